From an optimization exercise on the open Yosys and OpenROAD flow, aimed at a short achievable clock period and few clock cycles; shortcuts taken in it are not production practice.
In this exercise RTL edits were held to simulation tests only and were not proved equivalent to the original.
Order is by start time. A run may have started before the one above it ended, and the first run may already hold edits.
Not every run is shown, and edits may drop behaviour that the tests do not exercise.
No activity file was given, so power comes from the tool's default toggle rates.

<file path="design.v">
module alu(clk,src0,src1,shamt,func,dst,dst_EX_DM,ov,zr,neg);
localparam ADD	= 3'b000;
localparam SUB 	= 3'b001;
localparam AND	= 3'b010;
localparam NOR	= 3'b011; 
localparam SLL	= 3'b100;
localparam SRL	= 3'b101;
localparam SRA	= 3'b110;
localparam LHB  = 3'b111;
localparam ADDi 	= 4'b0000;
localparam ADDZi 	= 4'b0001;
localparam SUBi 	= 4'b0010;
localparam ANDi		= 4'b0011;
localparam NORi		= 4'b0100;
localparam SLLi		= 4'b0101;
localparam SRLi		= 4'b0110;
localparam SRAi		= 4'b0111;
localparam LWi		= 4'b1000;
localparam SWi		= 4'b1001;
localparam LHBi		= 4'b1010;
localparam LLBi		= 4'b1011;
localparam BRi		= 4'b1100;
localparam JALi		= 4'b1101;
localparam JRi		= 4'b1110;
localparam HLTi		= 4'b1111;
localparam RF2SRC0 	= 2'b00;
localparam IMM_BR2SRC0 = 2'b01;			 
localparam IMM_JMP2SRC0 = 2'b10;		 
localparam IMM2SRC0 = 2'b11;			 
localparam RF2SRC1	= 2'b00;
localparam IMM2SRC1 = 2'b01;			 
localparam NPC2SRC1 = 2'b10;			 
input clk;
input [15:0] src0,src1;
input [2:0] func;			 
input [3:0] shamt;			 
output [15:0] dst;			 
output reg [15:0] dst_EX_DM;
output ov,zr,neg;
wire [15:0] sum;		 
wire [15:0] sum_sat;	 
wire [15:0] src0_2s_cmp;
wire cin;
wire sat_neg,sat_pos;
wire shft_in;
wire [15:0] shft_l1,shft_l2,shft_l4,shft_l;		 
wire [15:0] shft_r1,shft_r2,shft_r4,shft_r;		 
assign src0_2s_cmp = (func==SUB) ? ~src0 : src0;	 
assign cin = (func==SUB) ? 1 : 0;					 
assign sum = src1 + src0_2s_cmp + cin;
assign sat_neg = (src1[15] && src0_2s_cmp[15] && ~sum[15]) ? 1 : 0;
assign sat_pos = (~src1[15] && !src0_2s_cmp[15] && sum[15]) ? 1 : 0;
assign sum_sat = (sat_pos) ? 16'h7fff :
                 (sat_neg) ? 16'h8000 :
				 sum;
assign ov = sat_pos | sat_neg;
assign shft_l1 = (shamt[0]) ? {src1[14:0],1'b0} : src1;
assign shft_l2 = (shamt[1]) ? {shft_l1[13:0],2'b00} : shft_l1;
assign shft_l4 = (shamt[2]) ? {shft_l2[11:0],4'h0} : shft_l2;
assign shft_l = (shamt[3]) ? {shft_l4[7:0],8'h00} : shft_l4;
assign shft_in = (func==SRA) ? src1[15] : 0;
assign shft_r1 = (shamt[0]) ? {shft_in,src1[15:1]} : src1;
assign shft_r2 = (shamt[1]) ? {{2{shft_in}},shft_r1[15:2]} : shft_r1;
assign shft_r4 = (shamt[2]) ? {{4{shft_in}},shft_r2[15:4]} : shft_r2;
assign shft_r = (shamt[3]) ? {{8{shft_in}},shft_r4[15:8]} : shft_r4;
assign dst = (func==AND) ? src1 & src0 :
			 (func==NOR) ? ~(src1 | src0) :
			 (func==SLL) ? shft_l :
			 ((func==SRL) || (func==SRA)) ? shft_r :
			 (func==LHB) ? {src1[7:0],src0[7:0]} : sum_sat;	 
assign zr = ~|dst;
assign neg = dst[15];
always @(posedge clk)
  dst_EX_DM <= dst;
endmodule
module br_bool(clk,rst_n,clk_z_ID_EX,clk_nv_ID_EX,br_instr_ID_EX,
               jmp_imm_ID_EX,jmp_reg_ID_EX,cc_ID_EX,zr,ov,neg,
			   zr_EX_DM,flow_change_ID_EX);
input clk,rst_n;
input clk_z_ID_EX;			 
input clk_nv_ID_EX;			 
input br_instr_ID_EX;		 
input jmp_imm_ID_EX;		 
input jmp_reg_ID_EX;		 
input [2:0] cc_ID_EX;		 
input zr,ov,neg;			 
output reg flow_change_ID_EX;		 
output reg zr_EX_DM;				 
reg neg_EX_DM,ov_EX_DM;
always @(posedge clk, negedge rst_n)
  if (!rst_n)
    zr_EX_DM  <= 0;
  else if (clk_z_ID_EX) 
    zr_EX_DM  <= zr;
always @(posedge clk, negedge rst_n)
  if (!rst_n)
    begin
      ov_EX_DM  <= 0;
	  neg_EX_DM <= 0;
	end
  else if (clk_nv_ID_EX)
    begin
      ov_EX_DM  <= ov;
	  neg_EX_DM <= neg;
	end
always @* begin
  flow_change_ID_EX = jmp_imm_ID_EX | jmp_reg_ID_EX;	 
  if (br_instr_ID_EX)
    case (cc_ID_EX)
	  3'b000 : flow_change_ID_EX = ~zr_EX_DM;
	  3'b001 : flow_change_ID_EX = zr_EX_DM;
	  3'b010 : flow_change_ID_EX = ~zr_EX_DM & ~neg_EX_DM;
	  3'b011 : flow_change_ID_EX = neg_EX_DM;
	  3'b100 : flow_change_ID_EX = zr_EX_DM | (~zr_EX_DM & ~neg_EX_DM);
	  3'b101 : flow_change_ID_EX = neg_EX_DM | zr_EX_DM;
	  3'b110 : flow_change_ID_EX = ov_EX_DM;
	  3'b111 : flow_change_ID_EX = 1;
	endcase
end
endmodule
module dst_mux(clk,dm_re_EX_DM,dm_rd_data_EX_DM,pc_EX_DM,dst_EX_DM,rf_w_data_DM_WB,jmp_imm_EX_DM);
input clk;
input dm_re_EX_DM;
input jmp_imm_EX_DM;
input [15:0] dm_rd_data_EX_DM;		 
input [15:0] pc_EX_DM;				 
input [15:0] dst_EX_DM;				 
output reg[15:0] rf_w_data_DM_WB;		 
always @(posedge clk)
  if (dm_re_EX_DM)
    rf_w_data_DM_WB <= dm_rd_data_EX_DM;
  else if (jmp_imm_EX_DM)
    rf_w_data_DM_WB <= pc_EX_DM;
  else
    rf_w_data_DM_WB <= dst_EX_DM;
endmodule
module src_mux(clk,stall_ID_EX,stall_EX_DM,src0sel_ID_EX,src1sel_ID_EX,p0,p1,
               imm_ID_EX,pc_ID_EX,p0_EX_DM,src0,src1,dst_EX_DM,dst_DM_WB,
			   byp0_EX,byp0_DM,byp1_EX,byp1_DM);
input clk;
input stall_ID_EX,stall_EX_DM;					 
input [1:0] src0sel_ID_EX,src1sel_ID_EX;		 
input [15:0] p0;					 
input [15:0] p1;					 
input [15:0] pc_ID_EX;				 
input [11:0] imm_ID_EX;				 
input [15:0] dst_EX_DM;				 
input [15:0] dst_DM_WB;				 
input byp0_EX,byp1_EX;				 
input byp0_DM,byp1_DM;				 
output reg [15:0] p0_EX_DM;			 
output [15:0] src0,src1;			 
reg [15:0] p0_ID_EX,p1_ID_EX;		 
wire[15:0] RF_p0,RF_p1;				 
localparam ADD	= 3'b000;
localparam SUB 	= 3'b001;
localparam AND	= 3'b010;
localparam NOR	= 3'b011; 
localparam SLL	= 3'b100;
localparam SRL	= 3'b101;
localparam SRA	= 3'b110;
localparam LHB  = 3'b111;
localparam ADDi 	= 4'b0000;
localparam ADDZi 	= 4'b0001;
localparam SUBi 	= 4'b0010;
localparam ANDi		= 4'b0011;
localparam NORi		= 4'b0100;
localparam SLLi		= 4'b0101;
localparam SRLi		= 4'b0110;
localparam SRAi		= 4'b0111;
localparam LWi		= 4'b1000;
localparam SWi		= 4'b1001;
localparam LHBi		= 4'b1010;
localparam LLBi		= 4'b1011;
localparam BRi		= 4'b1100;
localparam JALi		= 4'b1101;
localparam JRi		= 4'b1110;
localparam HLTi		= 4'b1111;
localparam RF2SRC0 	= 2'b00;
localparam IMM_BR2SRC0 = 2'b01;			 
localparam IMM_JMP2SRC0 = 2'b10;		 
localparam IMM2SRC0 = 2'b11;			 
localparam RF2SRC1	= 2'b00;
localparam IMM2SRC1 = 2'b01;			 
localparam NPC2SRC1 = 2'b10;			 
always @(posedge clk)
  if (!stall_ID_EX)
    begin
	  p0_ID_EX <= p0;
	  p1_ID_EX <= p1;
	end
assign RF_p0 = (byp0_EX) ? dst_EX_DM :		 
               (byp0_DM) ? dst_DM_WB :
			   p0_ID_EX;
assign RF_p1 = (byp1_EX) ? dst_EX_DM :		 
               (byp1_DM) ? dst_DM_WB :
			   p1_ID_EX;	
always @(posedge clk)
  if (!stall_EX_DM)
	p0_EX_DM <= RF_p0;
assign src0 = (src0sel_ID_EX == RF2SRC0) ? RF_p0 : 
              (src0sel_ID_EX == IMM_BR2SRC0) ? {{7{imm_ID_EX[8]}},imm_ID_EX[8:0]} :		 
			  (src0sel_ID_EX == IMM_JMP2SRC0) ? {{4{imm_ID_EX[11]}},imm_ID_EX[11:0]} :	 
              {{12{imm_ID_EX[3]}},imm_ID_EX[3:0]};		 
assign src1 = (src1sel_ID_EX == RF2SRC1) ? RF_p1 : 
              (src1sel_ID_EX == NPC2SRC1) ? pc_ID_EX :	 
			  {{8{imm_ID_EX[7]}},imm_ID_EX[7:0]};			 
endmodule
module pc(clk,rst_n,stall_IM_ID,dst_ID_EX,
          pc,pc_ID_EX,flow_change_ID_EX,pc_EX_DM);
input clk,rst_n;
input flow_change_ID_EX;			 
input stall_IM_ID;					 
input [15:0] dst_ID_EX;				 
output [15:0] pc;					 
output reg [15:0] pc_ID_EX;			 
output reg [15:0] pc_EX_DM;			 
reg [15:0] pc,pc_IM_ID;
wire [15:0] nxt_pc;
assign nxt_pc = pc + 1;
always @(posedge clk, negedge rst_n)
  if (!rst_n)
    pc <= 16'h0000;
  else if (!stall_IM_ID)	 
    if (flow_change_ID_EX)
      pc <= dst_ID_EX;
    else
	  pc <= nxt_pc;
always @(posedge clk)
  if (!stall_IM_ID)
    pc_IM_ID <= nxt_pc;		 
always @(posedge clk)
  pc_ID_EX <= pc_IM_ID;	 
always @(posedge clk)
  pc_EX_DM <= pc_ID_EX;	 
endmodule
module id(clk,rst_n,instr,zr_EX_DM,br_instr_ID_EX,jmp_imm_ID_EX,jmp_reg_ID_EX,
          jmp_imm_EX_DM,rf_re0,rf_re1,
          rf_we_DM_WB,rf_p0_addr,rf_p1_addr,rf_dst_addr_DM_WB,alu_func_ID_EX,src0sel_ID_EX,
		  src1sel_ID_EX,dm_re_EX_DM,dm_we_EX_DM,clk_z_ID_EX,clk_nv_ID_EX,instr_ID_EX,
		  cc_ID_EX, stall_IM_ID,stall_ID_EX,stall_EX_DM,hlt_DM_WB,byp0_EX,byp0_DM,
		  byp1_EX,byp1_DM,flow_change_ID_EX);
input clk,rst_n;
input [15:0] instr;					 
input zr_EX_DM;						 
input flow_change_ID_EX;
output reg jmp_imm_ID_EX;
output reg jmp_reg_ID_EX;
output reg br_instr_ID_EX;			 
output reg jmp_imm_EX_DM;			 
output reg rf_re0;					 
output reg rf_re1;					 
output reg rf_we_DM_WB;				 
output reg [3:0] rf_p0_addr;		 
output reg [3:0] rf_p1_addr;		 
output reg [3:0] rf_dst_addr_DM_WB;	 
output reg [2:0] alu_func_ID_EX;	 
output reg [1:0] src0sel_ID_EX;		 
output reg [1:0] src1sel_ID_EX;		 
output reg dm_re_EX_DM;				 
output reg dm_we_EX_DM;				 
output reg clk_z_ID_EX;				 
output reg clk_nv_ID_EX;			 
output [11:0] instr_ID_EX;			 
output [2:0] cc_ID_EX;				 
output stall_IM_ID;					 
output stall_ID_EX;					 
output stall_EX_DM;					 
output reg hlt_DM_WB;				 
output reg byp0_EX,byp0_DM;			 
output reg byp1_EX,byp1_DM;			 
reg br_instr;
reg jmp_imm;
reg jmp_reg;
reg rf_we;
reg hlt;
reg [3:0] rf_dst_addr;
reg [2:0] alu_func;
reg [1:0] src0sel,src1sel;
reg dm_re;
reg dm_we;
reg clk_z;
reg clk_nv;
reg cond_ex;
reg [15:0] instr_IM_ID;			 
reg	rf_we_ID_EX,rf_we_EX_DM;
reg [3:0] rf_dst_addr_ID_EX,rf_dst_addr_EX_DM;
reg	dm_re_ID_EX;
reg	dm_we_ID_EX;
reg hlt_ID_EX,hlt_EX_DM;
reg [11:0] instr_ID_EX;		 
reg flow_change_EX_DM;		 
reg cond_ex_ID_EX;			 
wire load_use_hazard,flush;
localparam ADD	= 3'b000;
localparam SUB 	= 3'b001;
localparam AND	= 3'b010;
localparam NOR	= 3'b011; 
localparam SLL	= 3'b100;
localparam SRL	= 3'b101;
localparam SRA	= 3'b110;
localparam LHB  = 3'b111;
localparam ADDi 	= 4'b0000;
localparam ADDZi 	= 4'b0001;
localparam SUBi 	= 4'b0010;
localparam ANDi		= 4'b0011;
localparam NORi		= 4'b0100;
localparam SLLi		= 4'b0101;
localparam SRLi		= 4'b0110;
localparam SRAi		= 4'b0111;
localparam LWi		= 4'b1000;
localparam SWi		= 4'b1001;
localparam LHBi		= 4'b1010;
localparam LLBi		= 4'b1011;
localparam BRi		= 4'b1100;
localparam JALi		= 4'b1101;
localparam JRi		= 4'b1110;
localparam HLTi		= 4'b1111;
localparam RF2SRC0 	= 2'b00;
localparam IMM_BR2SRC0 = 2'b01;			 
localparam IMM_JMP2SRC0 = 2'b10;		 
localparam IMM2SRC0 = 2'b11;			 
localparam RF2SRC1	= 2'b00;
localparam IMM2SRC1 = 2'b01;			 
localparam NPC2SRC1 = 2'b10;			 
always @(posedge clk, negedge rst_n)
  if (!rst_n)
    instr_IM_ID <= 16'hb000;			 
  else if (!stall_IM_ID)
    instr_IM_ID <= instr;				 
always @(posedge clk)
  if (!stall_ID_EX)
    begin
	  br_instr_ID_EX 	<= br_instr & !load_use_hazard & !flush;
	  jmp_imm_ID_EX   	<= jmp_imm & !load_use_hazard & !flush;
	  jmp_reg_ID_EX   	<= jmp_reg & !load_use_hazard & !flush;
	  rf_we_ID_EX     	<= rf_we & !load_use_hazard & !flush;
	  rf_dst_addr_ID_EX	<= rf_dst_addr;
	  alu_func_ID_EX    <= alu_func;
	  src0sel_ID_EX		<= src0sel;
	  src1sel_ID_EX		<= src1sel;
	  dm_re_ID_EX       <= dm_re & !load_use_hazard & !flush;
	  dm_we_ID_EX       <= dm_we & !load_use_hazard & !flush;
	  clk_z_ID_EX		<= clk_z & !load_use_hazard & !flush;
	  clk_nv_ID_EX		<= clk_nv & !load_use_hazard & !flush;
	  instr_ID_EX		<= instr_IM_ID[11:0];
	  cond_ex_ID_EX 	<= cond_ex;
	end
always @(posedge clk)
  if (!stall_EX_DM)
    begin
	  rf_we_EX_DM		<= rf_we_ID_EX & (!(cond_ex_ID_EX & !zr_EX_DM));	 
	  rf_dst_addr_EX_DM <= rf_dst_addr_ID_EX;
      dm_re_EX_DM		<= dm_re_ID_EX;
	  dm_we_EX_DM		<= dm_we_ID_EX;
	  jmp_imm_EX_DM 	<= jmp_imm_ID_EX;
	end
always @(posedge clk) begin
  rf_we_DM_WB 		<= rf_we_EX_DM;
  rf_dst_addr_DM_WB <= rf_dst_addr_EX_DM;
end
always @(posedge clk, negedge rst_n)
  if (!rst_n) 
    begin
	  byp0_EX <= 1'b0;
	  byp0_DM <= 1'b0;
	  byp1_EX <= 1'b0;
	  byp1_DM <= 1'b0;
	end
  else
    begin
	  byp0_EX <= (rf_dst_addr_ID_EX==rf_p0_addr) ? (rf_we_ID_EX & !(cond_ex_ID_EX & !zr_EX_DM) & |rf_p0_addr) : 1'b0;
	  byp0_DM <= (rf_dst_addr_EX_DM==rf_p0_addr) ? (rf_we_EX_DM & |rf_p0_addr) : 1'b0;
	  byp1_EX <= (rf_dst_addr_ID_EX==rf_p1_addr) ? (rf_we_ID_EX & !(cond_ex_ID_EX & !zr_EX_DM) & |rf_p1_addr) : 1'b0;
	  byp1_DM <= (rf_dst_addr_EX_DM==rf_p1_addr) ? (rf_we_EX_DM & |rf_p1_addr) : 1'b0;
	end
always @(posedge clk, negedge rst_n)
  if (!rst_n)
    begin
	  hlt_ID_EX <= 1'b0;
	  hlt_EX_DM <= 1'b0;
	  hlt_DM_WB <= 1'b0;
    end
  else
    begin
	  hlt_ID_EX <= hlt & !flush | hlt_ID_EX;	 
	  hlt_EX_DM <= hlt_ID_EX;
	  hlt_DM_WB <= hlt_EX_DM;
	end
always @(posedge clk, negedge rst_n)
  if (!rst_n)
    flow_change_EX_DM <= 1'b0;
  else if(!stall_EX_DM)
    flow_change_EX_DM <= flow_change_ID_EX;
assign flush = flow_change_ID_EX | flow_change_EX_DM | hlt_ID_EX | hlt_EX_DM;
assign load_use_hazard = (((rf_dst_addr_ID_EX==rf_p0_addr) && rf_re0) || 
                          ((rf_dst_addr_ID_EX==rf_p1_addr) && rf_re1)) ? dm_re_ID_EX : 1'b0;
assign stall_IM_ID = hlt_ID_EX | load_use_hazard;
assign stall_ID_EX = 1'b0;  
assign stall_EX_DM = 1'b0;  
assign cc_ID_EX = instr_ID_EX[11:9];
always @* begin
  br_instr = 0;
  jmp_imm = 0;
  jmp_reg = 0;
  rf_re0 = 0;
  rf_re1 = 0;
  rf_we = 0;
  rf_p0_addr = instr_IM_ID[3:0];
  rf_p1_addr = instr_IM_ID[7:4];
  rf_dst_addr = instr_IM_ID[11:8];
  alu_func = ADD;
  src0sel = RF2SRC0;
  src1sel = RF2SRC1;
  dm_re = 0;
  dm_we = 0;
  clk_z = 0;
  clk_nv = 0;
  hlt = 0;
  cond_ex = 0;
  case (instr_IM_ID[15:12])
    ADDi : begin
	  rf_re0 = 1;
	  rf_re1 = 1;
	  rf_we = 1;
      clk_z = 1;
      clk_nv = 1;
	end
	ADDZi : begin
	  rf_re0 = 1;
	  rf_re1 = 1;
	  rf_we = 1;	 
      clk_z = 1;
      clk_nv = 1;
	  cond_ex = 1;	 
	end
	SUBi : begin
	  rf_re0 = 1;
	  rf_re1 = 1;
	  rf_we = 1;
      alu_func = SUB;	
      clk_z = 1;
      clk_nv = 1;	  
	end
	ANDi : begin
	  rf_re0 = 1;
	  rf_re1 = 1;
	  rf_we = 1;
      alu_func = AND;
	  clk_z = 1;
	end
	NORi : begin
	  rf_re0 = 1;
	  rf_re1 = 1;
	  rf_we = 1;
      alu_func = NOR;
	  clk_z = 1;
	end	
	SLLi : begin
	  rf_re1 = 1;
	  rf_we = 1;
      alu_func = SLL;
	  clk_z = 1;
	end	
	SRLi : begin
	  rf_re1 = 1;
	  rf_we = 1;
      alu_func = SRL;
	  clk_z = 1;
	end	
	SRAi : begin
	  rf_re1 = 1;
	  rf_we = 1;
      alu_func = SRA;
	  clk_z = 1;
	end
	LWi : begin
	  src0sel = IMM2SRC0;		 
	  rf_re1 = 1;
	  rf_we = 1;
	  dm_re = 1;
	end
	SWi : begin
	  src0sel = IMM2SRC0;					 
	  rf_re1 = 1;							 
	  rf_re0 = 1;							 
	  rf_p0_addr = instr_IM_ID[11:8];		 
	  dm_we = 1;
	end
	LHBi : begin
	  rf_re0 = 1;
	  rf_p0_addr = instr_IM_ID[11:8];		 
	  src1sel = IMM2SRC1;					 
	  rf_we = 1;
	  alu_func = LHB;
	end
	LLBi : begin
	  rf_re0 = 1;					 
	  rf_p0_addr = 4'h0;			 
	  src1sel = IMM2SRC1;			 
	  rf_we = 1;
	end
    BRi : begin
	  src0sel = IMM_BR2SRC0;		 
	  src1sel = NPC2SRC1;			 
	  br_instr = 1;
	end
	JALi : begin
	  src0sel = IMM_JMP2SRC0;		 
	  src1sel = NPC2SRC1;			 
	  rf_we = 1;
	  rf_dst_addr = 4'hF;			 
	  jmp_imm = 1;
	end
	JRi : begin
	  rf_re0 = 1;					 
	  rf_p0_addr = 4'h0;
	  rf_re1 = 1;					 
	  jmp_reg = 1;
	end
	HLTi : begin
	  hlt = 1;
	end
  endcase
end
endmodule
module rf(clk,p0_addr,p1_addr,p0,p1,re0,re1,dst_addr,dst,we);
input clk;
input [3:0] p0_addr, p1_addr;			 
input re0,re1;							 
input [3:0] dst_addr;					 
input [15:0] dst;						 
input we;								 
output [15:0] p0,p1;  					 
reg [15:0] mem[0:15];					 
always @(posedge clk)
  if (we)
    mem[dst_addr] <= dst;
assign p0 = (p0_addr == 4'h0) ? 16'b0 : ((we && (p0_addr == dst_addr)) ? dst : mem[p0_addr]);
assign p1 = (p1_addr == 4'h0) ? 16'b0 : ((we && (p1_addr == dst_addr)) ? dst : mem[p1_addr]);
endmodule
module cpu(clk,rst_n, iaddr, instr, wdata, we, addr, re, rdata, hlt);
input clk,rst_n;
input [15:0] instr;				 
input [15:0] rdata; 			 
output we, re; 
output [15:0] iaddr;			 
output [15:0] addr; 
output [15:0] wdata; 
output hlt;						 
wire [11:0] instr_ID_EX;		 
wire [15:0] src0,src1;			 
wire [15:0] dst_EX_DM;			 
wire [15:0] dst_ID_EX;			 
wire [15:0] pc_ID_EX;			 
wire [15:0] pc_EX_DM;			 
wire [15:0] rf_w_data_DM_WB;	 
wire [15:0] p0,p1;				 
wire [3:0] rf_p0_addr;			 
wire [3:0] rf_p1_addr;			 
wire [3:0] rf_dst_addr_DM_WB;	 
wire [2:0] alu_func_ID_EX;		 
wire [1:0] src0sel_ID_EX;		 
wire [1:0] src1sel_ID_EX;		 
wire [2:0] cc_ID_EX;			 
wire [15:0] p0_EX_DM;			 
wire stall_IM_ID,stall_ID_EX,stall_EX_DM;
wire flow_change_ID_EX,zr_EX_DM,br_instr_ID_EX,jmp_imm_ID_EX,jmp_reg_ID_EX,jmp_imm_EX_DM;
wire rf_re0,rf_re1,rf_we_DM_WB,dm_re_EX_DM,dm_we_EX_DM,clk_z_ID_EX,clk_nv_ID_EX;
wire hlt_DM_WB,byp0_EX,byp0_DM,byp1_EX,byp1_DM;
wire ov,zr,neg;
pc iPC(.clk(clk), .rst_n(rst_n), .stall_IM_ID(stall_IM_ID), .pc(iaddr), .dst_ID_EX(dst_ID_EX),
       .pc_ID_EX(pc_ID_EX), .pc_EX_DM(pc_EX_DM), .flow_change_ID_EX(flow_change_ID_EX));
id	iID(.clk(clk), .rst_n(rst_n), .instr(instr), .zr_EX_DM(zr_EX_DM), .br_instr_ID_EX(br_instr_ID_EX),
        .jmp_imm_ID_EX(jmp_imm_ID_EX), .jmp_reg_ID_EX(jmp_reg_ID_EX), .jmp_imm_EX_DM(jmp_imm_EX_DM), .rf_re0(rf_re0),
		.rf_re1(rf_re1), .rf_we_DM_WB(rf_we_DM_WB), .rf_p0_addr(rf_p0_addr), .rf_p1_addr(rf_p1_addr),
		.rf_dst_addr_DM_WB(rf_dst_addr_DM_WB), .alu_func_ID_EX(alu_func_ID_EX),
		.src0sel_ID_EX(src0sel_ID_EX), .src1sel_ID_EX(src1sel_ID_EX), .dm_re_EX_DM(dm_re_EX_DM),
		.dm_we_EX_DM(dm_we_EX_DM), .clk_z_ID_EX(clk_z_ID_EX), .clk_nv_ID_EX(clk_nv_ID_EX),
		.instr_ID_EX(instr_ID_EX), .cc_ID_EX(cc_ID_EX), .stall_IM_ID(stall_IM_ID),
		.stall_ID_EX(stall_ID_EX), .stall_EX_DM(stall_EX_DM), .hlt_DM_WB(hlt_DM_WB),
		.byp0_EX(byp0_EX), .byp0_DM(byp0_DM), .byp1_EX(byp1_EX), .byp1_DM(byp1_DM),
		.flow_change_ID_EX(flow_change_ID_EX));
rf iRF(.clk(clk), .p0_addr(rf_p0_addr), .p1_addr(rf_p1_addr), .p0(p0), .p1(p1),
       .re0(rf_re0), .re1(rf_re1), .dst_addr(rf_dst_addr_DM_WB), .dst(rf_w_data_DM_WB),
 	   .we(rf_we_DM_WB));
src_mux ISRCMUX(.clk(clk), .stall_ID_EX(stall_ID_EX), .stall_EX_DM(stall_EX_DM),
                .src0sel_ID_EX(src0sel_ID_EX), .src1sel_ID_EX(src1sel_ID_EX), .p0(p0), .p1(p1),
                .imm_ID_EX(instr_ID_EX), .pc_ID_EX(pc_ID_EX), .p0_EX_DM(p0_EX_DM),
				.src0(src0), .src1(src1), .dst_EX_DM(dst_EX_DM), .dst_DM_WB(rf_w_data_DM_WB),
			    .byp0_EX(byp0_EX), .byp0_DM(byp0_DM), .byp1_EX(byp1_EX), .byp1_DM(byp1_DM));
alu iALU(.clk(clk), .src0(src0), .src1(src1), .shamt(instr_ID_EX[3:0]), .func(alu_func_ID_EX),
         .dst(dst_ID_EX), .dst_EX_DM(dst_EX_DM), .ov(ov), .zr(zr), .neg(neg));
dst_mux iDSTMUX(.clk(clk), .dm_re_EX_DM(dm_re_EX_DM), .dm_rd_data_EX_DM(rdata),
                .dst_EX_DM(dst_EX_DM), .pc_EX_DM(pc_EX_DM), .rf_w_data_DM_WB(rf_w_data_DM_WB),
				.jmp_imm_EX_DM(jmp_imm_EX_DM));
br_bool iBRL(.clk(clk), .rst_n(rst_n), .clk_z_ID_EX(clk_z_ID_EX), .clk_nv_ID_EX(clk_nv_ID_EX),
             .br_instr_ID_EX(br_instr_ID_EX), .jmp_imm_ID_EX(jmp_imm_ID_EX),
			 .jmp_reg_ID_EX(jmp_reg_ID_EX), .cc_ID_EX(cc_ID_EX), .zr(zr), .ov(ov),
			 .zr_EX_DM(zr_EX_DM), .neg(neg), .flow_change_ID_EX(flow_change_ID_EX));	
assign wdata = p0_EX_DM; 
assign addr = dst_EX_DM; 
assign re = dm_re_EX_DM;
assign we = dm_we_EX_DM; 
assign hlt = hlt_DM_WB;
endmodule
</file>
<file path="run.sh">
#!/bin/bash
# synth_recipe.tcl (not shown) runs the flow's synth.tcl, then flattens the netlist and writes it again
# the make line also repeats each setting of config.mk as NAME=value (left out here)
make -C /OpenROAD-flow-scripts/flow DESIGN_CONFIG=/design/flow/config.mk WORK_HOME=/design/flow/orfs CLKGATE_MAP_FILE= SYNTH_SCRIPT=/design/flow/synth_recipe.tcl finish
</file>
<file path="config.mk">
export PLATFORM = sky130hd
export DESIGN_NAME = cpu
export DESIGN_NICKNAME = cpu
export VERILOG_FILES = /design/flow/design.v
export SDC_FILE = /design/flow/constraint.sdc
export NUM_CORES = 4
export LEC_CHECK = 0
export CAP_MARGIN = 20
export CORE_MARGIN = 2
export CORE_UTILIZATION = 40
export SLEW_MARGIN = 20
</file>
<file path="constraint.sdc">
create_clock -name core_clock -period 6.2 [get_ports {clk}]
set_input_delay 1.2400 -clock core_clock [delete_from_list [all_inputs] [get_ports {clk}]]
set_output_delay 1.2400 -clock core_clock [all_outputs]
set_load 0.01 [all_outputs]
</file>
==> flow_metrics.py, run 1 <==
metrics = {
    "die": {
        "start_util_pct": 40.4,
        "die_h_um": 251,
        "coreArea_sq_um": 60400,
        "die_area_sq_um": 62900,
        "row_count": 90,
        "die_w_um": 251,
        "pin_count": 85,
    },
    "critical_path": {
        "crit_chain": "nor2_1 -> a221oi_1 -> xnor2_1 -> ha_1 -> and4_1 -> and2_1 -> a221oi_1 -> nand2b_1 -> o211ai_1 -> a31oi_1 -> a2111o_1 -> or4_4 -> nor3b_2 -> nand4b_1 -> o41ai_2",
        "max_stage_delay_ns": 0.78,
        "slowest_stage": "a221oi_1",
        "worstPathRequired_ns": 6.69,
        "setup.worst_path.class": "register to register",
        "path_max_fanout": 18,
        "start_kind": "register",
        "arrival_ns": 6.19,
        "crit_top_cell": "a221oi_1",
        "end_kind": "register",
        "ff2ff_setup_slack_ns": 0.50,
    },
    "final_layout": {
        "drive_gt1_share_pct": 14.9,
        "nets": 2322,
        "antennaDiodeCount": 0,
        "regArea_sq_um": 12400,
        "fillers": 5519,
        "area.growth.synth_to_final_pct": 14.9,
        "multi_input_area_sq_um": 11400,
    },
    "place": {
        "dp_hpwl_mm": 65.6,
        "io_buffers": 84,
        "place_congestion": 1.03,
    },
    "global_route": {
        "antenna_found_initial": 3,
        "grt_pass1_vias": 19285,
        "grt_pass1_wl_mm": 136,
        "grtUsageTotal_pct": 29.5,
        "overflow": 0,
        "grt_max_degree": 130,
    },
    "sta": {
        "relSlewSlack_pct": 26.7,
        "setup_viol": 0,
        "fmax_ghz": 0.175,
        "fin_crit_sh_pct": 92.0,
        "rsz0062_at_grt": "false",
        "final.setup.tns_ns": 0,
        "period_needed_ns": 5.70,
        "drv_slew": 0,
        "report.final.hold_viol_count": 0,
        "worstMarginPinSlew_ns": 1.10,
        "finalClockSkew_ns": 0.0432,
    },
    "detailed_routing": {
        "drt_iter0_drc": 2387,
        "drc": 0,
        "num_vias": 19692,
        "wire_per_inst_um": 30.3,
        "antenna_left": 0,
        "dr.pass1.iters": 5,
        "avgViaCountPerCell": 6.37,
        "wirelength_mm": 93.6,
    },
    "logic_synthesis": {
        "synth_ff_type": "edfxtp_1",
        "async_reset_ff_share_pct": 9.11,
        "yosysSeqAreaShare_pct": 50.8,
        "syn_avg_cell_area_sq_um": 11.1,
        "syn-cell-area_sq_um": 24400,
        "synth_seq_cells": 472,
        "syn_nets": 2259,
        "yosys.cell_types.count": 98,
        "synth_edf_count": 272,
        "ys_warn_count": 7,
        "syn-instance-count": 2205,
    },
    "clocking": {
        "cts_hold_buf": 0,
        "cts_root_buffer": "clkbuf_16",
        "clk_pin_slew_ns": 0.06,
        "clk_latency_ns": 0.63,
        "cts_buffers": 51,
        "cts_buffer_depth": 3,
        "cts.sinks": 472,
        "post-cts-setup-buffers": 0,
        "cts_tree": "yes",
        "htreeDepth": 2,
        "cts.repair.resized": 0,
    },
    "run_status": {
        "status": "complete, no violations",
    },
    "job": {
        "maxCapViolCount": 0,
    },
    "worst_hold_path": {
        "hp-class": "register to register",
    },
}
==> logic make-up (layout without fill, tap and decap cells) <==
group	count (synthesis)	in the layout	share of synthesized area, %
and+or+nand+nor	685	685	13.8
AOI/OAI and AO/OA	574	574	16.3
DFF	472	472	50.8
buffers and inverters	203	308	3.33
muxes	184	184	12.2
xor gates and xnor gates	67	67	2.41
adders and majority gates	20	20	1.06
==> critical path: cells and delay by family (launching register included) <==
family / cells / cell delay [ns]
and+or+nand+nor: 7 / 1.82
AOI/OAI and AO/OA: 6 / 2.52
xor gates and xnor gates: 1 / 0.14
DFF: 1 / 0.70
adders and majority gates: 1 / 0.38
==> worst paths after layout <==
check | depth (start not counted) | end | startpoint
min in group asynchronous | 2 | iPC.pc[9]$_DFFE_PN0N_ | rst_n
max in group asynchronous | 2 | iID.instr_IM_ID[4]$_DFFE_PN0N_ | rst_n
max | 15 | iBRL.zr_EX_DM$_DFFE_PN0P_ | iID.src0sel_ID_EX[0]$_DFF_P_
min | 0 | iID.dm_we_EX_DM$_DFF_P_ | iID.dm_we_ID_EX$_DFF_P_
max reg2reg | 15 | iBRL.zr_EX_DM$_DFFE_PN0P_ | iID.src0sel_ID_EX[0]$_DFF_P_
min reg2reg | 0 | iID.dm_we_EX_DM$_DFF_P_ | iID.dm_we_ID_EX$_DFF_P_
==> per-layer routing <==
| layer | share of wire, % | global-route usage (%) |
|---|---|---|
| met1 | 44 | 42.4 |
| met2 | 44 | 44.4 |
| met3 | 8.6 | 5.96 |
| met4 | 3.6 | 10.4 |
| met5 | 0.019 | 0 |
==> sequential cells by signal (all words and copies together) (netlist names), 12 cells and up <==
name                     flops
iALU.dst_EX_DM              16
ISRCMUX.p0_ID_EX            16
iRF.mem                    256
iPC.pc_IM_ID                16
iPC.pc_EX_DM                16
iPC.pc_ID_EX                16
iPC.pc                      16
iDSTMUX.rf_w_data_DM_WB     16
iID.instr_IM_ID             16
iID.instr_ID_EX             12
ISRCMUX.p0_EX_DM            16
ISRCMUX.p1_ID_EX            16
==> synthesized netlist by cell type (6+ instances only) <==
cell      instances  area, sq um
o31ai_1           6         45.0
ha_1             19          238
o221ai_1         11         96.3
nor4_1            9         56.3
nor2b_1          17          106
inv_1            38          143
xnor2_1          38          333
or3_1             8         50.1
a211o_1          10         87.6
o22ai_1          16          100
o211ai_1         25          188
nand3_1          33          165
a221oi_1         16          140
nand2b_1         36          225
dfrtp_1          40         1000
a21oi_1         114          571
buf_1            14         52.6
or4bb_1           6         67.6
dfxtp_1         157         3140
a22oi_1           8         60.1
mux2i_1          71          711
edfxtp_1        272         8170
nor2_1          138          518
nor3_1           38          190
a311oi_1         32          280
mux4_2           88         1980
nand4_1          12         75.1
nand3b_1         12         90.1
mux2_2           23          259
o21ai_0          95          475
and2_1           70          438
xor2_1           29          254
o311ai_0          6         52.6
a22o_1            7         61.3
buf_2            16         80.1
a31oi_1          47          294
nand2_1         252          946
a21o_1            6         45.0
clkbuf_1        124          465
o31a_1            6         52.6
a211oi_1        112          841
and3_1           14         87.6
==> area by class of cell <==
cell class	instances	area share [%]
clock inverter	21	0.567
tap	782	3.49
sequential	472	44.2
inverter	44	0.607
multi-input combinational	1530	40.6
timing repair buffer	169	5.30
clock buffer	74	5.22
==> per-stage QoR <==
| step | instances | utilization, % | instance area, sq um | setup slack (ns) | hold WS [ns] |
|---|---|---|---|---|---|
| global placement | 2997 | 43.7 | 26400 | 0.801 | 0.322 |
| CTS | 3092 | 46.4 | 28000 | 0.675 | 0.337 |
| floorplan | 2205 | - | 24400 | 1.21 | 0.310 |
| finish | 3092 | 46.4 | 28000 | 0.496 | 0.332 |
| detailed placement | 2997 | 43.7 | 26400 | 0.722 | 0.323 |
| global route | 3092 | 46.4 | 28000 | 0.275 | 0.344 |
==> placed cells by master, fill, tap and decap left out, drive strengths merged, types with 9 or more instances in the layout <==
cell type,n
a211o,10
a211oi,112
a21oi,115
a221oi,17
a311oi,32
a31oi,48
and2,74
and3,14
buf,86
clkbuf,74
clkdlybuf4s50,83
clkinv,17
dfrtp,40
dfxtp,157
edfxtp,272
ha,19
inv,47
mux2,24
mux2i,72
mux4,88
nand2,254
nand2b,36
nand3,33
nand3b,12
nand4,13
nor2,139
nor2b,17
nor3,39
nor4,9
o211ai,25
o21ai,95
o221ai,12
o22ai,16
or3,10
xnor2,38
xor2,29
Testbench counts, summed over its fixed seeds: cycles 91,947.
Power of run 1 is left out: the tool's default activity adds up to more than one toggle a clock period on the data nets, which glitch-free logic cannot reach.
==> run 2: changes to the inputs <==
==> design.v (replaced) <==
module cpu(clk,rst_n, iaddr, instr, wdata, we, addr, re, rdata, hlt);
input clk,rst_n;
input [15:0] instr;
input [15:0] rdata;
output we, re;
output [15:0] iaddr;
output [15:0] addr;
output [15:0] wdata;
output hlt;
function [15:0] satadd;
  input [15:0] a, b;
  reg [15:0] s;
  begin
    s = a + b;
    if (a[15] == b[15] && s[15] != a[15])
      satadd = a[15] ? 16'h8000 : 16'h7fff;
    else
      satadd = s;
  end
endfunction
wire        redirect;         
wire [15:0] redirect_pc;
wire        stall_id;         
wire        halt_dec;         
reg         halted;
reg  [15:0] pc;
reg  [15:0] ras;              
wire [15:0] pc1 = pc + 16'd1;
wire [3:0]  if_op    = instr[15:12];
wire        if_jal   = (if_op == 4'hD);
wire        if_br    = (if_op == 4'hC) & (|instr[8:0]);
wire        if_jr    = (if_op == 4'hE);
wire        if_br_pt = if_br & ((&instr[11:9]) | instr[8]);    
wire [15:0] if_off   = if_jal ? {{4{instr[11]}}, instr[11:0]} : {{7{instr[8]}}, instr[8:0]};
wire [15:0] if_tgt   = satadd(pc1, if_off);
always @(posedge clk, negedge rst_n)
  if (!rst_n)
    pc <= 16'h0000;
  else if (redirect)
    pc <= redirect_pc;
  else if (!stall_id)
    pc <= (if_jal | if_br_pt) ? if_tgt : if_jr ? ras : pc1;
always @(posedge clk, negedge rst_n)
  if (!rst_n)
    ras <= 16'h0000;
  else if (!redirect && !stall_id && if_jal)
    ras <= pc1;
assign iaddr = pc;
reg         v_d;
reg  [15:0] instr_d;
reg  [15:0] pc1_d;
reg         pt_d;             
reg  [15:0] alt_d;            
always @(posedge clk, negedge rst_n)
  if (!rst_n)
    v_d <= 1'b0;
  else if (redirect || halt_dec || halted)
    v_d <= 1'b0;
  else if (!stall_id)
    v_d <= 1'b1;
always @(posedge clk)
  if (!stall_id) begin
    instr_d <= instr;
    pc1_d   <= pc1;
    pt_d    <= if_br_pt;
    alt_d   <= if_jr ? ras : if_br_pt ? pc1 : if_tgt;
  end
wire [3:0] op   = instr_d[15:12];
wire [3:0] f_rd = instr_d[11:8];
wire [3:0] f_rs = instr_d[7:4];
wire [3:0] f_rt = instr_d[3:0];
wire d_add  = (op == 4'h0);
wire d_addz = (op == 4'h1);
wire d_sub  = (op == 4'h2);
wire d_and  = (op == 4'h3);
wire d_nor  = (op == 4'h4);
wire d_sll  = (op == 4'h5);
wire d_srl  = (op == 4'h6);
wire d_sra  = (op == 4'h7);
wire d_lw   = (op == 4'h8);
wire d_sw   = (op == 4'h9);
wire d_lhb  = (op == 4'hA);
wire d_llb  = (op == 4'hB);
wire d_br   = (op == 4'hC) & (|instr_d[8:0]);
wire d_jal  = (op == 4'hD);
wire d_jr   = (op == 4'hE);
wire d_hlt  = (op == 4'hF);
wire d_rr    = d_add | d_addz | d_sub | d_and | d_nor;    
wire d_shift = d_sll | d_srl | d_sra;
wire d_sum   = d_add | d_addz | d_lw | d_sw | d_llb | d_jal;
wire d_wr    = d_rr | d_shift | d_lw | d_lhb | d_llb | d_jal;
wire d_setz  = d_rr | d_shift;
wire d_setnv = d_add | d_addz | d_sub;
wire [3:0] ra    = d_lhb ? f_rd : (d_llb | d_jal) ? 4'h0 : f_rs;
wire [3:0] rb    = d_sw ? f_rd : f_rt;
wire [3:0] d_dst = d_jal ? 4'hF : f_rd;
wire use_a_ex = d_rr | d_shift | d_lw | d_sw | d_jr;
wire use_b_ex = d_rr;
reg  [15:0] rf [1:15];
wire [15:0] rf_a = (ra == 4'h0) ? 16'h0000 : rf[ra];
wire [15:0] rf_b = (rb == 4'h0) ? 16'h0000 : rf[rb];
reg         v_m_wr;           
reg  [3:0]  dst_m;
reg  [15:0] res_m;
reg         re_m, we_m;
reg  [15:0] wdata_m;
wire [15:0] dm_res = re_m ? rdata : res_m;
wire a_dm = v_m_wr & (dst_m == ra) & (|ra);
wire b_dm = v_m_wr & (dst_m == rb) & (|rb);
wire [15:0] a_val = a_dm ? dm_res : rf_a;
wire [15:0] y_val = b_dm ? dm_res : rf_b;
wire [15:0] imm_val = (d_lw | d_sw) ? {{12{instr_d[3]}}, instr_d[3:0]} :
                      d_jal          ? pc1_d :
                                       {{8{instr_d[7]}}, instr_d[7:0]};
wire [15:0] b_val = d_rr ? y_val : imm_val;
reg         v_e;
reg  [15:0] a_e, b_e, c_e;
reg         bypA_e, bypB_e, bypC_e;
reg         f_sum_e, f_sub_e, f_and_e, f_nor_e, f_sll_e, f_shr_e, f_lhb_e;
reg         sra_e;
reg  [3:0]  shamt_e;
reg  [3:0]  dst_e;
reg         wr_e, addz_e, lw_e, sw_e, setz_e, setnv_e, br_e, jr_e, pt_e;
reg  [2:0]  cc_e;
reg  [15:0] alt_e;
reg         zf, nf, vf;
wire e_writes = v_e & wr_e & ~(addz_e & ~zf);
assign stall_id = v_d & v_e & lw_e & (|dst_e) &
                  ((use_a_ex & (dst_e == ra)) | (use_b_ex & (dst_e == rb)));
assign halt_dec = v_d & d_hlt & ~redirect;
always @(posedge clk, negedge rst_n)
  if (!rst_n)
    halted <= 1'b0;
  else if (halt_dec)
    halted <= 1'b1;
wire issue = v_d & ~stall_id & ~redirect & ~halted;
always @(posedge clk, negedge rst_n)
  if (!rst_n) begin
    v_e <= 1'b0;
  end else begin
    v_e <= issue & ~d_hlt;
  end
always @(posedge clk) begin
  a_e     <= a_val;
  b_e     <= b_val;
  c_e     <= y_val;
  bypA_e  <= e_writes & (dst_e == ra) & (|ra);
  bypB_e  <= e_writes & (dst_e == rb) & (|rb) & d_rr;
  bypC_e  <= e_writes & (dst_e == rb) & (|rb);
  f_sum_e <= d_sum;
  f_sub_e <= d_sub;
  f_and_e <= d_and;
  f_nor_e <= d_nor;
  f_sll_e <= d_sll;
  f_shr_e <= d_srl | d_sra;
  f_lhb_e <= d_lhb;
  sra_e   <= d_sra;
  shamt_e <= f_rt;
  dst_e   <= d_dst;
  wr_e    <= d_wr;
  addz_e  <= d_addz;
  lw_e    <= d_lw;
  sw_e    <= d_sw;
  setz_e  <= d_setz;
  setnv_e <= d_setnv;
  br_e    <= d_br;
  jr_e    <= d_jr;
  pt_e    <= pt_d;
  cc_e    <= instr_d[11:9];
  alt_e   <= alt_d;
end
wire [15:0] A = bypA_e ? res_m : a_e;
wire [15:0] B = bypB_e ? res_m : b_e;
wire [15:0] Bx  = f_sub_e ? ~B : B;
wire [15:0] sum = A + Bx + {15'd0, f_sub_e};
wire sat_pos = ~A[15] & ~Bx[15] &  sum[15];
wire sat_neg =  A[15] &  Bx[15] & ~sum[15];
wire ovf = sat_pos | sat_neg;
wire [15:0] sum_sat = sat_pos ? 16'h7fff : sat_neg ? 16'h8000 : sum;
wire [15:0] shl = A << shamt_e;
wire        shin = sra_e & A[15];
wire [15:0] shr1 = shamt_e[0] ? {shin, A[15:1]} : A;
wire [15:0] shr2 = shamt_e[1] ? {{2{shin}}, shr1[15:2]} : shr1;
wire [15:0] shr4 = shamt_e[2] ? {{4{shin}}, shr2[15:4]} : shr2;
wire [15:0] shr  = shamt_e[3] ? {{8{shin}}, shr4[15:8]} : shr4;
wire [7:0] lhb_lo = bypA_e ? dm_res[7:0] : a_e[7:0];
wire [15:0] res_e = ({16{f_sum_e | f_sub_e}} & sum_sat) |
                    ({16{f_and_e}} & (A & B)) |
                    ({16{f_nor_e}} & ~(A | B)) |
                    ({16{f_sll_e}} & shl) |
                    ({16{f_shr_e}} & shr) |
                    ({16{f_lhb_e}} & {b_e[7:0], lhb_lo});
wire [15:0] c_fwd = bypC_e ? dm_res : c_e;
always @(posedge clk, negedge rst_n)
  if (!rst_n) begin
    zf <= 1'b0; nf <= 1'b0; vf <= 1'b0;
  end else begin
    if (v_e & setz_e)  zf <= ~|res_e;
    if (v_e & setnv_e) begin nf <= res_e[15]; vf <= ovf; end
  end
reg taken;
always @* begin
  case (cc_e)
    3'b000: taken = ~zf;
    3'b001: taken = zf;
    3'b010: taken = ~zf & ~nf;
    3'b011: taken = nf;
    3'b100: taken = zf | ~nf;
    3'b101: taken = nf | zf;
    3'b110: taken = vf;
    default: taken = 1'b1;
  endcase
end
wire br_mis = v_e & br_e & (taken ^ pt_e);
wire jr_mis = v_e & jr_e & (A != alt_e);
assign redirect    = br_mis | jr_mis;
assign redirect_pc = jr_e ? A : alt_e;
always @(posedge clk, negedge rst_n)
  if (!rst_n) begin
    v_m_wr <= 1'b0;
    re_m   <= 1'b0;
    we_m   <= 1'b0;
  end else begin
    v_m_wr <= e_writes;
    re_m   <= v_e & lw_e;
    we_m   <= v_e & sw_e;
  end
always @(posedge clk) begin
  dst_m   <= dst_e;
  res_m   <= res_e;
  wdata_m <= c_fwd;
end
always @(posedge clk)
  if (v_m_wr && (|dst_m))
    rf[dst_m] <= dm_res;
assign addr  = res_m;
assign re    = re_m;
assign we    = we_m;
assign wdata = wdata_m;
assign hlt   = halted;
endmodule
--- a/config.mk
+++ b/config.mk
@@ -5,7 +5,9 @@
 export SDC_FILE = /design/flow/constraint.sdc
 export NUM_CORES = 4
 export LEC_CHECK = 0
+export ABC_CLOCK_PERIOD_IN_PS = 3000
 export CAP_MARGIN = 20
 export CORE_MARGIN = 2
 export CORE_UTILIZATION = 40
+export SETUP_SLACK_MARGIN = 3.0
 export SLEW_MARGIN = 20
==> flow_metrics.py, run 2 <==
metrics = {
    "power_and_ir_drop": {
        "combPwrFrac_pct": 40.3,
        "p_per_area_nw_per_um2": 400,
        "p_total_mw": 12.8,
        "p_sw_share_pct": 37.2,
        "leakage_nw": 12.0,
        "p_switching_mw": 4.78,
        "intPower_mw": 8.07,
        "seq_power_share_pct": 35.3,
        "ir_worst_vdd_uv": 245,
        "clkPwrFrac_pct": 24.4,
    },
    "place": {
        "post-place-ws_ns": 1.40,
        "io_buffers": 84,
        "place_congestion": 0.969,
        "dpl-instance-area_sq_um": 26400,
        "dp_hpwl_mm": 57.5,
    },
    "sta": {
        "rsz0062_at_grt": "true",
        "worstMarginPinSlew_ns": 1.09,
        "fin_crit_sh_pct": 61.9,
        "drv_slew": 0,
        "period_needed_ns": 3.84,
        "setup_viol": 0,
        "fmax_ghz": 0.260,
        "relSlewSlack_pct": 26.8,
        "finalWorstSetupSlack_ns": 2.36,
        "report.final.hold_viol_count": 0,
        "finalClockSkew_ns": 0.0427,
        "final.setup.tns_ns": 0,
    },
    "run_status": {
        "status": "complete, no violations",
    },
    "logic_synthesis": {
        "yosys.cell_types.count": 89,
        "yosysMostFrequentCell": "nand2_1",
        "async_reset_ff_share_pct": 8.89,
        "netlist_top_cells_area": "edfxtp_1 (36%), dfxtp_1 (11%), mux4_2 (9.2%)",
        "synth_top_cell_by_area": "edfxtp_1",
        "synth_common_cells": "nand2_1 (328), edfxtp_1 (289), nor2_1 (179)",
        "syn_nets": 2317,
        "synth_edf_count": 289,
        "ys_warn_count": 1,
        "syn-cell-area_sq_um": 24400,
        "synth_seq_cells": 461,
        "synth_ff_type": "edfxtp_1",
        "syn_avg_cell_area_sq_um": 10.8,
        "syn-instance-count": 2249,
        "synth.top_cell.area_share_pct": 35.6,
        "yosysSeqAreaShare_pct": 50.6,
    },
    "clocking": {
        "clk_pin_slew_ns": 0.07,
        "cts_tree": "yes",
        "clk_latency_ns": 0.63,
        "cts.sinks": 461,
        "cts_root_buffer": "clkbuf_16",
        "htreeDepth": 2,
        "cts_buffers": 50,
        "cts_buffer_depth": 3,
    },
    "critical_path": {
        "reg2reg_depth": 14,
        "ff2ff_setup_slack_ns": 2.36,
        "path_max_fanout": 8,
        "start_kind": "register",
        "end_kind": "register",
        "setup.worst_path.class": "register to register",
        "r2r-end": "zf$_DFFE_PN0P_",
        "r2r_start": "bypB_e$_DFF_P_",
        "worstPathRequired_ns": 6.71,
        "arrival_ns": 4.35,
    },
    "detailed_routing": {
        "antenna_left": 0,
        "wl_met3_mm": 8.02,
        "drc": 0,
        "met1Wirelength_mm": 36.6,
        "num_vias": 20751,
        "wire_per_inst_um": 28.1,
        "drt_iter0_drc": 2375,
        "dr.pass1.iters": 6,
        "avgViaCountPerCell": 6.19,
        "met2_wirelength_mm": 44.3,
        "highest_layer": "met4",
        "wirelength_mm": 94.1,
    },
    "global_route": {
        "antenna_found_initial": 2,
        "grt_pass1_vias": 19914,
        "overflow": 0,
        "grtUsageTotal_pct": 28.6,
        "grt_pass1_wl_mm": 133,
        "grt_max_degree": 43,
    },
    "worst_hold_path": {
        "whs_path_depth": 0,
        "hold_path.startpoint": "alt_d[0]$_DFFE_PN_",
        "hold_end": "alt_e[0]$_DFF_P_",
        "hp-class": "register to register",
    },
    "final_layout": {
        "drive_gt1_share_pct": 31.5,
        "nets": 2593,
        "layout_commonest_cell": "nand2_1",
        "layout_common_cells": "nand2_1 (305), edfxtp_1 (289), buf_4 (185)",
        "largest_reg_flops": 240,
        "area.growth.synth_to_final_pct": 32.0,
        "fillers": 5049,
        "largest_register": "rf",
        "stdcell_area_sq_um": 32200,
        "postLayoutCoreUtil_pct": 53.4,
    },
    "die": {
        "row_count": 90,
        "start_util_pct": 40.4,
        "die_area_sq_um": 62900,
        "die_h_um": 251,
        "pin_count": 85,
        "die_w_um": 251,
        "coreArea_sq_um": 60200,
    },
    "job": {
        "maxCapViolCount": 0,
    },
}
## run 2: layer usage
metal | global-route usage (%) | vias to the layer above
li1 | - | 8981
met1 | 37.4 | 10259
met2 | 45.7 | 1242
met3 | 4.92 | 269
met4 | 15.0 | 0
met5 | 0 | -
## run 2: cells by family after synthesis
logic type | after synthesis | share of synthesized area [%]
AND/OR/NAND/NOR | 719 | 13.0
AO/OA/AOI/OAI | 538 | 14.3
flip-flops | 461 | 50.6
buffers and inverters | 203 | 3.34
multiplexers | 198 | 13.5
XOR/XNOR | 95 | 3.42
adder cells (fa/ha/maj) | 35 | 1.82
## run 2: critical path, cell delays in order, from the launching register on
cell	delay (ns)
dfxtp_4	0.37
buf_12	0.16
mux2i_4	0.34
xnor2_4	0.17
ha_4	0.24
a21o_1	0.15
a21o_1	0.18
a221o_1	0.38
and2_4	0.17
a21o_1	0.18
o2111ai_2	0.21
nand2_2	0.14
a211o_1	0.26
or4_1	0.54
o31ai_2	0.24
## run 2: what timing repair did
action | 4_1_cts | 5_1_grt
cloned | 15 | 10
hold buffers | 0 | 0
setup endpoints to repair | 170 | 150
setup buffers | 142 | 59
hold endpoints to repair | 0 | 0
pin swaps | 75 | 107
gates resized for setup | 272 | 205
## run 2: layout make-up
type	instances	area (sq um)	share of cell area, %
diodes	1	2.50	0.00778
clock buffers	66	1380	4.30
clock inverters	28	342	1.06
inverters	60	236	0.735
multi-input cells	1598	13300	41.3
flip-flops and latches	461	12400	38.4
well taps	782	978	3.04
repair buffers	354	3590	11.2
## run 2: how the worst max path moves through the flow
stage / from / to / cells past startpoint
after global placement: instr[14] / pc[3]$_DFFE_PN0P_ / 15
after floorplan: bypB_e$_DFF_P_ / zf$_DFFE_PN0P_ / 16
final: bypB_e$_DFF_P_ / zf$_DFFE_PN0P_ / 14
after detailed placement: instr_d[13]$_DFFE_PN_ / pc[0]$_DFFE_PN0P_ / 9
after CTS: bypA_e$_DFF_P_ / zf$_DFFE_PN0P_ / 14
after global routing: bypA_e$_DFF_P_ / zf$_DFFE_PN0P_ / 15
## run 2: power groups by stage
stage               clock (mW)  sequential [mW]  combinational [mW]
floorplan                    0             4.34                2.50
finish                    3.14             4.54                5.18
detailed placement           0             4.54                3.85
CTS                       3.16             4.49                4.65
global route              3.29             4.56                5.46
global placement             0             4.54                3.82
## run 2: through the flow
step	instances	hold slack [ns]
after floorplan	2249	0.323
after global placement	3028	0.337
after detailed placement	3029	0.329
after CTS	3280	0.351
after global routing	3349	0.361
final	3350	0.349
Testbench counts for the RTL of run 2, summed over its fixed seeds: cycles 71,233.
==> run 3: changes to the inputs <==
--- a/design.v
+++ b/design.v
@@ -20,7 +20,7 @@
 endfunction
 wire        redirect;         
 wire [15:0] redirect_pc;
-wire        stall_id;         
+reg         stall_id;         
 wire        halt_dec;         
 reg         halted;
 reg  [15:0] pc;
@@ -46,11 +46,34 @@
   else if (!redirect && !stall_id && if_jal)
     ras <= pc1;
 assign iaddr = pc;
+wire p_add  = (if_op == 4'h0);
+wire p_addz = (if_op == 4'h1);
+wire p_sub  = (if_op == 4'h2);
+wire p_and  = (if_op == 4'h3);
+wire p_nor  = (if_op == 4'h4);
+wire p_sll  = (if_op == 4'h5);
+wire p_srl  = (if_op == 4'h6);
+wire p_sra  = (if_op == 4'h7);
+wire p_lw   = (if_op == 4'h8);
+wire p_sw   = (if_op == 4'h9);
+wire p_lhb  = (if_op == 4'hA);
+wire p_llb  = (if_op == 4'hB);
+wire p_hlt  = (if_op == 4'hF);
+wire p_rr    = p_add | p_addz | p_sub | p_and | p_nor;    
+wire p_shift = p_sll | p_srl | p_sra;
+wire [3:0] p_ra  = p_lhb ? instr[11:8] : (p_llb | if_jal) ? 4'h0 : instr[7:4];
+wire [3:0] p_rb  = p_sw ? instr[11:8] : instr[3:0];
+wire [3:0] p_dst = if_jal ? 4'hF : instr[11:8];
+wire p_use_a = p_rr | p_shift | p_lw | p_sw | if_jr;
+wire p_use_b = p_rr;
 reg         v_d;
 reg  [15:0] instr_d;
 reg  [15:0] pc1_d;
 reg         pt_d;             
 reg  [15:0] alt_d;            
+reg  [3:0]  ra_d, rb_d, dst_d;
+reg         d_rr, d_sum, d_sub, d_and, d_nor, d_sll, d_shr, d_sra, d_lhb, d_wr,
+            d_addz, d_lw, d_sw, d_setz, d_setnv, d_br, d_jr, d_hlt, d_jal, d_immls;
 always @(posedge clk, negedge rst_n)
   if (!rst_n)
     v_d <= 1'b0;
@@ -64,59 +87,52 @@
     pc1_d   <= pc1;
     pt_d    <= if_br_pt;
     alt_d   <= if_jr ? ras : if_br_pt ? pc1 : if_tgt;
-  end
-wire [3:0] op   = instr_d[15:12];
-wire [3:0] f_rd = instr_d[11:8];
-wire [3:0] f_rs = instr_d[7:4];
-wire [3:0] f_rt = instr_d[3:0];
-wire d_add  = (op == 4'h0);
-wire d_addz = (op == 4'h1);
-wire d_sub  = (op == 4'h2);
-wire d_and  = (op == 4'h3);
-wire d_nor  = (op == 4'h4);
-wire d_sll  = (op == 4'h5);
-wire d_srl  = (op == 4'h6);
-wire d_sra  = (op == 4'h7);
-wire d_lw   = (op == 4'h8);
-wire d_sw   = (op == 4'h9);
-wire d_lhb  = (op == 4'hA);
-wire d_llb  = (op == 4'hB);
-wire d_br   = (op == 4'hC) & (|instr_d[8:0]);
-wire d_jal  = (op == 4'hD);
-wire d_jr   = (op == 4'hE);
-wire d_hlt  = (op == 4'hF);
-wire d_rr    = d_add | d_addz | d_sub | d_and | d_nor;    
-wire d_shift = d_sll | d_srl | d_sra;
-wire d_sum   = d_add | d_addz | d_lw | d_sw | d_llb | d_jal;
-wire d_wr    = d_rr | d_shift | d_lw | d_lhb | d_llb | d_jal;
-wire d_setz  = d_rr | d_shift;
-wire d_setnv = d_add | d_addz | d_sub;
-wire [3:0] ra    = d_lhb ? f_rd : (d_llb | d_jal) ? 4'h0 : f_rs;
-wire [3:0] rb    = d_sw ? f_rd : f_rt;
-wire [3:0] d_dst = d_jal ? 4'hF : f_rd;
-wire use_a_ex = d_rr | d_shift | d_lw | d_sw | d_jr;
-wire use_b_ex = d_rr;
+    ra_d    <= p_ra;
+    rb_d    <= p_rb;
+    dst_d   <= p_dst;
+    d_rr    <= p_rr;
+    d_sum   <= p_add | p_addz | p_lw | p_sw | p_llb | if_jal;
+    d_sub   <= p_sub;
+    d_and   <= p_and;
+    d_nor   <= p_nor;
+    d_sll   <= p_sll;
+    d_shr   <= p_srl | p_sra;
+    d_sra   <= p_sra;
+    d_lhb   <= p_lhb;
+    d_wr    <= p_rr | p_shift | p_lw | p_lhb | p_llb | if_jal;
+    d_addz  <= p_addz;
+    d_lw    <= p_lw;
+    d_sw    <= p_sw;
+    d_setz  <= p_rr | p_shift;
+    d_setnv <= p_add | p_addz | p_sub;
+    d_br    <= if_br;
+    d_jr    <= if_jr;
+    d_hlt   <= p_hlt;
+    d_jal   <= if_jal;
+    d_immls <= p_lw | p_sw;
+  end
 reg  [15:0] rf [1:15];
-wire [15:0] rf_a = (ra == 4'h0) ? 16'h0000 : rf[ra];
-wire [15:0] rf_b = (rb == 4'h0) ? 16'h0000 : rf[rb];
+wire [15:0] rf_a = (ra_d == 4'h0) ? 16'h0000 : rf[ra_d];
+wire [15:0] rf_b = (rb_d == 4'h0) ? 16'h0000 : rf[rb_d];
 reg         v_m_wr;           
 reg  [3:0]  dst_m;
 reg  [15:0] res_m;
 reg         re_m, we_m;
 reg  [15:0] wdata_m;
 wire [15:0] dm_res = re_m ? rdata : res_m;
-wire a_dm = v_m_wr & (dst_m == ra) & (|ra);
-wire b_dm = v_m_wr & (dst_m == rb) & (|rb);
+wire a_dm = v_m_wr & (dst_m == ra_d) & (|ra_d);
+wire b_dm = v_m_wr & (dst_m == rb_d) & (|rb_d);
 wire [15:0] a_val = a_dm ? dm_res : rf_a;
 wire [15:0] y_val = b_dm ? dm_res : rf_b;
-wire [15:0] imm_val = (d_lw | d_sw) ? {{12{instr_d[3]}}, instr_d[3:0]} :
-                      d_jal          ? pc1_d :
-                                       {{8{instr_d[7]}}, instr_d[7:0]};
+wire [15:0] imm_val = d_immls ? {{12{instr_d[3]}}, instr_d[3:0]} :
+                      d_jal   ? pc1_d :
+                                {{8{instr_d[7]}}, instr_d[7:0]};
 wire [15:0] b_val = d_rr ? y_val : imm_val;
+wire [15:0] shmask = d_sll ? (16'hffff >> instr_d[3:0]) : (16'hffff << instr_d[3:0]);
 reg         v_e;
-reg  [15:0] a_e, b_e, c_e;
+reg  [15:0] a_e, b_e, c_e, mask_e;
 reg         bypA_e, bypB_e, bypC_e;
-reg         f_sum_e, f_sub_e, f_and_e, f_nor_e, f_sll_e, f_shr_e, f_lhb_e;
+reg         f_sum_e, f_sub_e, f_and_e, f_nor_e, f_sll_e, f_shr_e, f_lhb_e, f_sh_e;
 reg         sra_e;
 reg  [3:0]  shamt_e;
 reg  [3:0]  dst_e;
@@ -125,8 +141,6 @@
 reg  [15:0] alt_e;
 reg         zf, nf, vf;
 wire e_writes = v_e & wr_e & ~(addz_e & ~zf);
-assign stall_id = v_d & v_e & lw_e & (|dst_e) &
-                  ((use_a_ex & (dst_e == ra)) | (use_b_ex & (dst_e == rb)));
 assign halt_dec = v_d & d_hlt & ~redirect;
 always @(posedge clk, negedge rst_n)
   if (!rst_n)
@@ -135,6 +149,12 @@
     halted <= 1'b1;
 wire issue = v_d & ~stall_id & ~redirect & ~halted;
 always @(posedge clk, negedge rst_n)
+  if (!rst_n)
+    stall_id <= 1'b0;
+  else
+    stall_id <= issue & d_lw & (|dst_d) & ~halt_dec &
+                ((p_use_a & (p_ra == dst_d)) | (p_use_b & (p_rb == dst_d)));
+always @(posedge clk, negedge rst_n)
   if (!rst_n) begin
     v_e <= 1'b0;
   end else begin
@@ -144,19 +164,21 @@
   a_e     <= a_val;
   b_e     <= b_val;
   c_e     <= y_val;
-  bypA_e  <= e_writes & (dst_e == ra) & (|ra);
-  bypB_e  <= e_writes & (dst_e == rb) & (|rb) & d_rr;
-  bypC_e  <= e_writes & (dst_e == rb) & (|rb);
+  mask_e  <= shmask;
+  bypA_e  <= e_writes & (dst_e == ra_d) & (|ra_d);
+  bypB_e  <= e_writes & (dst_e == rb_d) & (|rb_d) & d_rr;
+  bypC_e  <= e_writes & (dst_e == rb_d) & (|rb_d);
   f_sum_e <= d_sum;
   f_sub_e <= d_sub;
   f_and_e <= d_and;
   f_nor_e <= d_nor;
   f_sll_e <= d_sll;
-  f_shr_e <= d_srl | d_sra;
+  f_shr_e <= d_shr;
+  f_sh_e  <= d_sll | d_shr;
   f_lhb_e <= d_lhb;
   sra_e   <= d_sra;
-  shamt_e <= f_rt;
-  dst_e   <= d_dst;
+  shamt_e <= instr_d[3:0];
+  dst_e   <= dst_d;
   wr_e    <= d_wr;
   addz_e  <= d_addz;
   lw_e    <= d_lw;
@@ -172,7 +194,8 @@
 wire [15:0] A = bypA_e ? res_m : a_e;
 wire [15:0] B = bypB_e ? res_m : b_e;
 wire [15:0] Bx  = f_sub_e ? ~B : B;
-wire [15:0] sum = A + Bx + {15'd0, f_sub_e};
+wire [16:0] sum1 = {A, 1'b1} + {Bx, f_sub_e};
+wire [15:0] sum = sum1[16:1];
 wire sat_pos = ~A[15] & ~Bx[15] &  sum[15];
 wire sat_neg =  A[15] &  Bx[15] & ~sum[15];
 wire ovf = sat_pos | sat_neg;
@@ -191,12 +214,19 @@
                     ({16{f_shr_e}} & shr) |
                     ({16{f_lhb_e}} & {b_e[7:0], lhb_lo});
 wire [15:0] c_fwd = bypC_e ? dm_res : c_e;
+wire        f_ar_e = f_sum_e | f_sub_e;
+wire [15:0] kin    = {A[14:0] | Bx[14:0], f_sub_e};
+wire [15:0] zbits  = ({16{f_ar_e}}  & ~(A ^ Bx ^ kin)) |
+                     ({16{f_and_e}} & ~(A & B)) |
+                     ({16{f_nor_e}} &  (A | B)) |
+                     ({16{f_sh_e}}  & ~(A & mask_e));
+wire        z_e    = (&zbits) & ~(f_ar_e & A[15] & Bx[15]);
 always @(posedge clk, negedge rst_n)
   if (!rst_n) begin
     zf <= 1'b0; nf <= 1'b0; vf <= 1'b0;
   end else begin
-    if (v_e & setz_e)  zf <= ~|res_e;
-    if (v_e & setnv_e) begin nf <= res_e[15]; vf <= ovf; end
+    if (v_e & setz_e)  zf <= z_e;
+    if (v_e & setnv_e) begin nf <= ovf ? A[15] : sum[15]; vf <= ovf; end
   end
 reg taken;
 always @* begin
@@ -211,8 +241,9 @@
     default: taken = 1'b1;
   endcase
 end
+wire jr_neq = bypA_e ? (res_m != alt_e) : (a_e != alt_e);
 wire br_mis = v_e & br_e & (taken ^ pt_e);
-wire jr_mis = v_e & jr_e & (A != alt_e);
+wire jr_mis = v_e & jr_e & jr_neq;
 assign redirect    = br_mis | jr_mis;
 assign redirect_pc = jr_e ? A : alt_e;
 always @(posedge clk, negedge rst_n)
==> config.mk (replaced) <==
export PLATFORM = sky130hd
export DESIGN_NAME = cpu
export DESIGN_NICKNAME = cpu
export VERILOG_FILES = /design/flow/design.v
export SDC_FILE = /design/flow/constraint.sdc
export NUM_CORES = 4
export LEC_CHECK = 0
export ABC_CLOCK_PERIOD_IN_PS = 2500
export CAP_MARGIN = 20
export CORE_MARGIN = 2
export CORE_UTILIZATION = 40
export SETUP_SLACK_MARGIN = 3.6
export SLEW_MARGIN = 20
==> flow_metrics.py, run 3 <==
metrics = {
    "run_status": {
        "status": "complete, no violations",
    },
    "global_route": {
        "grt_max_degree": 66,
        "busiest_layer": "met2",
        "grt.met3_usage_pct": 5.80,
        "gr-usage-met2_pct": 39.5,
        "grt_pass1_wl_mm": 133,
        "antenna_found_initial": 2,
        "overflow": 0,
        "grt_use_met1_pct": 36.8,
        "grt_pass1_vias": 20269,
        "grtUsageTotal_pct": 26.3,
    },
    "clocking": {
        "cts_buffers": 55,
        "cts_hold_buf": 0,
        "cts_buffer_depth": 3,
        "cts.sinks": 514,
        "clk_latency_ns": 0.64,
        "cts_root_buffer": "clkbuf_16",
        "clk_pin_slew_ns": 0.07,
        "cts_tree": "yes",
        "htreeDepth": 2,
    },
    "critical_path": {
        "start_kind": "register",
        "setup.worst_path.class": "register to register",
        "worstPathRequired_ns": 6.72,
        "r2r_start": "bypA_e$_DFF_P_",
        "end_kind": "register",
        "path_max_fanout": 7,
        "critPathLaunch": "bypA_e$_DFF_P_",
        "arrival_ns": 4.58,
        "ff2ff_setup_slack_ns": 2.14,
    },
    "place": {
        "dpl-instance-area_sq_um": 28800,
        "dp_hpwl_mm": 59.7,
        "io_buffers": 84,
        "post-place-ws_ns": 0.937,
        "place_inst": 3114,
        "place_congestion": 0.968,
    },
    "detailed_routing": {
        "wirelength_mm": 92.3,
        "antenna_left": 0,
        "wire_per_inst_um": 27.0,
        "num_vias": 20881,
        "drc": 0,
        "avgViaCountPerCell": 6.11,
        "dr.pass1.iters": 5,
        "drt_iter0_drc": 2148,
    },
    "logic_synthesis": {
        "synth_common_cells": "edfxtp_1 (316), nor2_1 (183), dfxtp_1 (156)",
        "synth.top_cell.area_share_pct": 35.6,
        "syn_nets": 2334,
        "ys_warn_count": 1,
        "syn-cell-area_sq_um": 26600,
        "syn-instance-count": 2250,
        "yosysSeqAreaShare_pct": 51.3,
        "synth_seq_cells": 514,
        "synth_edf_count": 316,
        "synth_top_cell_by_area": "edfxtp_1",
        "syn_avg_cell_area_sq_um": 11.8,
        "async_reset_ff_share_pct": 8.17,
        "synth_ff_type": "edfxtp_1",
        "yosysMostFrequentCell": "edfxtp_1",
        "netlist_top_cells_area": "edfxtp_1 (36%), dfxtp_1 (12%), mux4_2 (11%)",
        "yosys.cell_types.count": 85,
    },
    "die": {
        "die_h_um": 262,
        "coreArea_sq_um": 65900,
        "die_w_um": 262,
        "row_count": 94,
        "pin_count": 85,
        "start_util_pct": 40.5,
        "die_area_sq_um": 68700,
    },
    "job": {
        "maxCapViolCount": 0,
    },
    "final_layout": {
        "area.growth.synth_to_final_pct": 28.6,
        "finalNonFillerCells": 3415,
        "nets": 2589,
        "layout_commonest_cell": "edfxtp_1",
        "drive_gt1_share_pct": 33.2,
        "largest_reg_flops": 240,
        "postLayoutCoreUtil_pct": 52.0,
        "largest_register": "rf",
        "layout_common_cells": "edfxtp_1 (316), buf_4 (184), nor2_1 (165)",
        "stdcell_area_sq_um": 34300,
        "antennaDiodeCount": 0,
    },
    "sta": {
        "setup_viol": 0,
        "fin_crit_sh_pct": 65.5,
        "fin_hold_ws_ns": 0.337,
        "rsz0062_at_grt": "true",
        "fmax_ghz": 0.246,
        "drv_slew": 0,
        "finalWorstSetupSlack_ns": 2.14,
        "relSlewSlack_pct": 32.9,
        "final.setup.tns_ns": 0,
        "period_needed_ns": 4.06,
        "worstMarginPinSlew_ns": 0.997,
        "finalClockSkew_ns": 0.0347,
        "report.final.hold_viol_count": 0,
    },
    "power_and_ir_drop": {
        "leakage_nw": 12.6,
        "p_switching_mw": 5.23,
        "p_sw_share_pct": 36.2,
        "intPower_mw": 9.23,
        "seq_power_share_pct": 33.8,
        "p_per_area_nw_per_um2": 422,
        "p_total_mw": 14.5,
        "ir_worst_vdd_uv": 231,
        "clkPwrFrac_pct": 24.2,
        "combPwrFrac_pct": 42.1,
    },
    "worst_hold_path": {
        "hp-class": "register to register",
        "hold_path.startpoint": "d_and$_DFFE_PN_",
    },
}
==> run 3: repair_timing <==
item,4_1_cts,5_1_grt
cloned,4,0
endpoints found under the setup margin,179,104
setup buffers,137,57
resized for setup,441,105
pin swaps,88,58
==> run 3: worst paths after layout <==
kind	depth (start not counted)	endpoint
hold / removal	0	f_and_e$_DFF_P_
setup / recovery	17	res_m[11]$_DFF_P_
max in group asynchronous	2	pc[13]$_DFFE_PN0P_
hold reg to reg	0	f_and_e$_DFF_P_
min in group asynchronous	2	ras[3]$_DFFE_PN0P_
setup reg to reg	17	res_m[11]$_DFF_P_
==> run 3: per-layer routing <==
| layer | wire length, um | vias to the layer above | part of all wire [%] |
|---|---|---|---|
| met3 | 8500 | 246 | 9.2 |
| met2 | 41200 | 1070 | 45 |
| met4 | 4270 | 0 | 4.6 |
| li1 | - | 9042 | - |
| met5 | 0 | - | 0 |
| met1 | 38300 | 10523 | 42 |
==> run 3: cell families after synthesis <==
family	share of synthesized area, %
compound gates	12.3
xor+xnor	3.42
fa+ha+maj	2.44
buf+inv	3.41
flops	51.3
mux	17.6
simple gates	9.49
==> run 3: critical path, stage by stage (launching register included) <==
cell	delay, ns
dfxtp_4	0.43
buf_12	0.12
buf_8	0.12
mux2i_4	0.27
inv_1	0.15
ha_1	0.49
and3_1	0.31
a21boi_4	0.09
o21ai_2	0.13
o21ai_2	0.10
fa_2	0.61
nor2b_4	0.06
buf_4	0.14
nor2b_4	0.16
buf_6	0.14
a221oi_2	0.16
nand3_1	0.16
a221o_1	0.32
==> run 3: final cells by class <==
cell class	instances	area, sq um
fillers	5565	31600
multi-input cells	1508	14000
flip-flops and latches	514	13800
repair buffers	339	3140
clock buffers	71	1460
well taps	864	1080
clock inverters	32	458
inverters	87	349
==> run 3: power groups by stage <==
| stage | registers, mW | logic [mW] | clock network [mW] |
|---|---|---|---|
| finish | 4.88 | 6.08 | 3.50 |
| floorplan | 4.74 | 2.64 | 0 |
| CTS | 4.86 | 5.34 | 3.54 |
| global placement | 4.93 | 4.03 | 0 |
| detailed placement | 4.94 | 4.06 | 0 |
| global route | 4.92 | 6.41 | 3.69 |
Testbench counts for the RTL of run 3, summed over its fixed seeds: cycles 71,233.
==> run 4: changes to the inputs <==
--- a/design.v
+++ b/design.v
@@ -18,7 +18,10 @@
       satadd = s;
   end
 endfunction
-wire        redirect;         
+wire        kill_e;           
+wire        redirect_ex;      
+wire        redirect_id;      
+wire        redirect = kill_e | redirect_ex | redirect_id;
 wire [15:0] redirect_pc;
 reg         stall_id;         
 wire        halt_dec;         
@@ -30,16 +33,30 @@
 wire        if_jal   = (if_op == 4'hD);
 wire        if_br    = (if_op == 4'hC) & (|instr[8:0]);
 wire        if_jr    = (if_op == 4'hE);
-wire        if_br_pt = if_br & ((&instr[11:9]) | instr[8]);    
-wire [15:0] if_off   = if_jal ? {{4{instr[11]}}, instr[11:0]} : {{7{instr[8]}}, instr[8:0]};
-wire [15:0] if_tgt   = satadd(pc1, if_off);
+wire [2:0]  if_cc    = instr[11:9];
+wire        if_br_pt = if_br & ((&if_cc) | (if_cc == 3'b000) | (if_cc == 3'b100) | instr[8]);
+wire        pc1_neg  = pc[15] ^ (&pc[14:0]);           
+wire [6:0]  hi9_p1   = pc[15:9] + 7'd1;
+wire [6:0]  hi9_m1   = pc[15:9] - 7'd1;
+wire [3:0]  hi12_p1  = pc[15:12] + 4'd1;
+wire [3:0]  hi12_m1  = pc[15:12] - 4'd1;
+wire [9:0]  lo9      = {1'b0, pc[8:0]} + {1'b0, instr[8:0]} + 10'd1;
+wire [6:0]  hi9      = (instr[8] == lo9[9]) ? pc[15:9] : lo9[9] ? hi9_p1 : hi9_m1;
+wire [15:0] raw9     = {hi9, lo9[8:0]};
+wire        ovf9     = (pc1_neg == instr[8]) & (raw9[15] != pc1_neg);
+wire [15:0] tgt_br   = ovf9 ? (pc1_neg ? 16'h8000 : 16'h7fff) : raw9;
+wire [12:0] lo12     = {1'b0, pc[11:0]} + {1'b0, instr[11:0]} + 13'd1;
+wire [3:0]  hi12     = (instr[11] == lo12[12]) ? pc[15:12] : lo12[12] ? hi12_p1 : hi12_m1;
+wire [15:0] raw12    = {hi12, lo12[11:0]};
+wire        ovf12    = (pc1_neg == instr[11]) & (raw12[15] != pc1_neg);
+wire [15:0] tgt_jal  = ovf12 ? (pc1_neg ? 16'h8000 : 16'h7fff) : raw12;
 always @(posedge clk, negedge rst_n)
   if (!rst_n)
     pc <= 16'h0000;
   else if (redirect)
     pc <= redirect_pc;
   else if (!stall_id)
-    pc <= (if_jal | if_br_pt) ? if_tgt : if_jr ? ras : pc1;
+    pc <= if_jal ? tgt_jal : if_br_pt ? tgt_br : if_jr ? ras : pc1;
 always @(posedge clk, negedge rst_n)
   if (!rst_n)
     ras <= 16'h0000;
@@ -64,7 +81,7 @@
 wire [3:0] p_ra  = p_lhb ? instr[11:8] : (p_llb | if_jal) ? 4'h0 : instr[7:4];
 wire [3:0] p_rb  = p_sw ? instr[11:8] : instr[3:0];
 wire [3:0] p_dst = if_jal ? 4'hF : instr[11:8];
-wire p_use_a = p_rr | p_shift | p_lw | p_sw | if_jr;
+wire p_use_a = p_rr | p_shift | p_lw | p_sw;
 wire p_use_b = p_rr;
 reg         v_d;
 reg  [15:0] instr_d;
@@ -86,7 +103,7 @@
     instr_d <= instr;
     pc1_d   <= pc1;
     pt_d    <= if_br_pt;
-    alt_d   <= if_jr ? ras : if_br_pt ? pc1 : if_tgt;
+    alt_d   <= if_jr ? ras : if_br_pt ? pc1 : tgt_br;
     ra_d    <= p_ra;
     rb_d    <= p_rb;
     dst_d   <= p_dst;
@@ -111,14 +128,19 @@
     d_jal   <= if_jal;
     d_immls <= p_lw | p_sw;
   end
-reg  [15:0] rf [1:15];
-wire [15:0] rf_a = (ra_d == 4'h0) ? 16'h0000 : rf[ra_d];
-wire [15:0] rf_b = (rb_d == 4'h0) ? 16'h0000 : rf[rb_d];
+reg  [255:16] rf;
+wire [255:0]  rf_all = {rf, 16'h0000};
+wire [15:0]   rf_a = rf_all[ra_d*16 +: 16];
+wire [15:0]   rf_b = rf_all[rb_d*16 +: 16];
 reg         v_m_wr;           
 reg  [3:0]  dst_m;
 reg  [15:0] res_m;
 reg         re_m, we_m;
 reg  [15:0] wdata_m;
+reg         jrl_m;            
+reg  [15:0] alt_m;            
+reg  [15:0] wb_res;           
+assign kill_e = jrl_m & (wb_res != alt_m);
 wire [15:0] dm_res = re_m ? rdata : res_m;
 wire a_dm = v_m_wr & (dst_m == ra_d) & (|ra_d);
 wire b_dm = v_m_wr & (dst_m == rb_d) & (|rb_d);
@@ -140,20 +162,38 @@
 reg  [2:0]  cc_e;
 reg  [15:0] alt_e;
 reg         zf, nf, vf;
-wire e_writes = v_e & wr_e & ~(addz_e & ~zf);
-assign halt_dec = v_d & d_hlt & ~redirect;
+wire e_live   = v_e & ~kill_e;
+wire e_writes = e_live & wr_e & ~(addz_e & ~zf);
+wire jr_defer = bypA_e & re_m;
+assign halt_dec = v_d & d_hlt & ~stall_id & ~redirect_ex & ~kill_e;
 always @(posedge clk, negedge rst_n)
   if (!rst_n)
     halted <= 1'b0;
   else if (halt_dec)
     halted <= 1'b1;
-wire issue = v_d & ~stall_id & ~redirect & ~halted;
+wire issue = v_d & ~stall_id & ~redirect_ex & ~kill_e & ~halted;
+wire ex_setsflags = v_e & (setz_e | setnv_e);
+reg  taken_id;
+always @* begin
+  case (instr_d[11:9])
+    3'b000: taken_id = ~zf;
+    3'b001: taken_id = zf;
+    3'b010: taken_id = ~zf & ~nf;
+    3'b011: taken_id = nf;
+    3'b100: taken_id = zf | ~nf;
+    3'b101: taken_id = nf | zf;
+    3'b110: taken_id = vf;
+    default: taken_id = 1'b1;
+  endcase
+end
+assign redirect_id = v_d & d_br & ~ex_setsflags & (taken_id ^ pt_d) & ~redirect_ex & ~kill_e;
 always @(posedge clk, negedge rst_n)
   if (!rst_n)
     stall_id <= 1'b0;
   else
-    stall_id <= issue & d_lw & (|dst_d) & ~halt_dec &
-                ((p_use_a & (p_ra == dst_d)) | (p_use_b & (p_rb == dst_d)));
+    stall_id <= (issue & d_lw & (|dst_d) &
+                 ((p_use_a & (p_ra == dst_d)) | (p_use_b & (p_rb == dst_d)))) |
+                (issue & d_jr & p_hlt & e_writes & lw_e & (dst_e == ra_d) & (|ra_d));
 always @(posedge clk, negedge rst_n)
   if (!rst_n) begin
     v_e <= 1'b0;
@@ -185,7 +225,7 @@
   sw_e    <= d_sw;
   setz_e  <= d_setz;
   setnv_e <= d_setnv;
-  br_e    <= d_br;
+  br_e    <= d_br & ex_setsflags;       
   jr_e    <= d_jr;
   pt_e    <= pt_d;
   cc_e    <= instr_d[11:9];
@@ -225,8 +265,8 @@
   if (!rst_n) begin
     zf <= 1'b0; nf <= 1'b0; vf <= 1'b0;
   end else begin
-    if (v_e & setz_e)  zf <= z_e;
-    if (v_e & setnv_e) begin nf <= ovf ? A[15] : sum[15]; vf <= ovf; end
+    if (e_live & setz_e)  zf <= z_e;
+    if (e_live & setnv_e) begin nf <= ovf ? A[15] : sum[15]; vf <= ovf; end
   end
 reg taken;
 always @* begin
@@ -242,28 +282,34 @@
   endcase
 end
 wire jr_neq = bypA_e ? (res_m != alt_e) : (a_e != alt_e);
-wire br_mis = v_e & br_e & (taken ^ pt_e);
-wire jr_mis = v_e & jr_e & jr_neq;
-assign redirect    = br_mis | jr_mis;
-assign redirect_pc = jr_e ? A : alt_e;
+wire br_mis = e_live & br_e & (taken ^ pt_e);
+wire jr_mis = e_live & jr_e & ~jr_defer & jr_neq;
+assign redirect_ex = br_mis | jr_mis;
+assign redirect_pc = kill_e ? wb_res : redirect_ex ? (jr_e ? A : alt_e) : alt_d;
 always @(posedge clk, negedge rst_n)
   if (!rst_n) begin
     v_m_wr <= 1'b0;
     re_m   <= 1'b0;
     we_m   <= 1'b0;
+    jrl_m  <= 1'b0;
   end else begin
     v_m_wr <= e_writes;
-    re_m   <= v_e & lw_e;
-    we_m   <= v_e & sw_e;
+    re_m   <= e_live & lw_e;
+    we_m   <= e_live & sw_e;
+    jrl_m  <= e_live & jr_e & jr_defer;
   end
 always @(posedge clk) begin
+  alt_m   <= alt_e;
+  wb_res  <= dm_res;
   dst_m   <= dst_e;
   res_m   <= res_e;
   wdata_m <= c_fwd;
 end
+integer k;
 always @(posedge clk)
-  if (v_m_wr && (|dst_m))
-    rf[dst_m] <= dm_res;
+  for (k = 1; k < 16; k = k + 1)
+    if (v_m_wr && (dst_m == k))
+      rf[k*16 +: 16] <= dm_res;
 assign addr  = res_m;
 assign re    = re_m;
 assign we    = we_m;
==> flow/run.sh (new file) <==
#!/bin/bash
# The standard layout (standard.sh), except that synthesis does not
# map adders onto the library's full/half-adder cells (ADDER_MAP_FILE left
# empty), so abc restructures the carry logic for speed.  Registers are
# unchanged.  make's full output goes to make.log in the work folder.
set -euo pipefail
bash standard.sh ADDER_MAP_FILE= finish > make.log 2>&1
==> standard.sh (new file) <==
#!/bin/bash
# synth_recipe.tcl (not shown) runs the flow's synth.tcl, then flattens the netlist and writes it again
# the make line also repeats each setting of config.mk as NAME=value (left out here)
make -C /OpenROAD-flow-scripts/flow DESIGN_CONFIG=/design/flow/config.mk WORK_HOME=/design/flow/orfs CLKGATE_MAP_FILE= SYNTH_SCRIPT=/design/flow/synth_recipe.tcl "${@:-finish}"
==> config.mk (replaced) <==
export PLATFORM = sky130hd
export DESIGN_NAME = cpu
export DESIGN_NICKNAME = cpu
export VERILOG_FILES = /design/flow/design.v
export SDC_FILE = /design/flow/constraint.sdc
export NUM_CORES = 4
export LEC_CHECK = 0
export ABC_CLOCK_PERIOD_IN_PS = 2200
export CAP_MARGIN = 20
export CORE_MARGIN = 2
export CORE_UTILIZATION = 40
export SETUP_SLACK_MARGIN = 3.8
export SLEW_MARGIN = 20
removed: run.sh
==> flow_metrics.py, run 4 <==
metrics = {
    "run_status": {
        "status": "complete, no violations",
    },
    "logic_synthesis": {
        "yosys.cell_types.count": 93,
        "yosysMostFrequentCell": "edfxtp_1",
        "netlist_top_cells_area": "edfxtp_1 (33%), dfxtp_1 (12%), mux4_2 (10%)",
        "syn-instance-count": 2523,
        "syn-cell-area_sq_um": 28800,
        "synth_seq_cells": 539,
        "synth_edf_count": 316,
        "async_reset_ff_share_pct": 7.98,
        "synth_top_cell_by_area": "edfxtp_1",
        "yosysSeqAreaShare_pct": 49.1,
        "synth_ff_type": "edfxtp_1",
        "synth.top_cell.area_share_pct": 32.9,
        "ys_warn_count": 1,
        "syn_avg_cell_area_sq_um": 11.4,
        "synth_common_cells": "edfxtp_1 (316), nor2_1 (190), dfxtp_1 (180)",
        "syn_nets": 2557,
    },
    "sta": {
        "period_needed_ns": 3.43,
        "finalClockSkew_ns": 0.0343,
        "final.setup.tns_ns": 0,
        "report.final.hold_viol_count": 0,
        "fmax_ghz": 0.292,
        "drv_slew": 0,
        "worstMarginPinSlew_ns": 1.19,
        "relSlewSlack_pct": 20.6,
        "rsz0062_at_grt": "true",
        "setup_viol": 0,
        "finalWorstSetupSlack_ns": 2.77,
        "fin_crit_sh_pct": 55.3,
    },
    "clocking": {
        "cts_buffers": 60,
        "cts_hold_buf": 0,
        "cts_buffer_depth": 3,
        "cts.sinks": 539,
        "clk_pin_slew_ns": 0.06,
        "cts_root_buffer": "clkbuf_16",
        "htreeDepth": 2,
        "clk_latency_ns": 0.66,
        "cts_tree": "yes",
    },
    "final_layout": {
        "postLayoutCoreUtil_pct": 53.8,
        "layout_commonest_cell": "edfxtp_1",
        "area.growth.synth_to_final_pct": 33.3,
        "largest_reg_flops": 240,
        "largest_register": "rf",
        "layout_common_cells": "edfxtp_1 (316), buf_4 (243), dfxtp_1 (158)",
        "nets": 2905,
        "stdcell_area_sq_um": 38400,
        "drive_gt1_share_pct": 40.9,
    },
    "global_route": {
        "grt_use_met1_pct": 42.2,
        "gr-usage-met2_pct": 44.6,
        "busiest_layer": "met2",
        "grt_max_degree": 61,
        "grt_pass1_wl_mm": 161,
        "grtUsageTotal_pct": 29.6,
        "overflow": 0,
        "grt_pass1_vias": 23226,
        "grt.met3_usage_pct": 5.02,
        "antenna_found_initial": 5,
    },
    "detailed_routing": {
        "num_vias": 24170,
        "drt_iter0_drc": 3200,
        "antenna_left": 0,
        "wirelength_mm": 113,
        "wire_per_inst_um": 29.2,
        "drc": 0,
        "dr.pass1.iters": 6,
        "avgViaCountPerCell": 6.24,
    },
    "power_and_ir_drop": {
        "leakage_nw": 14.2,
        "ir_worst_vdd_uv": 311,
        "p_total_mw": 14.8,
        "p_per_area_nw_per_um2": 384,
    },
    "worst_hold_path": {
        "hp-class": "register to register",
    },
    "die": {
        "die_h_um": 272,
        "die_w_um": 272,
        "die_area_sq_um": 74200,
        "row_count": 98,
        "coreArea_sq_um": 71500,
        "start_util_pct": 40.3,
        "pin_count": 85,
    },
    "place": {
        "dpl-instance-area_sq_um": 31000,
        "place_congestion": 0.953,
        "post-place-ws_ns": 1.14,
        "io_buffers": 84,
        "dp_hpwl_mm": 70.0,
    },
    "critical_path": {
        "max_stage_delay_ns": 0.39,
        "end_kind": "register",
        "path_max_fanout": 7,
        "arrival_ns": 3.96,
        "crit_chain": "buf_12 -> a211oi_4 -> a311oi_4 -> o21ai_2 -> nand3_2 -> maj3_4 -> mux2i_4 -> mux2_4 -> a21oi_4 -> nand3_1 -> a311o_1 -> mux2_2",
        "slowest_stage": "maj3_4",
        "start_kind": "primary input",
        "worstPathRequired_ns": 6.73,
        "setup.worst_path.class": "primary input to register",
    },
    "job": {
        "maxCapViolCount": 0,
    },
}
==> run 4: final cells by class <==
type	count	area, sq um
Multi-Input combinational cell	1742	15800
Tap cell	950	1190
Clock inverter	30	259
Sequential cell	539	14300
Timing Repair Buffer	476	4960
Fill cell	5841	33100
Antenna cell	2	5.00
Inverter	52	214
Clock buffer	83	1760
==> run 4: per-stage QoR <==
stage                     hold WS (ns)  std cells
final                            0.324       3874
after global routing             0.342       3873
after CTS                        0.332       3800
after detailed placement         0.327       3438
after global placement           0.328       3438
after floorplan                  0.323       2523
==> run 4: final timing paths <==
| check | cells past startpoint | startpoint | end | slack (ns) |
|---|---|---|---|---|
| max reg2reg | 14 | bypA_e$_DFF_P_ | res_m[10]$_DFF_P_ | 2.81 |
| min reg2reg | 0 | d_wr$_DFFE_PN_ | wr_e$_DFF_P_ | 0.32 |
| min in group asynchronous | 2 | rst_n | pc[14]$_DFFE_PN0P_ | 0.72 |
| max in group asynchronous | 2 | rst_n | halted$_DFFE_PN0P_ | 4.96 |
| min | 0 | d_wr$_DFFE_PN_ | wr_e$_DFF_P_ | 0.32 |
| max | 12 | instr[2] | pc[13]$_DFFE_PN0P_ | 2.77 |
==> run 4: where the power goes <==
| group | switching (mW) | internal [mW] |
|---|---|---|
| Combinational | 3.18 | 2.73 |
| Clock | 1.58 | 2.04 |
| Sequential | 0.649 | 4.59 |
| Total | 5.41 | 9.37 |
==> run 4: layer usage <==
metal	share of wire, %	vias to the layer above
met5	0	-
met3	10	319
met1	41	12080
met2	44	1519
met4	4.9	0
li1	-	10252
==> run 4: critical path, delay by kind of cell <==
kind            cells  cell delay (ns)
compound gates      5             1.04
fa+ha+maj           1             0.39
buf+inv             1             0.13
mux                 3             0.94
simple gates        2             0.22
==> run 4: timing repair <==
| action | CTS | global route |
|---|---|---|
| setup endpoints to repair | 208 | 138 |
| buffers inserted | 232 | 69 |
| gates cloned | 17 | 3 |
| pin swaps | 94 | 74 |
| gates resized for setup | 701 | 197 |
==> run 4: cell families (layout without fill, tap and decap cells) <==
group           Yosys count  after routing  share of synthesized area (%)
other cells               0              2                              0
compound gates          615            615                           13.8
mux                     339            339                           18.1
flops                   539            539                           49.1
simple gates            604            606                           9.82
buf+inv                 244            641                           3.54
fa+ha+maj                10             10                          0.360
xor+xnor                172            172                           5.22
Testbench counts for the RTL of run 4, summed over its fixed seeds: cycles 68,708.
==> run 5: changes to the inputs <==
==> config.mk (replaced) <==
export PLATFORM = sky130hd
export DESIGN_NAME = cpu
export DESIGN_NICKNAME = cpu
export VERILOG_FILES = /design/flow/design.v
export SDC_FILE = /design/flow/constraint.sdc
export NUM_CORES = 4
export LEC_CHECK = 0
export ABC_CLOCK_PERIOD_IN_PS = 2000
export CAP_MARGIN = 20
export CORE_MARGIN = 2
export CORE_UTILIZATION = 40
export SETUP_SLACK_MARGIN = 4.3
export SLEW_MARGIN = 20
==> flow_metrics.py, run 5 <==
metrics = {
    "run_status": {
        "status": "complete, no violations",
    },
    "sta": {
        "rsz0062_at_grt": "true",
        "relSlewSlack_pct": 23.5,
        "setup_viol": 0,
        "fin_hold_ws_ns": 0.341,
        "final.setup.tns_ns": 0,
        "fin_crit_sh_pct": 55.0,
        "report.final.hold_viol_count": 0,
        "fmax_ghz": 0.293,
        "finalClockSkew_ns": 0.0382,
        "worstMarginPinSlew_ns": 1.15,
        "drv_slew": 0,
        "period_needed_ns": 3.41,
    },
    "detailed_routing": {
        "wire_per_inst_um": 29.4,
        "antenna_left": 0,
        "avgViaCountPerCell": 6.27,
        "drc": 0,
        "dr.pass1.iters": 6,
        "drt_iter0_drc": 3077,
        "num_vias": 24408,
        "wirelength_mm": 114,
    },
    "critical_path": {
        "path_max_fanout": 4,
        "setup.worst_path.class": "primary input to register",
        "end_kind": "register",
        "critPathLaunch": "instr[0]",
        "start_kind": "primary input",
        "worstPathRequired_ns": 6.77,
        "arrival_ns": 3.98,
        "crit_chain": "buf_6 -> buf_8 -> nor2_4 -> a311oi_4 -> o21ai_2 -> nand3_2 -> maj3_4 -> mux2i_4 -> mux2i_4 -> buf_6 -> buf_12 -> nand3_1 -> a32o_2 -> buf_4 -> a21oi_1 -> o22a_1",
        "max_stage_delay_ns": 0.37,
        "slowest_stage": "maj3_4",
        "r2r_start": "bypA_e$_DFF_P_",
    },
    "logic_synthesis": {
        "yosysSeqAreaShare_pct": 49.1,
        "synth_common_cells": "edfxtp_1 (316), nor2_1 (190), dfxtp_1 (180)",
        "syn_nets": 2557,
        "syn_avg_cell_area_sq_um": 11.4,
        "synth_edf_count": 316,
        "synth_top_cell_by_area": "edfxtp_1",
        "synth_seq_cells": 539,
        "netlist_top_cells_area": "edfxtp_1 (33%), dfxtp_1 (12%), mux4_2 (10%)",
        "syn-instance-count": 2523,
        "async_reset_ff_share_pct": 7.98,
        "synth.top_cell.area_share_pct": 32.9,
        "syn-cell-area_sq_um": 28800,
        "ys_warn_count": 1,
        "synth_ff_type": "edfxtp_1",
        "yosys.cell_types.count": 93,
        "yosysMostFrequentCell": "edfxtp_1",
    },
    "final_layout": {
        "nets": 2925,
        "layout_commonest_cell": "edfxtp_1",
        "layout_common_cells": "edfxtp_1 (316), buf_4 (214), nor2_1 (152)",
        "largest_register": "rf",
        "multi_input_area_sq_um": 15900,
        "drive_gt1_share_pct": 41.1,
        "fillers": 5841,
        "area.growth.synth_to_final_pct": 36.1,
        "largest_reg_flops": 240,
        "regArea_sq_um": 14300,
    },
    "die": {
        "die_h_um": 272,
        "row_count": 98,
        "start_util_pct": 40.3,
        "pin_count": 85,
        "die_w_um": 272,
        "coreArea_sq_um": 71500,
        "die_area_sq_um": 74200,
    },
    "clocking": {
        "cts_tree": "yes",
        "clk_pin_slew_ns": 0.06,
        "cts_hold_buf": 0,
        "cts_buffer_depth": 3,
        "htreeDepth": 2,
        "cts.sinks": 539,
        "clk_latency_ns": 0.64,
        "cts_root_buffer": "clkbuf_16",
        "cts_buffers": 57,
    },
    "power_and_ir_drop": {
        "p_total_mw": 14.6,
        "combPwrFrac_pct": 40.8,
        "ir_worst_vdd_uv": 237,
        "leakage_nw": 14.6,
        "p_switching_mw": 5.31,
        "intPower_mw": 9.34,
        "p_sw_share_pct": 36.3,
        "seq_power_share_pct": 35.8,
        "clkPwrFrac_pct": 23.5,
        "p_per_area_nw_per_um2": 373,
    },
    "global_route": {
        "grt_max_degree": 67,
        "grt_pass1_vias": 23477,
        "antenna_found_initial": 2,
        "overflow": 0,
        "grt_pass1_wl_mm": 164,
        "grtUsageTotal_pct": 30.2,
    },
    "place": {
        "place_congestion": 0.969,
        "dp_hpwl_mm": 68.5,
        "io_buffers": 84,
    },
    "job": {
        "maxCapViolCount": 0,
    },
    "worst_hold_path": {
        "hp-class": "register to register",
        "hold_path.startpoint": "d_setz$_DFFE_PN_",
    },
}
-- run 5: changes by cell type in the layout (fill, tap and decap cells not counted), sizes merged --
cell,change
clkdlybuf4s15,-3
nor2,+1
dlygate4sd2,+1
clkinvlp,-1
buf,+26
clkbuf,-9
inv,+1
bufinv,+2
or2,+1
bufbuf,-2
clkinv,+1
-- run 5: area by class of cell --
cell class / instances / area share, %
clock buffers: 75 / 4.04
clock inverters: 33 / 0.733
multi-input cells: 1744 / 40.5
well taps: 950 / 3.03
flip-flops and latches: 539 / 36.4
repair buffers: 497 / 14.6
inverters: 52 / 0.584
diodes: 2 / 0.0128
-- run 5: kinds of logic after synthesis --
family                     Yosys count  share of synthesized area (%)
DFF                                539                           49.1
buffers and inverters              244                           3.54
and+or+nand+nor                    604                           9.82
xor gates and xnor gates           172                           5.22
AOI/OAI and AO/OA                  615                           13.8
muxes                              339                           18.1
adders and majority gates           10                          0.360
-- run 5: repair_timing --
item	4_1_cts	5_1_grt
gates resized for setup	756	190
buffers inserted	265	49
pin swaps	89	72
cloned	31	2
setup endpoints to repair	420	292
-- run 5: final timing paths --
kind                                            to  slack, ns  cells after the start
worst max-delay path            pc[10]$_DFFE_PN0P_       2.79                     16
worst min-delay path                setz_e$_DFF_P_       0.34                      0
worst max register to register  pc[13]$_DFFE_PN0P_       2.79                     16
worst min register to register      setz_e$_DFF_P_       0.34                      0
max in group asynchronous        pc[0]$_DFFE_PN0P_       4.94                      2
min in group asynchronous       pc[15]$_DFFE_PN0P_       0.73                      2
-- run 5: power groups by stage --
stage          Sequential (mW)  Combinational (mW)  Clock, mW
6_report                  5.24                5.97       3.44
5_1_grt                   5.27                6.27       3.61
4_1_cts                   5.18                5.43       3.47
3_5_place_dp              5.34                3.96          0
3_3_place_gp              5.33                3.93          0
2_1_floorplan             4.96                2.85          0
-- run 5: per-stage QoR --
stage                     utilization (%)  worst slack [ns]  cells  instance area [sq um]
final                                54.9              2.79   3892                  39200
after global routing                 54.9              2.68   3890                  39200
after CTS                            53.2              2.80   3839                  38000
after detailed placement             43.6              1.01   3435                  31200
after global placement               43.6              1.10   3435                  31200
after floorplan                         -              2.38   2523                  30000
-- run 5: per-layer routing --
metal  global-route usage [%]  vias up  wire [um]
met3                     6.30      333      11800
met1                     41.8    12200      46000
li1                         -    10288          -
met5                        0        -         11
met2                     46.3     1585      50900
met4                     12.1        2       5660
-- run 5: critical path: cells and delay by family --
kind / cells / cell delay [ns]
AOI/OAI and AO/OA: 5 / 0.86
adders and majority gates: 1 / 0.37
buffers and inverters: 5 / 0.58
muxes: 2 / 0.61
and+or+nand+nor: 3 / 0.30
==> run 6: changes to the inputs <==
--- a/design.v
+++ b/design.v
@@ -34,7 +34,8 @@
 wire        if_br    = (if_op == 4'hC) & (|instr[8:0]);
 wire        if_jr    = (if_op == 4'hE);
 wire [2:0]  if_cc    = instr[11:9];
-wire        if_br_pt = if_br & ((&if_cc) | (if_cc == 3'b000) | (if_cc == 3'b100) | instr[8]);
+wire        if_bra   = (if_op == 4'hC);
+wire        if_br_pt = if_bra & ((&if_cc) | (if_cc == 3'b000) | (if_cc == 3'b100) | instr[8]);
 wire        pc1_neg  = pc[15] ^ (&pc[14:0]);           
 wire [6:0]  hi9_p1   = pc[15:9] + 7'd1;
 wire [6:0]  hi9_m1   = pc[15:9] - 7'd1;
@@ -50,13 +51,14 @@
 wire [15:0] raw12    = {hi12, lo12[11:0]};
 wire        ovf12    = (pc1_neg == instr[11]) & (raw12[15] != pc1_neg);
 wire [15:0] tgt_jal  = ovf12 ? (pc1_neg ? 16'h8000 : 16'h7fff) : raw12;
+wire [15:0] pred_pc  = if_jal ? tgt_jal : if_br_pt ? tgt_br : if_jr ? ras : pc1;
+wire        special  = redirect | stall_id;
+wire [15:0] spec_pc  = redirect ? redirect_pc : pc;
 always @(posedge clk, negedge rst_n)
   if (!rst_n)
     pc <= 16'h0000;
-  else if (redirect)
-    pc <= redirect_pc;
-  else if (!stall_id)
-    pc <= if_jal ? tgt_jal : if_br_pt ? tgt_br : if_jr ? ras : pc1;
+  else
+    pc <= special ? spec_pc : pred_pc;
 always @(posedge clk, negedge rst_n)
   if (!rst_n)
     ras <= 16'h0000;
@@ -153,7 +155,8 @@
 wire [15:0] shmask = d_sll ? (16'hffff >> instr_d[3:0]) : (16'hffff << instr_d[3:0]);
 reg         v_e;
 reg  [15:0] a_e, b_e, c_e, mask_e;
-reg         bypA_e, bypB_e, bypC_e;
+reg         bypC_e;
+reg         aL_e;             
 reg         f_sum_e, f_sub_e, f_and_e, f_nor_e, f_sll_e, f_shr_e, f_lhb_e, f_sh_e;
 reg         sra_e;
 reg  [3:0]  shamt_e;
@@ -164,7 +167,7 @@
 reg         zf, nf, vf;
 wire e_live   = v_e & ~kill_e;
 wire e_writes = e_live & wr_e & ~(addz_e & ~zf);
-wire jr_defer = bypA_e & re_m;
+wire jr_defer = aL_e;
 assign halt_dec = v_d & d_hlt & ~stall_id & ~redirect_ex & ~kill_e;
 always @(posedge clk, negedge rst_n)
   if (!rst_n)
@@ -200,14 +203,16 @@
   end else begin
     v_e <= issue & ~d_hlt;
   end
+wire [15:0] res_e;            
+wire bypA_n = e_writes & (dst_e == ra_d) & (|ra_d);
+wire bypY_n = e_writes & (dst_e == rb_d) & (|rb_d);
 always @(posedge clk) begin
-  a_e     <= a_val;
-  b_e     <= b_val;
+  a_e     <= bypA_n ? res_e : a_val;
+  b_e     <= (bypY_n & d_rr) ? res_e : b_val;
   c_e     <= y_val;
   mask_e  <= shmask;
-  bypA_e  <= e_writes & (dst_e == ra_d) & (|ra_d);
-  bypB_e  <= e_writes & (dst_e == rb_d) & (|rb_d) & d_rr;
-  bypC_e  <= e_writes & (dst_e == rb_d) & (|rb_d);
+  bypC_e  <= bypY_n;
+  aL_e    <= bypA_n & lw_e;
   f_sum_e <= d_sum;
   f_sub_e <= d_sub;
   f_and_e <= d_and;
@@ -231,8 +236,8 @@
   cc_e    <= instr_d[11:9];
   alt_e   <= alt_d;
 end
-wire [15:0] A = bypA_e ? res_m : a_e;
-wire [15:0] B = bypB_e ? res_m : b_e;
+wire [15:0] A = a_e;
+wire [15:0] B = b_e;
 wire [15:0] Bx  = f_sub_e ? ~B : B;
 wire [16:0] sum1 = {A, 1'b1} + {Bx, f_sub_e};
 wire [15:0] sum = sum1[16:1];
@@ -246,8 +251,8 @@
 wire [15:0] shr2 = shamt_e[1] ? {{2{shin}}, shr1[15:2]} : shr1;
 wire [15:0] shr4 = shamt_e[2] ? {{4{shin}}, shr2[15:4]} : shr2;
 wire [15:0] shr  = shamt_e[3] ? {{8{shin}}, shr4[15:8]} : shr4;
-wire [7:0] lhb_lo = bypA_e ? dm_res[7:0] : a_e[7:0];
-wire [15:0] res_e = ({16{f_sum_e | f_sub_e}} & sum_sat) |
+wire [7:0] lhb_lo = aL_e ? rdata[7:0] : a_e[7:0];
+assign res_e = ({16{f_sum_e | f_sub_e}} & sum_sat) |
                     ({16{f_and_e}} & (A & B)) |
                     ({16{f_nor_e}} & ~(A | B)) |
                     ({16{f_sll_e}} & shl) |
@@ -281,11 +286,11 @@
     default: taken = 1'b1;
   endcase
 end
-wire jr_neq = bypA_e ? (res_m != alt_e) : (a_e != alt_e);
+wire jr_neq = (a_e != alt_e);
 wire br_mis = e_live & br_e & (taken ^ pt_e);
 wire jr_mis = e_live & jr_e & ~jr_defer & jr_neq;
 assign redirect_ex = br_mis | jr_mis;
-assign redirect_pc = kill_e ? wb_res : redirect_ex ? (jr_e ? A : alt_e) : alt_d;
+assign redirect_pc = kill_e ? wb_res : redirect_ex ? (jr_e ? a_e : alt_e) : alt_d;
 always @(posedge clk, negedge rst_n)
   if (!rst_n) begin
     v_m_wr <= 1'b0;
==> config.mk (replaced) <==
export PLATFORM = sky130hd
export DESIGN_NAME = cpu
export DESIGN_NICKNAME = cpu
export VERILOG_FILES = /design/flow/design.v
export SDC_FILE = /design/flow/constraint.sdc
export NUM_CORES = 4
export LEC_CHECK = 0
export ABC_CLOCK_PERIOD_IN_PS = 2200
export CAP_MARGIN = 20
export CORE_MARGIN = 2
export CORE_UTILIZATION = 40
export SETUP_SLACK_MARGIN = 3.8
export SLEW_MARGIN = 20
==> flow_metrics.py, run 6 <==
metrics = {
    "final_layout": {
        "nets": 2948,
        "antennaDiodeCount": 0,
        "drive_gt1_share_pct": 38.1,
        "layout_common_cells": "edfxtp_1 (316), buf_4 (224), nand2_1 (162)",
        "largest_register": "rf",
        "area.growth.synth_to_final_pct": 30.5,
        "stdcell_area_sq_um": 37900,
        "multi_input_area_sq_um": 15700,
        "postLayoutCoreUtil_pct": 52.9,
        "layout_commonest_cell": "edfxtp_1",
        "regArea_sq_um": 14300,
        "largest_reg_flops": 240,
        "fillers": 6014,
        "finalNonFillerCells": 3911,
    },
    "critical_path": {
        "max_stage_delay_ns": 0.41,
        "start_kind": "primary input",
        "setup.worst_path.class": "primary input to register",
        "crit_buf_inv": 5,
        "slowest_stage": "o41ai_4",
        "crit_chain": "buf_12 -> nor2_4 -> o311ai_4 -> a21oi_2 -> o41ai_4 -> buf_6 -> nor3b_4 -> nor2_4 -> buf_4 -> buf_6 -> buf_6 -> a211oi_1 -> o21ai_0 -> nor2_1 -> a21oi_1 -> a21oi_1",
        "arrival_ns": 3.89,
        "crit_family": "compound AO/OA/AOI/OAI gates",
        "worstPathRequired_ns": 6.68,
        "crit_top_cell": "buf_6",
        "end_kind": "register",
        "path_max_fanout": 4,
    },
    "place": {
        "io_buffers": 84,
        "dp_hpwl_mm": 67.9,
        "dpl-instance-area_sq_um": 31400,
        "place_inst": 3516,
        "place_congestion": 0.953,
    },
    "global_route": {
        "grtUsageTotal_pct": 28.3,
        "antenna_found_initial": 5,
        "overflow": 0,
        "grt_max_degree": 78,
        "grt_pass1_wl_mm": 157,
        "grt_pass1_vias": 23531,
    },
    "detailed_routing": {
        "wirelength_mm": 109,
        "num_vias": 24261,
        "drc": 0,
        "dr.pass1.iters": 6,
        "avgViaCountPerCell": 6.20,
        "wire_per_inst_um": 27.7,
        "drt_iter0_drc": 2968,
        "antenna_left": 0,
    },
    "logic_synthesis": {
        "async_reset_ff_share_pct": 7.99,
        "syn_nets": 2658,
        "syn-cell-area_sq_um": 29000,
        "netlist_top_cells_area": "edfxtp_1 (33%), dfxtp_1 (12%), mux4_2 (10%)",
        "syn_avg_cell_area_sq_um": 11.1,
        "syn-instance-count": 2624,
        "synth_seq_cells": 538,
        "yosys.cell_types.count": 94,
        "synth_ff_type": "edfxtp_1",
        "yosysSeqAreaShare_pct": 48.7,
        "yosysMostFrequentCell": "edfxtp_1",
        "ys_warn_count": 1,
        "synth_common_cells": "edfxtp_1 (316), o21ai_0 (193), nor2_1 (189)",
        "synth_top_cell_by_area": "edfxtp_1",
        "synth.top_cell.area_share_pct": 32.7,
        "synth_edf_count": 316,
    },
    "die": {
        "pin_count": 85,
        "row_count": 98,
        "start_util_pct": 40.5,
        "coreArea_sq_um": 71700,
        "die_h_um": 273,
        "die_area_sq_um": 74800,
        "die_w_um": 273,
    },
    "power_and_ir_drop": {
        "ir_worst_vdd_uv": 291,
        "leakage_nw": 14.1,
        "p_per_area_nw_per_um2": 391,
    },
    "clocking": {
        "cts.sinks": 538,
        "cts_buffer_depth": 3,
        "clk_pin_slew_ns": 0.06,
        "htreeDepth": 2,
        "clk_latency_ns": 0.64,
        "cts_root_buffer": "clkbuf_16",
        "cts_tree": "yes",
        "cts_buffers": 57,
    },
    "sta": {
        "relSlewSlack_pct": 27.5,
        "drv_slew": 0,
        "finalClockSkew_ns": 0.0231,
        "fin_crit_sh_pct": 55.0,
        "period_needed_ns": 3.41,
        "final.setup.tns_ns": 0,
        "rsz0062_at_grt": "true",
        "worstMarginPinSlew_ns": 1.09,
        "fin_hold_ws_ns": 0.344,
        "setup_viol": 0,
        "fmax_ghz": 0.293,
        "report.final.hold_viol_count": 0,
    },
    "worst_hold_path": {
        "hp-class": "register to register",
    },
    "run_status": {
        "status": "complete, no violations",
    },
    "job": {
        "maxCapViolCount": 0,
    },
}
[run 6: changes by cell type after synthesis, sizes merged, moves of 18 or more]
cell,change
inv,+39
xnor2,-18
nor3,+22
nor2b,-25
o21ai,+26
mux2,-26
clkbuf,+36
[run 6: where the power goes]
part           switching (mW)  internal [mW]  total [mW]
combinational            3.27           2.61        5.88
sequential              0.640           4.64        5.28
clock                    1.52           2.12        3.64
total                    5.44           9.37        14.8
[run 6: area by class of cell]
type	count	share of cell area, %
Clock buffer	74	4.21
Timing Repair inverter	1	0.0132
Timing Repair Buffer	444	11.5
Multi-Input combinational cell	1783	41.5
Sequential cell	538	37.7
Inverter	89	0.960
Clock inverter	32	1.01
Tap cell	950	3.14
[run 6: cell families after synthesis]
kind of cell | after synthesis | synth area share [%]
flops | 538 | 48.7
compound gates | 682 | 15.5
simple gates | 636 | 10.2
buf+inv | 307 | 4.10
mux | 308 | 16.8
fa+ha+maj | 6 | 0.215
xor+xnor | 147 | 4.43
[run 6: final timing paths]
check | from | endpoint | slack [ns] | cells after the start
setup / recovery | instr[1] | alt_d[9]$_DFFE_PN_ | 2.79 | 16
setup reg to reg | a_e[6]$_DFF_P_ | b_e[6]$_DFF_P_ | 2.92 | 15
max in group asynchronous | rst_n | pc[15]$_DFFE_PN0P_ | 4.90 | 2
min in group asynchronous | rst_n | ras[15]$_DFFE_PN0P_ | 0.73 | 2
hold reg to reg | d_wr$_DFFE_PN_ | wr_e$_DFF_P_ | 0.34 | 0
hold / removal | d_wr$_DFFE_PN_ | wr_e$_DFF_P_ | 0.34 | 0
[run 6: routing by layer]
layer	GRT usage, %	wire length [um]	vias up
li1	-	-	10485
met1	40.1	45300	12173
met2	43.2	48500	1335
met3	4.71	9830	266
met4	11.2	4890	2
met5	0	7	-
[run 6: repair_timing]
| action | in CTS | in global routing |
|---|---|---|
| buffers inserted | 211 | 63 |
| pin swaps | 103 | 94 |
| endpoints found under the setup margin | 186 | 134 |
| cloned | 11 | 4 |
| gates resized for setup | 667 | 197 |
| hold buffers | 0 | 0 |
[run 6: stage by stage]
step	power [mW]	setup slack [ns]
4_1_cts	14.2	2.85
2_1_floorplan	7.91	2.45
5_1_grt	15.3	2.67
3_5_place_dp	9.51	1.26
6_report	14.8	2.79
3_3_place_gp	9.44	1.34
Testbench counts for the RTL of run 6, summed over its fixed seeds: cycles 68,708.
==> run 7: changes to the inputs <==
==> flow/run.sh (replaced) <==
#!/bin/bash
# The standard layout (standard.sh) with two changes:
#  - synthesis does not map adders onto the library's full/half-adder cells
#    (ADDER_MAP_FILE left empty), so abc restructures the carry logic for
#    speed; registers are unchanged;
#  - every input and output port is still buffered, but with buf_4 instead
#    of the delay-cell buffer buffer_ports picks by itself.
# make's full output goes to make.log in the work folder.
set -euo pipefail
bash standard.sh ADDER_MAP_FILE= "BUFFER_PORTS_ARGS=-buffer_cell sky130_fd_sc_hd__buf_4" finish > make.log 2>&1
==> flow_metrics.py, run 7 <==
metrics = {
    "detailed_routing": {
        "wire_per_inst_um": 28.4,
        "drc": 0,
        "num_vias": 23719,
        "drt_iter0_drc": 2771,
        "dr.pass1.iters": 6,
        "avgViaCountPerCell": 6.21,
        "antenna_left": 0,
        "wirelength_mm": 108,
    },
    "final_layout": {
        "layout_commonest_cell": "edfxtp_1",
        "largest_reg_flops": 240,
        "layout_common_cells": "edfxtp_1 (316), buf_4 (234), nand2_1 (170)",
        "area.growth.synth_to_final_pct": 27.0,
        "stdcell_area_sq_um": 36900,
        "fillers": 6239,
        "multi_input_area_sq_um": 15500,
        "regArea_sq_um": 14300,
        "antennaDiodeCount": 0,
        "largest_register": "rf",
        "drive_gt1_share_pct": 35.4,
        "nets": 2854,
    },
    "critical_path": {
        "slowest_stage": "o41ai_4",
        "crit_buf_inv": 2,
        "end_kind": "register",
        "arrival_ns": 3.70,
        "setup.worst_path.class": "primary input to register",
        "crit_family": "compound AO/OA/AOI/OAI gates",
        "crit_top_cell": "nor2_4",
        "start_kind": "primary input",
        "crit_chain": "buf_12 -> nor2_4 -> o311ai_4 -> a21oi_2 -> o41ai_4 -> buf_6 -> nor3b_4 -> nor2_4 -> mux2_4 -> and2b_4 -> nor2_2 -> o311ai_1 -> nand2_1",
        "worstPathRequired_ns": 6.59,
        "path_max_fanout": 6,
        "ff2ff_setup_slack_ns": 2.93,
        "max_stage_delay_ns": 0.36,
    },
    "logic_synthesis": {
        "syn_avg_cell_area_sq_um": 11.1,
        "syn_nets": 2658,
        "async_reset_ff_share_pct": 7.99,
        "synth_compound_area_share_pct": 15.5,
        "synth_ff_type": "edfxtp_1",
        "syn-instance-count": 2624,
        "synth_adder_area_share_pct": 0.215,
        "synth_mux_area_share_pct": 16.8,
        "synth_edf_count": 316,
        "synth.top_cell.area_share_pct": 32.7,
        "netlist_top_cells_area": "edfxtp_1 (33%), dfxtp_1 (12%), mux4_2 (10%)",
        "synth_top_family_by_area": "multiplexers",
        "yosysMostFrequentCell": "edfxtp_1",
        "synth_seq_cells": 538,
        "ys_warn_count": 1,
        "synth_xor_area_share_pct": 4.43,
        "synth_top_cell_by_area": "edfxtp_1",
        "syn-cell-area_sq_um": 29000,
        "synth_common_cells": "edfxtp_1 (316), o21ai_0 (193), nor2_1 (189)",
        "yosys.area_share.simple_pct": 10.2,
        "yosysSeqAreaShare_pct": 48.7,
        "yosys.cell_types.count": 94,
    },
    "run_status": {
        "status": "complete, no violations",
    },
    "place": {
        "place_congestion": 0.975,
        "io_buffers": 84,
        "dpl-instance-area_sq_um": 31100,
        "dp_hpwl_mm": 70.8,
    },
    "sta": {
        "relSlewSlack_pct": 31.0,
        "setup_viol": 0,
        "fin_hold_ws_ns": 0.342,
        "fmax_ghz": 0.302,
        "fin_crit_sh_pct": 53.4,
        "period_needed_ns": 3.31,
        "finalClockSkew_ns": 0.0487,
        "worstMarginPinSlew_ns": 1.04,
        "drv_slew": 0,
        "rsz0062_at_grt": "true",
        "final.setup.tns_ns": 0,
        "report.final.hold_viol_count": 0,
    },
    "global_route": {
        "grt_pass1_vias": 22944,
        "grt_pass1_wl_mm": 157,
        "antenna_found_initial": 7,
        "overflow": 0,
        "grt_max_degree": 58,
        "grtUsageTotal_pct": 28.5,
    },
    "die": {
        "die_h_um": 273,
        "die_area_sq_um": 74800,
        "pin_count": 85,
        "coreArea_sq_um": 71700,
        "die_w_um": 273,
        "row_count": 98,
        "start_util_pct": 40.5,
    },
    "job": {
        "maxCapViolCount": 0,
    },
    "clocking": {
        "cts_buffer_depth": 3,
        "cts_tree": "yes",
        "clk_pin_slew_ns": 0.06,
        "htreeDepth": 2,
        "cts.sinks": 538,
        "clk_latency_ns": 0.66,
        "cts_root_buffer": "clkbuf_16",
        "cts_buffers": 57,
    },
    "power_and_ir_drop": {
        "p_sw_share_pct": 37.1,
        "combPwrFrac_pct": 38.3,
        "intPower_mw": 9.01,
        "clkPwrFrac_pct": 24.2,
        "p_switching_mw": 5.32,
        "leakage_nw": 13.6,
        "ir_worst_vdd_uv": 283,
        "p_per_area_nw_per_um2": 388,
        "seq_power_share_pct": 37.5,
    },
    "worst_hold_path": {
        "hp-class": "register to register",
    },
}
==> run 7: cell types whose count changed in the layout (fill, tap and decap cells not counted), sizes merged <==
cell	before	now
clkinvlp	9	10
dlygate4sd2	2	0
buf	414	344
clkbuf	79	78
clkinv	16	20
o31a	4	3
clkdlybuf4s50	16	0
nor3	58	57
inv	90	87
bufinv	7	3
and2	13	14
clkdlybuf4s15	4	0
bufbuf	3	7
==> run 7: power groups by stage <==
stage | registers [mW] | clock network (mW) | logic, mW
6_report | 5.37 | 3.47 | 5.49
5_1_grt | 5.41 | 3.64 | 5.80
4_1_cts | 5.32 | 3.49 | 4.99
3_5_place_dp | 5.41 | 0 | 4.06
3_3_place_gp | 5.40 | 0 | 4.04
2_1_floorplan | 4.96 | 0 | 2.95
==> run 7: cell families (layout without fill, tap and decap cells) <==
family | count (synthesis) | in the layout
AOI/OAI and AO/OA | 682 | 682
buffers and inverters | 307 | 549
and+or+nand+nor | 636 | 639
xor gates and xnor gates | 147 | 147
DFF | 538 | 538
muxes | 308 | 308
adders and majority gates | 6 | 6
==> run 7: metal layers <==
layer / share of wire [%] / wire length (um) / track usage (%) / vias up
met2: 45 / 48300 / 43.2 / 1298
met3: 9.4 / 10200 / 5.49 / 264
met4: 4.8 / 5230 / 12.2 / 4
met1: 41 / 44700 / 39.8 / 11871
li1: - / - / - / 10282
met5: 0.025 / 27 / 0 / -
==> run 7: timing repair <==
action / in CTS / in global routing
cloned: 13 / 2
endpoints found under the setup margin: 153 / 139
setup buffers: 135 / 53
gates resized for setup: 369 / 147
pin swaps: 90 / 88
hold buffers: 0 / 0
==> run 7: final timing paths <==
check / depth (start not counted) / startpoint / end
setup / recovery: 13 / instr[1] / alt_d[7]$_DFFE_PN_
hold / removal: 0 / d_sub$_DFFE_PN_ / f_sub_e$_DFF_P_
setup reg to reg: 13 / a_e[10]$_DFF_P_ / a_e[10]$_DFF_P_
hold reg to reg: 0 / d_sub$_DFFE_PN_ / f_sub_e$_DFF_P_
max in group asynchronous: 1 / rst_n / re_m$_DFF_PN0_
min in group asynchronous: 1 / rst_n / pc[14]$_DFFE_PN0P_
==> run 7: metrics by stage <==
step | power [mW] | worst slack, ns | std cells | util [%]
after floorplan | 7.91 | 2.45 | 2624 | -
after global placement | 9.44 | 1.88 | 3507 | 43.3
after detailed placement | 9.47 | 1.85 | 3508 | 43.4
after CTS | 13.8 | 2.92 | 3764 | 49.9
after global routing | 14.8 | 2.80 | 3819 | 51.4
final | 14.3 | 2.89 | 3819 | 51.4
==> run 7: cell type report <==
| class | instances | area share [%] |
|---|---|---|
| clock inverter | 31 | 0.905 |
| sequential | 538 | 38.8 |
| timing repair buffer | 352 | 9.80 |
| clock buffer | 77 | 4.27 |
| tap | 950 | 3.22 |
| multi-input combinational | 1782 | 42.1 |
| inverter | 89 | 0.994 |
==> run 8: changes to the inputs <==
--- a/design.v
+++ b/design.v
@@ -36,21 +36,30 @@
 wire [2:0]  if_cc    = instr[11:9];
 wire        if_bra   = (if_op == 4'hC);
 wire        if_br_pt = if_bra & ((&if_cc) | (if_cc == 3'b000) | (if_cc == 3'b100) | instr[8]);
-wire        pc1_neg  = pc[15] ^ (&pc[14:0]);           
-wire [6:0]  hi9_p1   = pc[15:9] + 7'd1;
-wire [6:0]  hi9_m1   = pc[15:9] - 7'd1;
-wire [3:0]  hi12_p1  = pc[15:12] + 4'd1;
-wire [3:0]  hi12_m1  = pc[15:12] - 4'd1;
-wire [9:0]  lo9      = {1'b0, pc[8:0]} + {1'b0, instr[8:0]} + 10'd1;
-wire [6:0]  hi9      = (instr[8] == lo9[9]) ? pc[15:9] : lo9[9] ? hi9_p1 : hi9_m1;
-wire [15:0] raw9     = {hi9, lo9[8:0]};
-wire        ovf9     = (pc1_neg == instr[8]) & (raw9[15] != pc1_neg);
-wire [15:0] tgt_br   = ovf9 ? (pc1_neg ? 16'h8000 : 16'h7fff) : raw9;
-wire [12:0] lo12     = {1'b0, pc[11:0]} + {1'b0, instr[11:0]} + 13'd1;
-wire [3:0]  hi12     = (instr[11] == lo12[12]) ? pc[15:12] : lo12[12] ? hi12_p1 : hi12_m1;
-wire [15:0] raw12    = {hi12, lo12[11:0]};
-wire        ovf12    = (pc1_neg == instr[11]) & (raw12[15] != pc1_neg);
-wire [15:0] tgt_jal  = ovf12 ? (pc1_neg ? 16'h8000 : 16'h7fff) : raw12;
+wire [6:0]  h9       = pc1[15:9];
+wire [6:0]  h9_p1    = h9 + 7'd1;
+wire [6:0]  h9_m1    = h9 - 7'd1;
+wire        ov9_p    = (h9 == 7'h3f);
+wire        ov9_m    = (h9 == 7'h40);
+wire [9:0]  lo9      = {1'b0, pc1[8:0]} + {1'b0, instr[8:0]};
+wire        s9       = instr[8];
+wire        c9       = lo9[9];
+wire [6:0]  tb_hi    = (s9 == c9) ? h9 :
+                       c9 ? (ov9_p ? 7'h3f : h9_p1) : (ov9_m ? 7'h40 : h9_m1);
+wire [8:0]  tb_lo    = (~s9 & c9 & ov9_p) ? 9'h1ff : (s9 & ~c9 & ov9_m) ? 9'h000 : lo9[8:0];
+wire [15:0] tgt_br   = {tb_hi, tb_lo};
+wire [3:0]  h12      = pc1[15:12];
+wire [3:0]  h12_p1   = h12 + 4'd1;
+wire [3:0]  h12_m1   = h12 - 4'd1;
+wire        ov12_p   = (h12 == 4'h7);
+wire        ov12_m   = (h12 == 4'h8);
+wire [12:0] lo12     = {1'b0, pc1[11:0]} + {1'b0, instr[11:0]};
+wire        s12      = instr[11];
+wire        c12      = lo12[12];
+wire [3:0]  tj_hi    = (s12 == c12) ? h12 :
+                       c12 ? (ov12_p ? 4'h7 : h12_p1) : (ov12_m ? 4'h8 : h12_m1);
+wire [11:0] tj_lo    = (~s12 & c12 & ov12_p) ? 12'hfff : (s12 & ~c12 & ov12_m) ? 12'h000 : lo12[11:0];
+wire [15:0] tgt_jal  = {tj_hi, tj_lo};
 wire [15:0] pred_pc  = if_jal ? tgt_jal : if_br_pt ? tgt_br : if_jr ? ras : pc1;
 wire        special  = redirect | stall_id;
 wire [15:0] spec_pc  = redirect ? redirect_pc : pc;
@@ -239,12 +248,18 @@
 wire [15:0] A = a_e;
 wire [15:0] B = b_e;
 wire [15:0] Bx  = f_sub_e ? ~B : B;
-wire [16:0] sum1 = {A, 1'b1} + {Bx, f_sub_e};
-wire [15:0] sum = sum1[16:1];
-wire sat_pos = ~A[15] & ~Bx[15] &  sum[15];
-wire sat_neg =  A[15] &  Bx[15] & ~sum[15];
-wire ovf = sat_pos | sat_neg;
-wire [15:0] sum_sat = sat_pos ? 16'h7fff : sat_neg ? 16'h8000 : sum;
+wire [8:0]  slo  = {1'b0, A[7:0]} + {1'b0, Bx[7:0]} + {8'd0, f_sub_e};
+wire [7:0]  shi0 = A[15:8] + Bx[15:8];
+wire [7:0]  shi1 = A[15:8] + Bx[15:8] + 8'd1;
+wire        c8   = slo[8];
+wire        same = (A[15] == Bx[15]);
+wire        ovf0 = same & (shi0[7] != A[15]);
+wire        ovf1 = same & (shi1[7] != A[15]);
+wire [7:0]  sat_hi = {A[15], {7{~A[15]}}};
+wire [7:0]  ar_hi0 = ovf0 ? sat_hi : shi0;
+wire [7:0]  ar_hi1 = ovf1 ? sat_hi : shi1;
+wire        ovf  = c8 ? ovf1 : ovf0;
+wire [15:0] sum_sat = {c8 ? ar_hi1 : ar_hi0, ovf ? {8{~A[15]}} : slo[7:0]};
 wire [15:0] shl = A << shamt_e;
 wire        shin = sra_e & A[15];
 wire [15:0] shr1 = shamt_e[0] ? {shin, A[15:1]} : A;
@@ -271,7 +286,7 @@
     zf <= 1'b0; nf <= 1'b0; vf <= 1'b0;
   end else begin
     if (e_live & setz_e)  zf <= z_e;
-    if (e_live & setnv_e) begin nf <= ovf ? A[15] : sum[15]; vf <= ovf; end
+    if (e_live & setnv_e) begin nf <= sum_sat[15]; vf <= ovf; end
   end
 reg taken;
 always @* begin
==> flow_metrics.py, run 8 <==
metrics = {
    "run_status": {
        "status": "complete, no violations",
    },
    "logic_synthesis": {
        "syn_avg_cell_area_sq_um": 11.0,
        "yosys.cell_types.count": 102,
        "synth.top_cell.area_share_pct": 32.5,
        "synth_ff_type": "edfxtp_1",
        "syn-instance-count": 2654,
        "netlist_top_cells_area": "edfxtp_1 (33%), dfxtp_1 (12%), mux4_2 (10%)",
        "synth_common_cells": "edfxtp_1 (316), nand2_1 (227), o21ai_0 (212)",
        "ys_warn_count": 1,
        "synth_edf_count": 316,
        "synth_compound_area_share_pct": 15.3,
        "synth_adder_area_share_pct": 0.352,
        "syn_nets": 2688,
        "synth_seq_cells": 538,
        "synth_xor_area_share_pct": 4.32,
        "synth_mux_area_share_pct": 16.8,
        "yosysSeqAreaShare_pct": 48.5,
        "synth_top_family_by_area": "multiplexers",
        "async_reset_ff_share_pct": 7.99,
        "yosys.area_share.simple_pct": 10.8,
        "syn-cell-area_sq_um": 29200,
        "synth_top_cell_by_area": "edfxtp_1",
        "yosysMostFrequentCell": "edfxtp_1",
    },
    "final_layout": {
        "layout_commonest_cell": "edfxtp_1",
        "largest_reg_flops": 240,
        "nets": 2906,
        "multi_input_area_sq_um": 15500,
        "regArea_sq_um": 14300,
        "fillers": 6439,
        "largest_register": "rf",
        "area.growth.synth_to_final_pct": 25.6,
        "layout_common_cells": "edfxtp_1 (316), buf_4 (266), nand2_1 (216)",
        "drive_gt1_share_pct": 36.0,
        "finalNonFillerCells": 3880,
    },
    "global_route": {
        "antenna_found_initial": 2,
        "grt_pass1_wl_mm": 155,
        "grt_max_degree": 81,
        "busiest_layer": "met2",
        "gr-usage-met2_pct": 44.2,
        "grt_pass1_vias": 23016,
        "grt_use_met1_pct": 37.4,
        "grtUsageTotal_pct": 27.9,
        "grt.met3_usage_pct": 5.43,
        "overflow": 0,
    },
    "power_and_ir_drop": {
        "p_per_area_nw_per_um2": 403,
        "intPower_mw": 9.22,
        "seq_power_share_pct": 36.2,
        "p_switching_mw": 5.52,
        "clkPwrFrac_pct": 23.2,
        "p_sw_share_pct": 37.5,
        "leakage_nw": 13.5,
        "ir_worst_vdd_uv": 351,
        "combPwrFrac_pct": 40.6,
    },
    "detailed_routing": {
        "dr.pass1.iters": 6,
        "wire_per_inst_um": 27.5,
        "drt_iter0_drc": 2775,
        "num_vias": 23837,
        "antenna_left": 0,
        "drc": 0,
        "avgViaCountPerCell": 6.14,
        "wirelength_mm": 107,
    },
    "sta": {
        "worstMarginPinSlew_ns": 1.10,
        "finalWorstSetupSlack_ns": 2.72,
        "rsz0062_at_grt": "true",
        "final.setup.tns_ns": 0,
        "report.final.hold_viol_count": 0,
        "drv_slew": 0,
        "setup_viol": 0,
        "fin_crit_sh_pct": 56.1,
        "fmax_ghz": 0.287,
        "fin_hold_ws_ns": 0.337,
        "finalClockSkew_ns": 0.0585,
        "relSlewSlack_pct": 26.9,
        "period_needed_ns": 3.48,
    },
    "clocking": {
        "cts_tree": "yes",
        "clk_latency_ns": 0.66,
        "cts.sinks": 538,
        "clk_pin_slew_ns": 0.06,
        "cts_buffer_depth": 3,
        "cts_root_buffer": "clkbuf_16",
        "cts_buffers": 58,
        "cts_hold_buf": 0,
        "htreeDepth": 2,
    },
    "worst_hold_path": {
        "hold_path.startpoint": "d_sra$_DFFE_PN_",
        "hp-class": "register to register",
    },
    "critical_path": {
        "arrival_ns": 3.86,
        "max_stage_delay_ns": 0.37,
        "setup.worst_path.class": "primary input to register",
        "worstPathRequired_ns": 6.58,
        "r2r_start": "pc[1]$_DFFE_PN0P_",
        "slowest_stage": "maj3_2",
        "path_max_fanout": 8,
        "end_kind": "register",
        "critPathLaunch": "instr[1]",
        "start_kind": "primary input",
        "crit_chain": "buf_6 -> a211oi_4 -> nor3b_2 -> o221a_4 -> maj3_2 -> o211ai_4 -> buf_4 -> buf_6 -> a31oi_4 -> o211ai_1 -> buf_4 -> a311oi_2 -> a311oi_2 -> nand2_1 -> o21ai_1 -> a21oi_1",
    },
    "place": {
        "io_buffers": 84,
        "post-place-ws_ns": 1.72,
        "dp_hpwl_mm": 69.4,
        "place_inst": 3546,
        "place_congestion": 0.964,
    },
    "die": {
        "pin_count": 85,
        "row_count": 99,
        "start_util_pct": 40.2,
        "die_w_um": 274,
        "die_h_um": 274,
        "die_area_sq_um": 75100,
        "coreArea_sq_um": 72600,
    },
    "job": {
        "maxCapViolCount": 0,
    },
}
## run 8: changes by cell type after synthesis, moves of 8 or more
cell	before	now
a211oi_1	43	25
mux2i_1	84	69
o21a_1	10	18
o211ai_1	13	23
nand3_1	44	33
o311ai_2	9	0
mux2_2	90	109
o21ai_0	193	212
nor3_1	56	38
a22oi_1	24	14
nand2_1	184	227
inv_1	86	74
## run 8: worst max-delay path, delay by kind of cell
family / cells / cell delay, ns
simple gates: 2 / 0.23
buf+inv: 4 / 0.51
fa+ha+maj: 1 / 0.37
compound gates: 9 / 1.48
## run 8: power by group through the flow
stage               clock network, mW  logic (mW)  registers, mW
floorplan                           0        3.12           4.98
global placement                    0        4.35           5.37
detailed placement                  0        4.38           5.37
CTS                              3.45        5.48           5.29
global route                     3.61        6.33           5.39
finish                           3.42        5.98           5.34
## run 8: cell families (layout without fill, tap and decap cells)
group | Yosys count | in the layout
XOR/XNOR | 141 | 141
AND/OR/NAND/NOR | 671 | 674
adder cells (fa/ha/maj) | 10 | 10
other | 0 | 1
flip-flops | 538 | 538
AO/OA/AOI/OAI | 691 | 692
buffers and inverters | 292 | 554
multiplexers | 311 | 311
## run 8: repair_timing
item,CTS,global route
resized for setup,349,136
setup endpoints to repair,157,132
pin swaps,120,86
gates cloned,10,1
buffers inserted,168,46
## run 8: stage by stage
step	instance area, sq um	utilization (%)	power [mW]
3_5_place_dp	31000	42.7	9.75
3_3_place_gp	31000	42.7	9.72
4_1_cts	35700	49.2	14.2
6_report	36600	50.4	14.7
5_1_grt	36600	50.4	15.3
2_1_floorplan	29600	-	8.10
## run 8: cell type report
type                       instances  share of cell area (%)
clock buffer                      79                    4.51
antenna                            1                 0.00683
timing repair buffer             365                    9.32
sequential                       538                    39.0
clock inverter                    29                   0.639
multi-input combinational       1828                    42.3
tap                              959                    3.28
inverter                          81                   0.909
## run 8: worst paths after layout
check | end | slack (ns) | cells past startpoint
worst max register to register | pc[14]$_DFFE_PN0P_ | 2.76 | 14
worst min register to register | sra_e$_DFF_P_ | 0.34 | 0
worst min-delay path | sra_e$_DFF_P_ | 0.34 | 0
max in group asynchronous | zf$_DFFE_PN0P_ | 5.00 | 1
worst max-delay path | alt_d[14]$_DFFE_PN_ | 2.72 | 16
min in group asynchronous | ras[13]$_DFFE_PN0P_ | 0.64 | 1
## run 8: layer usage
layer	vias to the layer above	wire length, um
met5	-	0
met4	0	4980
met3	234	8760
met2	1218	48900
met1	11959	44200
li1	10426	-
Testbench counts for the RTL of run 8, summed over its fixed seeds: cycles 68,708.
==> run 9: changes to the inputs <==
--- a/config.mk
+++ b/config.mk
@@ -8,6 +8,7 @@
 export ABC_CLOCK_PERIOD_IN_PS = 2200
 export CAP_MARGIN = 20
 export CORE_MARGIN = 2
-export CORE_UTILIZATION = 40
+export CORE_UTILIZATION = 55
+export PLACE_DENSITY = 0.7
 export SETUP_SLACK_MARGIN = 3.8
 export SLEW_MARGIN = 20
==> flow_metrics.py, run 9 <==
metrics = {
    "run_status": {
        "status": "complete, no violations",
    },
    "logic_synthesis": {
        "yosys.cell_types.count": 102,
        "synth_top_family_by_area": "multiplexers",
        "syn_nets": 2688,
        "yosysMostFrequentCell": "edfxtp_1",
        "yosysSeqAreaShare_pct": 48.5,
        "synth_mux_area_share_pct": 16.8,
        "yosys.area_share.simple_pct": 10.8,
        "synth_seq_cells": 538,
        "synth_ff_type": "edfxtp_1",
        "synth.top_cell.area_share_pct": 32.5,
        "synth_common_cells": "edfxtp_1 (316), nand2_1 (227), o21ai_0 (212)",
        "synth_adder_area_share_pct": 0.352,
        "synth_top_cell_by_area": "edfxtp_1",
        "syn_avg_cell_area_sq_um": 11.0,
        "synth_xor_area_share_pct": 4.32,
        "syn-instance-count": 2654,
        "netlist_top_cells_area": "edfxtp_1 (33%), dfxtp_1 (12%), mux4_2 (10%)",
        "synth_compound_area_share_pct": 15.3,
        "async_reset_ff_share_pct": 7.99,
        "synth_edf_count": 316,
        "syn-cell-area_sq_um": 29200,
        "ys_warn_count": 1,
    },
    "sta": {
        "finalClockSkew_ns": 0.0391,
        "relSlewSlack_pct": 35.6,
        "final.setup.tns_ns": 0,
        "worstMarginPinSlew_ns": 0.965,
        "drv_slew": 0,
        "fmax_ghz": 0.276,
        "rsz0062_at_grt": "true",
        "report.final.hold_viol_count": 0,
        "setup_viol": 0,
        "fin_crit_sh_pct": 58.4,
        "period_needed_ns": 3.62,
        "fin_hold_ws_ns": 0.329,
    },
    "critical_path": {
        "path_max_fanout": 7,
        "setup.worst_path.class": "primary input to register",
        "slowest_stage": "maj3_2",
        "arrival_ns": 4.14,
        "end_kind": "register",
        "worstPathRequired_ns": 6.72,
        "crit_chain": "buf_12 -> o21a_1 -> o22a_1 -> o221a_4 -> maj3_2 -> o211ai_4 -> a222oi_1 -> o22a_1 -> maj3_2 -> nor4_4 -> or2_4 -> o21ai_2 -> a221o_1",
        "max_stage_delay_ns": 0.38,
        "ff2ff_setup_slack_ns": 2.67,
        "start_kind": "primary input",
    },
    "power_and_ir_drop": {
        "clkPwrFrac_pct": 22.9,
        "p_switching_mw": 5.55,
        "combPwrFrac_pct": 41.5,
        "intPower_mw": 9.25,
        "p_per_area_nw_per_um2": 405,
        "leakage_nw": 13.6,
        "ir_worst_vdd_uv": 322,
        "seq_power_share_pct": 35.5,
        "p_sw_share_pct": 37.5,
    },
    "place": {
        "dpl-instance-area_sq_um": 30600,
        "dp_hpwl_mm": 66.0,
        "place_congestion": 0.975,
        "io_buffers": 84,
    },
    "job": {
        "maxCapViolCount": 0,
    },
    "die": {
        "die_h_um": 234,
        "die_area_sq_um": 54900,
        "row_count": 84,
        "die_w_um": 234,
        "start_util_pct": 55.6,
        "pin_count": 85,
        "coreArea_sq_um": 52400,
    },
    "detailed_routing": {
        "wire_per_inst_um": 29.0,
        "dr.pass1.iters": 6,
        "antenna_left": 0,
        "num_vias": 24553,
        "wirelength_mm": 105,
        "drt_iter0_drc": 3225,
        "avgViaCountPerCell": 6.79,
        "drc": 0,
    },
    "final_layout": {
        "largest_register": "rf",
        "nets": 2914,
        "area.growth.synth_to_final_pct": 25.2,
        "largest_reg_flops": 240,
        "stdcell_area_sq_um": 36500,
        "postLayoutCoreUtil_pct": 69.6,
        "layout_common_cells": "edfxtp_1 (316), buf_4 (275), nand2_1 (220)",
        "drive_gt1_share_pct": 36.5,
        "layout_commonest_cell": "edfxtp_1",
    },
    "clocking": {
        "clk_latency_ns": 0.65,
        "clk_pin_slew_ns": 0.07,
        "cts_buffer_depth": 3,
        "cts_root_buffer": "clkbuf_16",
        "cts_buffers": 54,
        "htreeDepth": 2,
        "cts_tree": "yes",
        "cts.sinks": 538,
    },
    "global_route": {
        "grt_pass1_vias": 23162,
        "grtUsageTotal_pct": 37.6,
        "antenna_found_initial": 3,
        "grt_pass1_wl_mm": 151,
        "overflow": 0,
        "grt_max_degree": 69,
    },
    "worst_hold_path": {
        "hp-class": "register to register",
    },
}
[run 9: cell counts after synthesis]
Identical to the previous run, type by type.
[run 9: kinds of logic after synthesis]
group	count (synthesis)
AOI/OAI and AO/OA	691
xor gates and xnor gates	141
adders and majority gates	10
buffers and inverters	292
DFF	538
muxes	311
and+or+nand+nor	671
[run 9: stage by stage]
stage / setup slack (ns) / power [mW] / instances
2_1_floorplan: 2.21 / 8.10 / 2654
3_3_place_gp: 1.66 / 9.54 / 3266
3_5_place_dp: 1.68 / 9.61 / 3266
4_1_cts: 2.68 / 14.1 / 3544
5_1_grt: 2.55 / 15.3 / 3614
6_report: 2.58 / 14.8 / 3616
[run 9: power groups by stage]
stage | logic (mW) | clock network (mW) | registers (mW)
floorplan | 3.12 | 0 | 4.98
detailed placement | 4.26 | 0 | 5.34
CTS | 5.44 | 3.41 | 5.21
global route | 6.47 | 3.54 | 5.30
finish | 6.15 | 3.39 | 5.26
global placement | 4.21 | 0 | 5.33
[run 9: layout make-up]
cell class | count | area (sq um)
Antenna cell | 2 | 5.00
Clock buffer | 75 | 1600
Clock inverter | 27 | 256
Fill cell | 3606 | 15900
Inverter | 81 | 335
Multi-Input combinational cell | 1826 | 15600
Sequential cell | 538 | 14300
Tap cell | 688 | 861
Timing Repair Buffer | 378 | 3530
Timing Repair inverter | 1 | 5.00
[run 9: worst paths after layout]
check,start,to,cells after the start
worst max-delay path,instr[0],pc[0]$_DFFE_PN0P_,13
worst min-delay path,d_setnv$_DFFE_PN_,setnv_e$_DFF_P_,0
worst max register to register,pc[1]$_DFFE_PN0P_,pc[0]$_DFFE_PN0P_,13
worst min register to register,d_setnv$_DFFE_PN_,setnv_e$_DFF_P_,0
max in group asynchronous,rst_n,re_m$_DFF_PN0_,1
min in group asynchronous,rst_n,pc[7]$_DFFE_PN0P_,1
[run 9: critical path, delay by kind of cell]
family	cells	cell delay (ns)
buffers and inverters	1	0.11
adder cells (fa/ha/maj)	2	0.74
AND/OR/NAND/NOR	2	0.53
AO/OA/AOI/OAI	8	1.51
[run 9: layer usage]
layer / up-vias / part of all wire, % / track usage [%]
li1: 10416 / - / -
met5: - / 0.010 / 0
met4: 2 / 7.1 / 21.1
met2: 1631 / 45 / 57.3
met1: 12087 / 38 / 50.8
met3: 417 / 9.9 / 7.00
[run 9: timing repair]
item,4_1_cts,5_1_grt
pin swaps,103,101
endpoints found under the hold margin,0,0
setup endpoints to repair,151,146
setup buffers,167,68
resized for setup,344,169
hold buffers,0,0
gates cloned,9,2
==> run 10: changes to the inputs <==
--- a/design.v
+++ b/design.v
@@ -36,30 +36,21 @@
 wire [2:0]  if_cc    = instr[11:9];
 wire        if_bra   = (if_op == 4'hC);
 wire        if_br_pt = if_bra & ((&if_cc) | (if_cc == 3'b000) | (if_cc == 3'b100) | instr[8]);
-wire [6:0]  h9       = pc1[15:9];
-wire [6:0]  h9_p1    = h9 + 7'd1;
-wire [6:0]  h9_m1    = h9 - 7'd1;
-wire        ov9_p    = (h9 == 7'h3f);
-wire        ov9_m    = (h9 == 7'h40);
-wire [9:0]  lo9      = {1'b0, pc1[8:0]} + {1'b0, instr[8:0]};
-wire        s9       = instr[8];
-wire        c9       = lo9[9];
-wire [6:0]  tb_hi    = (s9 == c9) ? h9 :
-                       c9 ? (ov9_p ? 7'h3f : h9_p1) : (ov9_m ? 7'h40 : h9_m1);
-wire [8:0]  tb_lo    = (~s9 & c9 & ov9_p) ? 9'h1ff : (s9 & ~c9 & ov9_m) ? 9'h000 : lo9[8:0];
-wire [15:0] tgt_br   = {tb_hi, tb_lo};
-wire [3:0]  h12      = pc1[15:12];
-wire [3:0]  h12_p1   = h12 + 4'd1;
-wire [3:0]  h12_m1   = h12 - 4'd1;
-wire        ov12_p   = (h12 == 4'h7);
-wire        ov12_m   = (h12 == 4'h8);
-wire [12:0] lo12     = {1'b0, pc1[11:0]} + {1'b0, instr[11:0]};
-wire        s12      = instr[11];
-wire        c12      = lo12[12];
-wire [3:0]  tj_hi    = (s12 == c12) ? h12 :
-                       c12 ? (ov12_p ? 4'h7 : h12_p1) : (ov12_m ? 4'h8 : h12_m1);
-wire [11:0] tj_lo    = (~s12 & c12 & ov12_p) ? 12'hfff : (s12 & ~c12 & ov12_m) ? 12'h000 : lo12[11:0];
-wire [15:0] tgt_jal  = {tj_hi, tj_lo};
+wire        pc1_neg  = pc[15] ^ (&pc[14:0]);           
+wire [6:0]  hi9_p1   = pc[15:9] + 7'd1;
+wire [6:0]  hi9_m1   = pc[15:9] - 7'd1;
+wire [3:0]  hi12_p1  = pc[15:12] + 4'd1;
+wire [3:0]  hi12_m1  = pc[15:12] - 4'd1;
+wire [9:0]  lo9      = {1'b0, pc[8:0]} + {1'b0, instr[8:0]} + 10'd1;
+wire [6:0]  hi9      = (instr[8] == lo9[9]) ? pc[15:9] : lo9[9] ? hi9_p1 : hi9_m1;
+wire [15:0] raw9     = {hi9, lo9[8:0]};
+wire        ovf9     = (pc1_neg == instr[8]) & (raw9[15] != pc1_neg);
+wire [15:0] tgt_br   = ovf9 ? (pc1_neg ? 16'h8000 : 16'h7fff) : raw9;
+wire [12:0] lo12     = {1'b0, pc[11:0]} + {1'b0, instr[11:0]} + 13'd1;
+wire [3:0]  hi12     = (instr[11] == lo12[12]) ? pc[15:12] : lo12[12] ? hi12_p1 : hi12_m1;
+wire [15:0] raw12    = {hi12, lo12[11:0]};
+wire        ovf12    = (pc1_neg == instr[11]) & (raw12[15] != pc1_neg);
+wire [15:0] tgt_jal  = ovf12 ? (pc1_neg ? 16'h8000 : 16'h7fff) : raw12;
 wire [15:0] pred_pc  = if_jal ? tgt_jal : if_br_pt ? tgt_br : if_jr ? ras : pc1;
 wire        special  = redirect | stall_id;
 wire [15:0] spec_pc  = redirect ? redirect_pc : pc;
@@ -184,12 +175,15 @@
   else if (halt_dec)
     halted <= 1'b1;
 wire issue = v_d & ~stall_id & ~redirect_ex & ~kill_e & ~halted;
+wire z_e;                     
 wire ex_setsflags = v_e & (setz_e | setnv_e);
+wire d_zonly      = (instr_d[11:10] == 2'b00);
+wire z_now        = (v_e & setz_e) ? z_e : zf;
 reg  taken_id;
 always @* begin
   case (instr_d[11:9])
-    3'b000: taken_id = ~zf;
-    3'b001: taken_id = zf;
+    3'b000: taken_id = ~z_now;
+    3'b001: taken_id = z_now;
     3'b010: taken_id = ~zf & ~nf;
     3'b011: taken_id = nf;
     3'b100: taken_id = zf | ~nf;
@@ -198,7 +192,7 @@
     default: taken_id = 1'b1;
   endcase
 end
-assign redirect_id = v_d & d_br & ~ex_setsflags & (taken_id ^ pt_d) & ~redirect_ex & ~kill_e;
+assign redirect_id = v_d & d_br & (~ex_setsflags | d_zonly) & (taken_id ^ pt_d) & ~redirect_ex & ~kill_e;
 always @(posedge clk, negedge rst_n)
   if (!rst_n)
     stall_id <= 1'b0;
@@ -239,7 +233,7 @@
   sw_e    <= d_sw;
   setz_e  <= d_setz;
   setnv_e <= d_setnv;
-  br_e    <= d_br & ex_setsflags;       
+  br_e    <= d_br & ex_setsflags & ~d_zonly;    
   jr_e    <= d_jr;
   pt_e    <= pt_d;
   cc_e    <= instr_d[11:9];
@@ -248,18 +242,12 @@
 wire [15:0] A = a_e;
 wire [15:0] B = b_e;
 wire [15:0] Bx  = f_sub_e ? ~B : B;
-wire [8:0]  slo  = {1'b0, A[7:0]} + {1'b0, Bx[7:0]} + {8'd0, f_sub_e};
-wire [7:0]  shi0 = A[15:8] + Bx[15:8];
-wire [7:0]  shi1 = A[15:8] + Bx[15:8] + 8'd1;
-wire        c8   = slo[8];
-wire        same = (A[15] == Bx[15]);
-wire        ovf0 = same & (shi0[7] != A[15]);
-wire        ovf1 = same & (shi1[7] != A[15]);
-wire [7:0]  sat_hi = {A[15], {7{~A[15]}}};
-wire [7:0]  ar_hi0 = ovf0 ? sat_hi : shi0;
-wire [7:0]  ar_hi1 = ovf1 ? sat_hi : shi1;
-wire        ovf  = c8 ? ovf1 : ovf0;
-wire [15:0] sum_sat = {c8 ? ar_hi1 : ar_hi0, ovf ? {8{~A[15]}} : slo[7:0]};
+wire [16:0] sum1 = {A, 1'b1} + {Bx, f_sub_e};
+wire [15:0] sum = sum1[16:1];
+wire sat_pos = ~A[15] & ~Bx[15] &  sum[15];
+wire sat_neg =  A[15] &  Bx[15] & ~sum[15];
+wire ovf = sat_pos | sat_neg;
+wire [15:0] sum_sat = sat_pos ? 16'h7fff : sat_neg ? 16'h8000 : sum;
 wire [15:0] shl = A << shamt_e;
 wire        shin = sra_e & A[15];
 wire [15:0] shr1 = shamt_e[0] ? {shin, A[15:1]} : A;
@@ -280,13 +268,13 @@
                      ({16{f_and_e}} & ~(A & B)) |
                      ({16{f_nor_e}} &  (A | B)) |
                      ({16{f_sh_e}}  & ~(A & mask_e));
-wire        z_e    = (&zbits) & ~(f_ar_e & A[15] & Bx[15]);
+assign z_e = (&zbits) & ~(f_ar_e & A[15] & Bx[15]);
 always @(posedge clk, negedge rst_n)
   if (!rst_n) begin
     zf <= 1'b0; nf <= 1'b0; vf <= 1'b0;
   end else begin
     if (e_live & setz_e)  zf <= z_e;
-    if (e_live & setnv_e) begin nf <= sum_sat[15]; vf <= ovf; end
+    if (e_live & setnv_e) begin nf <= ovf ? A[15] : sum[15]; vf <= ovf; end
   end
 reg taken;
 always @* begin
--- a/config.mk
+++ b/config.mk
@@ -8,7 +8,6 @@
 export ABC_CLOCK_PERIOD_IN_PS = 2200
 export CAP_MARGIN = 20
 export CORE_MARGIN = 2
-export CORE_UTILIZATION = 55
-export PLACE_DENSITY = 0.7
+export CORE_UTILIZATION = 40
 export SETUP_SLACK_MARGIN = 3.8
 export SLEW_MARGIN = 20
==> flow_metrics.py, run 10 <==
metrics = {
    "clocking": {
        "cts.sinks": 538,
        "cts_root_buffer": "clkbuf_16",
        "cts_buffer_depth": 3,
        "htreeDepth": 2,
        "clk_latency_ns": 0.65,
        "cts_buffers": 57,
        "cts_tree": "yes",
        "clk_pin_slew_ns": 0.06,
    },
    "detailed_routing": {
        "wirelength_mm": 110,
        "wire_per_inst_um": 28.6,
        "num_vias": 24475,
        "avgViaCountPerCell": 6.38,
        "drt_iter0_drc": 2920,
        "drc": 0,
        "dr.pass1.iters": 24,
        "antenna_left": 0,
    },
    "logic_synthesis": {
        "yosysMostFrequentCell": "edfxtp_1",
        "netlist_top_cells_area": "edfxtp_1 (32%), dfxtp_1 (12%), mux4_2 (10%)",
        "syn_nets": 2672,
        "synth_compound_area_share_pct": 15.7,
        "async_reset_ff_share_pct": 7.99,
        "ys_warn_count": 1,
        "syn-instance-count": 2638,
        "synth_xor_area_share_pct": 4.26,
        "synth_top_family_by_area": "multiplexers",
        "synth_common_cells": "edfxtp_1 (316), nor2_1 (194), dfxtp_1 (179)",
        "synth_edf_count": 316,
        "syn-cell-area_sq_um": 29600,
        "synth.top_cell.area_share_pct": 32.1,
        "synth_ff_type": "edfxtp_1",
        "synth_seq_cells": 538,
        "synth_mux_area_share_pct": 17.1,
        "synth_adder_area_share_pct": 0.237,
        "syn_avg_cell_area_sq_um": 11.2,
        "yosys.area_share.simple_pct": 10.9,
        "yosysSeqAreaShare_pct": 47.9,
        "yosys.cell_types.count": 98,
        "synth_top_cell_by_area": "edfxtp_1",
    },
    "sta": {
        "period_needed_ns": 3.28,
        "fin_crit_sh_pct": 52.9,
        "worstMarginPinSlew_ns": 1.05,
        "drv_slew": 0,
        "rsz0062_at_grt": "true",
        "finalClockSkew_ns": 0.0694,
        "final.setup.tns_ns": 0,
        "fmax_ghz": 0.305,
        "setup_viol": 0,
        "relSlewSlack_pct": 30.1,
        "report.final.hold_viol_count": 0,
        "finalWorstSetupSlack_ns": 2.92,
    },
    "worst_hold_path": {
        "hold_path.startpoint": "d_nor$_DFFE_PN_",
        "hold_end": "f_nor_e$_DFF_P_",
        "whs_path_depth": 0,
        "hp-class": "register to register",
    },
    "die": {
        "die_h_um": 276,
        "die_area_sq_um": 76100,
        "die_w_um": 276,
        "start_util_pct": 40.4,
        "pin_count": 85,
        "coreArea_sq_um": 73100,
        "row_count": 99,
    },
    "power_and_ir_drop": {
        "p_per_area_nw_per_um2": 389,
        "leakage_nw": 13.7,
        "p_total_mw": 14.6,
        "ir_worst_vdd_uv": 268,
    },
    "place": {
        "dpl-instance-area_sq_um": 31500,
        "post-place-ws_ns": 1.63,
        "dp_hpwl_mm": 70.8,
        "io_buffers": 84,
        "place_congestion": 0.986,
    },
    "critical_path": {
        "setup.worst_path.class": "register to register",
        "reg2reg_depth": 12,
        "arrival_ns": 3.80,
        "worstPathRequired_ns": 6.72,
        "path_max_fanout": 8,
        "r2r-end": "ras[0]$_DFFE_PN0P_",
        "start_kind": "register",
        "r2r_start": "f_sub_e$_DFF_P_",
        "ff2ff_setup_slack_ns": 2.92,
        "end_kind": "register",
    },
    "final_layout": {
        "nets": 2860,
        "largest_reg_flops": 240,
        "layout_common_cells": "edfxtp_1 (316), buf_4 (247), nor2_1 (171)",
        "drive_gt1_share_pct": 37.3,
        "stdcell_area_sq_um": 37400,
        "layout_commonest_cell": "edfxtp_1",
        "largest_register": "rf",
        "antennaDiodeCount": 0,
        "area.growth.synth_to_final_pct": 26.7,
        "postLayoutCoreUtil_pct": 51.2,
    },
    "global_route": {
        "grt_pass1_vias": 23002,
        "grtUsageTotal_pct": 27.9,
        "overflow": 0,
        "grt_max_degree": 52,
        "antenna_found_initial": 4,
        "grt_pass1_wl_mm": 157,
    },
    "run_status": {
        "status": "complete, no violations",
    },
    "job": {
        "maxCapViolCount": 0,
    },
}
[run 10: cells by family (layout without fill, tap and decap cells)]
logic type                 count (synthesis)  count (layout)
muxes                                    320             320
buffers and inverters                    285             522
xor gates and xnor gates                 142             142
adders and majority gates                  7               7
AOI/OAI and AO/OA                        682             682
DFF                                      538             538
and+or+nand+nor                          664             664
[run 10: layer usage]
metal	vias up	GRT usage [%]	share of wire (%)
li1	10398	-	-
met1	12314	39.2	41
met2	1511	44.2	46
met3	250	4.06	9.5
met4	2	9.88	3.9
met5	-	0	0.010
[run 10: repair_timing]
item / in CTS / in global routing
buffers inserted: 144 / 52
hold buffers: 0 / 0
cloned: 14 / 3
pin swaps: 94 / 61
resized for setup: 381 / 109
setup endpoints to repair: 194 / 131
[run 10: cell type report]
type / count / area [sq um]
Inverter: 60 / 253
Timing Repair Buffer: 354 / 3610
Tap cell: 959 / 1200
Sequential cell: 538 / 14300
Fill cell: 6212 / 35600
Multi-Input combinational cell: 1815 / 16100
Clock buffer: 76 / 1570
Clock inverter: 32 / 365
[run 10: power by group]
part | switching (mW) | internal (mW) | total, mW
registers | 0.798 | 4.65 | 5.44
clock network | 1.52 | 2.01 | 3.52
logic | 3.08 | 2.50 | 5.58
total | 5.40 | 9.15 | 14.6
[run 10: worst max-delay path by stage]
stage / to / slack [ns] / from
6_report: ras[0]$_DFFE_PN0P_ / 2.92 / f_sub_e$_DFF_P_
5_1_grt: ras[1]$_DFFE_PN0P_ / 2.88 / f_sub_e$_DFF_P_
4_1_cts: ras[0]$_DFFE_PN0P_ / 2.99 / f_sub_e$_DFF_P_
3_5_place_dp: pc[0]$_DFFE_PN0P_ / 1.63 / instr[0]
3_3_place_gp: pc[0]$_DFFE_PN0P_ / 1.59 / instr[0]
2_1_floorplan: pc[14]$_DFFE_PN0P_ / 2.64 / instr[8]
[run 10: stage by stage]
step                cells  hold slack [ns]
finish               3834            0.319
global route         3834            0.328
global placement     3513            0.325
floorplan            2638            0.323
CTS                  3779            0.295
detailed placement   3513            0.327
[run 10: worst max-delay path, stage by stage, from the launching register on]
cell	delay (ns)
dfxtp_4	0.48
clkinvlp_4	0.18
buf_12	0.17
a31o_4	0.22
o32ai_4	0.23
o21ai_1	0.11
and4b_2	0.38
a31oi_4	0.12
o311ai_4	0.34
and3b_4	0.35
buf_6	0.16
buf_16	0.13
mux2_2	0.32
Testbench counts for the RTL of run 10, summed over its fixed seeds: cycles 67,984.
==> run 11: changes to the inputs <==
--- a/design.v
+++ b/design.v
@@ -45,13 +45,11 @@
 wire [6:0]  hi9      = (instr[8] == lo9[9]) ? pc[15:9] : lo9[9] ? hi9_p1 : hi9_m1;
 wire [15:0] raw9     = {hi9, lo9[8:0]};
 wire        ovf9     = (pc1_neg == instr[8]) & (raw9[15] != pc1_neg);
-wire [15:0] tgt_br   = ovf9 ? (pc1_neg ? 16'h8000 : 16'h7fff) : raw9;
 wire [12:0] lo12     = {1'b0, pc[11:0]} + {1'b0, instr[11:0]} + 13'd1;
 wire [3:0]  hi12     = (instr[11] == lo12[12]) ? pc[15:12] : lo12[12] ? hi12_p1 : hi12_m1;
 wire [15:0] raw12    = {hi12, lo12[11:0]};
 wire        ovf12    = (pc1_neg == instr[11]) & (raw12[15] != pc1_neg);
-wire [15:0] tgt_jal  = ovf12 ? (pc1_neg ? 16'h8000 : 16'h7fff) : raw12;
-wire [15:0] pred_pc  = if_jal ? tgt_jal : if_br_pt ? tgt_br : if_jr ? ras : pc1;
+wire [15:0] pred_pc  = if_jal ? raw12 : if_br_pt ? raw9 : if_jr ? ras : pc1;
 wire        special  = redirect | stall_id;
 wire [15:0] spec_pc  = redirect ? redirect_pc : pc;
 always @(posedge clk, negedge rst_n)
@@ -90,6 +88,8 @@
 reg  [15:0] pc1_d;
 reg         pt_d;             
 reg  [15:0] alt_d;            
+reg  [15:0] rawb_d;           
+reg         satb_d, satj_d;   
 reg  [3:0]  ra_d, rb_d, dst_d;
 reg         d_rr, d_sum, d_sub, d_and, d_nor, d_sll, d_shr, d_sra, d_lhb, d_wr,
             d_addz, d_lw, d_sw, d_setz, d_setnv, d_br, d_jr, d_hlt, d_jal, d_immls;
@@ -105,7 +105,10 @@
     instr_d <= instr;
     pc1_d   <= pc1;
     pt_d    <= if_br_pt;
-    alt_d   <= if_jr ? ras : if_br_pt ? pc1 : tgt_br;
+    alt_d   <= if_jr ? ras : pc1;
+    rawb_d  <= raw9;
+    satb_d  <= ovf9;
+    satj_d  <= ovf12;
     ra_d    <= p_ra;
     rb_d    <= p_rb;
     dst_d   <= p_dst;
@@ -192,7 +195,15 @@
     default: taken_id = 1'b1;
   endcase
 end
-assign redirect_id = v_d & d_br & (~ex_setsflags | d_zonly) & (taken_id ^ pt_d) & ~redirect_ex & ~kill_e;
+wire        resolv     = ~ex_setsflags | d_zonly;
+wire [15:0] tgt_br_fix = satb_d ? (instr_d[8] ? 16'h8000 : 16'h7fff) : rawb_d;
+wire [15:0] alt_id     = (d_br & ~pt_d) ? tgt_br_fix : alt_d;
+assign redirect_id = v_d & ~redirect_ex & ~kill_e &
+                     ((d_jal & satj_d) |
+                      (d_br & resolv & ((taken_id ^ pt_d) | (taken_id & pt_d & satb_d))) |
+                      (d_br & ~resolv & pt_d & satb_d));
+wire [15:0] id_target  = d_jal ? (instr_d[11] ? 16'h8000 : 16'h7fff) :
+                         (resolv & ~taken_id) ? pc1_d : tgt_br_fix;
 always @(posedge clk, negedge rst_n)
   if (!rst_n)
     stall_id <= 1'b0;
@@ -237,7 +248,7 @@
   jr_e    <= d_jr;
   pt_e    <= pt_d;
   cc_e    <= instr_d[11:9];
-  alt_e   <= alt_d;
+  alt_e   <= alt_id;
 end
 wire [15:0] A = a_e;
 wire [15:0] B = b_e;
@@ -293,7 +304,7 @@
 wire br_mis = e_live & br_e & (taken ^ pt_e);
 wire jr_mis = e_live & jr_e & ~jr_defer & jr_neq;
 assign redirect_ex = br_mis | jr_mis;
-assign redirect_pc = kill_e ? wb_res : redirect_ex ? (jr_e ? a_e : alt_e) : alt_d;
+assign redirect_pc = kill_e ? wb_res : redirect_ex ? (jr_e ? a_e : alt_e) : id_target;
 always @(posedge clk, negedge rst_n)
   if (!rst_n) begin
     v_m_wr <= 1'b0;
==> flow_metrics.py, run 11 <==
metrics = {
    "global_route": {
        "grt_pass1_wl_mm": 154,
        "grt_max_degree": 73,
        "grt_pass1_vias": 22393,
        "grtUsageTotal_pct": 27.7,
        "overflow": 0,
        "antenna_found_initial": 2,
    },
    "sta": {
        "period_needed_ns": 3.67,
        "fin_crit_sh_pct": 59.3,
        "fmax_ghz": 0.272,
        "finalWorstSetupSlack_ns": 2.53,
        "worstMarginPinSlew_ns": 1.00,
        "final.setup.tns_ns": 0,
        "report.final.hold_viol_count": 0,
        "drv_slew": 0,
        "finalClockSkew_ns": 0.0691,
        "relSlewSlack_pct": 32.8,
        "rsz0062_at_grt": "true",
        "setup_viol": 0,
    },
    "logic_synthesis": {
        "syn_avg_cell_area_sq_um": 11.6,
        "synth_common_cells": "edfxtp_1 (335), dfxtp_1 (179), nor2_1 (171)",
        "syn-instance-count": 2541,
        "ys_warn_count": 1,
        "yosys.cell_types.count": 95,
        "synth_seq_cells": 557,
        "synth_edf_count": 335,
        "synth.top_cell.area_share_pct": 34.1,
        "async_reset_ff_share_pct": 7.72,
        "yosysSeqAreaShare_pct": 49.9,
        "netlist_top_cells_area": "edfxtp_1 (34%), dfxtp_1 (12%), mux4_2 (11%)",
        "syn_nets": 2575,
        "synth_top_cell_by_area": "edfxtp_1",
        "yosysMostFrequentCell": "edfxtp_1",
        "syn-cell-area_sq_um": 29500,
        "synth_ff_type": "edfxtp_1",
    },
    "die": {
        "die_w_um": 276,
        "row_count": 99,
        "die_h_um": 276,
        "coreArea_sq_um": 73000,
        "start_util_pct": 40.5,
        "die_area_sq_um": 76000,
        "pin_count": 85,
    },
    "final_layout": {
        "stdcell_area_sq_um": 36800,
        "postLayoutCoreUtil_pct": 50.5,
        "largest_reg_flops": 240,
        "layout_commonest_cell": "edfxtp_1",
        "nets": 2765,
        "drive_gt1_share_pct": 35.9,
        "largest_register": "rf",
        "area.growth.synth_to_final_pct": 24.8,
        "layout_common_cells": "edfxtp_1 (335), buf_4 (243), nand2_1 (154)",
    },
    "detailed_routing": {
        "antenna_left": 0,
        "avgViaCountPerCell": 6.18,
        "wirelength_mm": 107,
        "dr.pass1.iters": 7,
        "num_vias": 23115,
        "drc": 0,
        "drt_iter0_drc": 2764,
        "wire_per_inst_um": 28.5,
    },
    "clocking": {
        "cts.sinks": 557,
        "htreeDepth": 2,
        "cts_buffers": 60,
        "clk_latency_ns": 0.67,
        "cts_buffer_depth": 3,
        "cts_tree": "yes",
        "clk_pin_slew_ns": 0.07,
        "cts_root_buffer": "clkbuf_16",
        "cts_hold_buf": 0,
    },
    "place": {
        "io_buffers": 84,
        "place_congestion": 0.963,
        "dpl-instance-area_sq_um": 31400,
        "dp_hpwl_mm": 69.5,
        "post-place-ws_ns": 1.41,
    },
    "power_and_ir_drop": {
        "ir_worst_vdd_uv": 294,
        "p_per_area_nw_per_um2": 400,
        "leakage_nw": 13.8,
    },
    "run_status": {
        "status": "complete, no violations",
    },
    "worst_hold_path": {
        "hp-class": "register to register",
    },
    "critical_path": {
        "reg2reg_depth": 12,
        "r2r-end": "pc[9]$_DFFE_PN0P_",
        "start_kind": "register",
        "ff2ff_setup_slack_ns": 2.53,
        "worstPathRequired_ns": 6.74,
        "crit_end": "pc[9]$_DFFE_PN0P_",
        "r2r_start": "a_e[10]$_DFF_P_",
        "arrival_ns": 4.22,
        "setup.worst_path.class": "register to register",
        "end_kind": "register",
        "path_max_fanout": 5,
        "critPathLaunch": "a_e[10]$_DFF_P_",
    },
    "job": {
        "maxCapViolCount": 0,
    },
}
## run 11: layout make-up
cell class	count	area, sq um
fillers	6276	36100
multi-input cells	1702	15000
flip-flops and latches	557	14900
repair buffers	337	3250
clock buffers	88	1890
well taps	959	1200
inverters	73	290
clock inverters	24	278
diodes	2	5.00
## run 11: what timing repair did
| action | CTS | global route |
|---|---|---|
| cloned | 12 | 1 |
| pin swaps | 62 | 40 |
| setup buffers | 157 | 31 |
| gates resized for setup | 314 | 72 |
| endpoints found under the setup margin | 158 | 159 |
## run 11: cell families (layout without fill, tap and decap cells)
logic type               after synthesis  count (layout)  share of synthesized area [%]
flip-flops                           557             557                           49.9
buffers and inverters                286             522                           3.77
AND/OR/NAND/NOR                      592             593                           9.54
XOR/XNOR                             142             142                           4.28
AO/OA/AOI/OAI                        610             613                           14.1
adder cells (fa/ha/maj)               18              18                          0.610
multiplexers                         336             336                           17.8
other                                  0               2                              0
## run 11: per-stage QoR
stage / instances / power, mW / hold WS (ns)
after global placement: 3427 / 9.61 / 0.327
after CTS: 3708 / 14.4 / 0.318
after detailed placement: 3427 / 9.67 / 0.334
final: 3742 / 14.7 / 0.327
after global routing: 3741 / 15.3 / 0.340
after floorplan: 2541 / 8.11 / 0.323
## run 11: how the worst min path moves through the flow
stage | startpoint | end | slack, ns | cells past startpoint
after floorplan | d_addz$_DFFE_PN_ | addz_e$_DFF_P_ | 0.32 | 0
after CTS | d_lhb$_DFFE_PN_ | f_lhb_e$_DFF_P_ | 0.32 | 0
after global routing | d_lhb$_DFFE_PN_ | f_lhb_e$_DFF_P_ | 0.34 | 0
after detailed placement | d_wr$_DFFE_PN_ | wr_e$_DFF_P_ | 0.33 | 0
final | d_lhb$_DFFE_PN_ | f_lhb_e$_DFF_P_ | 0.33 | 0
after global placement | d_wr$_DFFE_PN_ | wr_e$_DFF_P_ | 0.33 | 0
## run 11: report_power, final
| group | total, mW | leakage, nW | internal (mW) | switching [mW] |
|---|---|---|---|---|
| Sequential | 5.63 | 5.27 | 4.88 | 0.744 |
| Clock | 3.85 | 1.07 | 2.27 | 1.59 |
| Combinational | 5.24 | 7.45 | 2.36 | 2.87 |
| Total | 14.7 | 13.8 | 9.51 | 5.20 |
## run 11: per-layer routing
metal,vias up,part of all wire (%),track usage [%]
li1,9999,-,-
met2,1177,45,42.5
met4,0,4.2,10.9
met5,-,0,0
met1,11727,43,39.3
met3,212,8.3,4.51
## run 11: worst max-delay path, cell delays in order, from the launching register on
cell,delay (ns)
dfxtp_4,0.38
xnor2_4,0.16
a21bo_1,0.23
a221oi_4,0.35
o21ai_1,0.12
or4_4,0.44
or4_4,0.48
mux2i_2,0.19
mux2i_2,0.20
o21a_4,0.25
buf_4,0.15
or2_4,0.30
o311ai_4,0.30
Testbench counts for the RTL of run 11, summed over its fixed seeds: cycles 67,984.
==> run 12: changes to the inputs <==
--- a/config.mk
+++ b/config.mk
@@ -5,7 +5,8 @@
 export SDC_FILE = /design/flow/constraint.sdc
 export NUM_CORES = 4
 export LEC_CHECK = 0
-export ABC_CLOCK_PERIOD_IN_PS = 2200
+export ABC_AREA = 1
+export ABC_CLOCK_PERIOD_IN_PS = 1000
 export CAP_MARGIN = 20
 export CORE_MARGIN = 2
 export CORE_UTILIZATION = 40
==> flow_metrics.py, run 12 <==
metrics = {
    "critical_path": {
        "setup.worst_path.class": "register to register",
        "arrival_ns": 3.57,
        "reg2reg_depth": 26,
        "start_kind": "register",
        "worstPathRequired_ns": 6.72,
        "end_kind": "register",
        "path_max_fanout": 7,
    },
    "place": {
        "dpl-instance-area_sq_um": 30700,
        "place_congestion": 0.994,
        "io_buffers": 84,
        "post-place-ws_ns": 1.73,
        "dp_hpwl_mm": 74.2,
        "place_inst": 4397,
    },
    "final_layout": {
        "layout_common_cells": "nand2_1 (599), o21ai_0 (352), inv_1 (337)",
        "layout_commonest_cell": "nand2_1",
        "largest_reg_flops": 240,
        "antennaDiodeCount": 0,
        "drive_gt1_share_pct": 26.4,
        "area.growth.synth_to_final_pct": 28.0,
        "stdcell_area_sq_um": 37100,
        "finalNonFillerCells": 4758,
        "multi_input_area_sq_um": 14000,
        "regArea_sq_um": 14800,
        "nets": 3794,
        "fillers": 6635,
        "largest_register": "rf",
    },
    "logic_synthesis": {
        "synth_seq_cells": 557,
        "yosysSeqAreaShare_pct": 50.8,
        "synth_ff_type": "edfxtp_1",
        "synth_edf_count": 335,
        "syn_nets": 3533,
        "syn-instance-count": 3499,
        "yosysMostFrequentCell": "nand2_1",
        "ys_warn_count": 1,
        "netlist_top_cells_area": "edfxtp_1 (35%), dfxtp_1 (12%), nand2_1 (9.5%)",
        "yosys.cell_types.count": 67,
        "syn_avg_cell_area_sq_um": 8.28,
        "syn-cell-area_sq_um": 29000,
        "synth.top_cell.area_share_pct": 34.7,
        "synth_top_cell_by_area": "edfxtp_1",
        "synth_common_cells": "nand2_1 (733), o21ai_0 (398), inv_1 (394)",
        "async_reset_ff_share_pct": 7.72,
    },
    "sta": {
        "setup_viol": 0,
        "rsz0062_at_grt": "true",
        "drv_slew": 0,
        "fin_crit_sh_pct": 49.1,
        "report.final.hold_viol_count": 0,
        "fin_hold_ws_ns": 0.361,
        "final.setup.tns_ns": 0,
        "finalWorstSetupSlack_ns": 3.16,
        "period_needed_ns": 3.04,
        "finalClockSkew_ns": 0.0243,
        "relSlewSlack_pct": 26.9,
        "worstMarginPinSlew_ns": 1.09,
        "fmax_ghz": 0.329,
    },
    "clocking": {
        "clk_pin_slew_ns": 0.07,
        "cts.sinks": 557,
        "cts_hold_buf": 0,
        "htreeDepth": 2,
        "clk_latency_ns": 0.64,
        "cts_root_buffer": "clkbuf_16",
        "cts_tree": "yes",
        "cts_buffer_depth": 3,
        "cts_buffers": 58,
    },
    "power_and_ir_drop": {
        "p_per_area_nw_per_um2": 389,
        "intPower_mw": 8.87,
        "p_sw_share_pct": 38.6,
        "p_switching_mw": 5.57,
        "leakage_nw": 15.3,
        "combPwrFrac_pct": 38.1,
        "seq_power_share_pct": 37.3,
        "ir_worst_vdd_uv": 287,
        "clkPwrFrac_pct": 24.6,
    },
    "detailed_routing": {
        "wirelength_mm": 116,
        "drt_iter0_drc": 3510,
        "drc": 0,
        "antenna_left": 0,
        "avgViaCountPerCell": 5.86,
        "wire_per_inst_um": 24.3,
        "dr.pass1.iters": 6,
        "num_vias": 27873,
    },
    "die": {
        "die_w_um": 273,
        "coreArea_sq_um": 71600,
        "die_area_sq_um": 74600,
        "row_count": 98,
        "start_util_pct": 40.5,
        "die_h_um": 273,
        "pin_count": 85,
    },
    "global_route": {
        "grtUsageTotal_pct": 29.8,
        "overflow": 0,
        "grt_pass1_vias": 25525,
        "antenna_found_initial": 5,
        "grt_max_degree": 93,
        "grt_pass1_wl_mm": 166,
    },
    "worst_hold_path": {
        "hp-class": "register to register",
        "whs_path_depth": 0,
    },
    "job": {
        "maxCapViolCount": 0,
    },
    "run_status": {
        "status": "complete, no violations",
    },
}
==> run 12: cell types whose count changed in the layout (fill, tap and decap cells not counted), moves of 58 or more <==
| cell | previous run | this run |
|---|---|---|
| xnor2_1 | 78 | 20 |
| nand3_1 | 36 | 152 |
| mux2_2 | 101 | 3 |
| o221ai_1 | 11 | 74 |
| o21ai_0 | 101 | 352 |
| nand2_1 | 154 | 599 |
| mux4_2 | 138 | 0 |
| a21oi_1 | 103 | 236 |
| inv_1 | 62 | 337 |
| nand2_2 | 4 | 106 |
==> run 12: final timing paths <==
path                                       from                  end  slack, ns
worst max register to register  f_sub_e$_DFF_P_   pc[13]$_DFFE_PN0P_       3.16
worst min-delay path             d_sw$_DFFE_PN_         sw_e$_DFF_P_       0.36
min in group asynchronous                 rst_n  ras[12]$_DFFE_PN0P_       0.62
worst min register to register   d_sw$_DFFE_PN_         sw_e$_DFF_P_       0.36
max in group asynchronous                 rst_n       re_m$_DFF_PN0_       5.03
worst max-delay path            f_sub_e$_DFF_P_   pc[13]$_DFFE_PN0P_       3.16
==> run 12: power by group through the flow <==
stage          Combinational [mW]  Sequential [mW]  Clock, mW
4_1_cts                      4.85             5.35       3.56
2_1_floorplan                2.57             5.15          0
5_1_grt                      5.91             5.43       3.70
3_5_place_dp                 3.80             5.49          0
6_report                     5.51             5.39       3.54
3_3_place_gp                 3.79             5.49          0
==> run 12: final cells by class <==
type | instances | area share, %
Timing Repair inverter | 5 | 0.128
Multi-Input combinational cell | 2350 | 37.7
Clock inverter | 29 | 0.864
Inverter | 410 | 4.56
Timing Repair Buffer | 378 | 9.25
Sequential cell | 557 | 40.0
Tap cell | 950 | 3.20
Clock buffer | 79 | 4.30
==> run 12: logic make-up (layout without fill, tap and decap cells) <==
group,count (synthesis),after routing,share of synthesized area [%]
and+or+nand+nor,1330,1336,19.8
DFF,557,557,50.8
AOI/OAI and AO/OA,949,949,19.3
buffers and inverters,598,901,8.03
xor gates and xnor gates,58,58,1.80
muxes,7,7,0.259
==> run 12: layer usage <==
metal	routed length, um	vias to the layer above	GRT usage, %
met4	5670	4	13.3
met2	49400	1734	44.3
met1	47600	13217	42.1
met3	12900	300	5.49
met5	21	-	0
li1	-	12618	-
==> run 12: repair_timing <==
item | CTS | global route
buffers inserted | 177 | 59
gates resized for setup | 433 | 242
gates cloned | 13 | 4
setup endpoints to repair | 153 | 138
pin swaps | 89 | 102
==> run 12: metrics by stage <==
stage               total power [mW]  utilization (%)
finish                          14.4             51.8
global route                    15.0             51.8
CTS                             13.8             49.8
detailed placement              9.29             42.9
global placement                9.28             42.8
floorplan                       7.72                -
==> run 12: worst max-delay path, stage by stage (launching register included) <==
cell and delay (ns):
dfxtp_4 0.37, buf_12 0.16, buf_12 0.16, nand2_4 0.08
nand2_1 0.06, nand2_2 0.09, nand2_4 0.07, a21oi_2 0.11
o21ai_1 0.08, nand2_1 0.10, nand3_2 0.10, nor2_4 0.19
nand3_4 0.12, nand3_4 0.11, nand3_4 0.08, buf_6 0.13
nor2_4 0.18, buf_12 0.17, nand2_4 0.04, nand3_2 0.05
nand2_1 0.06, nand2_1 0.07, nand2_1 0.06, nand2_1 0.06
nand2_1 0.07, nand3_1 0.08, nand2_1 0.07
==> run 13: changes to the inputs <==
--- a/design.v
+++ b/design.v
@@ -198,12 +198,12 @@
 wire        resolv     = ~ex_setsflags | d_zonly;
 wire [15:0] tgt_br_fix = satb_d ? (instr_d[8] ? 16'h8000 : 16'h7fff) : rawb_d;
 wire [15:0] alt_id     = (d_br & ~pt_d) ? tgt_br_fix : alt_d;
+wire        br_refetch = d_br & pt_d & satb_d;
 assign redirect_id = v_d & ~redirect_ex & ~kill_e &
-                     ((d_jal & satj_d) |
-                      (d_br & resolv & ((taken_id ^ pt_d) | (taken_id & pt_d & satb_d))) |
-                      (d_br & ~resolv & pt_d & satb_d));
+                     ((d_jal & satj_d) | br_refetch |
+                      (d_br & resolv & (taken_id ^ pt_d)));
 wire [15:0] id_target  = d_jal ? (instr_d[11] ? 16'h8000 : 16'h7fff) :
-                         (resolv & ~taken_id) ? pc1_d : tgt_br_fix;
+                         (pt_d & ~satb_d) ? pc1_d : tgt_br_fix;
 always @(posedge clk, negedge rst_n)
   if (!rst_n)
     stall_id <= 1'b0;
@@ -244,7 +244,7 @@
   sw_e    <= d_sw;
   setz_e  <= d_setz;
   setnv_e <= d_setnv;
-  br_e    <= d_br & ex_setsflags & ~d_zonly;    
+  br_e    <= d_br & (~resolv | (pt_d & satb_d));    
   jr_e    <= d_jr;
   pt_e    <= pt_d;
   cc_e    <= instr_d[11:9];
==> flow_metrics.py, run 13 <==
metrics = {
    "critical_path": {
        "ff2ff_setup_slack_ns": 3.15,
        "critPathLaunch": "a_e[9]$_DFF_P_",
        "worstPathRequired_ns": 6.73,
        "start_kind": "register",
        "reg2reg_depth": 22,
        "r2r_start": "a_e[9]$_DFF_P_",
        "end_kind": "register",
        "arrival_ns": 3.58,
        "setup.worst_path.class": "register to register",
        "path_max_fanout": 10,
        "crit_end": "pc[14]$_DFFE_PN0P_",
        "r2r-end": "pc[14]$_DFFE_PN0P_",
    },
    "clocking": {
        "clk_pin_slew_ns": 0.06,
        "clk_latency_ns": 0.64,
        "cts_hold_buf": 0,
        "htreeDepth": 2,
        "cts_tree": "yes",
        "cts_buffer_depth": 3,
        "cts.sinks": 557,
        "cts_root_buffer": "clkbuf_16",
        "cts_buffers": 56,
    },
    "die": {
        "die_w_um": 272,
        "coreArea_sq_um": 71400,
        "row_count": 98,
        "die_area_sq_um": 74000,
        "die_h_um": 272,
        "start_util_pct": 40.3,
        "pin_count": 85,
    },
    "logic_synthesis": {
        "synth_common_cells": "nand2_1 (685), o21ai_0 (386), inv_1 (379)",
        "synth_top_cell_by_area": "edfxtp_1",
        "syn-instance-count": 3452,
        "synth_compound_area_share_pct": 19.9,
        "syn_avg_cell_area_sq_um": 8.33,
        "syn-cell-area_sq_um": 28800,
        "synth_edf_count": 335,
        "yosysMostFrequentCell": "nand2_1",
        "ys_warn_count": 1,
        "synth_xor_area_share_pct": 2.04,
        "synth_top_family_by_area": "compound AO/OA/AOI/OAI gates",
        "synth_seq_cells": 557,
        "synth_ff_type": "edfxtp_1",
        "synth_mux_area_share_pct": 0.178,
        "synth_adder_area_share_pct": 0,
        "yosys.area_share.simple_pct": 18.8,
        "yosysSeqAreaShare_pct": 51.2,
        "netlist_top_cells_area": "edfxtp_1 (35%), dfxtp_1 (12%), nand2_1 (8.9%)",
        "syn_nets": 3486,
        "synth.top_cell.area_share_pct": 35.0,
        "yosys.cell_types.count": 70,
        "async_reset_ff_share_pct": 7.72,
    },
    "final_layout": {
        "regArea_sq_um": 14800,
        "largest_register": "rf",
        "multi_input_area_sq_um": 13700,
        "drive_gt1_share_pct": 25.8,
        "largest_reg_flops": 240,
        "fillers": 6552,
        "finalNonFillerCells": 4723,
        "antennaDiodeCount": 0,
        "layout_common_cells": "nand2_1 (567), o21ai_0 (350), edfxtp_1 (335)",
        "area.growth.synth_to_final_pct": 27.8,
        "layout_commonest_cell": "nand2_1",
        "postLayoutCoreUtil_pct": 51.5,
        "nets": 3759,
    },
    "global_route": {
        "antenna_found_initial": 0,
        "grt_pass1_wl_mm": 164,
        "overflow": 0,
        "grt_pass1_vias": 25567,
        "grt_max_degree": 76,
        "grtUsageTotal_pct": 29.3,
    },
    "job": {
        "maxCapViolCount": 0,
    },
    "sta": {
        "fmax_ghz": 0.328,
        "finalClockSkew_ns": 0.0512,
        "final.setup.tns_ns": 0,
        "drv_slew": 0,
        "period_needed_ns": 3.05,
        "fin_crit_sh_pct": 49.2,
        "relSlewSlack_pct": 31.4,
        "worstMarginPinSlew_ns": 1.02,
        "report.final.hold_viol_count": 0,
        "setup_viol": 0,
        "rsz0062_at_grt": "true",
    },
    "place": {
        "place_congestion": 1.01,
        "io_buffers": 84,
        "dp_hpwl_mm": 73.4,
        "place_inst": 4362,
    },
    "worst_hold_path": {
        "hp-class": "register to register",
    },
    "power_and_ir_drop": {
        "p_per_area_nw_per_um2": 385,
        "ir_worst_vdd_uv": 237,
        "leakage_nw": 15.1,
        "p_total_mw": 14.2,
    },
    "run_status": {
        "status": "complete, no violations",
    },
    "detailed_routing": {
        "wire_per_inst_um": 23.8,
        "num_vias": 27542,
        "drc": 0,
        "wirelength_mm": 112,
        "dr.pass1.iters": 6,
        "avgViaCountPerCell": 5.83,
        "drt_iter0_drc": 3732,
        "antenna_left": 0,
    },
}
-- run 13: cell type report --
cell class,instances,area share (%)
timing repair inverter,7,0.150
timing repair buffer,386,9.46
tap,950,3.23
sequential,557,40.3
multi-input combinational,2315,37.3
clock inverter,24,0.677
inverter,402,4.54
clock buffer,82,4.32
-- run 13: how the worst min path moves through the flow --
stage                     start         endpoint  slack, ns  depth (start not counted)
2_1_floorplan  d_addz$_DFFE_PN_   addz_e$_DFF_P_       0.32                          0
3_3_place_gp     d_wr$_DFFE_PN_     wr_e$_DFF_P_       0.32                          0
3_5_place_dp    d_lhb$_DFFE_PN_  f_lhb_e$_DFF_P_       0.33                          0
4_1_cts         d_lhb$_DFFE_PN_  f_lhb_e$_DFF_P_       0.34                          0
5_1_grt         d_lhb$_DFFE_PN_  f_lhb_e$_DFF_P_       0.34                          0
6_report        d_sum$_DFFE_PN_  f_sum_e$_DFF_P_       0.34                          0
-- run 13: cells by family after synthesis --
logic type	count (synthesis)
flip-flops	557
AND/OR/NAND/NOR	1272
buffers and inverters	585
XOR/XNOR	66
AO/OA/AOI/OAI	967
multiplexers	5
-- run 13: worst max-delay path, stage by stage, from the launching register on --
cell and delay (ns):
dfxtp_1 0.33, buf_6 0.22, clkinvlp_4 0.20, buf_4 0.21, a21oi_1 0.14, nor3_1 0.07, nand2_2 0.07, nand3_2 0.10
nor2_4 0.14, nand4_1 0.21, nand3_1 0.16, nand3_1 0.09, nand2_1 0.08, nand3_2 0.06, nand2_2 0.09, nand2_4 0.09
buf_4 0.14, buf_6 0.11, buf_4 0.13, nand4_1 0.07, nand2_1 0.12, nand3_2 0.08, nand2_1 0.06
-- run 13: repair_timing --
| action | CTS | global route |
|---|---|---|
| pin swaps | 86 | 83 |
| cloned | 15 | 1 |
| resized for setup | 417 | 201 |
| buffers inserted | 170 | 69 |
| hold endpoints to repair | 0 | 0 |
| endpoints found under the setup margin | 158 | 210 |
-- run 13: power breakdown --
part           switching, mW  internal [mW]  leakage [nW]  total (mW)
combinational           3.30           2.02          8.93        5.32
clock                   1.49           1.92         0.899        3.41
sequential             0.647           4.80          5.25        5.44
-- run 13: layer usage --
layer / vias to the layer above / part of all wire (%) / track usage (%)
met5: - / 0 / 0
met2: 1584 / 43 / 44.4
met1: 13127 / 41 / 41.5
li1: 12521 / - / -
met4: 0 / 4.8 / 11.8
met3: 310 / 10 / 5.03
-- run 13: stage by stage --
| stage | cell area [sq um] | hold WS [ns] | setup slack [ns] |
|---|---|---|---|
| finish | 36800 | 0.341 | 3.15 |
| global route | 36800 | 0.344 | 3.03 |
| CTS | 35500 | 0.341 | 3.29 |
| detailed placement | 30700 | 0.327 | 2.02 |
| global placement | 30700 | 0.325 | 2.09 |
| floorplan | 29100 | 0.323 | 3.11 |
Testbench counts for the RTL of run 13, summed over its fixed seeds: cycles 67,984.
==> run 14: changes to the inputs <==
--- a/design.v
+++ b/design.v
@@ -178,15 +178,12 @@
   else if (halt_dec)
     halted <= 1'b1;
 wire issue = v_d & ~stall_id & ~redirect_ex & ~kill_e & ~halted;
-wire z_e;                     
 wire ex_setsflags = v_e & (setz_e | setnv_e);
-wire d_zonly      = (instr_d[11:10] == 2'b00);
-wire z_now        = (v_e & setz_e) ? z_e : zf;
 reg  taken_id;
 always @* begin
   case (instr_d[11:9])
-    3'b000: taken_id = ~z_now;
-    3'b001: taken_id = z_now;
+    3'b000: taken_id = ~zf;
+    3'b001: taken_id = zf;
     3'b010: taken_id = ~zf & ~nf;
     3'b011: taken_id = nf;
     3'b100: taken_id = zf | ~nf;
@@ -195,7 +192,7 @@
     default: taken_id = 1'b1;
   endcase
 end
-wire        resolv     = ~ex_setsflags | d_zonly;
+wire        resolv     = ~ex_setsflags;
 wire [15:0] tgt_br_fix = satb_d ? (instr_d[8] ? 16'h8000 : 16'h7fff) : rawb_d;
 wire [15:0] alt_id     = (d_br & ~pt_d) ? tgt_br_fix : alt_d;
 wire        br_refetch = d_br & pt_d & satb_d;
@@ -279,7 +276,7 @@
                      ({16{f_and_e}} & ~(A & B)) |
                      ({16{f_nor_e}} &  (A | B)) |
                      ({16{f_sh_e}}  & ~(A & mask_e));
-assign z_e = (&zbits) & ~(f_ar_e & A[15] & Bx[15]);
+wire   z_e = (&zbits) & ~(f_ar_e & A[15] & Bx[15]);
 always @(posedge clk, negedge rst_n)
   if (!rst_n) begin
     zf <= 1'b0; nf <= 1'b0; vf <= 1'b0;
==> flow_metrics.py, run 14 <==
metrics = {
    "sta": {
        "final.setup.tns_ns": 0,
        "fin_hold_ws_ns": 0.340,
        "relSlewSlack_pct": 27.8,
        "worstMarginPinSlew_ns": 1.08,
        "finalClockSkew_ns": 0.0436,
        "drv_slew": 0,
        "report.final.hold_viol_count": 0,
        "rsz0062_at_grt": "true",
        "period_needed_ns": 2.69,
        "fmax_ghz": 0.371,
        "setup_viol": 0,
        "fin_crit_sh_pct": 43.4,
    },
    "critical_path": {
        "start_kind": "register",
        "end_kind": "register",
        "arrival_ns": 3.21,
        "worstPathRequired_ns": 6.72,
        "setup.worst_path.class": "register to register",
        "path_max_fanout": 8,
    },
    "final_layout": {
        "area.growth.synth_to_final_pct": 30.7,
        "largest_reg_flops": 240,
        "drive_gt1_share_pct": 29.4,
        "layout_common_cells": "nand2_1 (557), o21ai_0 (347), edfxtp_1 (335)",
        "largest_register": "rf",
        "postLayoutCoreUtil_pct": 52.6,
        "layout_commonest_cell": "nand2_1",
        "nets": 3834,
    },
    "logic_synthesis": {
        "syn_nets": 3523,
        "syn-instance-count": 3489,
        "yosysMostFrequentCell": "nand2_1",
        "synth_edf_count": 335,
        "async_reset_ff_share_pct": 7.72,
        "syn-cell-area_sq_um": 29300,
        "yosysSeqAreaShare_pct": 50.3,
        "synth_seq_cells": 557,
        "synth_ff_type": "edfxtp_1",
        "ys_warn_count": 1,
        "netlist_top_cells_area": "edfxtp_1 (34%), dfxtp_1 (12%), nand2_1 (9.0%)",
        "yosys.cell_types.count": 76,
        "syn_avg_cell_area_sq_um": 8.39,
        "synth_common_cells": "nand2_1 (700), o21ai_0 (420), inv_1 (380)",
        "synth.top_cell.area_share_pct": 34.4,
        "synth_top_cell_by_area": "edfxtp_1",
    },
    "clocking": {
        "cts_buffer_depth": 3,
        "clk_latency_ns": 0.65,
        "cts_buffers": 57,
        "cts_hold_buf": 0,
        "cts_tree": "yes",
        "htreeDepth": 2,
        "cts_root_buffer": "clkbuf_16",
        "cts.sinks": 557,
        "clk_pin_slew_ns": 0.07,
    },
    "place": {
        "io_buffers": 84,
        "place_congestion": 0.975,
        "dp_hpwl_mm": 76.0,
    },
    "detailed_routing": {
        "avgViaCountPerCell": 5.96,
        "num_vias": 28655,
        "drc": 0,
        "drt_iter0_drc": 4614,
        "antenna_left": 0,
        "dr.pass1.iters": 6,
        "wirelength_mm": 119,
        "wire_per_inst_um": 24.8,
    },
    "global_route": {
        "grt_max_degree": 62,
        "grt_pass1_wl_mm": 170,
        "antenna_found_initial": 5,
        "overflow": 0,
        "gr-usage-met2_pct": 44.8,
        "grt_pass1_vias": 25720,
        "grtUsageTotal_pct": 30.4,
        "grt_use_met1_pct": 43.4,
        "busiest_layer": "met2",
        "grt.met3_usage_pct": 6.31,
    },
    "die": {
        "coreArea_sq_um": 72700,
        "start_util_pct": 40.3,
        "die_h_um": 274,
        "row_count": 99,
        "die_w_um": 274,
        "die_area_sq_um": 75300,
        "pin_count": 85,
    },
    "worst_hold_path": {
        "hp-class": "register to register",
    },
    "power_and_ir_drop": {
        "p_per_area_nw_per_um2": 402,
        "ir_worst_vdd_uv": 450,
        "leakage_nw": 15.7,
    },
    "run_status": {
        "status": "complete, no violations",
    },
    "job": {
        "maxCapViolCount": 0,
    },
}
[run 14: changes by cell type after synthesis, sizes merged, moves of 15 or more]
| cell | delta |
|---|---|
| nand2 | +45 |
| nand3 | -37 |
| o21ai | +35 |
| a21oi | -33 |
| o221ai | +29 |
| o211ai | -28 |
| mux2 | +22 |
| nand4 | +22 |
| nor3 | -15 |
[run 14: metal layers]
| metal | vias up | part of all wire [%] |
|---|---|---|
| met5 | - | 0.0084 |
| met4 | 2 | 4.7 |
| met3 | 354 | 12 |
| met2 | 2037 | 42 |
| met1 | 13539 | 41 |
| li1 | 12723 | - |
[run 14: worst paths after layout]
path                                  startpoint  depth (start not counted)               end  slack, ns
worst min-delay path            d_setz$_DFFE_PN_                          0    setz_e$_DFF_P_       0.34
worst min register to register  d_setz$_DFFE_PN_                          0    setz_e$_DFF_P_       0.34
worst max register to register   f_sub_e$_DFF_P_                         21   a_e[14]$_DFF_P_       3.51
max in group asynchronous                  rst_n                          1    we_m$_DFF_PN0_       5.04
min in group asynchronous                  rst_n                          1  v_m_wr$_DFF_PN0_       0.65
worst max-delay path             f_sub_e$_DFF_P_                         21   a_e[14]$_DFF_P_       3.51
[run 14: cell type report]
| type | count | area, sq um |
|---|---|---|
| clock buffer | 78 | 1620 |
| tap | 959 | 1200 |
| clock inverter | 30 | 487 |
| fill | 6482 | 34500 |
| sequential | 557 | 14800 |
| timing repair inverter | 11 | 77.6 |
| antenna | 1 | 2.50 |
| timing repair buffer | 421 | 3990 |
| inverter | 404 | 1670 |
| multi-input combinational | 2348 | 14400 |
[run 14: power breakdown]
group          total, mW  switching [mW]  internal, mW
clock network       3.87            1.54          2.33
registers           5.35           0.570          4.78
logic               6.16            3.87          2.29
total               15.4            5.98          9.40
[run 14: critical path, cell delays in order (launching register included)]
cell        delay, ns
dfxtp_4          0.37
buf_12           0.12
clkinvlp_4       0.10
buf_8            0.16
nand2_4          0.08
nand2_4          0.05
nand2_4          0.08
nand2_4          0.08
inv_4            0.09
nand2_4          0.06
nor3_4           0.17
nand2_2          0.10
nand2_4          0.09
nand4_4          0.12
nand2_4          0.11
nand3_4          0.11
buf_4            0.19
o21ai_2          0.06
nand2_2          0.09
nand2_4          0.13
nand2_1          0.08
o21ai_2          0.13
[run 14: stage by stage]
step / worst slack (ns) / power [mW] / std cells / instance area, sq um
floorplan: 3.38 / 7.82 / 3489 / 29500
global placement: 2.52 / 9.50 / 4406 / 30900
detailed placement: 2.45 / 9.51 / 4406 / 30900
CTS: 3.58 / 14.3 / 4717 / 36100
global route: 3.41 / 15.9 / 4808 / 38200
finish: 3.51 / 15.4 / 4809 / 38300
[run 14: kinds of logic (layout without fill, tap and decap cells)]
family	Yosys count	in the layout	share of synthesized area (%)
multiplexers	25	25	0.953
XOR/XNOR	59	59	1.86
buffers and inverters	590	944	8.09
AND/OR/NAND/NOR	1300	1306	19.4
other	0	1	0
AO/OA/AOI/OAI	958	958	19.4
flip-flops	557	557	50.3
[run 14: repair_timing]
action                                 CTS  global route
gates cloned                            24             3
gates resized for setup                404           393
setup buffers                          179            88
pin swaps                               96           158
setup endpoints to repair              200           125
endpoints found under the hold margin    0             0
Testbench counts for the RTL of run 14, summed over its fixed seeds: cycles 68,708.
==> run 15: changes to the inputs <==
--- a/design.v
+++ b/design.v
@@ -28,7 +28,9 @@
 reg         halted;
 reg  [15:0] pc;
 reg  [15:0] ras;              
-wire [15:0] pc1 = pc + 16'd1;
+reg  [15:0] ras1;             
+reg  [15:0] pc1r;             
+wire [15:0] pc1 = pc1r;
 wire [3:0]  if_op    = instr[15:12];
 wire        if_jal   = (if_op == 4'hD);
 wire        if_br    = (if_op == 4'hC) & (|instr[8:0]);
@@ -36,32 +38,46 @@
 wire [2:0]  if_cc    = instr[11:9];
 wire        if_bra   = (if_op == 4'hC);
 wire        if_br_pt = if_bra & ((&if_cc) | (if_cc == 3'b000) | (if_cc == 3'b100) | instr[8]);
-wire        pc1_neg  = pc[15] ^ (&pc[14:0]);           
-wire [6:0]  hi9_p1   = pc[15:9] + 7'd1;
-wire [6:0]  hi9_m1   = pc[15:9] - 7'd1;
-wire [3:0]  hi12_p1  = pc[15:12] + 4'd1;
-wire [3:0]  hi12_m1  = pc[15:12] - 4'd1;
-wire [9:0]  lo9      = {1'b0, pc[8:0]} + {1'b0, instr[8:0]} + 10'd1;
-wire [6:0]  hi9      = (instr[8] == lo9[9]) ? pc[15:9] : lo9[9] ? hi9_p1 : hi9_m1;
+wire        pc1_neg  = pc1[15];                        
+wire [6:0]  hi9_p1   = pc1[15:9] + 7'd1;
+wire [6:0]  hi9_m1   = pc1[15:9] - 7'd1;
+wire [3:0]  hi12_p1  = pc1[15:12] + 4'd1;
+wire [3:0]  hi12_m1  = pc1[15:12] - 4'd1;
+wire [9:0]  lo9      = {1'b0, pc1[8:0]} + {1'b0, instr[8:0]};
+wire [6:0]  hi9      = (instr[8] == lo9[9]) ? pc1[15:9] : lo9[9] ? hi9_p1 : hi9_m1;
 wire [15:0] raw9     = {hi9, lo9[8:0]};
 wire        ovf9     = (pc1_neg == instr[8]) & (raw9[15] != pc1_neg);
-wire [12:0] lo12     = {1'b0, pc[11:0]} + {1'b0, instr[11:0]} + 13'd1;
-wire [3:0]  hi12     = (instr[11] == lo12[12]) ? pc[15:12] : lo12[12] ? hi12_p1 : hi12_m1;
+wire [9:0]  lo9p     = {1'b0, pc1[8:0]} + {1'b0, instr[8:0]} + 10'd1;
+wire [6:0]  hi9p     = (instr[8] == lo9p[9]) ? pc1[15:9] : lo9p[9] ? hi9_p1 : hi9_m1;
+wire [15:0] raw9p    = {hi9p, lo9p[8:0]};
+wire [12:0] lo12     = {1'b0, pc1[11:0]} + {1'b0, instr[11:0]};
+wire [3:0]  hi12     = (instr[11] == lo12[12]) ? pc1[15:12] : lo12[12] ? hi12_p1 : hi12_m1;
 wire [15:0] raw12    = {hi12, lo12[11:0]};
 wire        ovf12    = (pc1_neg == instr[11]) & (raw12[15] != pc1_neg);
+wire [12:0] lo12p    = {1'b0, pc1[11:0]} + {1'b0, instr[11:0]} + 13'd1;
+wire [3:0]  hi12p    = (instr[11] == lo12p[12]) ? pc1[15:12] : lo12p[12] ? hi12_p1 : hi12_m1;
+wire [15:0] raw12p   = {hi12p, lo12p[11:0]};
 wire [15:0] pred_pc  = if_jal ? raw12 : if_br_pt ? raw9 : if_jr ? ras : pc1;
+wire [15:0] pred_pc1 = if_jal ? raw12p : if_br_pt ? raw9p : if_jr ? ras1 : pc1 + 16'd1;
 wire        special  = redirect | stall_id;
 wire [15:0] spec_pc  = redirect ? redirect_pc : pc;
+wire [15:0] spec_pc1 = redirect ? redirect_pc + 16'd1 : pc1;
 always @(posedge clk, negedge rst_n)
-  if (!rst_n)
-    pc <= 16'h0000;
-  else
-    pc <= special ? spec_pc : pred_pc;
+  if (!rst_n) begin
+    pc   <= 16'h0000;
+    pc1r <= 16'h0001;
+  end else begin
+    pc   <= special ? spec_pc : pred_pc;
+    pc1r <= special ? spec_pc1 : pred_pc1;
+  end
 always @(posedge clk, negedge rst_n)
-  if (!rst_n)
-    ras <= 16'h0000;
-  else if (!redirect && !stall_id && if_jal)
-    ras <= pc1;
+  if (!rst_n) begin
+    ras  <= 16'h0000;
+    ras1 <= 16'h0001;
+  end else if (!redirect && !stall_id && if_jal) begin
+    ras  <= pc1;
+    ras1 <= pc1 + 16'd1;
+  end
 assign iaddr = pc;
 wire p_add  = (if_op == 4'h0);
 wire p_addz = (if_op == 4'h1);
==> flow_metrics.py, run 15 <==
metrics = {
    "detailed_routing": {
        "avgViaCountPerCell": 5.88,
        "drt_iter0_drc": 4258,
        "wire_per_inst_um": 24.4,
        "met2_wirelength_mm": 56.8,
        "wirelength_mm": 131,
        "drc": 0,
        "num_vias": 31604,
        "dr.pass1.iters": 14,
        "antenna_left": 0,
        "met1Wirelength_mm": 53.4,
        "wl_met3_mm": 14.0,
        "highest_layer": "met5",
    },
    "die": {
        "die_w_um": 285,
        "row_count": 103,
        "die_area_sq_um": 81300,
        "pin_count": 85,
        "die_h_um": 285,
        "coreArea_sq_um": 78600,
        "start_util_pct": 40.2,
    },
    "logic_synthesis": {
        "synth_mux_area_share_pct": 0.946,
        "yosysMostFrequentCell": "nand2_1",
        "syn-cell-area_sq_um": 31600,
        "synth_common_cells": "nand2_1 (905), inv_1 (439), o21ai_0 (431)",
        "synth_xor_area_share_pct": 1.39,
        "netlist_top_cells_area": "edfxtp_1 (32%), dfxtp_1 (11%), nand2_1 (11%)",
        "synth_edf_count": 335,
        "synth.top_cell.area_share_pct": 31.8,
        "syn_avg_cell_area_sq_um": 8.06,
        "synth_adder_area_share_pct": 0,
        "syn-instance-count": 3922,
        "synth_seq_cells": 589,
        "yosys.cell_types.count": 73,
        "yosysSeqAreaShare_pct": 49.1,
        "yosys.area_share.simple_pct": 21.1,
        "synth_top_family_by_area": "simple AND/OR/NAND/NOR gates",
        "async_reset_ff_share_pct": 12.7,
        "syn_nets": 3956,
        "synth_ff_type": "edfxtp_1",
        "ys_warn_count": 1,
        "synth_compound_area_share_pct": 19.0,
        "synth_top_cell_by_area": "edfxtp_1",
    },
    "critical_path": {
        "worstPathRequired_ns": 6.70,
        "crit_family": "buffers and inverters",
        "crit_top_cell": "nand2_4",
        "max_stage_delay_ns": 0.36,
        "arrival_ns": 3.42,
        "slowest_stage": "dfxtp_4",
        "crit_buf_inv": 10,
        "setup.worst_path.class": "register to register",
        "end_kind": "register",
        "start_kind": "register",
        "ff2ff_setup_slack_ns": 3.28,
        "crit_chain": "buf_12 -> clkinvlp_4 -> buf_12 -> nand2_4 -> nand2_4 -> nand2_4 -> buf_6 -> a21oi_4 -> inv_2 -> a21oi_4 -> nand2_4 -> a21oi_4 -> buf_12 -> nor2_4 -> clkinv_4 -> buf_12 -> nand2_4 -> nand2_2 -> nand4_1 -> buf_6 -> buf_4",
        "path_max_fanout": 7,
    },
    "final_layout": {
        "finalNonFillerCells": 5378,
        "fillers": 7130,
        "nets": 4305,
        "postLayoutCoreUtil_pct": 53.0,
        "regArea_sq_um": 15600,
        "largest_register": "rf",
        "largest_reg_flops": 240,
        "area.growth.synth_to_final_pct": 31.8,
        "multi_input_area_sq_um": 16000,
        "drive_gt1_share_pct": 28.3,
        "layout_commonest_cell": "nand2_1",
        "layout_common_cells": "nand2_1 (715), inv_1 (382), o21ai_0 (366)",
    },
    "clocking": {
        "clk_pin_slew_ns": 0.06,
        "cts_buffers": 68,
        "clk_latency_ns": 0.64,
        "cts.sinks": 589,
        "cts_buffer_depth": 3,
        "cts_hold_buf": 0,
        "htreeDepth": 3,
        "cts_root_buffer": "clkbuf_16",
        "cts_tree": "yes",
    },
    "sta": {
        "final.setup.tns_ns": 0,
        "relSlewSlack_pct": 29.6,
        "drv_slew": 0,
        "report.final.hold_viol_count": 0,
        "fmax_ghz": 0.343,
        "period_needed_ns": 2.92,
        "setup_viol": 0,
        "fin_hold_ws_ns": 0.338,
        "worstMarginPinSlew_ns": 1.05,
        "rsz0062_at_grt": "true",
        "fin_crit_sh_pct": 47.1,
        "finalClockSkew_ns": 0.0409,
    },
    "power_and_ir_drop": {
        "p_per_area_nw_per_um2": 410,
        "ir_worst_vdd_uv": 282,
        "leakage_nw": 17.4,
        "p_total_mw": 17.1,
    },
    "place": {
        "place_congestion": 0.998,
        "dp_hpwl_mm": 85.3,
        "io_buffers": 84,
        "place_inst": 4919,
    },
    "job": {
        "maxCapViolCount": 0,
    },
    "global_route": {
        "grt_max_degree": 82,
        "grt_pass1_vias": 28432,
        "grtUsageTotal_pct": 30.5,
        "antenna_found_initial": 4,
        "overflow": 0,
        "grt_pass1_wl_mm": 186,
    },
    "run_status": {
        "status": "complete, no violations",
    },
    "worst_hold_path": {
        "hp-class": "register to register",
    },
}
## run 15: cell count changes in the layout (fill, tap and decap cells not counted), sizes merged, moves of 27 or more
cell and change:
nand2 +190, inv +87, nor2 +60, nand3 +48, buf +33, dfrtp +30
a21oi +27
## run 15: timing repair
item,CTS,global route
cloned,22,6
setup buffers,166,138
hold endpoints to repair,0,0
setup endpoints to repair,167,239
gates resized for setup,423,430
pin swaps,114,156
## run 15: logic make-up (layout without fill, tap and decap cells)
| logic type | after synthesis | in the layout |
|---|---|---|
| flops | 589 | 589 |
| other cells | 0 | 3 |
| mux | 27 | 27 |
| buf+inv | 673 | 1068 |
| simple gates | 1574 | 1582 |
| xor+xnor | 45 | 45 |
| compound gates | 1014 | 1014 |
## run 15: cell type report
cell class                      instances  share of cell area [%]
Sequential cell                       589                    37.5
Inverter                              479                    4.84
Multi-Input combinational cell       2668                    38.4
Timing Repair inverter                 16                   0.402
Timing Repair Buffer                  449                    10.2
Clock buffer                           98                    4.69
Antenna cell                            3                  0.0180
Clock inverter                         26                   0.748
Tap cell                             1050                    3.15
## run 15: worst register-to-register path: stages, from the launching register on
cell and delay, ns:
dfxtp_4 0.36, buf_12 0.15, clkinvlp_4 0.19, buf_12 0.17, nand2_4 0.06, nand2_4 0.10
nand2_4 0.08, buf_6 0.12, a21oi_4 0.16, inv_2 0.06, a21oi_4 0.16, nand2_4 0.07
a21oi_4 0.14, buf_12 0.16, nor2_4 0.07, clkinv_4 0.11, buf_12 0.13, nand2_4 0.04
nand2_2 0.05, nand4_1 0.13, buf_6 0.17, buf_4 0.14
## run 15: path summary, 6_finish.rpt
| check | from | end | cells after the start |
|---|---|---|---|
| worst max register to register | f_sub_e$_DFF_P_ | res_m[2]$_DFF_P_ | 21 |
| worst max-delay path | f_sub_e$_DFF_P_ | res_m[2]$_DFF_P_ | 21 |
| min in group asynchronous | rst_n | ras[8]$_DFFE_PN0P_ | 1 |
| worst min register to register | d_sub$_DFFE_PN_ | f_sub_e$_DFF_P_ | 0 |
| max in group asynchronous | rst_n | re_m$_DFF_PN0_ | 1 |
| worst min-delay path | d_sub$_DFFE_PN_ | f_sub_e$_DFF_P_ | 0 |
## run 15: per-stage QoR
step / area [sq um] / setup slack, ns
floorplan: 31900 / 3.19
global placement: 33500 / 2.24
detailed placement: 33500 / 2.23
CTS: 39000 / 3.40
global route: 41600 / 3.24
finish: 41700 / 3.28
## run 15: power breakdown
| group | switching [mW] | internal [mW] | total [mW] |
|---|---|---|---|
| Clock | 1.70 | 2.39 | 4.09 |
| Sequential | 0.747 | 5.08 | 5.83 |
| Combinational | 4.53 | 2.61 | 7.14 |
## run 15: per-layer routing
metal / GRT usage [%] / vias to the layer above
li1: - / 14143
met1: 42.5 / 15028
met2: 46.0 / 2016
met3: 5.71 / 415
met4: 13.6 / 2
met5: 0 / -
Testbench counts for the RTL of run 15, summed over its fixed seeds: cycles 68,708.
==> run 16: changes to the inputs <==
==> design.v: back to that of run 14 <==
--- a/config.mk
+++ b/config.mk
@@ -10,5 +10,5 @@
 export CAP_MARGIN = 20
 export CORE_MARGIN = 2
 export CORE_UTILIZATION = 40
-export SETUP_SLACK_MARGIN = 3.8
+export SETUP_SLACK_MARGIN = 4.3
 export SLEW_MARGIN = 20
==> flow_metrics.py, run 16 <==
metrics = {
    "place": {
        "dpl-instance-area_sq_um": 31300,
        "dp_hpwl_mm": 76.6,
        "io_buffers": 84,
        "post-place-ws_ns": 2.38,
        "place_congestion": 1.03,
    },
    "sta": {
        "fin_crit_sh_pct": 42.8,
        "fmax_ghz": 0.377,
        "report.final.hold_viol_count": 0,
        "finalClockSkew_ns": 0.0267,
        "relSlewSlack_pct": 43.0,
        "final.setup.tns_ns": 0,
        "setup_viol": 0,
        "worstMarginPinSlew_ns": 0.854,
        "rsz0062_at_grt": "true",
        "finalWorstSetupSlack_ns": 3.55,
        "period_needed_ns": 2.65,
        "fin_hold_ws_ns": 0.340,
        "drv_slew": 0,
    },
    "power_and_ir_drop": {
        "leakage_nw": 16.5,
        "p_total_mw": 15.6,
        "ir_worst_vdd_uv": 349,
        "p_per_area_nw_per_um2": 386,
    },
    "final_layout": {
        "stdcell_area_sq_um": 40500,
        "fillers": 6205,
        "layout_common_cells": "nand2_1 (551), edfxtp_1 (335), o21ai_0 (320)",
        "nets": 3896,
        "drive_gt1_share_pct": 34.1,
        "layout_commonest_cell": "nand2_1",
        "largest_reg_flops": 240,
        "largest_register": "rf",
        "area.growth.synth_to_final_pct": 38.4,
    },
    "clocking": {
        "cts.sinks": 557,
        "htreeDepth": 2,
        "clk_pin_slew_ns": 0.06,
        "cts_root_buffer": "clkbuf_16",
        "cts_buffers": 60,
        "clk_latency_ns": 0.65,
        "cts_buffer_depth": 3,
        "cts_tree": "yes",
    },
    "critical_path": {
        "max_stage_delay_ns": 0.35,
        "crit_chain": "buf_12 -> buf_6 -> buf_16 -> nand2_4 -> nand2_2 -> nand2_2 -> nand2_4 -> inv_4 -> nand2_4 -> nor3_4 -> nand2_2 -> nand2_2 -> nand4_4 -> buf_12 -> nand3_4 -> buf_4 -> buf_6 -> buf_4 -> nand2_2 -> nand2_1 -> o21ai_0",
        "end_kind": "register",
        "arrival_ns": 3.16,
        "crit_top_cell": "nand2_2",
        "setup.worst_path.class": "register to register",
        "worstPathRequired_ns": 6.70,
        "slowest_stage": "dfxtp_4",
        "start_kind": "register",
        "path_max_fanout": 8,
    },
    "logic_synthesis": {
        "ys_warn_count": 1,
        "yosys.cell_types.count": 76,
        "syn_avg_cell_area_sq_um": 8.39,
        "syn-instance-count": 3489,
        "synth_seq_cells": 557,
        "syn-cell-area_sq_um": 29300,
        "yosysMostFrequentCell": "nand2_1",
        "synth_common_cells": "nand2_1 (700), o21ai_0 (420), inv_1 (380)",
        "netlist_top_cells_area": "edfxtp_1 (34%), dfxtp_1 (12%), nand2_1 (9.0%)",
        "synth_ff_type": "edfxtp_1",
        "syn_nets": 3523,
        "synth.top_cell.area_share_pct": 34.4,
        "synth_top_cell_by_area": "edfxtp_1",
        "synth_edf_count": 335,
        "yosysSeqAreaShare_pct": 50.3,
        "async_reset_ff_share_pct": 7.72,
    },
    "detailed_routing": {
        "avgViaCountPerCell": 5.96,
        "drc": 0,
        "antenna_left": 0,
        "drt_iter0_drc": 4232,
        "wirelength_mm": 123,
        "num_vias": 29032,
        "wire_per_inst_um": 25.2,
        "dr.pass1.iters": 6,
    },
    "global_route": {
        "grt_pass1_wl_mm": 174,
        "grt_max_degree": 96,
        "overflow": 0,
        "grtUsageTotal_pct": 31.0,
        "grt_pass1_vias": 26411,
        "antenna_found_initial": 1,
    },
    "die": {
        "coreArea_sq_um": 72700,
        "die_area_sq_um": 75300,
        "row_count": 99,
        "pin_count": 85,
        "start_util_pct": 40.3,
        "die_h_um": 274,
        "die_w_um": 274,
    },
    "run_status": {
        "status": "complete, no violations",
    },
    "worst_hold_path": {
        "hp-class": "register to register",
    },
    "job": {
        "maxCapViolCount": 0,
    },
}
==> run 16: changes by cell type in the layout (fill, tap and decap cells not counted), moves of 21 or more <==
cell	delta
nand2_1	-164
inv_1	-72
buf_6	+58
nand3_1	-55
nor2_1	-55
o21ai_0	-46
buf_4	-37
dfrtp_1	-37
a21oi_1	-36
o221ai_2	+21
==> run 16: through the flow <==
stage,cells,utilization (%)
final,4875,55.7
after detailed placement,4388,43.1
after global routing,4873,55.7
after floorplan,3489,-
after global placement,4387,43.0
after CTS,4777,52.6
==> run 16: timing repair <==
action,in CTS,in global routing
buffers inserted,245,91
resized for setup,666,354
hold buffers,0,0
cloned,30,5
pin swaps,130,170
setup endpoints to repair,401,252
==> run 16: area by class of cell <==
cell class / instances / area [sq um] / area share, %
Multi-Input combinational cell: 2350 / 15600 / 38.4
Inverter: 404 / 1780 / 4.40
Tap cell: 959 / 1200 / 2.96
Clock inverter: 23 / 238 / 0.587
Clock buffer: 91 / 1870 / 4.62
Timing Repair Buffer: 480 / 4910 / 12.1
Sequential cell: 557 / 14900 / 36.7
Timing Repair inverter: 9 / 86.3 / 0.213
Antenna cell: 2 / 5.00 / 0.0124
==> run 16: final timing paths <==
kind	start	endpoint	slack (ns)	cells after the start
setup / recovery	f_sub_e$_DFF_P_	vf$_DFFE_PN0P_	3.55	21
hold / removal	d_and$_DFFE_PN_	f_and_e$_DFF_P_	0.34	0
setup reg to reg	f_sub_e$_DFF_P_	vf$_DFFE_PN0P_	3.55	21
hold reg to reg	d_and$_DFFE_PN_	f_and_e$_DFF_P_	0.34	0
max in group asynchronous	rst_n	pc[2]$_DFFE_PN0P_	4.99	1
min in group asynchronous	rst_n	pc[14]$_DFFE_PN0P_	0.64	1
==> run 16: cells by family (layout without fill, tap and decap cells) <==
logic type	after synthesis	in the layout	share of synthesized area (%)
mux	25	25	0.953
xor+xnor	59	59	1.86
flops	557	557	50.3
compound gates	958	958	19.4
simple gates	1300	1308	19.4
other cells	0	2	0
buf+inv	590	1007	8.09
==> run 16: critical path: cells and delay by family (launching register included) <==
kind | cells | cell delay (ns)
and+or+nand+nor | 12 | 1.15
AOI/OAI and AO/OA | 1 | 0.07
DFF | 1 | 0.35
buffers and inverters | 8 | 0.96
==> run 16: metal layers <==
layer / wire (um) / global-route usage (%) / vias to the layer above / part of all wire, %
li1: - / - / 12887 / -
met1: 49100 / 44.1 / 13813 / 40
met2: 52800 / 46.8 / 1957 / 43
met3: 14600 / 5.87 / 375 / 12
met4: 6190 / 11.4 / 0 / 5.0
met5: 0 / 0 / - / 0
==> run 16: where the power goes <==
part           internal (mW)  switching, mW  leakage [nW]
clock                   2.22           1.57          1.05
combinational           2.51           3.95          10.2
sequential              4.79          0.589          5.25
total                   9.53           6.11          16.5
Testbench counts for the RTL of run 16, summed over its fixed seeds: cycles 68,708.
==> run 17: changes to the inputs <==
--- a/config.mk
+++ b/config.mk
@@ -10,5 +10,6 @@
 export CAP_MARGIN = 20
 export CORE_MARGIN = 2
 export CORE_UTILIZATION = 40
-export SETUP_SLACK_MARGIN = 4.3
+export PLACE_DENSITY = 0.75
+export SETUP_SLACK_MARGIN = 3.8
 export SLEW_MARGIN = 20
==> flow_metrics.py, run 17 <==
metrics = {
    "detailed_routing": {
        "num_vias": 29411,
        "drt_iter0_drc": 5265,
        "wire_per_inst_um": 24.9,
        "dr.pass1.iters": 7,
        "drc": 0,
        "wirelength_mm": 119,
        "avgViaCountPerCell": 6.14,
        "antenna_left": 0,
    },
    "logic_synthesis": {
        "yosysMostFrequentCell": "nand2_1",
        "netlist_top_cells_area": "edfxtp_1 (34%), dfxtp_1 (12%), nand2_1 (9.0%)",
        "syn_avg_cell_area_sq_um": 8.39,
        "synth_top_cell_by_area": "edfxtp_1",
        "async_reset_ff_share_pct": 7.72,
        "yosysSeqAreaShare_pct": 50.3,
        "yosys.cell_types.count": 76,
        "synth_seq_cells": 557,
        "syn-cell-area_sq_um": 29300,
        "synth_common_cells": "nand2_1 (700), o21ai_0 (420), inv_1 (380)",
        "ys_warn_count": 1,
        "synth.top_cell.area_share_pct": 34.4,
        "synth_ff_type": "edfxtp_1",
        "syn-instance-count": 3489,
        "syn_nets": 3523,
        "synth_edf_count": 335,
    },
    "critical_path": {
        "max_stage_delay_ns": 0.38,
        "critPathLaunch": "ra_d[2]$_DFFE_PN_",
        "start_kind": "register",
        "worstPathRequired_ns": 6.71,
        "crit_buf_inv": 3,
        "crit_end": "a_e[8]$_DFF_P_",
        "crit_chain": "buf_6 -> inv_1 -> buf_4 -> a221o_1 -> o221ai_1 -> nand3_1 -> o211ai_1 -> nand2_1",
        "r2r_start": "ra_d[2]$_DFFE_PN_",
        "r2r-end": "a_e[8]$_DFF_P_",
        "path_max_fanout": 39,
        "reg2reg_depth": 8,
        "ff2ff_setup_slack_ns": 3.47,
        "arrival_ns": 3.24,
        "cp.depth": 8,
        "crit_family": "buffers and inverters",
        "end_kind": "register",
        "setup.worst_path.class": "register to register",
        "slowest_stage": "buf_6",
    },
    "clocking": {
        "clk_pin_slew_ns": 0.06,
        "cts_tree": "yes",
        "cts_buffers": 56,
        "clk_latency_ns": 0.63,
        "htreeDepth": 2,
        "cts.sinks": 557,
        "cts_buffer_depth": 3,
        "cts_root_buffer": "clkbuf_16",
        "cts_hold_buf": 0,
    },
    "place": {
        "place_congestion": 1.05,
        "dp_hpwl_mm": 74.5,
        "io_buffers": 84,
        "place_inst": 4404,
    },
    "sta": {
        "fmax_ghz": 0.366,
        "fin_crit_sh_pct": 44.1,
        "finalClockSkew_ns": 0.0323,
        "period_needed_ns": 2.73,
        "drv_slew": 0,
        "rsz0062_at_grt": "true",
        "final.setup.tns_ns": 0,
        "setup_viol": 0,
        "relSlewSlack_pct": 36.5,
        "report.final.hold_viol_count": 0,
        "worstMarginPinSlew_ns": 0.951,
        "fin_hold_ws_ns": 0.337,
    },
    "die": {
        "die_h_um": 274,
        "start_util_pct": 40.3,
        "die_w_um": 274,
        "row_count": 99,
        "die_area_sq_um": 75300,
        "pin_count": 85,
        "coreArea_sq_um": 72700,
    },
    "global_route": {
        "grt_pass1_vias": 26365,
        "antenna_found_initial": 5,
        "overflow": 0,
        "grtUsageTotal_pct": 30.1,
        "grt_pass1_wl_mm": 170,
        "grt_max_degree": 66,
    },
    "final_layout": {
        "area.growth.synth_to_final_pct": 29.1,
        "postLayoutCoreUtil_pct": 52.0,
        "finalNonFillerCells": 4789,
        "largest_reg_flops": 240,
        "layout_commonest_cell": "nand2_1",
        "layout_common_cells": "nand2_1 (545), o21ai_0 (345), edfxtp_1 (335)",
        "drive_gt1_share_pct": 28.2,
        "nets": 3818,
        "antennaDiodeCount": 0,
        "largest_register": "rf",
    },
    "power_and_ir_drop": {
        "leakage_nw": 15.4,
        "ir_worst_vdd_uv": 365,
        "p_per_area_nw_per_um2": 394,
        "p_total_mw": 14.9,
    },
    "run_status": {
        "status": "complete, no violations",
    },
    "worst_hold_path": {
        "hp-class": "register to register",
    },
    "job": {
        "maxCapViolCount": 0,
    },
}
## run 17: cell counts after synthesis
Identical to the previous run, type by type.
## run 17: how the worst min path moves through the flow
stage,startpoint,end,slack [ns],depth (start not counted)
global placement,d_nor$_DFFE_PN_,f_nor_e$_DFF_P_,0.32,0
global route,d_sw$_DFFE_PN_,sw_e$_DFF_P_,0.34,0
floorplan,d_addz$_DFFE_PN_,addz_e$_DFF_P_,0.32,0
CTS,d_sw$_DFFE_PN_,sw_e$_DFF_P_,0.34,0
detailed placement,d_setnv$_DFFE_PN_,setnv_e$_DFF_P_,0.33,0
finish,d_sw$_DFFE_PN_,sw_e$_DFF_P_,0.34,0
## run 17: routing by layer
layer	up-vias	share of wire [%]	track usage (%)	routed length, um
met5	-	0.016	0	19
met4	2	6.3	13.3	7550
li1	12668	-	-	-
met1	13565	37	41.0	44200
met2	2645	41	44.1	49200
met3	531	15	8.80	18200
## run 17: cell families (layout without fill, tap and decap cells)
| kind of cell | after synthesis | in the layout | synth area share, % |
|---|---|---|---|
| compound gates | 958 | 958 | 19.4 |
| xor+xnor | 59 | 59 | 1.86 |
| buf+inv | 590 | 927 | 8.09 |
| flops | 557 | 557 | 50.3 |
| mux | 25 | 25 | 0.953 |
| simple gates | 1300 | 1304 | 19.4 |
## run 17: layout make-up
| cell class | instances | area (sq um) |
|---|---|---|
| inverter | 404 | 1680 |
| multi-input combinational | 2346 | 14300 |
| clock buffer | 84 | 1580 |
| clock inverter | 20 | 155 |
| tap | 959 | 1200 |
| fill | 6317 | 34900 |
| timing repair buffer | 407 | 3990 |
| sequential | 557 | 14800 |
| timing repair inverter | 12 | 87.6 |
## run 17: stage by stage
step	cell area, sq um	setup slack, ns
detailed placement	30900	2.45
global route	37800	3.41
finish	37800	3.47
global placement	30900	2.45
CTS	36000	3.61
floorplan	29500	3.38
## run 17: where the power goes
group          internal (mW)  switching (mW)
Combinational           2.30            3.98
Sequential              4.78           0.556
Clock                   1.81            1.49
## run 17: repair_timing
item | 4_1_cts | 5_1_grt
endpoints found under the hold margin | 0 | 0
buffers inserted | 181 | 73
gates cloned | 24 | 3
endpoints found under the setup margin | 187 | 124
pin swaps | 101 | 109
gates resized for setup | 458 | 333
==> run 18: changes to the inputs <==
--- a/design.v
+++ b/design.v
@@ -219,7 +219,7 @@
 wire bypY_n = e_writes & (dst_e == rb_d) & (|rb_d);
 always @(posedge clk) begin
   a_e     <= bypA_n ? res_e : a_val;
-  b_e     <= (bypY_n & d_rr) ? res_e : b_val;
+  b_e     <= (bypY_n & d_rr) ? (d_sub ? ~res_e : res_e) : (d_sub ? ~b_val : b_val);
   c_e     <= y_val;
   mask_e  <= shmask;
   bypC_e  <= bypY_n;
@@ -249,7 +249,7 @@
 end
 wire [15:0] A = a_e;
 wire [15:0] B = b_e;
-wire [15:0] Bx  = f_sub_e ? ~B : B;
+wire [15:0] Bx  = B;          
 wire [16:0] sum1 = {A, 1'b1} + {Bx, f_sub_e};
 wire [15:0] sum = sum1[16:1];
 wire sat_pos = ~A[15] & ~Bx[15] &  sum[15];
--- a/config.mk
+++ b/config.mk
@@ -10,6 +10,5 @@
 export CAP_MARGIN = 20
 export CORE_MARGIN = 2
 export CORE_UTILIZATION = 40
-export PLACE_DENSITY = 0.75
-export SETUP_SLACK_MARGIN = 3.8
+export SETUP_SLACK_MARGIN = 4.3
 export SLEW_MARGIN = 20
==> flow_metrics.py, run 18 <==
metrics = {
    "run_status": {
        "status": "complete, no violations",
    },
    "logic_synthesis": {
        "ys_warn_count": 1,
        "yosysMostFrequentCell": "nand2_1",
        "synth.top_cell.area_share_pct": 34.6,
        "syn_nets": 3503,
        "synth_top_cell_by_area": "edfxtp_1",
        "yosysSeqAreaShare_pct": 50.7,
        "synth_common_cells": "nand2_1 (764), inv_1 (357), o21ai_0 (352)",
        "syn-cell-area_sq_um": 29000,
        "syn_avg_cell_area_sq_um": 8.37,
        "netlist_top_cells_area": "edfxtp_1 (35%), dfxtp_1 (12%), nand2_1 (9.9%)",
        "synth_edf_count": 335,
        "syn-instance-count": 3469,
        "synth_seq_cells": 557,
        "synth_ff_type": "edfxtp_1",
        "async_reset_ff_share_pct": 7.72,
        "yosys.cell_types.count": 69,
    },
    "clocking": {
        "htreeDepth": 2,
        "cts_buffers": 59,
        "cts_buffer_depth": 3,
        "cts_root_buffer": "clkbuf_16",
        "clk_latency_ns": 0.65,
        "cts.sinks": 557,
        "clk_pin_slew_ns": 0.06,
        "cts_tree": "yes",
    },
    "detailed_routing": {
        "drc": 0,
        "drt_iter0_drc": 4301,
        "wl_met3_mm": 15.1,
        "met2_wirelength_mm": 52.7,
        "highest_layer": "met5",
        "wirelength_mm": 122,
        "antenna_left": 0,
        "wire_per_inst_um": 25.2,
        "avgViaCountPerCell": 6.00,
        "dr.pass1.iters": 6,
        "num_vias": 29137,
        "met1Wirelength_mm": 47.8,
    },
    "sta": {
        "worstMarginPinSlew_ns": 1.09,
        "rsz0062_at_grt": "true",
        "finalClockSkew_ns": 0.0288,
        "drv_slew": 0,
        "period_needed_ns": 2.62,
        "fmax_ghz": 0.382,
        "relSlewSlack_pct": 26.9,
        "final.setup.tns_ns": 0,
        "setup_viol": 0,
        "report.final.hold_viol_count": 0,
        "fin_crit_sh_pct": 42.3,
    },
    "critical_path": {
        "path_max_fanout": 7,
        "arrival_ns": 3.18,
        "worstPathRequired_ns": 6.76,
        "setup.worst_path.class": "primary input to register",
        "end_kind": "register",
        "start_kind": "primary input",
    },
    "die": {
        "die_h_um": 273,
        "start_util_pct": 40.5,
        "coreArea_sq_um": 71700,
        "row_count": 98,
        "pin_count": 85,
        "die_area_sq_um": 74800,
        "die_w_um": 273,
    },
    "power_and_ir_drop": {
        "p_switching_mw": 6.18,
        "combPwrFrac_pct": 42.1,
        "p_per_area_nw_per_um2": 384,
        "intPower_mw": 9.44,
        "seq_power_share_pct": 34.6,
        "p_sw_share_pct": 39.6,
        "p_total_mw": 15.6,
        "clkPwrFrac_pct": 23.3,
        "leakage_nw": 16.7,
        "ir_worst_vdd_uv": 387,
    },
    "final_layout": {
        "area.growth.synth_to_final_pct": 39.9,
        "nets": 3891,
        "largest_register": "rf",
        "layout_commonest_cell": "nand2_1",
        "largest_reg_flops": 240,
        "postLayoutCoreUtil_pct": 56.7,
        "multi_input_area_sq_um": 15500,
        "fillers": 6119,
        "finalNonFillerCells": 4859,
        "regArea_sq_um": 14900,
        "layout_common_cells": "nand2_1 (624), edfxtp_1 (335), buf_4 (293)",
        "stdcell_area_sq_um": 40600,
        "drive_gt1_share_pct": 34.8,
    },
    "global_route": {
        "grt_max_degree": 67,
        "grt_pass1_vias": 26771,
        "antenna_found_initial": 5,
        "grt_pass1_wl_mm": 174,
        "grtUsageTotal_pct": 31.0,
        "overflow": 0,
    },
    "worst_hold_path": {
        "hp-class": "register to register",
    },
    "place": {
        "io_buffers": 84,
        "dp_hpwl_mm": 73.6,
        "dpl-instance-area_sq_um": 31200,
        "place_inst": 4359,
        "place_congestion": 0.974,
    },
    "job": {
        "maxCapViolCount": 0,
    },
}
## run 18: cell types whose count changed in the layout (fill, tap and decap cells not counted), moves of 28 or more
cell      delta
o21ai_0     -84
o221ai_1    -38
a21oi_1     -28
dfxtp_1     -51
dfxtp_2     +38
buf_6       +40
xor2_1      +30
nand2_2     -31
nand3_1     -46
inv_1       -45
nand2_1     +79
## run 18: repair_timing
item / in CTS / in global routing
setup endpoints to repair: 344 / 240
setup buffers: 256 / 91
pin swaps: 171 / 139
hold buffers: 0 / 0
gates cloned: 34 / 6
gates resized for setup: 810 / 266
## run 18: worst max-delay path, cell delays in order
cell and delay (ns):
buf_8 0.12, inv_6 0.05, nand2_4 0.08, nand2_4 0.08, nor2_2 0.14, nand3_2 0.14, nand2_4 0.13, nand2_8 0.11
nand2_8 0.12, nand2_4 0.06, nand3_4 0.12, nand2_4 0.06, nand3_2 0.10, nand2_2 0.05, nand2_2 0.10, nand3_4 0.08
buf_4 0.15, nand3_4 0.06, nand2_2 0.06, a21oi_2 0.12
## run 18: cell type report
cell class / instances / share of cell area [%]
antenna: 1 / 0.00616
clock buffer: 82 / 4.20
clock inverter: 30 / 0.708
inverter: 379 / 4.38
multi-input combinational: 2353 / 38.1
sequential: 557 / 36.6
tap: 950 / 2.92
timing repair buffer: 490 / 12.8
timing repair inverter: 17 / 0.332
## run 18: per-layer routing
metal	vias up	global-route usage, %
li1	12770	-
met1	13886	42.7
met4	4	13.9
met3	424	6.67
met5	-	0
met2	2053	47.0
## run 18: kinds of logic after synthesis
| logic type | share of synthesized area, % |
|---|---|
| and+or+nand+nor | 19.1 |
| DFF | 50.7 |
| buffers and inverters | 7.76 |
| muxes | 0.995 |
| xor gates and xnor gates | 2.41 |
| AOI/OAI and AO/OA | 19.1 |
## run 18: final timing paths
check / startpoint / end / slack [ns] / cells after the start
max in group asynchronous: rst_n / pc[14]$_DFFE_PN0P_ / 5.05 / 1
worst max-delay path: instr[4] / pc[15]$_DFFE_PN0P_ / 3.58 / 20
worst max register to register: rb_d[1]$_DFFE_PN_ / b_e[7]$_DFF_P_ / 3.59 / 15
min in group asynchronous: rst_n / ras[2]$_DFFE_PN0P_ / 0.65 / 1
worst min-delay path: d_addz$_DFFE_PN_ / addz_e$_DFF_P_ / 0.34 / 0
worst min register to register: d_addz$_DFFE_PN_ / addz_e$_DFF_P_ / 0.34 / 0
## run 18: power groups by stage
stage | clock network (mW) | registers [mW] | logic (mW)
floorplan | 0 | 5.16 | 2.84
global placement | 0 | 5.46 | 4.11
detailed placement | 0 | 5.47 | 4.13
CTS | 3.65 | 5.36 | 5.71
global route | 3.80 | 5.43 | 6.94
finish | 3.64 | 5.40 | 6.57
## run 18: metrics by stage
step / hold WS (ns) / setup WS, ns
after floorplan: 0.323 / 3.39
after global placement: 0.325 / 2.48
after detailed placement: 0.327 / 2.46
after CTS: 0.340 / 3.63
after global routing: 0.347 / 3.44
final: 0.340 / 3.58
Testbench counts for the RTL of run 18, summed over its fixed seeds: cycles 68,708.
==> run 19: changes to the inputs <==
--- a/design.v
+++ b/design.v
@@ -36,7 +36,6 @@
 wire [2:0]  if_cc    = instr[11:9];
 wire        if_bra   = (if_op == 4'hC);
 wire        if_br_pt = if_bra & ((&if_cc) | (if_cc == 3'b000) | (if_cc == 3'b100) | instr[8]);
-wire        pc1_neg  = pc[15] ^ (&pc[14:0]);           
 wire [6:0]  hi9_p1   = pc[15:9] + 7'd1;
 wire [6:0]  hi9_m1   = pc[15:9] - 7'd1;
 wire [3:0]  hi12_p1  = pc[15:12] + 4'd1;
@@ -44,11 +43,9 @@
 wire [9:0]  lo9      = {1'b0, pc[8:0]} + {1'b0, instr[8:0]} + 10'd1;
 wire [6:0]  hi9      = (instr[8] == lo9[9]) ? pc[15:9] : lo9[9] ? hi9_p1 : hi9_m1;
 wire [15:0] raw9     = {hi9, lo9[8:0]};
-wire        ovf9     = (pc1_neg == instr[8]) & (raw9[15] != pc1_neg);
 wire [12:0] lo12     = {1'b0, pc[11:0]} + {1'b0, instr[11:0]} + 13'd1;
 wire [3:0]  hi12     = (instr[11] == lo12[12]) ? pc[15:12] : lo12[12] ? hi12_p1 : hi12_m1;
 wire [15:0] raw12    = {hi12, lo12[11:0]};
-wire        ovf12    = (pc1_neg == instr[11]) & (raw12[15] != pc1_neg);
 wire [15:0] pred_pc  = if_jal ? raw12 : if_br_pt ? raw9 : if_jr ? ras : pc1;
 wire        special  = redirect | stall_id;
 wire [15:0] spec_pc  = redirect ? redirect_pc : pc;
@@ -89,7 +86,9 @@
 reg         pt_d;             
 reg  [15:0] alt_d;            
 reg  [15:0] rawb_d;           
-reg         satb_d, satj_d;   
+reg         rjs_d;            
+wire        satb_d = (pc1_d[15] == instr_d[8])  & (rawb_d[15] != pc1_d[15]);
+wire        satj_d = (pc1_d[15] == instr_d[11]) & (rjs_d != pc1_d[15]);
 reg  [3:0]  ra_d, rb_d, dst_d;
 reg         d_rr, d_sum, d_sub, d_and, d_nor, d_sll, d_shr, d_sra, d_lhb, d_wr,
             d_addz, d_lw, d_sw, d_setz, d_setnv, d_br, d_jr, d_hlt, d_jal, d_immls;
@@ -107,8 +106,7 @@
     pt_d    <= if_br_pt;
     alt_d   <= if_jr ? ras : pc1;
     rawb_d  <= raw9;
-    satb_d  <= ovf9;
-    satj_d  <= ovf12;
+    rjs_d   <= raw12[15];
     ra_d    <= p_ra;
     rb_d    <= p_rb;
     dst_d   <= p_dst;
==> flow_metrics.py, run 19 <==
metrics = {
    "run_status": {
        "status": "complete, no violations",
    },
    "worst_hold_path": {
        "whs_path_depth": 0,
        "hp-class": "register to register",
        "hold_path.startpoint": "d_setnv$_DFFE_PN_",
    },
    "power_and_ir_drop": {
        "combPwrFrac_pct": 44.4,
        "leakage_nw": 17.8,
        "intPower_mw": 9.88,
        "p_per_area_nw_per_um2": 383,
        "ir_worst_vdd_uv": 355,
        "clkPwrFrac_pct": 22.7,
        "seq_power_share_pct": 32.9,
        "p_sw_share_pct": 39.7,
        "p_switching_mw": 6.51,
    },
    "logic_synthesis": {
        "syn-cell-area_sq_um": 29400,
        "synth_common_cells": "nand2_1 (750), inv_1 (387), o21ai_0 (362)",
        "synth_seq_cells": 556,
        "ys_warn_count": 1,
        "syn_avg_cell_area_sq_um": 8.30,
        "async_reset_ff_share_pct": 7.73,
        "syn_nets": 3572,
        "synth_ff_type": "edfxtp_1",
        "synth_edf_count": 334,
        "syn-instance-count": 3538,
        "synth_top_cell_by_area": "edfxtp_1",
        "synth.top_cell.area_share_pct": 34.1,
        "yosysSeqAreaShare_pct": 50.0,
        "netlist_top_cells_area": "edfxtp_1 (34%), dfxtp_1 (12%), nand2_1 (9.6%)",
        "yosysMostFrequentCell": "nand2_1",
        "yosys.cell_types.count": 68,
    },
    "critical_path": {
        "path_max_fanout": 5,
        "slowest_stage": "edfxtp_1",
        "crit_top_cell": "buf_6",
        "end_kind": "register",
        "setup.worst_path.class": "register to register",
        "start_kind": "register",
        "crit_chain": "buf_6 -> buf_6 -> buf_12 -> nor2_4 -> inv_2 -> nor2_4 -> o21ai_2 -> nand3_4 -> buf_6 -> buf_6 -> buf_12 -> buf_6 -> nor2_4 -> a31oi_4 -> o21ai_2 -> xor2_1 -> nand2_1 -> nand2_1",
        "worstPathRequired_ns": 6.71,
        "critPathLaunch": "rb_d[0]$_DFFE_PN_",
        "max_stage_delay_ns": 0.44,
        "r2r_start": "rb_d[0]$_DFFE_PN_",
        "arrival_ns": 3.20,
        "reg2reg_depth": 18,
    },
    "die": {
        "start_util_pct": 40.3,
        "die_w_um": 275,
        "die_area_sq_um": 75600,
        "row_count": 99,
        "coreArea_sq_um": 72800,
        "pin_count": 85,
        "die_h_um": 275,
    },
    "sta": {
        "finalWorstSetupSlack_ns": 3.52,
        "fmax_ghz": 0.373,
        "relSlewSlack_pct": 40.5,
        "period_needed_ns": 2.68,
        "setup_viol": 0,
        "report.final.hold_viol_count": 0,
        "fin_crit_sh_pct": 43.3,
        "finalClockSkew_ns": 0.0577,
        "worstMarginPinSlew_ns": 0.891,
        "rsz0062_at_grt": "true",
        "final.setup.tns_ns": 0,
        "drv_slew": 0,
    },
    "clocking": {
        "htreeDepth": 2,
        "clk_pin_slew_ns": 0.07,
        "cts_root_buffer": "clkbuf_16",
        "cts_hold_buf": 0,
        "cts_tree": "yes",
        "cts.sinks": 556,
        "cts_buffers": 58,
        "cts_buffer_depth": 3,
        "clk_latency_ns": 0.67,
    },
    "detailed_routing": {
        "wirelength_mm": 129,
        "num_vias": 30279,
        "dr.pass1.iters": 7,
        "drc": 0,
        "avgViaCountPerCell": 6.00,
        "drt_iter0_drc": 4205,
        "wire_per_inst_um": 25.6,
        "antenna_left": 0,
    },
    "global_route": {
        "grt_pass1_wl_mm": 183,
        "grtUsageTotal_pct": 32.4,
        "overflow": 0,
        "grt_pass1_vias": 27771,
        "antenna_found_initial": 3,
        "grt_max_degree": 75,
    },
    "final_layout": {
        "layout_commonest_cell": "nand2_1",
        "largest_reg_flops": 240,
        "area.growth.synth_to_final_pct": 45.7,
        "finalNonFillerCells": 5047,
        "largest_register": "rf",
        "drive_gt1_share_pct": 37.3,
        "fillers": 5908,
        "nets": 4070,
        "postLayoutCoreUtil_pct": 58.8,
        "layout_common_cells": "nand2_1 (593), edfxtp_1 (334), buf_4 (314)",
    },
    "place": {
        "post-place-ws_ns": 2.59,
        "io_buffers": 84,
        "place_congestion": 1.01,
        "place_inst": 4446,
        "dp_hpwl_mm": 76.5,
    },
    "job": {
        "maxCapViolCount": 0,
    },
}
-- run 19: cell types whose count changed after synthesis, sizes merged, moves of 11 or more --
cell / change
nand3: +20
or2: -11
o211ai: +12
inv: +42
o21ai: +16
nor2: +13
a21oi: +37
-- run 19: worst max-delay path, delay by kind of cell (launching register included) --
kind | cells | cell delay, ns
buffers and inverters | 8 | 0.93
AND/OR/NAND/NOR | 6 | 0.59
XOR/XNOR | 1 | 0.19
flip-flops | 1 | 0.44
AO/OA/AOI/OAI | 3 | 0.38
-- run 19: repair_timing --
item	CTS	global route
endpoints found under the setup margin	375	243
pin swaps	210	184
setup buffers	348	91
cloned	45	5
resized for setup	881	353
-- run 19: layout make-up --
cell class,instances,area (sq um),area share [%]
Sequential cell,556,14800,34.7
Timing Repair Buffer,598,6550,15.3
Clock buffer,66,1520,3.55
Timing Repair inverter,13,126,0.295
Antenna cell,2,5.00,0.0117
Multi-Input combinational cell,2388,16100,37.6
Clock inverter,44,502,1.17
Inverter,421,1970,4.61
Tap cell,959,1200,2.80
-- run 19: metrics by stage --
step	instance area, sq um	total power, mW	hold WS (ns)
floorplan	30200	8.10	0.323
global placement	31500	9.73	0.324
detailed placement	31600	9.73	0.327
CTS	40600	15.2	0.341
global route	42800	17.0	0.349
finish	42800	16.4	0.341
-- run 19: per-layer routing --
| layer | wire length (um) | part of all wire [%] | up-vias | track usage, % |
|---|---|---|---|---|
| met4 | 8260 | 6.4 | 0 | 16.1 |
| li1 | - | - | 13193 | - |
| met5 | 0 | 0 | - | 0 |
| met2 | 55100 | 43 | 2293 | 48.3 |
| met3 | 16100 | 12 | 494 | 8.13 |
| met1 | 49600 | 38 | 14299 | 43.7 |
-- run 19: cells by family (layout without fill, tap and decap cells) --
group                     count (synthesis)  after routing  share of synthesized area (%)
muxes                                    23             23                          0.865
AOI/OAI and AO/OA                       955            955                           19.3
buffers and inverters                   603           1142                           8.06
other                                     0              2                              0
xor gates and xnor gates                 81             82                           2.44
DFF                                     556            556                           50.0
and+or+nand+nor                        1320           1328                           19.3
-- run 19: final timing paths --
check                      slack (ns)            endpoint
max in group asynchronous        4.99      re_m$_DFF_PN0_
max reg2reg                      3.52      b_e[4]$_DFF_P_
min reg2reg                      0.34     setnv_e$_DFF_P_
min                              0.34     setnv_e$_DFF_P_
max                              3.52      b_e[4]$_DFF_P_
min in group asynchronous        0.63  pc[15]$_DFFE_PN0P_
-- run 19: power by group through the flow --
stage | clock network, mW | logic, mW | registers (mW)
4_1_cts | 3.73 | 6.08 | 5.35
5_1_grt | 3.89 | 7.67 | 5.42
3_3_place_gp | 0 | 4.27 | 5.46
6_report | 3.72 | 7.28 | 5.39
2_1_floorplan | 0 | 2.94 | 5.16
3_5_place_dp | 0 | 4.27 | 5.46
Testbench counts for the RTL of run 19, summed over its fixed seeds: cycles 68,708.
==> run 20: changes to the inputs <==
--- a/design.v
+++ b/design.v
@@ -36,6 +36,7 @@
 wire [2:0]  if_cc    = instr[11:9];
 wire        if_bra   = (if_op == 4'hC);
 wire        if_br_pt = if_bra & ((&if_cc) | (if_cc == 3'b000) | (if_cc == 3'b100) | instr[8]);
+wire        pc1_neg  = pc[15] ^ (&pc[14:0]);           
 wire [6:0]  hi9_p1   = pc[15:9] + 7'd1;
 wire [6:0]  hi9_m1   = pc[15:9] - 7'd1;
 wire [3:0]  hi12_p1  = pc[15:12] + 4'd1;
@@ -43,9 +44,11 @@
 wire [9:0]  lo9      = {1'b0, pc[8:0]} + {1'b0, instr[8:0]} + 10'd1;
 wire [6:0]  hi9      = (instr[8] == lo9[9]) ? pc[15:9] : lo9[9] ? hi9_p1 : hi9_m1;
 wire [15:0] raw9     = {hi9, lo9[8:0]};
+wire        ovf9     = (pc1_neg == instr[8]) & (raw9[15] != pc1_neg);
 wire [12:0] lo12     = {1'b0, pc[11:0]} + {1'b0, instr[11:0]} + 13'd1;
 wire [3:0]  hi12     = (instr[11] == lo12[12]) ? pc[15:12] : lo12[12] ? hi12_p1 : hi12_m1;
 wire [15:0] raw12    = {hi12, lo12[11:0]};
+wire        ovf12    = (pc1_neg == instr[11]) & (raw12[15] != pc1_neg);
 wire [15:0] pred_pc  = if_jal ? raw12 : if_br_pt ? raw9 : if_jr ? ras : pc1;
 wire        special  = redirect | stall_id;
 wire [15:0] spec_pc  = redirect ? redirect_pc : pc;
@@ -86,9 +89,7 @@
 reg         pt_d;             
 reg  [15:0] alt_d;            
 reg  [15:0] rawb_d;           
-reg         rjs_d;            
-wire        satb_d = (pc1_d[15] == instr_d[8])  & (rawb_d[15] != pc1_d[15]);
-wire        satj_d = (pc1_d[15] == instr_d[11]) & (rjs_d != pc1_d[15]);
+reg         satb_d, satj_d;   
 reg  [3:0]  ra_d, rb_d, dst_d;
 reg         d_rr, d_sum, d_sub, d_and, d_nor, d_sll, d_shr, d_sra, d_lhb, d_wr,
             d_addz, d_lw, d_sw, d_setz, d_setnv, d_br, d_jr, d_hlt, d_jal, d_immls;
@@ -106,7 +107,8 @@
     pt_d    <= if_br_pt;
     alt_d   <= if_jr ? ras : pc1;
     rawb_d  <= raw9;
-    rjs_d   <= raw12[15];
+    satb_d  <= ovf9;
+    satj_d  <= ovf12;
     ra_d    <= p_ra;
     rb_d    <= p_rb;
     dst_d   <= p_dst;
--- a/config.mk
+++ b/config.mk
@@ -10,5 +10,5 @@
 export CAP_MARGIN = 20
 export CORE_MARGIN = 2
 export CORE_UTILIZATION = 40
-export SETUP_SLACK_MARGIN = 4.3
+export SETUP_SLACK_MARGIN = 5.0
 export SLEW_MARGIN = 20
==> flow_metrics.py, run 20 <==
metrics = {
    "run_status": {
        "status": "complete, no violations",
    },
    "critical_path": {
        "worstPathRequired_ns": 6.82,
        "path_max_fanout": 8,
        "setup.worst_path.class": "register to register",
        "crit_top_cell": "nand2_1",
        "max_stage_delay_ns": 0.43,
        "slowest_stage": "edfxtp_1",
        "crit_chain": "clkinvlp_4 -> buf_8 -> o22ai_1 -> a21oi_2 -> o2111ai_4 -> buf_6 -> buf_16 -> a31oi_4 -> nand2_1 -> nand2_1 -> xor2_1 -> nand2_1 -> nand2_1",
        "start_kind": "register",
        "end_kind": "register",
        "arrival_ns": 3.34,
    },
    "logic_synthesis": {
        "syn-instance-count": 3469,
        "yosysMostFrequentCell": "nand2_1",
        "synth.top_cell.area_share_pct": 34.6,
        "synth_ff_type": "edfxtp_1",
        "synth_top_cell_by_area": "edfxtp_1",
        "syn-cell-area_sq_um": 29000,
        "netlist_top_cells_area": "edfxtp_1 (35%), dfxtp_1 (12%), nand2_1 (9.9%)",
        "yosysSeqAreaShare_pct": 50.7,
        "synth_edf_count": 335,
        "async_reset_ff_share_pct": 7.72,
        "yosys.cell_types.count": 69,
        "ys_warn_count": 1,
        "synth_common_cells": "nand2_1 (764), inv_1 (357), o21ai_0 (352)",
        "syn_nets": 3503,
        "syn_avg_cell_area_sq_um": 8.37,
        "synth_seq_cells": 557,
    },
    "die": {
        "die_w_um": 273,
        "row_count": 98,
        "die_h_um": 273,
        "start_util_pct": 40.5,
        "coreArea_sq_um": 71700,
        "pin_count": 85,
        "die_area_sq_um": 74800,
    },
    "clocking": {
        "htreeDepth": 2,
        "clk_latency_ns": 0.68,
        "cts_buffer_depth": 3,
        "cts_root_buffer": "clkbuf_16",
        "clk_pin_slew_ns": 0.07,
        "cts_buffers": 58,
        "cts_tree": "yes",
        "cts.sinks": 557,
        "cts_hold_buf": 0,
    },
    "place": {
        "place_inst": 4354,
        "dp_hpwl_mm": 74.3,
        "place_congestion": 0.974,
        "io_buffers": 84,
    },
    "detailed_routing": {
        "drc": 0,
        "dr.pass1.iters": 10,
        "num_vias": 31908,
        "antenna_left": 0,
        "avgViaCountPerCell": 6.27,
        "drt_iter0_drc": 5272,
        "wirelength_mm": 142,
        "wire_per_inst_um": 27.8,
    },
    "final_layout": {
        "largest_register": "rf",
        "largest_reg_flops": 240,
        "area.growth.synth_to_final_pct": 56.8,
        "finalNonFillerCells": 5089,
        "nets": 4124,
        "antennaDiodeCount": 0,
        "layout_commonest_cell": "nand2_1",
        "layout_common_cells": "nand2_1 (586), edfxtp_1 (335), buf_4 (309)",
        "drive_gt1_share_pct": 42.4,
    },
    "sta": {
        "period_needed_ns": 2.72,
        "setup_viol": 0,
        "final.setup.tns_ns": 0,
        "report.final.hold_viol_count": 0,
        "drv_slew": 0,
        "fin_crit_sh_pct": 43.9,
        "relSlewSlack_pct": 29.5,
        "rsz0062_at_grt": "true",
        "worstMarginPinSlew_ns": 1.06,
        "finalClockSkew_ns": 0.0238,
        "fmax_ghz": 0.368,
    },
    "worst_hold_path": {
        "hp-class": "register to register",
    },
    "global_route": {
        "antenna_found_initial": 1,
        "grt_pass1_wl_mm": 186,
        "grt_pass1_vias": 28273,
        "grt_max_degree": 62,
        "grtUsageTotal_pct": 33.5,
        "overflow": 0,
    },
    "power_and_ir_drop": {
        "p_sw_share_pct": 40.1,
        "clkPwrFrac_pct": 22.1,
        "p_per_area_nw_per_um2": 377,
        "intPower_mw": 10.3,
        "p_switching_mw": 6.88,
        "leakage_nw": 18.8,
        "ir_worst_vdd_uv": 348,
        "seq_power_share_pct": 31.8,
        "p_total_mw": 17.2,
        "combPwrFrac_pct": 46.1,
    },
    "job": {
        "maxCapViolCount": 0,
    },
}
[run 20: final cells by class]
class	count	area, sq um
Fill cell	5258	26200
Clock buffer	78	1650
Inverter	379	1940
Tap cell	950	1190
Timing Repair Buffer	716	8540
Timing Repair inverter	23	199
Multi-Input combinational cell	2355	16800
Clock inverter	31	382
Sequential cell	557	14900
[run 20: cells by family (layout without fill, tap and decap cells)]
logic type,Yosys count,count (layout),synth area share (%)
AND/OR/NAND/NOR,1320,1328,19.1
AO/OA/AOI/OAI,920,920,19.1
buffers and inverters,566,1227,7.76
flip-flops,557,557,50.7
XOR/XNOR,80,80,2.41
multiplexers,26,27,0.995
[run 20: per-layer routing]
layer / vias to the layer above / track usage, % / part of all wire [%]
met5: - / 0 / 0.0071
li1: 13278 / - / -
met2: 2824 / 49.9 / 42
met4: 2 / 18.8 / 8.7
met3: 844 / 8.04 / 14
met1: 14960 / 44.5 / 36
[run 20: final timing paths]
kind / start / to / slack, ns / cells after the start
max: rb_d[1]$_DFFE_PN_ / b_e[11]$_DFF_P_ / 3.48 / 13
max in group asynchronous: rst_n / re_m$_DFF_PN0_ / 5.25 / 1
min in group asynchronous: rst_n / ras[2]$_DFFE_PN0P_ / 0.52 / 1
max reg2reg: rb_d[1]$_DFFE_PN_ / b_e[11]$_DFF_P_ / 3.48 / 13
min reg2reg: d_sw$_DFFE_PN_ / sw_e$_DFF_P_ / 0.34 / 0
min: d_sw$_DFFE_PN_ / sw_e$_DFF_P_ / 0.34 / 0
[run 20: repair_timing]
action / 4_1_cts / 5_1_grt
setup buffers: 334 / 217
cloned: 59 / 16
resized for setup: 955 / 494
endpoints found under the setup margin: 864 / 891
pin swaps: 202 / 186
[run 20: worst max-delay path, delay by kind of cell (launching register included)]
family                 cells  cell delay [ns]
AND/OR/NAND/NOR            4             0.34
AO/OA/AOI/OAI              4             0.96
flip-flops                 1             0.43
buffers and inverters      4             0.74
XOR/XNOR                   1             0.19
[run 20: power groups by stage]
stage	clock (mW)	combinational (mW)	sequential, mW
2_1_floorplan	0	2.96	5.20
3_3_place_gp	0	4.19	5.51
3_5_place_dp	0	4.21	5.51
4_1_cts	3.75	6.08	5.36
5_1_grt	3.91	8.22	5.48
6_report	3.79	7.91	5.45
[run 20: per-stage QoR]
step | setup WS [ns] | hold WS (ns) | util, % | cell area, sq um
after global routing | 3.47 | 0.353 | 63.5 | 45500
after global placement | 2.49 | 0.324 | 44.2 | 31700
after CTS | 3.65 | 0.342 | 57.8 | 41400
final | 3.48 | 0.341 | 63.5 | 45500
after floorplan | 3.39 | 0.323 | - | 30600
after detailed placement | 2.45 | 0.327 | 44.2 | 31700
Testbench counts for the RTL of run 20, summed over its fixed seeds: cycles 68,708.
==> run 21: changes to the inputs <==
--- a/config.mk
+++ b/config.mk
@@ -9,6 +9,6 @@
 export ABC_CLOCK_PERIOD_IN_PS = 1000
 export CAP_MARGIN = 20
 export CORE_MARGIN = 2
-export CORE_UTILIZATION = 40
-export SETUP_SLACK_MARGIN = 5.0
+export CORE_UTILIZATION = 30
+export SETUP_SLACK_MARGIN = 4.3
 export SLEW_MARGIN = 20
==> flow_metrics.py, run 21 <==
metrics = {
    "sta": {
        "rsz0062_at_grt": "true",
        "report.final.hold_viol_count": 0,
        "relSlewSlack_pct": 26.3,
        "period_needed_ns": 2.64,
        "fin_crit_sh_pct": 42.6,
        "setup_viol": 0,
        "drv_slew": 0,
        "worstMarginPinSlew_ns": 1.10,
        "finalClockSkew_ns": 0.0395,
        "fmax_ghz": 0.378,
        "final.setup.tns_ns": 0,
    },
    "critical_path": {
        "crit_chain": "buf_4 -> inv_2 -> nand2_4 -> nand2_8 -> nor2_4 -> a21oi_4 -> buf_12 -> buf_4 -> nand3_1 -> nand2_2 -> nor2_4 -> nand3_4 -> nand2_1 -> nand2_2 -> nand3_4 -> buf_4 -> nand3_2 -> nand2_1 -> a21oi_1",
        "start_kind": "register",
        "slowest_stage": "dfrtp_2",
        "arrival_ns": 3.20,
        "cp.depth": 19,
        "end_kind": "register",
        "r2r-end": "pc[15]$_DFFE_PN0P_",
        "crit_buf_inv": 5,
        "ff2ff_setup_slack_ns": 3.56,
        "reg2reg_depth": 19,
        "crit_top_cell": "buf_4",
        "max_stage_delay_ns": 0.46,
        "worstPathRequired_ns": 6.76,
        "crit_family": "simple AND/OR/NAND/NOR gates",
        "r2r_start": "pc[8]$_DFFE_PN0P_",
        "path_max_fanout": 6,
        "setup.worst_path.class": "register to register",
    },
    "clocking": {
        "cts.sinks": 557,
        "clk_pin_slew_ns": 0.06,
        "cts_buffers": 66,
        "cts_hold_buf": 0,
        "htreeDepth": 3,
        "cts_buffer_depth": 3,
        "cts_tree": "yes",
        "cts_root_buffer": "clkbuf_16",
        "clk_latency_ns": 0.63,
    },
    "place": {
        "dp_hpwl_mm": 76.2,
        "io_buffers": 84,
        "place_congestion": 0.982,
    },
    "power_and_ir_drop": {
        "p_total_mw": 16.3,
        "p_per_area_nw_per_um2": 393,
        "clkPwrFrac_pct": 24.4,
        "intPower_mw": 9.88,
        "seq_power_share_pct": 33.1,
        "leakage_nw": 16.8,
        "p_sw_share_pct": 39.2,
        "combPwrFrac_pct": 42.5,
        "ir_worst_vdd_uv": 356,
        "p_switching_mw": 6.37,
    },
    "logic_synthesis": {
        "netlist_top_cells_area": "edfxtp_1 (35%), dfxtp_1 (12%), nand2_1 (9.9%)",
        "syn-instance-count": 3469,
        "syn-cell-area_sq_um": 29000,
        "synth_mux_area_share_pct": 0.995,
        "synth_edf_count": 335,
        "synth_xor_area_share_pct": 2.41,
        "synth_common_cells": "nand2_1 (764), inv_1 (357), o21ai_0 (352)",
        "yosysMostFrequentCell": "nand2_1",
        "synth_compound_area_share_pct": 19.1,
        "ys_warn_count": 1,
        "yosysSeqAreaShare_pct": 50.7,
        "synth.top_cell.area_share_pct": 34.6,
        "yosys.cell_types.count": 69,
        "syn_avg_cell_area_sq_um": 8.37,
        "synth_adder_area_share_pct": 0,
        "yosys.area_share.simple_pct": 19.1,
        "synth_ff_type": "edfxtp_1",
        "synth_seq_cells": 557,
        "synth_top_family_by_area": "simple AND/OR/NAND/NOR gates",
        "async_reset_ff_share_pct": 7.72,
        "synth_top_cell_by_area": "edfxtp_1",
        "syn_nets": 3503,
    },
    "die": {
        "die_h_um": 315,
        "row_count": 114,
        "pin_count": 85,
        "start_util_pct": 30.2,
        "coreArea_sq_um": 96300,
        "die_w_um": 315,
        "die_area_sq_um": 99300,
    },
    "final_layout": {
        "layout_commonest_cell": "nand2_1",
        "nets": 3883,
        "largest_reg_flops": 240,
        "area.growth.synth_to_final_pct": 42.2,
        "drive_gt1_share_pct": 34.2,
        "layout_common_cells": "nand2_1 (621), edfxtp_1 (335), inv_1 (277)",
        "postLayoutCoreUtil_pct": 42.9,
        "largest_register": "rf",
        "fillers": 9083,
    },
    "worst_hold_path": {
        "hold_end": "addz_e$_DFF_P_",
        "whs_path_depth": 0,
        "hp-class": "register to register",
        "hold_path.startpoint": "d_addz$_DFFE_PN_",
    },
    "detailed_routing": {
        "avgViaCountPerCell": 5.61,
        "wire_per_inst_um": 24.1,
        "drt_iter0_drc": 3970,
        "wirelength_mm": 125,
        "num_vias": 29019,
        "drc": 0,
        "antenna_left": 0,
        "dr.pass1.iters": 7,
    },
    "global_route": {
        "grt_max_degree": 68,
        "grtUsageTotal_pct": 24.2,
        "busiest_layer": "met2",
        "grt_pass1_vias": 26936,
        "gr-usage-met2_pct": 36.4,
        "grt.met3_usage_pct": 5.20,
        "grt_pass1_wl_mm": 180,
        "grt_use_met1_pct": 33.4,
        "overflow": 0,
        "antenna_found_initial": 6,
    },
    "run_status": {
        "status": "complete, no violations",
    },
    "job": {
        "maxCapViolCount": 0,
    },
}
-- run 21: per-layer routing --
layer / part of all wire [%] / wire [um]
met5: 0.046 / 57
met4: 5.0 / 6200
met3: 12 / 14300
met2: 43 / 54000
met1: 40 / 49900
-- run 21: logic make-up (layout without fill, tap and decap cells) --
group           count (synthesis)  count (layout)
flops                         557             557
simple gates                 1320            1327
xor+xnor                       80              80
other cells                     0               1
buf+inv                       566             989
compound gates                920             920
mux                            26              26
-- run 21: through the flow --
step / hold slack (ns) / setup WS, ns / cell area (sq um) / instances
after global placement: 0.324 / 2.47 / 31600 / 4686
after detailed placement: 0.327 / 2.41 / 31600 / 4687
after CTS: 0.340 / 3.65 / 39600 / 5084
after global routing: 0.343 / 3.46 / 41300 / 5175
final: 0.340 / 3.56 / 41300 / 5176
after floorplan: 0.323 / 3.39 / 29900 / 3469
-- run 21: worst reg2reg max path, stage by stage, from the launching register on --
cell	delay, ns
dfrtp_2	0.46
buf_4	0.18
inv_2	0.17
nand2_4	0.10
nand2_8	0.10
nor2_4	0.05
a21oi_4	0.15
buf_12	0.16
buf_4	0.14
nand3_1	0.12
nand2_2	0.16
nor2_4	0.05
nand3_4	0.08
nand2_1	0.06
nand2_2	0.11
nand3_4	0.11
buf_4	0.15
nand3_2	0.05
nand2_1	0.05
a21oi_1	0.14
-- run 21: area by class of cell --
class,instances,area (sq um),area share [%]
antenna,1,2.50,0.00606
clock buffer,82,1750,4.25
clock inverter,36,407,0.984
inverter,379,1790,4.33
multi-input combinational,2353,15500,37.6
sequential,557,14900,36.0
tap,1276,1600,3.86
timing repair buffer,477,5240,12.7
timing repair inverter,15,133,0.321
-- run 21: how the worst max path moves through the flow --
stage,startpoint,endpoint,slack [ns]
after floorplan,instr[5],satb_d$_DFFE_PN_,3.39
after global placement,wb_res[5]$_DFF_P_,stall_id$_DFF_PN0_,2.47
after detailed placement,wb_res[5]$_DFF_P_,stall_id$_DFF_PN0_,2.41
after CTS,re_m$_DFF_PN0_,re,3.65
after global routing,instr[6],pc[15]$_DFFE_PN0P_,3.46
final,pc[8]$_DFFE_PN0P_,pc[15]$_DFFE_PN0P_,3.56
-- run 21: what timing repair did --
item / 4_1_cts / 5_1_grt
setup endpoints to repair: 390 / 224
endpoints found under the hold margin: 0 / 0
pin swaps: 166 / 142
buffers inserted: 241 / 89
resized for setup: 843 / 258
gates cloned: 38 / 2
-- run 21: power by group through the flow --
stage / Combinational [mW] / Sequential (mW) / Clock, mW
2_1_floorplan: 2.84 / 5.16 / 0
3_3_place_gp: 4.19 / 5.46 / 0
3_5_place_dp: 4.22 / 5.45 / 0
4_1_cts: 5.93 / 5.37 / 3.97
5_1_grt: 7.31 / 5.42 / 4.12
6_report: 6.90 / 5.38 / 3.96
==> run 22: changes to the inputs <==
--- a/design.v
+++ b/design.v
@@ -7,6 +7,14 @@
 output [15:0] addr;
 output [15:0] wdata;
 output hlt;
+function [15:1] oh15;
+  input [3:0] r;
+  integer i;
+  begin
+    for (i = 1; i < 16; i = i + 1)
+      oh15[i] = (r == i);
+  end
+endfunction
 function [15:0] satadd;
   input [15:0] a, b;
   reg [15:0] s;
@@ -36,7 +44,6 @@
 wire [2:0]  if_cc    = instr[11:9];
 wire        if_bra   = (if_op == 4'hC);
 wire        if_br_pt = if_bra & ((&if_cc) | (if_cc == 3'b000) | (if_cc == 3'b100) | instr[8]);
-wire        pc1_neg  = pc[15] ^ (&pc[14:0]);           
 wire [6:0]  hi9_p1   = pc[15:9] + 7'd1;
 wire [6:0]  hi9_m1   = pc[15:9] - 7'd1;
 wire [3:0]  hi12_p1  = pc[15:12] + 4'd1;
@@ -44,11 +51,9 @@
 wire [9:0]  lo9      = {1'b0, pc[8:0]} + {1'b0, instr[8:0]} + 10'd1;
 wire [6:0]  hi9      = (instr[8] == lo9[9]) ? pc[15:9] : lo9[9] ? hi9_p1 : hi9_m1;
 wire [15:0] raw9     = {hi9, lo9[8:0]};
-wire        ovf9     = (pc1_neg == instr[8]) & (raw9[15] != pc1_neg);
 wire [12:0] lo12     = {1'b0, pc[11:0]} + {1'b0, instr[11:0]} + 13'd1;
 wire [3:0]  hi12     = (instr[11] == lo12[12]) ? pc[15:12] : lo12[12] ? hi12_p1 : hi12_m1;
 wire [15:0] raw12    = {hi12, lo12[11:0]};
-wire        ovf12    = (pc1_neg == instr[11]) & (raw12[15] != pc1_neg);
 wire [15:0] pred_pc  = if_jal ? raw12 : if_br_pt ? raw9 : if_jr ? ras : pc1;
 wire        special  = redirect | stall_id;
 wire [15:0] spec_pc  = redirect ? redirect_pc : pc;
@@ -89,8 +94,11 @@
 reg         pt_d;             
 reg  [15:0] alt_d;            
 reg  [15:0] rawb_d;           
-reg         satb_d, satj_d;   
+reg         rjs_d;            
+wire        satb_d = (pc1_d[15] == instr_d[8])  & (rawb_d[15] != pc1_d[15]);
+wire        satj_d = (pc1_d[15] == instr_d[11]) & (rjs_d != pc1_d[15]);
 reg  [3:0]  ra_d, rb_d, dst_d;
+reg  [15:1] ra_oh_d, rb_oh_d;    
 reg         d_rr, d_sum, d_sub, d_and, d_nor, d_sll, d_shr, d_sra, d_lhb, d_wr,
             d_addz, d_lw, d_sw, d_setz, d_setnv, d_br, d_jr, d_hlt, d_jal, d_immls;
 always @(posedge clk, negedge rst_n)
@@ -107,10 +115,11 @@
     pt_d    <= if_br_pt;
     alt_d   <= if_jr ? ras : pc1;
     rawb_d  <= raw9;
-    satb_d  <= ovf9;
-    satj_d  <= ovf12;
+    rjs_d   <= raw12[15];
     ra_d    <= p_ra;
     rb_d    <= p_rb;
+    ra_oh_d <= oh15(p_ra);
+    rb_oh_d <= oh15(p_rb);
     dst_d   <= p_dst;
     d_rr    <= p_rr;
     d_sum   <= p_add | p_addz | p_lw | p_sw | p_llb | if_jal;
@@ -135,8 +144,16 @@
   end
 reg  [255:16] rf;
 wire [255:0]  rf_all = {rf, 16'h0000};
-wire [15:0]   rf_a = rf_all[ra_d*16 +: 16];
-wire [15:0]   rf_b = rf_all[rb_d*16 +: 16];
+reg  [15:0]   rf_a, rf_b;
+integer j;
+always @* begin
+  rf_a = 16'h0000;
+  rf_b = 16'h0000;
+  for (j = 1; j < 16; j = j + 1) begin
+    rf_a = rf_a | ({16{ra_oh_d[j]}} & rf_all[j*16 +: 16]);
+    rf_b = rf_b | ({16{rb_oh_d[j]}} & rf_all[j*16 +: 16]);
+  end
+end
 reg         v_m_wr;           
 reg  [3:0]  dst_m;
 reg  [15:0] res_m;
--- a/config.mk
+++ b/config.mk
@@ -9,6 +9,6 @@
 export ABC_CLOCK_PERIOD_IN_PS = 1000
 export CAP_MARGIN = 20
 export CORE_MARGIN = 2
-export CORE_UTILIZATION = 30
+export CORE_UTILIZATION = 40
 export SETUP_SLACK_MARGIN = 4.3
 export SLEW_MARGIN = 20
==> flow_metrics.py, run 22 <==
metrics = {
    "global_route": {
        "overflow": 0,
        "grt_pass1_vias": 26196,
        "grt_max_degree": 83,
        "grt_pass1_wl_mm": 171,
        "antenna_found_initial": 3,
        "grtUsageTotal_pct": 30.7,
    },
    "detailed_routing": {
        "avgViaCountPerCell": 5.82,
        "num_vias": 28364,
        "wirelength_mm": 118,
        "drt_iter0_drc": 3428,
        "wire_per_inst_um": 24.3,
        "dr.pass1.iters": 6,
        "antenna_left": 0,
        "drc": 0,
    },
    "logic_synthesis": {
        "syn_avg_cell_area_sq_um": 8.46,
        "synth_edf_count": 364,
        "synth_common_cells": "nand2_1 (1024), edfxtp_1 (364), inv_1 (326)",
        "synth_ff_type": "edfxtp_1",
        "yosys.area_share.simple_pct": 23.1,
        "syn_nets": 3495,
        "async_reset_ff_share_pct": 7.34,
        "synth_xor_area_share_pct": 2.20,
        "synth_top_cell_by_area": "edfxtp_1",
        "ys_warn_count": 1,
        "synth_seq_cells": 586,
        "netlist_top_cells_area": "edfxtp_1 (37%), nand2_1 (13%), dfxtp_1 (12%)",
        "synth.top_cell.area_share_pct": 37.3,
        "yosysSeqAreaShare_pct": 53.2,
        "synth_compound_area_share_pct": 14.6,
        "syn-cell-area_sq_um": 29300,
        "yosys.cell_types.count": 71,
        "synth_mux_area_share_pct": 0.0684,
        "synth_top_family_by_area": "simple AND/OR/NAND/NOR gates",
        "syn-instance-count": 3461,
        "yosysMostFrequentCell": "nand2_1",
        "synth_adder_area_share_pct": 0,
    },
    "critical_path": {
        "crit_buf_inv": 5,
        "crit_top_cell": "nand2_2",
        "setup.worst_path.class": "register to register",
        "end_kind": "register",
        "crit_family": "simple AND/OR/NAND/NOR gates",
        "crit_chain": "buf_6 -> buf_6 -> nor2_4 -> o21ai_2 -> a21oi_2 -> nand2_2 -> nand2_2 -> nand2_4 -> nand3_4 -> buf_12 -> nand3_4 -> buf_6 -> nand2_2 -> nand2_2 -> nand2_4 -> nand2_4 -> buf_6 -> nand2_2 -> o21ai_1",
        "arrival_ns": 3.04,
        "worstPathRequired_ns": 6.68,
        "slowest_stage": "dfxtp_4",
        "path_max_fanout": 7,
        "max_stage_delay_ns": 0.40,
        "start_kind": "register",
    },
    "die": {
        "row_count": 99,
        "pin_count": 85,
        "die_h_um": 275,
        "die_area_sq_um": 75400,
        "coreArea_sq_um": 72700,
        "start_util_pct": 40.3,
        "die_w_um": 275,
    },
    "sta": {
        "drv_slew": 0,
        "finalClockSkew_ns": 0.0372,
        "period_needed_ns": 2.56,
        "fin_crit_sh_pct": 41.4,
        "final.setup.tns_ns": 0,
        "setup_viol": 0,
        "report.final.hold_viol_count": 0,
        "rsz0062_at_grt": "true",
        "fmax_ghz": 0.390,
        "worstMarginPinSlew_ns": 0.970,
        "relSlewSlack_pct": 35.3,
    },
    "final_layout": {
        "largest_reg_flops": 240,
        "layout_common_cells": "nand2_1 (843), edfxtp_1 (364), buf_4 (287)",
        "finalNonFillerCells": 4874,
        "layout_commonest_cell": "nand2_1",
        "area.growth.synth_to_final_pct": 36.8,
        "drive_gt1_share_pct": 34.3,
        "largest_register": "rf",
        "nets": 3899,
    },
    "clocking": {
        "clk_pin_slew_ns": 0.06,
        "cts.sinks": 586,
        "htreeDepth": 3,
        "cts_buffer_depth": 3,
        "cts_buffers": 67,
        "cts_root_buffer": "clkbuf_16",
        "cts_tree": "yes",
        "clk_latency_ns": 0.63,
    },
    "place": {
        "place_inst": 4386,
        "io_buffers": 84,
        "place_congestion": 0.981,
        "dp_hpwl_mm": 76.4,
    },
    "job": {
        "maxCapViolCount": 0,
    },
    "worst_hold_path": {
        "hp-class": "register to register",
    },
    "power_and_ir_drop": {
        "ir_worst_vdd_uv": 298,
        "leakage_nw": 16.4,
        "p_per_area_nw_per_um2": 408,
    },
    "run_status": {
        "status": "complete, no violations",
    },
}
## run 22: changes by cell type after synthesis, moves of 29 or more
cell      previous run  this run
o221ai_1            81         8
nand2_1            764      1024
a21oi_1            219       142
a221oi_1            11        45
nand4_1             21        73
nor2_1             282       248
o21ai_0            352       315
edfxtp_1           335       364
o211ai_1            63        25
inv_1              357       326
## run 22: path summary, 6_finish.rpt
kind                           startpoint              to  slack, ns  cells after the start
hold / removal             d_sw$_DFFE_PN_    sw_e$_DFF_P_       0.34                      0
setup reg to reg           a_e[2]$_DFF_P_  a_e[9]$_DFF_P_       3.64                     19
hold reg to reg            d_sw$_DFFE_PN_    sw_e$_DFF_P_       0.34                      0
min in group asynchronous           rst_n  nf$_DFFE_PN0P_       0.66                      1
max in group asynchronous           rst_n  re_m$_DFF_PN0_       5.02                      1
setup / recovery           a_e[2]$_DFF_P_  a_e[9]$_DFF_P_       3.64                     19
## run 22: repair_timing
action / 4_1_cts / 5_1_grt
hold endpoints to repair: 0 / 0
hold buffers: 0 / 0
endpoints found under the setup margin: 385 / 275
gates resized for setup: 687 / 238
cloned: 23 / 1
pin swaps: 147 / 147
setup buffers: 267 / 78
## run 22: final cells by class
type,count,area (sq um)
clock inverter,30,364
clock buffer,88,1800
timing repair inverter,9,81.3
sequential,586,15800
tap,959,1200
multi-input combinational,2387,14600
inverter,337,1640
antenna,1,2.50
fill,6298,32700
timing repair buffer,477,4620
## run 22: through the flow
step | setup slack (ns) | cell area, sq um | util (%) | total power, mW | hold slack (ns)
floorplan | 3.18 | 30200 | - | 8.35 | 0.323
global placement | 2.74 | 31600 | 43.5 | 9.99 | 0.326
detailed placement | 2.64 | 31600 | 43.5 | 10.0 | 0.327
CTS | 3.65 | 38600 | 53.1 | 15.5 | 0.340
global route | 3.51 | 40000 | 55.1 | 17.0 | 0.349
finish | 3.64 | 40000 | 55.1 | 16.4 | 0.340
## run 22: metal layers
metal	GRT usage, %	routed length [um]	vias to the layer above
met5	0	0	-
met4	13.4	5940	0
met3	5.59	13200	354
met2	45.6	50600	1851
met1	43.6	48600	13547
li1	-	-	12612
## run 22: kinds of logic after synthesis
logic type | after synthesis
DFF | 586
buffers and inverters | 497
AOI/OAI and AO/OA | 705
muxes | 2
xor gates and xnor gates | 72
and+or+nand+nor | 1599
## run 22: report_power, final
group	leakage, nW	internal, mW	switching, mW
clock network	1.06	2.32	1.66
registers	5.60	5.10	0.719
logic	9.76	2.61	3.95
Testbench counts for the RTL of run 22, summed over its fixed seeds: cycles 68,708.
==> run 23: changes to the inputs <==
--- a/config.mk
+++ b/config.mk
@@ -9,6 +9,6 @@
 export ABC_CLOCK_PERIOD_IN_PS = 1000
 export CAP_MARGIN = 20
 export CORE_MARGIN = 2
-export CORE_UTILIZATION = 40
+export CORE_UTILIZATION = 30
 export SETUP_SLACK_MARGIN = 4.3
 export SLEW_MARGIN = 20
==> flow_metrics.py, run 23 <==
metrics = {
    "run_status": {
        "status": "complete, no violations",
    },
    "clocking": {
        "clk_latency_ns": 0.65,
        "cts_buffers": 60,
        "cts_tree": "yes",
        "cts_buffer_depth": 3,
        "cts_root_buffer": "clkbuf_16",
        "cts.sinks": 586,
        "cts_hold_buf": 0,
        "htreeDepth": 2,
        "clk_pin_slew_ns": 0.07,
    },
    "detailed_routing": {
        "wire_per_inst_um": 23.5,
        "drt_iter0_drc": 3775,
        "wirelength_mm": 123,
        "antenna_left": 0,
        "drc": 0,
        "dr.pass1.iters": 6,
        "avgViaCountPerCell": 5.50,
        "num_vias": 28838,
    },
    "die": {
        "pin_count": 85,
        "start_util_pct": 30.3,
        "die_area_sq_um": 100000,
        "die_w_um": 316,
        "die_h_um": 316,
        "coreArea_sq_um": 96700,
        "row_count": 114,
    },
    "sta": {
        "drv_slew": 0,
        "worstMarginPinSlew_ns": 0.965,
        "final.setup.tns_ns": 0,
        "report.final.hold_viol_count": 0,
        "relSlewSlack_pct": 35.7,
        "fmax_ghz": 0.390,
        "period_needed_ns": 2.57,
        "rsz0062_at_grt": "true",
        "finalWorstSetupSlack_ns": 3.63,
        "finalClockSkew_ns": 0.0314,
        "fin_crit_sh_pct": 41.4,
        "setup_viol": 0,
    },
    "final_layout": {
        "stdcell_area_sq_um": 41600,
        "largest_reg_flops": 240,
        "postLayoutCoreUtil_pct": 43.0,
        "layout_commonest_cell": "nand2_1",
        "nets": 3952,
        "layout_common_cells": "nand2_1 (815), edfxtp_1 (364), buf_4 (340)",
        "largest_register": "rf",
        "fillers": 9045,
        "area.growth.synth_to_final_pct": 41.9,
        "antennaDiodeCount": 0,
        "drive_gt1_share_pct": 37.1,
    },
    "power_and_ir_drop": {
        "ir_worst_vdd_uv": 268,
        "leakage_nw": 16.9,
        "p_total_mw": 16.7,
        "p_per_area_nw_per_um2": 403,
    },
    "global_route": {
        "gr-usage-met2_pct": 34.2,
        "grtUsageTotal_pct": 23.5,
        "overflow": 0,
        "antenna_found_initial": 4,
        "grt_pass1_vias": 26532,
        "grt.met3_usage_pct": 5.00,
        "busiest_layer": "met2",
        "grt_pass1_wl_mm": 175,
        "grt_max_degree": 94,
        "grt_use_met1_pct": 33.8,
    },
    "logic_synthesis": {
        "synth_top_cell_by_area": "edfxtp_1",
        "synth_common_cells": "nand2_1 (1024), edfxtp_1 (364), inv_1 (326)",
        "yosysMostFrequentCell": "nand2_1",
        "syn-instance-count": 3461,
        "synth.top_cell.area_share_pct": 37.3,
        "yosysSeqAreaShare_pct": 53.2,
        "synth_ff_type": "edfxtp_1",
        "syn-cell-area_sq_um": 29300,
        "ys_warn_count": 1,
        "synth_seq_cells": 586,
        "netlist_top_cells_area": "edfxtp_1 (37%), nand2_1 (13%), dfxtp_1 (12%)",
        "yosys.cell_types.count": 71,
        "syn_nets": 3495,
        "synth_edf_count": 364,
        "async_reset_ff_share_pct": 7.34,
        "syn_avg_cell_area_sq_um": 8.46,
    },
    "critical_path": {
        "crit_buf_inv": 5,
        "crit_family": "buffers and inverters",
        "arrival_ns": 3.09,
        "start_kind": "register",
        "max_stage_delay_ns": 0.37,
        "path_max_fanout": 5,
        "setup.worst_path.class": "register to register",
        "worstPathRequired_ns": 6.72,
        "critPathLaunch": "a_e[0]$_DFF_P_",
        "r2r-end": "b_e[4]$_DFF_P_",
        "reg2reg_depth": 18,
        "ff2ff_setup_slack_ns": 3.63,
        "r2r_start": "a_e[0]$_DFF_P_",
        "end_kind": "register",
        "cp.depth": 18,
        "crit_top_cell": "buf_6",
        "slowest_stage": "dfxtp_4",
        "crit_chain": "clkinvlp_4 -> buf_6 -> buf_6 -> buf_6 -> nand2_4 -> a21oi_2 -> o21ai_1 -> nand2_1 -> a31oi_4 -> buf_6 -> xor2_4 -> o21ai_2 -> nand2_2 -> nand2_4 -> nand2_2 -> nand2_2 -> nand2_1 -> nand2_1",
        "crit_end": "b_e[4]$_DFF_P_",
    },
    "place": {
        "place_congestion": 0.987,
        "dp_hpwl_mm": 79.3,
        "post-place-ws_ns": 2.64,
        "dpl-instance-area_sq_um": 32000,
        "io_buffers": 84,
    },
    "job": {
        "maxCapViolCount": 0,
    },
    "worst_hold_path": {
        "hp-class": "register to register",
    },
}
==> run 23: cell counts after synthesis <==
No cell type changed its count.
==> run 23: power by group <==
group	switching, mW	internal [mW]	leakage, nW
Clock	1.65	2.36	1.05
Sequential	0.740	5.11	5.60
Combinational	4.13	2.74	10.3
Total	6.52	10.2	16.9
==> run 23: routing by layer <==
| metal | up-vias | part of all wire [%] |
|---|---|---|
| met5 | - | 0.095 |
| met4 | 6 | 4.9 |
| met3 | 391 | 12 |
| met2 | 1902 | 42 |
| met1 | 13830 | 41 |
| li1 | 12709 | - |
==> run 23: through the flow <==
stage | cells | hold slack, ns
after global routing | 5246 | 0.346
after global placement | 4704 | 0.326
final | 5246 | 0.339
after detailed placement | 4704 | 0.327
after CTS | 5139 | 0.341
after floorplan | 3461 | 0.323
==> run 23: repair_timing <==
| item | CTS | global route |
|---|---|---|
| pin swaps | 181 | 151 |
| buffers inserted | 296 | 106 |
| setup endpoints to repair | 321 | 301 |
| cloned | 25 | 1 |
| resized for setup | 713 | 373 |
==> run 23: area by class of cell <==
type	count	area (sq um)	share of cell area, %
multi-input combinational	2385	15000	36.1
tap	1276	1600	3.84
timing repair buffer	540	5260	12.7
sequential	586	15800	38.0
clock buffer	69	1570	3.77
clock inverter	45	608	1.46
inverter	337	1660	4.00
timing repair inverter	8	76.3	0.184
==> run 23: cells by family after synthesis <==
family / Yosys count / share of synthesized area (%)
muxes: 2 / 0.0684
AOI/OAI and AO/OA: 705 / 14.6
buffers and inverters: 497 / 6.77
xor gates and xnor gates: 72 / 2.20
and+or+nand+nor: 1599 / 23.1
DFF: 586 / 53.2
==> run 23: worst min-delay path by stage <==
stage	from	end	slack, ns	depth (start not counted)
6_report	d_wr$_DFFE_PN_	wr_e$_DFF_P_	0.34	0
3_3_place_gp	d_sw$_DFFE_PN_	sw_e$_DFF_P_	0.33	0
5_1_grt	d_wr$_DFFE_PN_	wr_e$_DFF_P_	0.35	0
3_5_place_dp	d_sum$_DFFE_PN_	f_sum_e$_DFF_P_	0.33	0
2_1_floorplan	d_addz$_DFFE_PN_	addz_e$_DFF_P_	0.32	0
4_1_cts	d_sum$_DFFE_PN_	f_sum_e$_DFF_P_	0.34	0
==> run 23: worst register-to-register path: stages, from the launching register on <==
cell and delay, ns:
dfxtp_4 0.37, clkinvlp_4 0.20, buf_6 0.18, buf_6 0.10, buf_6 0.10, nand2_4 0.06
a21oi_2 0.06, o21ai_1 0.20, nand2_1 0.15, a31oi_4 0.22, buf_6 0.15, xor2_4 0.16
o21ai_2 0.07, nand2_2 0.09, nand2_4 0.12, nand2_2 0.08, nand2_2 0.05, nand2_1 0.05
nand2_1 0.04

[static timing again, ports no longer ideal]
The flow's constraints put no driver on any port. The routed layouts listed below were extracted and timed again, unchanged, in two steps. Step 1 (the two cells are an assumption about what drives the block):
set clk [get_ports {clk}]
set_driving_cell -lib_cell sky130_fd_sc_hd__clkbuf_16 $clk
set_driving_cell -lib_cell sky130_fd_sc_hd__buf_2 [delete_from_list [all_inputs] $clk]
Step 2 adds t to the input delays and takes it off the output delays; t is the mean of the earliest and latest rising clock arrival at the registers after step 1. Input paths then give back, and output paths get back, about the clock's delay inside the block. a / b / c = no drivers / after step 1 / after step 2; a / b = the first two.
run	t, ns	setup slack, ns	hold WS [ns]	clock arrival spread, ns	cell pins on the clock port's net
run 1	0.663	0.496 / 0.496 / 0.496	0.332 / 0.332 / 0.332	0.044 / 0.044	1
run 2	0.668	2.360 / 2.360 / 1.793	0.349 / 0.349 / 0.349	0.045 / 0.045	1
run 3	0.679	2.138 / 2.138 / 2.082	0.337 / 0.337 / 0.337	0.035 / 0.035	1
run 4	0.701	2.771 / 2.784 / 2.083	0.324 / 0.324 / 0.324	0.039 / 0.038	1
run 5	0.694	2.791 / 2.793 / 2.134	0.341 / 0.341 / 0.341	0.038 / 0.039	1
run 6	0.688	2.788 / 2.790 / 2.102	0.344 / 0.344 / 0.344	0.025 / 0.026	1
run 7	0.704	2.886 / 2.895 / 2.192	0.342 / 0.342 / 0.342	0.049 / 0.049	1
run 8	0.697	2.721 / 2.751 / 2.055	0.337 / 0.337 / 0.337	0.059 / 0.059	1
run 9	0.698	2.578 / 2.586 / 1.888	0.329 / 0.329 / 0.329	0.040 / 0.040	1
run 10	0.688	2.919 / 2.913 / 2.225	0.319 / 0.319 / 0.319	0.070 / 0.070	1
run 11	0.696	2.526 / 2.526 / 2.134	0.327 / 0.327 / 0.327	0.069 / 0.069	1
run 12	0.688	3.156 / 3.156 / 2.664	0.361 / 0.361 / 0.361	0.025 / 0.025	1
run 13	0.681	3.147 / 3.147 / 2.614	0.341 / 0.341 / 0.341	0.052 / 0.052	1
run 14	0.697	3.506 / 3.506 / 2.847	0.340 / 0.340 / 0.340	0.045 / 0.045	1
run 15	0.686	3.281 / 3.281 / 2.626	0.338 / 0.338 / 0.338	0.041 / 0.041	1
run 16	0.702	3.546 / 3.546 / 2.880	0.340 / 0.340 / 0.340	0.032 / 0.032	1
run 17	0.679	3.467 / 3.467 / 2.827	0.337 / 0.337 / 0.337	0.036 / 0.036	1
run 18	0.700	3.579 / 3.573 / 2.892	0.340 / 0.340 / 0.340	0.030 / 0.030	1
run 19	0.708	3.516 / 3.516 / 2.952	0.341 / 0.341 / 0.341	0.067 / 0.066	1
run 20	0.734	3.481 / 3.481 / 2.848	0.341 / 0.341 / 0.341	0.025 / 0.024	1
run 21	0.682	3.558 / 3.558 / 2.944	0.340 / 0.340 / 0.340	0.040 / 0.041	1
run 22	0.679	3.635 / 3.596 / 3.004	0.340 / 0.340 / 0.340	0.037 / 0.038	1
run 23	0.706	3.633 / 3.578 / 2.997	0.339 / 0.339 / 0.339	0.034 / 0.034	1
After both steps setup and hold are still met in every run listed.
